Context: an optimization exercise on an open-source flow, tuned for small area. The choices shown serve that exercise and are no tape-out recipe. Only simulation tests tie the RTL to the original design; equivalence was not proved. The runs stand in the order in which they began. Some may have run side by side, so a run need not build on the results above it, and the first need not be the original design. Not every run is shown, and edits may drop behaviour that the tests do not exercise.

[flow/run.sh]
#!/bin/bash
# synth_recipe.tcl (not shown) runs the flow's synth.tcl, then flattens the netlist and writes it again
# the make line also repeats each setting of config.mk as NAME=value (left out here)
make -C /OpenROAD-flow-scripts/flow DESIGN_CONFIG=/design/flow/config.mk WORK_HOME=/design/flow/orfs CLKGATE_MAP_FILE= SYNTH_SCRIPT=/design/flow/synth_recipe.tcl finish
[flow/config.mk]
export PLATFORM = sky130hd
export DESIGN_NAME = top_module
export DESIGN_NICKNAME = top_module
export VERILOG_FILES = /design/flow/design.v
export SDC_FILE = /design/flow/constraint.sdc
export NUM_CORES = 4
export LEC_CHECK = 0
export CAP_MARGIN = 20
export CORE_MARGIN = 2
export CORE_UTILIZATION = 40
export SLEW_MARGIN = 20
[flow/constraint.sdc]
create_clock -name core_clock -period 8.0 [get_ports {clk}]
set_input_delay 1.6000 -clock core_clock [delete_from_list [all_inputs] [get_ports {clk}]]
set_output_delay 1.6000 -clock core_clock [all_outputs]
set_load 0.01 [all_outputs]
[flow/design.v]
module spi_port (
    input wire clk,                
    input wire rst_n,              
    input wire spi_clk,           
    input wire spi_mosi,          
    output wire spi_miso,         
    input wire spi_cs_n,          
    output reg [15:0] capture_reg
);
    reg [15:0] shift_reg;          
    reg cs_n_prev;                 
    always @(posedge clk or negedge rst_n) begin
        if (!rst_n) begin
            shift_reg <= 16'b0;
            capture_reg <= 16'b0;
            cs_n_prev <= 1'b1;
        end else begin
            cs_n_prev <= spi_cs_n;
            if (!spi_cs_n) begin
                shift_reg <= {shift_reg[14:0], spi_mosi};
            end else if (cs_n_prev == 1'b0 && spi_cs_n == 1'b1) begin
                capture_reg <= shift_reg;
            end
        end
    end
    assign spi_miso = 1'b0;
    wire _unused_spi_clk = spi_clk;
endmodule
module config_memory #(
    parameter NUM_ADDRESSES = 8  
)(
    input wire clk,                    
    input wire rst_n,                  
    input wire [7:0] addr,             
    input wire [7:0] data_in,          
    input wire wr_en,                  
    input wire rd_en,                  
    output reg [7:0] data_out         
);
    reg [7:0] memory [0:NUM_ADDRESSES-1];  
    integer i;
    always @(posedge clk or negedge rst_n) begin
        if (!rst_n) begin
            for (i = 0; i < NUM_ADDRESSES; i = i + 1) begin
                memory[i] <= 8'b0;
            end
        end else if (wr_en && addr < NUM_ADDRESSES) begin
            memory[addr[2:0]] <= data_in;
        end
    end
    always @(posedge clk) begin
        if (rd_en) begin
            data_out <= (addr < NUM_ADDRESSES) ? memory[addr[2:0]] : 8'b0;
        end
    end
endmodule
module demux1to2 (
    input wire clk,                
    input wire rst_n,              
    input wire [7:0]sel,     
    input wire [7:0] d,            
    output wire [7:0] a,
    output wire [7:0] b            
);
    reg [7:0] a_hold;
    reg [7:0] b_hold;
    always @(posedge clk or negedge rst_n) begin
        if (!rst_n) begin
            a_hold <= 8'b0;
            b_hold <= 8'b0;
        end else begin
            case(sel)
                8'd0: a_hold <= d;
                8'd1: b_hold <= d;
                default: ;
            endcase
        end
    end
    assign a = (sel == 8'd0) ? d : a_hold;
    assign b = (sel == 8'd1) ? d : b_hold;
endmodule
module decimator (
    input wire clk,                
    input wire rst,                
    input wire [7:0] decimation_ratio,  
    input wire data,               
    output reg out,               
    output reg dec_clk            
);
    reg [7:0] counter;           
    always @(posedge clk or posedge rst) begin
        if (rst) begin
            counter <= 8'b0;
            out <= 1'b0;
            dec_clk <= 1'b0;
        end else begin
            if (decimation_ratio == 8'b1) begin
                out <= data;
            end else begin
                counter <= counter + 1;
                if (counter >= decimation_ratio-1) begin
                    counter <= 8'b0;
                    out <= data;
                    dec_clk <= ~dec_clk;
                end
            end
        end
    end
endmodule
module buffer #(
    parameter MAX_LENGTH = 256
)(
    input wire clk,             
    input wire rst,             
    input wire en,              
    input wire data_1,          
    input wire data_2,          
    input wire [7:0] length,    
    output reg [7:0] corr,      
    output reg pos,
    output reg neg
);
    reg [MAX_LENGTH-1:0] shift_reg_1;
    reg [MAX_LENGTH-1:0] shift_reg_2;
    reg [7:0] corr_neg;
    reg [7:0] corr_pos;
    integer i;
    always @(posedge clk or posedge rst) begin
        if (rst) begin
            shift_reg_1 <= {MAX_LENGTH{1'b0}};
            shift_reg_2 <= {MAX_LENGTH{1'b0}};
            pos <= 1'b0;
            neg <= 1'b0;
            corr <= 8'b0;
            corr_neg <= 8'b0;
            corr_pos <= 8'b0;
        end else if (en) begin
            shift_reg_1 <= {shift_reg_1[MAX_LENGTH-2:0], data_1};
            shift_reg_2 <= {shift_reg_2[MAX_LENGTH-2:0], data_2};
            corr <= corr + (data_1 ^ data_2) - (shift_reg_1[MAX_LENGTH - 1] ^ shift_reg_2[MAX_LENGTH - 1]) ;
            if (length > 1) begin
                corr_neg <= corr_neg + (shift_reg_1[0] ^ data_2) - (shift_reg_1[MAX_LENGTH - 1] ^ shift_reg_2[MAX_LENGTH - 2]);
                corr_pos <= corr_pos + (data_1 ^ shift_reg_2[0]) - (shift_reg_1[MAX_LENGTH - 2] ^ shift_reg_2[MAX_LENGTH - 1]);
            end
            if (corr_neg < corr_pos) begin
                neg <= 1'b1;
                pos <= 1'b0;
            end else if (corr_pos < corr_neg) begin
                pos <= 1'b1;
                neg <= 1'b0;
            end else begin
                pos <= 1'b0;
                neg <= 1'b0;
            end
        end
    end
endmodule
module top_module(
    input wire clk,
    input wire rst,
    input wire spi_mosi,
    input wire spi_cs_n,
    input wire mic_data_1,
    input wire mic_data_2,
    output wire [7:0] out,
    output wire pos,
    output wire neg
);
wire [7:0] addr;
wire [7:0] value;
wire wr_en = 1;
wire rd_en = 1;
wire [7:0] mem_out;
wire [7:0] decimation_ratio;
wire dec_data_1;
wire dec_data_2;
wire dec_clk;
wire [7:0] filter_length;
wire [7:0] filter_out;
wire [15:0] capture_reg;
wire dummy;
wire dummy2;
wire corr_dec_en;
assign addr = capture_reg[15:8];
assign value = capture_reg[7:0];
    spi_port u_spi_port(
        .clk(clk),
        .rst_n(!rst),
        .spi_clk(clk),
        .spi_mosi(spi_mosi),
        .spi_miso(dummy),
        .spi_cs_n(spi_cs_n),
        .capture_reg(capture_reg)
    );
    config_memory u_memory(
        .clk(clk),            
        .rst_n(!rst),          
        .addr(addr),     
        .data_in(value),  
        .wr_en(wr_en),          
        .rd_en(rd_en),          
        .data_out(mem_out) 
    );
    demux1to2 u_demux1to2(
        .clk(clk),
        .rst_n(!rst),
        .sel(addr),
        .d(mem_out),
        .a(decimation_ratio),  
        .b(filter_length)
    );
    decimator u_decimator_1(
        .clk(clk),              
        .rst(rst),              
        .decimation_ratio(decimation_ratio),
        .data(mic_data_1),             
        .out(dec_data_1),              
        .dec_clk(dec_clk)           
    );
    decimator u_decimator_2(
        .clk(clk),              
        .rst(rst),              
        .decimation_ratio(decimation_ratio),
        .data(mic_data_2),             
        .out(dec_data_2),              
        .dec_clk(dummy2)           
    );
    buffer u_buffer(
        .clk(clk),         
        .rst(rst),         
        .en(corr_dec_en),
        .data_1(dec_data_1),        
        .data_2(dec_data_2),        
        .length(filter_length),
        .corr(out),
        .pos(pos),
        .neg(neg)   
    );
reg dec_clk_q;
always @(posedge clk or posedge rst) begin
    if (rst) dec_clk_q <= 1'b0;
    else dec_clk_q <= dec_clk;
end
assign corr_dec_en = (decimation_ratio == 8'b1) | (dec_clk & ~dec_clk_q);
endmodule
==> run notes, run 1 <==
Inserted Clock Buffers 74; Clk Tree Root Cell clkbuf_16; CP required 8.47 ns; hold path cells 0; reg2reg setup slack 3.06 ns; Ys Warns 7; initial antenna violation count 0; grt ovf 0; XOR/XNOR Fraction of Synth Area 1.23%; Register-to-Register Path Depth 13; crit share post-route 61.8%; cell mode on critical path ha_1; Arr. time, crit path 5.41 ns; drt wl/cell 12.1 um; RSZ-0062 raised after global routing false; multiplexer area fraction after synthesis 5.07%; Synth area leaders dfrtp_1, nand2_1, mux2_2, ha_1, buf_2; Die Span Y 267 um; first-pass GRT wire length 84,300 um; Die Wd 267 um; Antenna Violating Nets Remaining 0; routed vias 18,245; initial drt markers 1,480; post-CTS setup buffers 0; Hold Path Sink dec_clk_q$_DFF_PP0_; worst hold path type reg -> reg; Worst Setup Path Type reg -> reg; CTS tree done; Critical Path Source Type register; vias per cell 4.69; hold buffers post-CTS 0; DRC Markers 0; vias in the first global route 17,950; Final Setup Violations 0; Post-Synth Simple-Gate Area 24.0%; Final Hold Vio Count 0; asr flop ratio synth 98.8%; Initial Util 40.3%; Clk Latency, worst-skew pair 0.61 ns; Final GP Congestion 0.783; CP Max Fanout 28; Top FF cell, synth dfrtp_1; R2R Path Start u_spi_port.capture_reg[9]$_DFFE_PP0P_; CP bufs+invs 0; clock skew 0.0271 ns; clk buf depth 3; largest net degree at the start of global routing 217; Diodes inserted 0; post-synth top area share 60.5%; top cell type by total area after synthesis dfrtp_1; HPWL Detailed 26,800 um; sequential fraction of the synthesis area 61.2%; MaxCap Viol Count 0; Worst path max stage delay 0.71 ns; Synth Net Count 2,989; number of synthesized flops with an enable pin 0; placed cell area 28,600 um2; Pre-antenna DRT Iters 5; die area 71,300 um2; final net count 2,956; highest-delay cell along the critical path dfrtp_1; HP Start u_decimator_1.dec_clk$_DFFE_PP0P_; Compound-Gate Fraction of Synth Area 3.27%; synth unique cells 59; Core ar. 68,600 um2; htree depth 3; I/O Pins 16; clk slew on worst S/H paths 0.06 ns; drt total wl 47,200 um; synthesized area 27,700 um2; CP Capture Type register; Buffers on Ports 15; fmax 0.202 GHz; outcome no timing/DRC/antenna violations; Area Growth Syn to Fin 12.9%; Slew headroom 30.1%; FILL cells 6,359; setup TNS 0 ns; main combinational cell family by area after synthesis simple AND/OR/NAND/NOR gates; Max Slew Vio Count 0; reg-to-reg critical path endpoint u_decimator_2.out$_DFFE_PP0P_; Worst Max-Slew Pin Slew 1.05 ns; GRT Overall Usage 13.9%; row cnt 96; min Tclk post-route 4.94 ns; clk sink count 678; ratio of cells with drive above 1 in the final layout 9.15%; Mean Syn Cell Area 9.43 um2; Finished Cell Area 31,200 um2; cell family contributing the most delay on the critical path compound AO/OA/AOI/OAI gates; Cells after Synth 2,935; adder-cell area share of the yosys netlist 2.33%; #FFs+latches synth 678; CP cell instances or3_1, nor3_4, mux2i_1, ha_1, xor2_1, ha_1, o21ai_0, o21bai_1, a21oi_1, a2111oi_2, o22ai_1, o21ai_1, mux2_2; post-cts resize count 0
[per-stage QoR]
step | hold slack [ns] | util [%] | setup WS [ns] | cells
after CTS | 0.381 | 45.5 | 3.08 | 3891
after global routing | 0.389 | 45.5 | 2.74 | 3893
final | 0.377 | 45.5 | 3.06 | 3893
after global placement | 0.372 | 41.7 | 3.26 | 3755
after detailed placement | 0.372 | 41.7 | 3.11 | 3755
after floorplan | 0.354 | - | -2.76 | 2935
[logic make-up after synthesis]
kind of cell	Yosys count
AND/OR/NAND/NOR	1708
flip-flops	678
buffers and inverters	192
AO/OA/AOI/OAI	142
multiplexers	126
adder cells (fa/ha/maj)	50
XOR/XNOR	39
[worst max path at each step]
stage / from / endpoint / depth (start not counted)
4_1_cts: u_spi_port.capture_reg[9]$_DFFE_PP0P_ / u_decimator_2.out$_DFFE_PP0P_ / 13
2_1_floorplan: rst / dec_clk_q$_DFF_PP0_ / 1
6_report: u_spi_port.capture_reg[9]$_DFFE_PP0P_ / u_decimator_2.out$_DFFE_PP0P_ / 13
5_1_grt: u_spi_port.capture_reg[9]$_DFFE_PP0P_ / u_decimator_2.out$_DFFE_PP0P_ / 13
3_5_place_dp: u_spi_port.capture_reg[9]$_DFFE_PP0P_ / u_decimator_2.out$_DFFE_PP0P_ / 13
3_3_place_gp: u_spi_port.capture_reg[9]$_DFFE_PP0P_ / u_decimator_2.out$_DFFE_PP0P_ / 13
[worst reg2reg max path, stage by stage (launching register included)]
cell       delay (ns)
dfrtp_1          0.71
or3_1            0.71
nor3_4           0.32
mux2i_1          0.48
ha_1             0.37
xor2_1           0.27
ha_1             0.21
o21ai_0          0.09
o21bai_1         0.21
a21oi_1          0.11
a2111oi_2        0.45
o22ai_1          0.19
o21ai_1          0.31
mux2_2           0.37
[placed cells by master (no fill, tap or decap), types with 18 or more instances in the layout]
| master | count |
|---|---|
| nor2_1 | 50 |
| a21oi_1 | 31 |
| inv_1 | 48 |
| clkbuf_1 | 18 |
| xor2_1 | 26 |
| clkbuf_16 | 78 |
| ha_1 | 45 |
| nand2_1 | 1577 |
| dfrtp_1 | 669 |
| o21ai_0 | 46 |
| mux2_2 | 113 |
[routing by layer]
metal  global-route usage (%)  vias up  routed length, um
li1                         -     9130                  -
met3                     2.45       60               1570
met4                     4.56        0                908
met1                     18.7     8863              23100
met5                        0        -                  0
met2                     22.7      192              21700
[cell usage after synthesis (6+ instances only)]
cell,n
xnor2_1,13
nor2_1,50
o22ai_1,6
xor2_1,26
dfrtp_1,669
a211oi_1,6
inv_1,49
buf_2,63
nand3_1,11
o21ai_0,46
clkbuf_1,76
nand2b_1,7
nand2_1,1577
nor2b_1,15
a21oi_1,31
mux2i_1,12
dfxtp_1,8
nor4_1,6
mux2_2,113
nand4_1,7
ha_1,45
nor3_1,9
a21o_1,10
[layout make-up]
cell class                 instances  area, um2  area share, %
sequential                       678      16900           54.2
multi-input combinational       2065       9960           31.9
clock buffer                     113       2250           7.22
tap                              931       1160           3.73
timing repair buffer              34        398           1.27
clock inverter                    23        338           1.08
inverter                          49        188          0.601
Power of run 1 is not shown: the default activity estimate is doubtful for this run.
==> run 2: changes to the inputs <==
==> flow/design.v (replaced) <==
module spi_port (
    input wire clk,
    input wire rst,
    input wire spi_mosi,
    input wire spi_cs_n,
    output wire cap_now,           
    output wire nxt_a0,            
    output wire nxt_a1,            
    output wire nxt_lt8,           
    output reg [7:0] value,
    output reg a0,
    output reg a1,
    output reg lt8
);
    reg [15:0] shift_reg;
    reg cs_n_prev;
    assign cap_now = spi_cs_n & ~cs_n_prev;
    assign nxt_lt8 = (shift_reg[15:11] == 5'd0);
    assign nxt_a0  = nxt_lt8 & (shift_reg[10:8] == 3'd0);
    assign nxt_a1  = nxt_lt8 & (shift_reg[10:8] == 3'd1);
    always @(posedge clk or posedge rst) begin
        if (rst) begin
            shift_reg <= 16'b0;
            cs_n_prev <= 1'b1;
            value <= 8'b0;
            a0 <= 1'b1;
            a1 <= 1'b0;
            lt8 <= 1'b1;
        end else begin
            cs_n_prev <= spi_cs_n;
            if (!spi_cs_n)
                shift_reg <= {shift_reg[14:0], spi_mosi};
            else if (!cs_n_prev) begin
                value <= shift_reg[7:0];
                a0 <= nxt_a0;
                a1 <= nxt_a1;
                lt8 <= nxt_lt8;
            end
        end
    end
endmodule
module config_memory (
    input wire clk,
    input wire rst,
    input wire cap_now,
    input wire nxt_a0,
    input wire nxt_a1,
    input wire [7:0] value,
    input wire a0,
    input wire a1,
    input wire lt8,
    output reg [7:0] ratio,
    output reg flen_gt1
);
    reg [7:0] mem0;
    reg mem1_gt1;
    wire val_gt1 = |value[7:1];
    always @(posedge clk or posedge rst) begin
        if (rst) begin
            mem0 <= 8'b0;
            mem1_gt1 <= 1'b0;
            ratio <= 8'b0;
            flen_gt1 <= 1'b0;
        end else begin
            if (a0) mem0 <= value;
            if (a1) mem1_gt1 <= val_gt1;
            if (cap_now) begin
                if (nxt_a0) ratio <= lt8 ? value : 8'b0;
                if (nxt_a1) flen_gt1 <= lt8 & val_gt1;
            end else begin
                if (a0) ratio <= mem0;
                if (a1) flen_gt1 <= mem1_gt1;
            end
        end
    end
endmodule
module decimator (
    input wire clk,
    input wire rst,
    input wire [7:0] ratio,
    input wire data_1,
    input wire data_2,
    output reg out_1,
    output reg out_2,
    output reg en
);
    reg [7:0] counter;
    reg dec_clk;
    wire r1 = (ratio == 8'd1);
    wire hit = (ratio != 8'd0) && (counter >= ratio - 8'd1);
    always @(posedge clk or posedge rst) begin
        if (rst) begin
            counter <= 8'b0;
            out_1 <= 1'b0;
            out_2 <= 1'b0;
            dec_clk <= 1'b0;
            en <= 1'b0;
        end else begin
            en <= 1'b0;
            if (r1) begin
                out_1 <= data_1;
                out_2 <= data_2;
            end else if (hit) begin
                counter <= 8'b0;
                out_1 <= data_1;
                out_2 <= data_2;
                dec_clk <= ~dec_clk;
                en <= ~dec_clk;
            end else begin
                counter <= counter + 8'd1;
            end
        end
    end
endmodule
module buffer (
    input wire clk,
    input wire rst,
    input wire en,
    input wire data_1,
    input wire data_2,
    input wire flen_gt1,
    output reg [7:0] corr,
    output reg pos,
    output reg neg
);
    reg [255:0] shift_reg_1;
    reg [255:0] shift_reg_2;
    reg [8:0] filled;              
    reg [7:0] corr_neg;
    reg [7:0] corr_pos;
    wire v0   = |filled;
    wire v255 = filled[8];
    wire v254 = filled[8] | (&filled[7:0]);
    wire n1_0   = v0 & shift_reg_1[0];
    wire n2_0   = v0 & shift_reg_2[0];
    wire o1_255 = v255 & shift_reg_1[255];
    wire o2_255 = v255 & shift_reg_2[255];
    wire o1_254 = v254 & shift_reg_1[254];
    wire o2_254 = v254 & shift_reg_2[254];
    always @(posedge clk) begin
        if (en) begin
            shift_reg_1 <= {shift_reg_1[254:0], data_1};
            shift_reg_2 <= {shift_reg_2[254:0], data_2};
        end
    end
    always @(posedge clk or posedge rst) begin
        if (rst) begin
            filled <= 9'b0;
            corr <= 8'b0;
            corr_neg <= 8'b0;
            corr_pos <= 8'b0;
            pos <= 1'b0;
            neg <= 1'b0;
        end else if (en) begin
            if (!filled[8]) filled <= filled + 9'd1;
            corr <= corr + (data_1 ^ data_2) - (o1_255 ^ o2_255);
            if (flen_gt1) begin
                corr_neg <= corr_neg + (n1_0 ^ data_2) - (o1_255 ^ o2_254);
                corr_pos <= corr_pos + (data_1 ^ n2_0) - (o1_254 ^ o2_255);
            end
            neg <= corr_neg < corr_pos;
            pos <= corr_pos < corr_neg;
        end
    end
endmodule
module top_module(
    input wire clk,
    input wire rst,
    input wire spi_mosi,
    input wire spi_cs_n,
    input wire mic_data_1,
    input wire mic_data_2,
    output wire [7:0] out,
    output wire pos,
    output wire neg
);
    wire cap_now, nxt_a0, nxt_a1, nxt_lt8;
    wire [7:0] value;
    wire a0, a1, lt8;
    wire [7:0] ratio;
    wire flen_gt1;
    wire dec_1, dec_2, dec_en;
    spi_port u_spi_port (
        .clk(clk), .rst(rst), .spi_mosi(spi_mosi), .spi_cs_n(spi_cs_n),
        .cap_now(cap_now), .nxt_a0(nxt_a0), .nxt_a1(nxt_a1), .nxt_lt8(nxt_lt8),
        .value(value), .a0(a0), .a1(a1), .lt8(lt8)
    );
    config_memory u_memory (
        .clk(clk), .rst(rst), .cap_now(cap_now), .nxt_a0(nxt_a0), .nxt_a1(nxt_a1),
        .value(value), .a0(a0), .a1(a1), .lt8(lt8),
        .ratio(ratio), .flen_gt1(flen_gt1)
    );
    decimator u_decimator (
        .clk(clk), .rst(rst), .ratio(ratio), .data_1(mic_data_1), .data_2(mic_data_2),
        .out_1(dec_1), .out_2(dec_2), .en(dec_en)
    );
    buffer u_buffer (
        .clk(clk), .rst(rst), .en(dec_en | (ratio == 8'd1)),
        .data_1(dec_1), .data_2(dec_2), .flen_gt1(flen_gt1),
        .corr(out), .pos(pos), .neg(neg)
    );
endmodule
==> run 2 against run 1 <==
  * First-iteration DRC count is 57% lower
  * Sequential share of layout area rose by 20 points
  * Still clean on timing, DRC and antenna
  * Cell count fell by 53%
  * Synthesized area decreased by 26%
  * Register-to-register slack better by 1.6 ns
  * Sequential cell count down 73
  * Synthesized cell count is 65% lower
  * Critical path type is now in -> reg
  * Maximum frequency grew 34%
  * Hold slack improved by 0.027 ns
==> run notes, run 2 <==
Arr. time, crit path 4.20 ns (-1.21 ns); Ys Warns 4 (-3); crit share post-route 46.0% (-16 points); hold path cells 0 (unchanged); drt wl/cell 14.8 um (+22%); clk slew on worst S/H paths 0.06 ns (about the same); Finished Cell Area 23,700 um2 (-24%); Post-synth top cells edfxtp_1, dfrtp_1, nand2_1; hold buffers post-CTS 0 (unchanged); Antenna Violating Nets Remaining 0 (unchanged); htree depth 2 (-1); outcome no timing/DRC/antenna violations; Multi-input gate area 2690 um2 (-73%); clk buf depth 3 (unchanged); ratio of cells with drive above 1 in the final layout 12.5% (+3.3 points); final net count 1,153 (-61%); Die Span Y 231 um (-13%); CTS tree done; Die Wd 231 um (-13%); grt ovf 0 (unchanged); register area 17,700 um2 (+4.6%); Buffers on Ports 15 (unchanged); Register-to-Register Path Depth 4 (-9); Final Hold Vio Count 0 (unchanged); row cnt 83 (-14%); Worst Setup Path Type in -> reg; Final GP Congestion 0.712 (-9.1%); WHS 0.404 ns (+0.0268 ns); Diodes inserted 0 (unchanged); vias in the first global route 8,279 (-54%); clk sink count 605 (-11%); Clk Latency, worst-skew pair 0.62 ns (about the same); setup TNS 0 ns (unchanged); post-CTS setup buffers 0 (unchanged); Clk Tree Root Cell clkbuf_16; Core ar. 51,100 um2 (-26%); clock skew 0.0289 ns (+0.00183 ns); Area Growth Syn to Fin 15.0%; Synth Net Count 1,085 (-64%); Top FF cell, synth edfxtp_1; Pre-antenna DRT Iters 5 (unchanged); synth unique cells 52 (-12%); most common cell after layout, fill and taps aside edfxtp_1; CP Max Fanout 22 (-21%); synthesized area 20,600 um2 (-26%); Critical Path Source Type input port; fmax 0.272 GHz (+34%); drt total wl 26,900 um (-43%); number of synthesized flops with an enable pin 512 (+512); min Tclk post-route 3.68 ns (-1.26 ns); placed cell area 21,600 um2 (-24%); Synth area leaders edfxtp_1, dfrtp_1, ha_1, mux2_2, nand2_1; die area 53,400 um2 (-25%); most common cell in the netlist edfxtp_1; MaxCap Viol Count 0 (unchanged); asr flop ratio synth 15.4% (-83 points); CP required 8.52 ns (+0.05 ns); HPWL Detailed 13,300 um (-51%); Slew headroom 29.1% (-1.1 points); Mean Syn Cell Area 20.0 um2 (+110%); initial antenna violation count 0 (unchanged); Worst Max-Slew Pin Slew 1.06 ns (+0.0158 ns); DRC Markers 0 (unchanged); post-synth top area share 74.6% (+14 points); Initial Util 40.3% (about the same); commonest non-fill, non-tap cells in the layout edfxtp_1, dfrtp_1, nand2_1; Post-Layout Cell Count 1,825 (-53%); sequential fraction of the synthesis area 85.9% (+25 points); Inserted Clock Buffers 59 (-20%); I/O Pins 16 (unchanged); Final Setup Violations 0 (unchanged); routed vias 8,450 (-54%); GRT Overall Usage 10.2% (-3.6 points); top cell type by total area after synthesis edfxtp_1; CP Capture Type register; Cells after Synth 1,030 (-65%); RSZ-0062 raised after global routing false; FILL cells 4,300 (-32%); largest net degree at the start of global routing 164 (-24%); Max Slew Vio Count 0 (unchanged); initial drt markers 635 (-57%); placed insts 1,717 (-54%); worst hold path type reg -> reg; post-cts resize count 0 (unchanged); vias per cell 4.63 (-1.2%); first-pass GRT wire length 44,200 um (-48%); #FFs+latches synth 605 (-11%)
run 2: changes by cell type in the layout (fill, tap and decap cells not counted), sizes merged, moves of 8 or more:
cell    before  now
a21oi       31   22
buf         19    5
clkbuf     113   69
dfrtp      669   90
dfxtp        8    0
edfxtp       0  512
mux2       114   30
mux2i       12    0
nand2     1577   73
nor2        50   25
o21ai       49   39
xor2        26   18
run 2: worst paths after layout:
path	start	endpoint	slack, ns
worst min-delay path	u_buffer.shift_reg_2[236]$_DFFE_PN_	u_buffer.shift_reg_2[237]$_DFFE_PN_	0.40
max in group asynchronous	rst	u_buffer.corr_pos[7]$_DFFE_PP0P_	5.74
worst max-delay path	spi_cs_n	u_memory.ratio[2]$_DFFE_PP0P_	4.32
worst max register to register	u_memory.ratio[2]$_DFFE_PP0P_	u_buffer.shift_reg_1[176]$_DFFE_PN_	4.66
worst min register to register	u_buffer.shift_reg_2[236]$_DFFE_PN_	u_buffer.shift_reg_2[237]$_DFFE_PN_	0.40
min in group asynchronous	rst	u_spi_port.shift_reg[10]$_DFFE_PP0N_	1.25
run 2: routing by layer:
layer,wire length (um),global-route usage [%],share of wire [%]
met1,14500,16.2,54
met3,975,2.37,3.6
met5,0,0,0
met4,772,4.62,2.9
met2,10700,13.2,40
run 2: worst max-delay path: stages:
cell,delay (ns)
clkdlybuf4s50_1,0.97
nand2b_1,0.64
o31ai_4,0.72
nor2_1,0.10
a31oi_1,0.17
run 2: final cells by class:
class	instances	share of cell area, %
inverters	41	0.686
multi-input cells	371	11.4
clock buffers	69	6.39
clock inverters	39	2.35
flip-flops and latches	605	74.7
repair buffers	20	0.913
well taps	680	3.59
run 2: per-stage QoR:
step                      setup slack, ns  util [%]
after floorplan                     0.500         -
after global placement               3.80      42.3
after detailed placement             3.70      42.3
after CTS                            4.34      46.4
after global routing                 4.02      46.4
final                                4.32      46.4
run 2: logic make-up (layout without fill, tap and decap cells):
logic type      after synthesis  after routing  share of synthesized area [%]
xor+xnor                     38             38                           1.61
compound gates              104            104                           3.20
simple gates                150            150                           3.53
buf+inv                      54            169                           1.02
mux                          30             30                           1.64
flops                       605            605                           85.9
fa+ha+maj                    49             49                           3.08
Power of run 2 is not shown: the default activity estimate is doubtful for this run.
==> run 3: changes to the inputs <==
--- a/flow/config.mk
+++ b/flow/config.mk
@@ -7,5 +7,8 @@
 export LEC_CHECK = 0
 export CAP_MARGIN = 20
 export CORE_MARGIN = 2
-export CORE_UTILIZATION = 40
+export CORE_UTILIZATION = 60
+export CTS_BUF_LIST = sky130_fd_sc_hd__clkbuf_8
+export CTS_CLUSTER_DIAMETER = 60
+export CTS_CLUSTER_SIZE = 20
 export SLEW_MARGIN = 20
==> run 3 against run 2 <==
  * Setup slack worse by 0.054 ns
  * Utilization is 19 points higher
  * Routed wire length is 5.8% lower
  * Via count is 3.2% lower
  * Critical endpoint is now u_memory.ratio[3]$_DFFE_PP0P_
  * Highest routed layer unchanged
==> run notes, run 3 <==
outcome no timing/DRC/antenna violations; final net count 1,132 (-1.8%); Post-synth top cells edfxtp_1, dfrtp_1, nand2_1; Worst Max-Slew Pin Slew 1.07 ns (+0.00463 ns); vias per cell 5.32 (+15%); CP cell instances clkdlybuf4s50_1, nand2b_1, o31ai_4, nor2_1, a31oi_1; GRT Overall Usage 14.5% (+4.2 points); #FFs+latches synth 605 (unchanged); hold buffers post-CTS 0 (unchanged); number of synthesized flops with an enable pin 512 (unchanged); initial antenna violation count 0 (unchanged); min Tclk post-route 3.73 ns (+0.0542 ns); met3 Use GR 2.85% (+0.48 points); Diodes inserted 0 (unchanged); Die Wd 189 um (-18%); crit share post-route 46.7% (+0.68 points); drt wl/cell 16.5 um (+12%); met2 Use GR 19.0% (+5.9 points); cell family contributing the most delay on the critical path buffers and inverters; CP Max Fanout 22 (unchanged); MaxCap Viol Count 0 (unchanged); routed vias 8,177 (-3.2%); die area 35,800 um2 (-33%); RSZ-0062 raised after global routing false; post-synth top area share 74.6% (unchanged); post-CTS setup buffers 0 (unchanged); largest net degree at the start of global routing 218 (+33%); Top FF cell, synth edfxtp_1; worst hold path type reg -> reg; CP required 8.48 ns (-0.04 ns); DRC Markers 0 (unchanged); reg2reg setup slack 4.54 ns (-0.12 ns); I/O Pins 16 (unchanged); HPWL Detailed 12,900 um (-2.5%); Die Span Y 189 um (-18%); CP Capture Type register; Worst path max stage delay 0.96 ns (about the same); clk slew on worst S/H paths 0.10 ns (+0.04 ns); row cnt 67 (-19%); Final Setup Violations 0 (unchanged); Core ar. 33,700 um2 (-34%); sequential fraction of the synthesis area 85.9% (unchanged); asr flop ratio synth 15.4% (unchanged); post-cts resize count 0 (unchanged); grt peak-use layer met1; CTS tree done; met1 GRT Util 24.5% (+8.3 points); Critical Path Source Type input port; Synth Net Count 1,085 (unchanged); clock skew 0.0290 ns (+0.000117 ns); Pre-antenna DRT Iters 6 (+1); Final GP Congestion 0.745 (+4.7%); Worst Setup Path Type in -> reg; drt total wl 25,400 um (-5.8%); setup TNS 0 ns (unchanged); first-pass GRT wire length 41,100 um (-6.9%); Max Slew Vio Count 0 (unchanged); Initial Util 61.2% (+21 points); Buffers on Ports 15 (unchanged); top cell type by total area after synthesis edfxtp_1; highest-delay cell along the critical path clkdlybuf4s50_1; initial drt markers 616 (-3.0%); ratio of cells with drive above 1 in the final layout 8.99% (-3.5 points); htree depth 2 (unchanged); Mean Syn Cell Area 20.0 um2 (unchanged); Ys Warns 4 (unchanged); clk sink count 605 (unchanged); clk buf depth 3 (unchanged); vias in the first global route 7,870 (-4.9%); Area Growth Syn to Fin 6.68%; Antenna Violating Nets Remaining 0 (unchanged); Slew headroom 28.8% (-0.31 points); Clk Tree Root Cell clkbuf_8; synthesized area 20,600 um2 (unchanged); Final Hold Vio Count 0 (unchanged); Inserted Clock Buffers 39 (-34%); most common cell after layout, fill and taps aside edfxtp_1; Clk Latency, worst-skew pair 0.58 ns (-0.04 ns); CP bufs+invs 1 (unchanged); Cells after Synth 1,030 (unchanged); grt ovf 0 (unchanged); synth unique cells 52 (unchanged); fmax 0.268 GHz (-1.5%); Arr. time, crit path 4.21 ns (about the same); most common cell in the netlist edfxtp_1; commonest non-fill, non-tap cells in the layout edfxtp_1, dfrtp_1, nand2_1; Synth area leaders edfxtp_1, dfrtp_1, ha_1, mux2_2, nand2_1
## run 3: cells by family (layout without fill, tap and decap cells)
kind of cell,count (synthesis),after routing,synth area share [%]
AND/OR/NAND/NOR,150,150,3.53
AO/OA/AOI/OAI,104,104,3.20
buffers and inverters,54,114,1.02
XOR/XNOR,38,38,1.61
flip-flops,605,605,85.9
adder cells (fa/ha/maj),49,49,3.08
multiplexers,30,30,1.64
## run 3: final timing paths
check / start / to / depth (start not counted)
worst max-delay path: spi_cs_n / u_memory.ratio[3]$_DFFE_PP0P_ / 5
worst min-delay path: u_buffer.shift_reg_1[52]$_DFFE_PN_ / u_buffer.shift_reg_1[53]$_DFFE_PN_ / 0
max in group asynchronous: rst / u_buffer.corr_pos[3]$_DFFE_PP0P_ / 3
worst min register to register: u_buffer.shift_reg_1[52]$_DFFE_PN_ / u_buffer.shift_reg_1[53]$_DFFE_PN_ / 0
worst max register to register: u_memory.ratio[2]$_DFFE_PP0P_ / u_buffer.shift_reg_2[80]$_DFFE_PN_ / 4
min in group asynchronous: rst / u_spi_port.shift_reg[0]$_DFFE_PP0N_ / 2
## run 3: per-stage QoR
step | worst slack, ns | util (%) | instances | cell area, um2 | hold WS (ns)
after global placement | 3.75 | 63.3 | 1484 | 21300 | 0.400
after floorplan | 0.500 | - | 1030 | 20600 | 0.400
after CTS | 4.29 | 65.2 | 1538 | 22000 | 0.426
after global routing | 3.99 | 65.2 | 1538 | 22000 | 0.427
after detailed placement | 3.67 | 63.3 | 1484 | 21300 | 0.405
final | 4.27 | 65.2 | 1538 | 22000 | 0.423
## run 3: worst reg2reg max path: stages, from the launching register on
cell     delay, ns
dfrtp_1       0.46
nor4_4        0.48
a31oi_4       0.38
inv_8         0.78
buf_12        0.87
## run 3: layer usage
metal	vias to the layer above	wire (um)
met4	0	604
li1	3949	-
met2	85	10100
met5	-	0
met1	4102	13900
met3	41	835
## run 3: area by class of cell
cell class	instances	area [um2]
Multi-Input combinational cell	371	2690
Fill cell	2278	11700
Timing Repair Buffer	19	205
Sequential cell	605	17700
Clock inverter	15	121
Inverter	41	163
Clock buffer	39	537
Tap cell	448	561
Power of run 3 is not shown: the default activity estimate is doubtful for this run.
==> run 4: changes to the inputs <==
--- a/flow/config.mk
+++ b/flow/config.mk
@@ -8,7 +8,7 @@
 export CAP_MARGIN = 20
 export CORE_MARGIN = 2
 export CORE_UTILIZATION = 60
-export CTS_BUF_LIST = sky130_fd_sc_hd__clkbuf_8
+export CTS_BUF_LIST = sky130_fd_sc_hd__clkbuf_4 sky130_fd_sc_hd__clkbuf_8 sky130_fd_sc_hd__clkbuf_16
 export CTS_CLUSTER_DIAMETER = 60
 export CTS_CLUSTER_SIZE = 20
 export SLEW_MARGIN = 20
==> run 4 against run 3 <==
  * Register-to-register slack worse by 0.14 ns
  * Routed wire length is 0.34% higher
  * First-iteration DRC count is 4.9% lower
  * Critical path depth stayed put
==> run notes, run 4 <==
grt ovf 0 (unchanged); Clk Latency, worst-skew pair 0.53 ns (-0.05 ns); clock skew 0.0164 ns (-0.0126 ns); htree depth 2 (unchanged); Worst Setup Path Type in -> reg; Crit path depth 5 (unchanged); min Tclk post-route 3.76 ns (+0.0290 ns); post-synth top area share 74.6% (unchanged); fmax 0.266 GHz (-0.77%); synthesized area 20,600 um2 (unchanged); #FFs+latches synth 605 (unchanged); reg-to-reg critical path endpoint u_buffer.shift_reg_1[212]$_DFFE_PN_; crit share post-route 47.0% (+0.36 points); Ys Warns 4 (unchanged); commonest non-fill, non-tap cells in the layout edfxtp_1, dfrtp_1, nand2_1; Synth Net Count 1,085 (unchanged); DRC Markers 0 (unchanged); Top FF cell, synth edfxtp_1; clk sink count 605 (unchanged); post-cts resize count 0 (unchanged); CP cell instances clkdlybuf4s50_1, nand2b_1, o31ai_4, nor2_1, a31oi_1; Inserted Clock Buffers 39 (unchanged); row cnt 67 (unchanged); Synth area leaders edfxtp_1, dfrtp_1, ha_1, mux2_2, nand2_1; most common cell after layout, fill and taps aside edfxtp_1; Core ar. 33,700 um2 (unchanged); Area Growth Syn to Fin 9.02%; HPWL Detailed 12,900 um (unchanged); clk buf depth 3 (unchanged); Mean Syn Cell Area 20.0 um2 (unchanged); CTS tree done; RSZ-0062 raised after global routing false; Diodes inserted 0 (unchanged); CP Capture Type register; CP Max Fanout 22 (unchanged); Buffers on Ports 15 (unchanged); Post-synth top cells edfxtp_1, dfrtp_1, nand2_1; vias per cell 5.36 (+0.79%); hold path cells 0 (unchanged); cell family contributing the most delay on the critical path buffers and inverters; initial drt markers 586 (-4.9%); MaxCap Viol Count 0 (unchanged); synth unique cells 52 (unchanged); number of synthesized flops with an enable pin 512 (unchanged); Pre-antenna DRT Iters 4 (-2); die area 35,800 um2 (unchanged); Cells after Synth 1,030 (unchanged); Register-to-Register Path Depth 5 (+1); Max Slew Vio Count 0 (unchanged); Critical Path Source Type input port; asr flop ratio synth 15.4% (unchanged); final net count 1,133 (+0.088%); most common cell in the netlist edfxtp_1; Hold Path Sink u_buffer.shift_reg_1[5]$_DFFE_PN_; Antenna Violating Nets Remaining 0 (unchanged); highest-delay cell along the critical path clkdlybuf4s50_1; routed vias 8,247 (+0.86%); top cell type by total area after synthesis edfxtp_1; CP required 8.45 ns (-0.03 ns); initial antenna violation count 0 (unchanged); I/O Pins 16 (unchanged); first-pass GRT wire length 41,400 um (+0.64%); worst hold path type reg -> reg; Die Wd 189 um (unchanged); GRT Overall Usage 14.6% (+0.097 points); Clk Tree Root Cell clkbuf_16; outcome no timing/DRC/antenna violations; ratio of cells with drive above 1 in the final layout 9.44% (+0.45 points); Worst path max stage delay 0.96 ns (about the same); largest net degree at the start of global routing 218 (unchanged); reg2reg setup slack 4.40 ns (-0.14 ns); Initial Util 61.2% (unchanged); Final GP Congestion 0.745 (unchanged); hold buffers post-CTS 0 (unchanged); Slew headroom 33.7% (+4.9 points); Worst Max-Slew Pin Slew 0.994 ns (-0.0738 ns); vias in the first global route 7,930 (+0.76%); sequential fraction of the synthesis area 85.9% (unchanged); HP Start u_buffer.shift_reg_1[4]$_DFFE_PN_; Die Span Y 189 um (unchanged); Arr. time, crit path 4.21 ns (about the same); post-CTS setup buffers 0 (unchanged); setup TNS 0 ns (unchanged); CP bufs+invs 1 (unchanged); FILL cells 2,222 (-2.5%); Final Hold Vio Count 0 (unchanged); R2R Path Start u_memory.ratio[2]$_DFFE_PP0P_; drt wl/cell 16.5 um (+0.27%); drt total wl 25,400 um (+0.34%); Final Setup Violations 0 (unchanged); clk slew on worst S/H paths 0.07 ns (-0.03 ns)
## run 4: per-layer routing
| layer | vias up | track usage (%) | wire, um |
|---|---|---|---|
| met3 | 38 | 2.87 | 832 |
| met4 | 0 | 4.17 | 524 |
| li1 | 3960 | - | - |
| met2 | 87 | 19.3 | 10200 |
| met1 | 4162 | 24.7 | 13900 |
| met5 | - | 0 | 0 |
## run 4: how the worst max path moves through the flow
stage	startpoint	endpoint	slack, ns
6_report	spi_cs_n	u_memory.ratio[3]$_DFFE_PP0P_	4.24
5_1_grt	spi_cs_n	u_memory.ratio[3]$_DFFE_PP0P_	3.94
2_1_floorplan	u_memory.ratio[2]$_DFFE_PP0P_	u_buffer.corr_neg[6]$_DFFE_PP0P_	0.50
3_5_place_dp	spi_cs_n	u_memory.ratio[7]$_DFFE_PP0P_	3.67
4_1_cts	spi_cs_n	u_memory.ratio[3]$_DFFE_PP0P_	4.24
3_3_place_gp	spi_cs_n	u_memory.ratio[2]$_DFFE_PP0P_	3.75
## run 4: worst register-to-register path, cell delays in order, from the launching register on
cell and delay (ns):
dfrtp_1 0.46, nor4_4 0.49, a31oi_4 0.38, inv_8 0.77, buf_12 0.53, buf_16 0.52
## run 4: cell type report
cell class              instances  area [um2]  share of cell area, %
repair buffers                 20         233                   1.04
multi-input cells             371        2690                   12.0
clock inverters                11         108                  0.479
clock buffers                  43        1010                   4.48
well taps                     448         561                   2.49
flip-flops and latches        605       17700                   78.8
inverters                      41         163                  0.724
## run 4: kinds of logic (layout without fill, tap and decap cells)
group	after synthesis	count (layout)	share of synthesized area, %
muxes	30	30	1.64
and+or+nand+nor	150	150	3.53
buffers and inverters	54	115	1.02
xor gates and xnor gates	38	38	1.61
adders and majority gates	49	49	3.08
AOI/OAI and AO/OA	104	104	3.20
DFF	605	605	85.9
## run 4: through the flow
| stage | util [%] | area, um2 | instances | hold slack [ns] | worst slack [ns] |
|---|---|---|---|---|---|
| finish | 66.7 | 22500 | 1539 | 0.415 | 4.24 |
| global route | 66.7 | 22500 | 1539 | 0.422 | 3.94 |
| CTS | 66.6 | 22400 | 1538 | 0.415 | 4.24 |
| detailed placement | 63.3 | 21300 | 1484 | 0.405 | 3.67 |
| global placement | 63.3 | 21300 | 1484 | 0.400 | 3.75 |
| floorplan | - | 20600 | 1030 | 0.400 | 0.500 |
Power of run 4 is not shown: the default activity estimate is doubtful for this run.
==> run 5: changes to the inputs <==
--- a/flow/design.v
+++ b/flow/design.v
@@ -87,7 +87,8 @@
     reg [7:0] counter;
     reg dec_clk;
     wire r1 = (ratio == 8'd1);
-    wire hit = (ratio != 8'd0) && (counter >= ratio - 8'd1);
+    wire [8:0] next = {1'b0, counter} + 9'd1;
+    wire hit = (ratio != 8'd0) && (next >= {1'b0, ratio});
     always @(posedge clk or posedge rst) begin
         if (rst) begin
             counter <= 8'b0;
@@ -107,7 +108,7 @@
                 dec_clk <= ~dec_clk;
                 en <= ~dec_clk;
             end else begin
-                counter <= counter + 8'd1;
+                counter <= next[7:0];
             end
         end
     end
@@ -137,6 +138,19 @@
     wire o2_255 = v255 & shift_reg_2[255];
     wire o1_254 = v254 & shift_reg_1[254];
     wire o2_254 = v254 & shift_reg_2[254];
+    function [7:0] step(input [7:0] x, input up, input dn);
+        integer i;
+        reg u, d;
+        begin
+            u = up & ~dn;
+            d = dn & ~up;
+            for (i = 0; i < 8; i = i + 1) begin
+                step[i] = x[i] ^ (u | d);
+                u = u & x[i];
+                d = d & ~x[i];
+            end
+        end
+    endfunction
     always @(posedge clk) begin
         if (en) begin
             shift_reg_1 <= {shift_reg_1[254:0], data_1};
@@ -153,10 +167,10 @@
             neg <= 1'b0;
         end else if (en) begin
             if (!filled[8]) filled <= filled + 9'd1;
-            corr <= corr + (data_1 ^ data_2) - (o1_255 ^ o2_255);
+            corr <= step(corr, data_1 ^ data_2, o1_255 ^ o2_255);
             if (flen_gt1) begin
-                corr_neg <= corr_neg + (n1_0 ^ data_2) - (o1_255 ^ o2_254);
-                corr_pos <= corr_pos + (data_1 ^ n2_0) - (o1_254 ^ o2_255);
+                corr_neg <= step(corr_neg, n1_0 ^ data_2, o1_255 ^ o2_254);
+                corr_pos <= step(corr_pos, data_1 ^ n2_0, o1_254 ^ o2_255);
             end
             neg <= corr_neg < corr_pos;
             pos <= corr_pos < corr_neg;
--- a/flow/config.mk
+++ b/flow/config.mk
@@ -8,7 +8,7 @@
 export CAP_MARGIN = 20
 export CORE_MARGIN = 2
 export CORE_UTILIZATION = 60
-export CTS_BUF_LIST = sky130_fd_sc_hd__clkbuf_4 sky130_fd_sc_hd__clkbuf_8 sky130_fd_sc_hd__clkbuf_16
+export CTS_BUF_LIST = sky130_fd_sc_hd__clkbuf_8
 export CTS_CLUSTER_DIAMETER = 60
 export CTS_CLUSTER_SIZE = 20
 export SLEW_MARGIN = 20
==> run 5 against run 4 <==
  * Cell count decreased by 4.4%
  * Synthesized area fell by 2.0%
  * Critical path type is now reg -> reg
  * Utilization down 1.8 points
  * Synthesized cell count fell by 6.8%
  * Maximum frequency increased by 7.8%
  * Clock-buffer cell count fell by 2
  * Critical path depth decreased by 1
  * Highest routed layer unchanged
  * Critical endpoint is now u_buffer.shift_reg_2[180]$_DFFE_PN_
  * Sequential share of layout area grew 3.0 points
==> run notes, run 5 <==
outcome no timing/DRC/antenna violations; DRC Markers 0 (unchanged); Inserted Clock Buffers 39 (unchanged); Core ar. 33,400 um2 (-0.99%); Pre-antenna DRT Iters 5 (+1); fmax 0.286 GHz (+7.8%); reg2reg setup slack 4.51 ns (+0.11 ns); Ys Warns 4 (unchanged); most common cell in the netlist edfxtp_1; Antenna Violating Nets Remaining 0 (unchanged); largest net degree at the start of global routing 195 (-11%); Final Hold Vio Count 0 (unchanged); HPWL Detailed 12,800 um (-1.1%); number of synthesized flops with an enable pin 512 (unchanged); Initial Util 60.5% (-0.64 points); sequential fraction of the synthesis area 87.7% (+1.8 points); HP Start u_buffer.shift_reg_2[4]$_DFFE_PN_; initial antenna violation count 0 (unchanged); MaxCap Viol Count 0 (unchanged); grt ovf 0 (unchanged); Buffers on Ports 15 (unchanged); drt wl/cell 17.4 um (+5.0%); Max Slew Vio Count 0 (unchanged); hold buffers post-CTS 0 (unchanged); htree depth 2 (unchanged); clk buf depth 3 (unchanged); synth unique cells 57 (+9.6%); Die Span Y 187 um (-1.0%); commonest non-fill, non-tap cells in the layout edfxtp_1, dfrtp_1, nand2_1; die area 35,100 um2 (-2.0%); #FFs+latches synth 605 (unchanged); GRT Overall Usage 14.8% (+0.29 points); Clk Latency, worst-skew pair 0.57 ns (+0.04 ns); post-CTS setup buffers 0 (unchanged); Clk Tree Root Cell clkbuf_8; crit share post-route 43.7% (-3.4 points); clock skew 0.0243 ns (+0.00785 ns); XOR/XNOR Fraction of Synth Area 1.87% (+0.25 points); Synth Net Count 991 (-8.7%); placed insts 1,415 (-4.6%); Synth area leaders edfxtp_1, dfrtp_1, mux2_2, ha_1, xnor2_1; min Tclk post-route 3.49 ns (-0.271 ns); Hold Path Sink u_buffer.shift_reg_2[5]$_DFFE_PN_; R2R Path Start u_memory.ratio[6]$_DFFE_PP0P_; vias in the first global route 7,882 (-0.61%); Final GP Congestion 0.790 (+6.0%); initial drt markers 608 (+3.8%); ratio of cells with drive above 1 in the final layout 10.6% (+1.2 points); Register-to-Register Path Depth 4 (-1); Die Wd 187 um (-1.0%); Area Growth Syn to Fin 7.14%; drt total wl 25,600 um (+0.43%); Compound-Gate Fraction of Synth Area 1.78% (-1.4 points); routed vias 7,817 (-5.2%); synthesized area 20,200 um2 (-2.0%); Mean Syn Cell Area 21.0 um2 (+5.1%); Arr. time, crit path 3.68 ns (-0.53 ns); Finished Cell Area 21,600 um2 (-3.7%); Cells after Synth 960 (-6.8%); I/O Pins 16 (unchanged); CTS tree done; top cell type by total area after synthesis edfxtp_1; Post-synth top cells edfxtp_1, dfrtp_1, nand2_1; post-cts resize count 0 (unchanged); WHS 0.418 ns (+0.00381 ns); Top FF cell, synth edfxtp_1; Critical Path Source Type register; vias per cell 5.31 (-0.90%); Worst Setup Path Type reg -> reg; Worst Max-Slew Pin Slew 1.13 ns (+0.133 ns); post-synth top area share 76.1% (+1.5 points); CP Capture Type register; Post-Layout Cell Count 1,472 (-4.4%); most common cell after layout, fill and taps aside edfxtp_1; CP Max Fanout 194 (+780%); clk slew on worst S/H paths 0.11 ns (+0.04 ns); reg-to-reg critical path endpoint u_buffer.shift_reg_2[180]$_DFFE_PN_; hold path cells 0 (unchanged); multiplexer area fraction after synthesis 2.72% (+1.1 points); main combinational cell family by area after synthesis simple AND/OR/NAND/NOR gates; worst hold path type reg -> reg; adder-cell area share of the yosys netlist 1.55% (-1.5 points); placed cell area 20,900 um2 (-2.0%); Diodes inserted 0 (unchanged); asr flop ratio synth 15.4% (unchanged); first-pass GRT wire length 41,900 um (+1.4%); clk sink count 605 (unchanged); row cnt 67 (unchanged); Slew headroom 24.6% (-9.1 points); final net count 1,039 (-8.3%); setup TNS 0 ns (unchanged); RSZ-0062 raised after global routing false; Post-Synth Simple-Gate Area 3.49% (-0.045 points); CP required 8.19 ns (-0.26 ns); Final Setup Violations 0 (unchanged)
[run 5: changes by cell type after synthesis, sizes merged, moves of 7 or more]
cell   delta
ha       -21
inv       -9
mux2i    +14
nand2    -21
nor2      +7
nor2b     -7
o21ai    -21
xnor2     +7
[run 5: final cells by class]
class                           instances  area [um2]
Clock inverter                         16         163
Timing Repair Buffer                   19         209
Clock buffer                           41         564
Sequential cell                       605       17700
Tap cell                              448         561
Multi-Input combinational cell        311        2300
Inverter                               32         129
Fill cell                            2277       11700
[run 5: how the worst max path moves through the flow]
| stage | startpoint | to | slack (ns) | depth (start not counted) |
|---|---|---|---|---|
| 2_1_floorplan | u_memory.ratio[3]$_DFFE_PP0P_ | u_buffer.corr[5]$_DFFE_PP0N_ | 0.55 | 6 |
| 6_report | u_memory.ratio[6]$_DFFE_PP0P_ | u_buffer.shift_reg_2[180]$_DFFE_PN_ | 4.51 | 4 |
| 5_1_grt | u_memory.ratio[3]$_DFFE_PP0P_ | u_buffer.shift_reg_1[121]$_DFFE_PN_ | 4.31 | 4 |
| 3_5_place_dp | spi_cs_n | u_memory.ratio[0]$_DFFE_PP0P_ | 3.97 | 5 |
| 3_3_place_gp | spi_cs_n | u_memory.ratio[0]$_DFFE_PP0P_ | 4.05 | 5 |
| 4_1_cts | spi_cs_n | u_memory.ratio[0]$_DFFE_PP0P_ | 4.57 | 5 |
[run 5: per-layer routing]
metal  global-route usage, %  vias up  wire, um
met3                    2.74       38       891
li1                        -     3696         -
met2                    20.7       98     10600
met5                       0        -         0
met1                    24.4     3985     13500
met4                    4.18        0       553
[run 5: stage by stage]
| step | setup WS (ns) | utilization [%] |
|---|---|---|
| 2_1_floorplan | 0.546 | - |
| 3_3_place_gp | 4.05 | 62.7 |
| 3_5_place_dp | 3.97 | 62.7 |
| 4_1_cts | 4.57 | 64.8 |
| 5_1_grt | 4.31 | 64.8 |
| 6_report | 4.51 | 64.8 |
[run 5: logic make-up after synthesis]
group	after synthesis
flops	605
simple gates	138
compound gates	55
mux	50
buf+inv	44
xor+xnor	43
fa+ha+maj	25
[run 5: worst max-delay path, stage by stage, from the launching register on]
cell and delay [ns]:
dfrtp_1 0.39, nor3_1 0.39, a31oi_2 0.49, inv_8 0.78
buf_12 0.68
Power of run 5 is not shown: the default activity estimate is doubtful for this run.
==> run 6: changes to the inputs <==
--- a/flow/config.mk
+++ b/flow/config.mk
@@ -8,7 +8,7 @@
 export CAP_MARGIN = 20
 export CORE_MARGIN = 2
 export CORE_UTILIZATION = 60
-export CTS_BUF_LIST = sky130_fd_sc_hd__clkbuf_8
+export CTS_BUF_LIST = sky130_fd_sc_hd__clkbuf_16
 export CTS_CLUSTER_DIAMETER = 60
-export CTS_CLUSTER_SIZE = 20
+export CTS_CLUSTER_SIZE = 36
 export SLEW_MARGIN = 20
==> run 6 against run 5 <==
  * Still clean
  * Via count up 1.6%
  * First-iteration DRC count up 8.1%
  * Setup slack worse by 0.021 ns
  * Sequential share of layout area down 1.7 points
  * Highest routed layer unchanged
==> run notes, run 6 <==
outcome no timing/DRC/antenna violations; met3 Use GR 2.55% (-0.19 points); vias per cell 5.37 (+1.1%); post-cts resize count 0 (unchanged); MaxCap Viol Count 0 (unchanged); crit share post-route 43.9% (+0.26 points); routed vias 7,944 (+1.6%); Worst Max-Slew Pin Slew 1.09 ns (-0.0375 ns); Final GP Congestion 0.790 (unchanged); Clk Latency, worst-skew pair 0.54 ns (-0.03 ns); synthesized area 20,200 um2 (unchanged); Cells after Synth 960 (unchanged); sequential fraction of the synthesis area 87.7% (unchanged); Final Setup Violations 0 (unchanged); Inserted Clock Buffers 36 (-7.7%); clk slew on worst S/H paths 0.09 ns (-0.02 ns); Post-synth top cells edfxtp_1, dfrtp_1, nand2_1; hold path cells 0 (unchanged); Core ar. 33,400 um2 (unchanged); Buffers on Ports 15 (unchanged); Synth Net Count 991 (unchanged); R2R Path Start u_memory.ratio[6]$_DFFE_PP0P_; vias in the first global route 7,843 (-0.49%); Worst path max stage delay 0.79 ns (about the same); adder-cell area share of the yosys netlist 1.55% (unchanged); Top FF cell, synth edfxtp_1; main combinational cell family by area after synthesis simple AND/OR/NAND/NOR gates; Post-Synth Simple-Gate Area 3.49% (unchanged); setup TNS 0 ns (unchanged); Hold Path Sink u_buffer.shift_reg_2[5]$_DFFE_PN_; CTS tree done; RSZ-0062 raised after global routing false; fmax 0.285 GHz (-0.60%); worst hold path type reg -> reg; Register-to-Register Path Depth 4 (unchanged); min Tclk post-route 3.51 ns (+0.0210 ns); met2 Use GR 20.7% (-0.057 points); grt ovf 0 (unchanged); grt peak-use layer met1; Initial Util 60.5% (unchanged); Worst Setup Path Type reg -> reg; I/O Pins 16 (unchanged); Synth area leaders edfxtp_1, dfrtp_1, mux2_2, ha_1, xnor2_1; reg-to-reg critical path endpoint u_buffer.shift_reg_2[108]$_DFFE_PN_; number of synthesized flops with an enable pin 512 (unchanged); Max Slew Vio Count 0 (unchanged); Pre-antenna DRT Iters 5 (unchanged); DRC Markers 0 (unchanged); Slew headroom 27.1% (+2.5 points); #FFs+latches synth 605 (unchanged); CP cell instances nor3_1, a31oi_2, inv_8, buf_12; post-CTS setup buffers 0 (unchanged); initial drt markers 657 (+8.1%); synth unique cells 57 (unchanged); drt wl/cell 17.2 um (-0.75%); met1 GRT Util 24.2% (-0.17 points); CP Max Fanout 194 (unchanged); ratio of cells with drive above 1 in the final layout 11.3% (+0.61 points); clk buf depth 3 (unchanged); CP required 8.16 ns (-0.03 ns); GRT Overall Usage 14.8% (-0.077 points); Antenna Violating Nets Remaining 0 (unchanged); die area 35,100 um2 (unchanged); cell family contributing the most delay on the critical path buffers and inverters; highest-delay cell along the critical path inv_8; multiplexer area fraction after synthesis 2.72% (unchanged); clk sink count 605 (unchanged); reg2reg setup slack 4.49 ns (-0.02 ns); Critical Path Source Type register; Ys Warns 4 (unchanged); Compound-Gate Fraction of Synth Area 1.78% (unchanged); Die Wd 187 um (unchanged); commonest non-fill, non-tap cells in the layout edfxtp_1, dfrtp_1, nand2_1; HPWL Detailed 12,800 um (unchanged); htree depth 2 (unchanged); most common cell in the netlist edfxtp_1; Diodes inserted 0 (unchanged); row cnt 67 (unchanged); Final Hold Vio Count 0 (unchanged); Clk Tree Root Cell clkbuf_16; Die Span Y 187 um (unchanged); HP Start u_buffer.shift_reg_2[4]$_DFFE_PN_; hold buffers post-CTS 0 (unchanged); post-synth top area share 76.1% (unchanged); asr flop ratio synth 15.4% (unchanged); CP Capture Type register; Area Growth Syn to Fin 9.47%; final net count 1,036 (-0.29%); Arr. time, crit path 3.67 ns (about the same); largest net degree at the start of global routing 195 (unchanged); drt total wl 25,500 um (-0.28%); most common cell after layout, fill and taps aside edfxtp_1; clock skew 0.0268 ns (+0.00256 ns); first-pass GRT wire length 41,900 um (-0.10%); top cell type by total area after synthesis edfxtp_1; initial antenna violation count 0 (unchanged); XOR/XNOR Fraction of Synth Area 1.87% (unchanged); Mean Syn Cell Area 21.0 um2 (unchanged); CP bufs+invs 2 (unchanged)
## run 6: cell types whose count changed in the layout (fill, tap and decap cells not counted), sizes merged
| cell | change |
|---|---|
| clkbuf | -4 |
| bufinv | -2 |
| inv | +13 |
| clkinvlp | -1 |
| clkinv | +1 |
## run 6: worst max-delay path by stage
| stage | start | end | cells after the start |
|---|---|---|---|
| 2_1_floorplan | u_memory.ratio[3]$_DFFE_PP0P_ | u_buffer.corr[5]$_DFFE_PP0N_ | 6 |
| 3_5_place_dp | spi_cs_n | u_memory.ratio[0]$_DFFE_PP0P_ | 5 |
| 4_1_cts | spi_cs_n | u_memory.ratio[0]$_DFFE_PP0P_ | 5 |
| 3_3_place_gp | spi_cs_n | u_memory.ratio[0]$_DFFE_PP0P_ | 5 |
| 6_report | u_memory.ratio[6]$_DFFE_PP0P_ | u_buffer.shift_reg_2[108]$_DFFE_PN_ | 4 |
| 5_1_grt | spi_cs_n | u_memory.ratio[0]$_DFFE_PP0P_ | 5 |
## run 6: cell families (layout without fill, tap and decap cells)
| logic type | count (synthesis) | in the layout |
|---|---|---|
| simple gates | 138 | 138 |
| mux | 50 | 50 |
| xor+xnor | 43 | 43 |
| fa+ha+maj | 25 | 25 |
| buf+inv | 44 | 115 |
| flops | 605 | 605 |
| compound gates | 55 | 55 |
## run 6: area by class of cell
type / instances / area, um2
flip-flops and latches: 605 / 17700
fillers: 2229 / 11300
multi-input cells: 311 / 2300
clock buffers: 37 / 926
well taps: 448 / 561
clock inverters: 27 / 270
repair buffers: 19 / 209
inverters: 32 / 129
## run 6: per-layer routing
layer / routed length, um / vias to the layer above
met5: 0 / -
met4: 605 / 0
met3: 827 / 49
met2: 10800 / 107
met1: 13200 / 4065
li1: - / 3723
## run 6: through the flow
| stage | worst slack, ns | cells | util [%] | cell area [um2] | hold WS, ns |
|---|---|---|---|---|---|
| CTS | 4.51 | 1479 | 66.2 | 22100 | 0.412 |
| floorplan | 0.546 | 960 | - | 20200 | 0.400 |
| detailed placement | 3.97 | 1415 | 62.7 | 20900 | 0.405 |
| finish | 4.49 | 1479 | 66.2 | 22100 | 0.411 |
| global route | 4.32 | 1479 | 66.2 | 22100 | 0.425 |
| global placement | 4.05 | 1415 | 62.7 | 20900 | 0.404 |
Power of run 6 is not shown: the default activity estimate is doubtful for this run.
==> run 7: changes to the inputs <==
--- a/flow/design.v
+++ b/flow/design.v
@@ -6,35 +6,38 @@
     output wire cap_now,           
     output wire nxt_a0,            
     output wire nxt_a1,            
-    output wire nxt_lt8,           
     output reg [7:0] value,
-    output reg a0,
-    output reg a1,
-    output reg lt8
-);
-    reg [15:0] shift_reg;
-    reg cs_n_prev;
-    assign cap_now = spi_cs_n & ~cs_n_prev;
-    assign nxt_lt8 = (shift_reg[15:11] == 5'd0);
+    output wire a0,                
+    output wire a1,                
+    output wire lt8                
+);
+    reg [10:0] shift_reg;          
+    reg [2:0] zeros;               
+    reg cs_low_prev;
+    reg [1:0] cls;                 
+    wire nxt_lt8 = (zeros == 3'd5);
     assign nxt_a0  = nxt_lt8 & (shift_reg[10:8] == 3'd0);
     assign nxt_a1  = nxt_lt8 & (shift_reg[10:8] == 3'd1);
-    always @(posedge clk or posedge rst) begin
-        if (rst) begin
-            shift_reg <= 16'b0;
-            cs_n_prev <= 1'b1;
+    assign cap_now = spi_cs_n & cs_low_prev;
+    assign a0  = (cls == 2'd0);
+    assign a1  = (cls == 2'd1);
+    assign lt8 = (cls != 2'd3);
+    always @(posedge clk or posedge rst) begin
+        if (rst) begin
+            shift_reg <= 11'b0;
+            zeros <= 3'd5;
+            cs_low_prev <= 1'b0;
             value <= 8'b0;
-            a0 <= 1'b1;
-            a1 <= 1'b0;
-            lt8 <= 1'b1;
+            cls <= 2'd0;
         end else begin
-            cs_n_prev <= spi_cs_n;
-            if (!spi_cs_n)
-                shift_reg <= {shift_reg[14:0], spi_mosi};
-            else if (!cs_n_prev) begin
+            cs_low_prev <= ~spi_cs_n;
+            if (!spi_cs_n) begin
+                shift_reg <= {shift_reg[9:0], spi_mosi};
+                if (shift_reg[10]) zeros <= 3'd0;
+                else if (!nxt_lt8) zeros <= zeros + 3'd1;
+            end else if (cs_low_prev) begin
                 value <= shift_reg[7:0];
-                a0 <= nxt_a0;
-                a1 <= nxt_a1;
-                lt8 <= nxt_lt8;
+                cls <= {~nxt_a0 & ~nxt_a1, ~nxt_a0 & (~nxt_lt8 | nxt_a1)};
             end
         end
     end
@@ -126,12 +129,14 @@
 );
     reg [255:0] shift_reg_1;
     reg [255:0] shift_reg_2;
-    reg [8:0] filled;              
+    reg seen, full;
+    reg [7:0] lfsr;
+    wire lfsr_home = (lfsr == 8'h01);
     reg [7:0] corr_neg;
     reg [7:0] corr_pos;
-    wire v0   = |filled;
-    wire v255 = filled[8];
-    wire v254 = filled[8] | (&filled[7:0]);
+    wire v0   = seen;
+    wire v255 = full;
+    wire v254 = full | (seen & lfsr_home);
     wire n1_0   = v0 & shift_reg_1[0];
     wire n2_0   = v0 & shift_reg_2[0];
     wire o1_255 = v255 & shift_reg_1[255];
@@ -159,14 +164,18 @@
     end
     always @(posedge clk or posedge rst) begin
         if (rst) begin
-            filled <= 9'b0;
+            seen <= 1'b0;
+            full <= 1'b0;
+            lfsr <= 8'h01;
             corr <= 8'b0;
             corr_neg <= 8'b0;
             corr_pos <= 8'b0;
             pos <= 1'b0;
             neg <= 1'b0;
         end else if (en) begin
-            if (!filled[8]) filled <= filled + 9'd1;
+            seen <= 1'b1;
+            if (v254) full <= 1'b1;
+            lfsr <= {lfsr[6:0], lfsr[7] ^ lfsr[5] ^ lfsr[4] ^ lfsr[3]};
             corr <= step(corr, data_1 ^ data_2, o1_255 ^ o2_255);
             if (flen_gt1) begin
                 corr_neg <= step(corr_neg, n1_0 ^ data_2, o1_255 ^ o2_254);
@@ -188,7 +197,7 @@
     output wire pos,
     output wire neg
 );
-    wire cap_now, nxt_a0, nxt_a1, nxt_lt8;
+    wire cap_now, nxt_a0, nxt_a1;
     wire [7:0] value;
     wire a0, a1, lt8;
     wire [7:0] ratio;
@@ -196,7 +205,7 @@
     wire dec_1, dec_2, dec_en;
     spi_port u_spi_port (
         .clk(clk), .rst(rst), .spi_mosi(spi_mosi), .spi_cs_n(spi_cs_n),
-        .cap_now(cap_now), .nxt_a0(nxt_a0), .nxt_a1(nxt_a1), .nxt_lt8(nxt_lt8),
+        .cap_now(cap_now), .nxt_a0(nxt_a0), .nxt_a1(nxt_a1),
         .value(value), .a0(a0), .a1(a1), .lt8(lt8)
     );
     config_memory u_memory (
--- a/flow/config.mk
+++ b/flow/config.mk
@@ -8,7 +8,7 @@
 export CAP_MARGIN = 20
 export CORE_MARGIN = 2
 export CORE_UTILIZATION = 60
-export CTS_BUF_LIST = sky130_fd_sc_hd__clkbuf_16
+export CTS_BUF_LIST = sky130_fd_sc_hd__clkbuf_8
 export CTS_CLUSTER_DIAMETER = 60
-export CTS_CLUSTER_SIZE = 36
+export CTS_CLUSTER_SIZE = 20
 export SLEW_MARGIN = 20
==> run 7 against run 6 <==
  * Utilization shrank 0.64 points
  * Synthesized area shrank 0.70%
  * Sequential share of layout area grew 2.2 points
  * Largest cell class unchanged
  * Routed wire length shrank 1.2%
  * Still clean
  * Die area shrank 0.68%
==> run notes, run 7 <==
CP required 8.50 ns (+0.34 ns); XOR/XNOR Fraction of Synth Area 1.92% (+0.057 points); clk slew on worst S/H paths 0.11 ns (+0.02 ns); reg2reg setup slack 4.82 ns (+0.33 ns); sequential fraction of the synthesis area 88.1% (+0.37 points); MaxCap Viol Count 0 (unchanged); highest-delay cell along the critical path clkdlybuf4s50_1; Worst Max-Slew Pin Slew 0.994 ns (-0.0956 ns); Worst Setup Path Type in -> reg; post-synth top area share 76.7% (+0.54 points); htree depth 2 (unchanged); clock skew 0.0161 ns (-0.0108 ns); number of synthesized flops with an enable pin 512 (unchanged); Inserted Clock Buffers 38 (+5.6%); CTS tree done; ratio of cells with drive above 1 in the final layout 9.56% (-1.7 points); clk buf depth 3 (unchanged); Slew headroom 33.7% (+6.6 points); CP cell instances clkdlybuf4s50_1, nand2_1, nor4_1, a22o_2, nor2_1, a21oi_1; first-pass GRT wire length 41,200 um (-1.7%); Pre-antenna DRT Iters 4 (-1); Clk Tree Root Cell clkbuf_8; clk sink count 603 (-0.33%); hold buffers post-CTS 0 (unchanged); setup TNS 0 ns (unchanged); Core ar. 32,700 um2 (-2.0%); post-cts resize count 0 (unchanged); Diodes inserted 0 (unchanged); synth unique cells 49 (-14%); drt wl/cell 17.2 um (-0.35%); Synth Net Count 992 (+0.10%); Initial Util 61.3% (+0.79 points); Ys Warns 4 (unchanged); adder-cell area share of the yosys netlist 1.56% (+0.011 points); post-CTS setup buffers 0 (unchanged); vias per cell 5.38 (+0.20%); Post-synth top cells edfxtp_1, dfrtp_1, nand2_1; GRT Overall Usage 14.6% (-0.21 points); synthesized area 20,100 um2 (-0.70%); cell family contributing the most delay on the critical path simple AND/OR/NAND/NOR gates; fmax 0.258 GHz (-9.2%); Worst path max stage delay 0.89 ns (+0.10 ns); Post-Synth Simple-Gate Area 3.56% (+0.068 points); Die Span Y 187 um (-0.34%); largest net degree at the start of global routing 302 (+55%); most common cell after layout, fill and taps aside edfxtp_1; DRC Markers 0 (unchanged); drt total wl 25,200 um (-1.2%); Compound-Gate Fraction of Synth Area 2.23% (+0.44 points); Cells after Synth 961 (+0.10%); row cnt 66 (-1.5%); Arr. time, crit path 4.37 ns (+0.70 ns); Final GP Congestion 0.777 (-1.6%); Die Wd 187 um (-0.34%); worst hold path type reg -> reg; Antenna Violating Nets Remaining 0 (unchanged); Final Hold Vio Count 0 (unchanged); Hold Path Sink u_buffer.shift_reg_2[10]$_DFFE_PP_; R2R Path Start u_memory.ratio[3]$_DFFE_PP0P_; Area Growth Syn to Fin 7.00%; routed vias 7,895 (-0.62%); Clk Latency, worst-skew pair 0.58 ns (+0.04 ns); crit share post-route 48.4% (+4.5 points); vias in the first global route 7,800 (-0.55%); Critical Path Source Type input port; Register-to-Register Path Depth 5 (+1); Buffers on Ports 15 (unchanged); CP Max Fanout 23 (-88%); Mean Syn Cell Area 20.9 um2 (-0.80%); asr flop ratio synth 15.1% (-0.28 points); RSZ-0062 raised after global routing false; final net count 1,041 (+0.48%); min Tclk post-route 3.87 ns (+0.357 ns); initial drt markers 642 (-2.3%); CP bufs+invs 1 (-1); hold path cells 0 (unchanged); multiplexer area fraction after synthesis 1.87% (-0.85 points); Max Slew Vio Count 0 (unchanged); #FFs+latches synth 603 (-0.33%); CP Capture Type register; commonest non-fill, non-tap cells in the layout edfxtp_1, dfrtp_1, nand2_1; Final Setup Violations 0 (unchanged); die area 34,900 um2 (-0.68%); HPWL Detailed 12,400 um (-3.3%); HP Start u_buffer.shift_reg_2[9]$_DFFE_PP_; Top FF cell, synth edfxtp_1; main combinational cell family by area after synthesis simple AND/OR/NAND/NOR gates; top cell type by total area after synthesis edfxtp_1; FILL cells 2,194 (-1.6%); grt ovf 0 (unchanged); outcome no timing/DRC/antenna violations; I/O Pins 16 (unchanged); Synth area leaders edfxtp_1, dfrtp_1, mux2_2, ha_1, xnor2_1; most common cell in the netlist edfxtp_1; initial antenna violation count 0 (unchanged); reg-to-reg critical path endpoint u_buffer.shift_reg_1[219]$_DFFE_PP_
[run 7: metal layers]
metal	global-route usage, %	up-vias	wire, um
met3	2.69	43	834
met5	0	-	0
met4	4.67	0	532
met2	20.4	102	10800
met1	23.6	4046	13000
li1	-	3704	-
[run 7: cell families after synthesis]
group | after synthesis
AND/OR/NAND/NOR | 150
flip-flops | 603
buffers and inverters | 38
adder cells (fa/ha/maj) | 25
XOR/XNOR | 44
multiplexers | 34
AO/OA/AOI/OAI | 67
[run 7: worst max-delay path by stage]
stage,slack (ns),start,to,cells past startpoint
2_1_floorplan,0.35,u_memory.ratio[3]$_DFFE_PP0P_,u_buffer.shift_reg_1[0]$_DFFE_PP_,5
3_3_place_gp,3.86,spi_cs_n,u_memory.ratio[0]$_DFFE_PP0P_,6
3_5_place_dp,3.64,spi_cs_n,u_memory.ratio[4]$_DFFE_PP0P_,6
4_1_cts,4.27,spi_cs_n,u_memory.ratio[4]$_DFFE_PP0P_,6
5_1_grt,3.95,spi_cs_n,u_memory.ratio[4]$_DFFE_PP0P_,6
6_report,4.13,spi_cs_n,u_memory.ratio[4]$_DFFE_PP0P_,6
[run 7: final cells by class]
class	instances	area [um2]	area share [%]
multi-input combinational	320	2230	10.4
tap	442	553	2.58
clock buffer	39	537	2.50
inverter	28	133	0.618
clock inverter	16	155	0.723
sequential	603	17700	82.3
timing repair buffer	19	188	0.875
[run 7: per-stage QoR]
stage	cells	instance area [um2]	setup slack [ns]	utilization, %	hold WS, ns
after floorplan	961	20100	0.354	-	0.400
final	1467	21500	4.13	65.6	0.420
after global routing	1467	21500	3.95	65.6	0.421
after detailed placement	1412	20800	3.64	63.5	0.405
after CTS	1467	21400	4.27	65.6	0.422
after global placement	1412	20800	3.86	63.5	0.403
Power of run 7 is not shown: the default activity estimate is doubtful for this run.
==> run 8: changes to the inputs <==
--- a/flow/config.mk
+++ b/flow/config.mk
@@ -5,10 +5,10 @@
 export SDC_FILE = /design/flow/constraint.sdc
 export NUM_CORES = 4
 export LEC_CHECK = 0
-export CAP_MARGIN = 20
+export CAP_MARGIN = 0
 export CORE_MARGIN = 2
 export CORE_UTILIZATION = 60
 export CTS_BUF_LIST = sky130_fd_sc_hd__clkbuf_8
 export CTS_CLUSTER_DIAMETER = 60
 export CTS_CLUSTER_SIZE = 20
-export SLEW_MARGIN = 20
+export SLEW_MARGIN = 0
==> run 8 against run 7 <==
  * Via count about the same
  * Hold slack stayed put
  * Clock-buffer cell count unchanged
  * First-iteration DRC count is the same
  * Synthesized area did not move
  * Non-clock buffer count stayed put
  * Sequential share of layout area about the same
  * Maximum frequency stayed put
  * Synthesized cell count unchanged
  * Global-route usage stayed put
  * Critical path depth stayed put
  * Utilization hardly changed
  * Highest routed layer unchanged
==> run notes, run 8 <==
clock skew 0.0161 ns (unchanged); CP Max Fanout 23 (unchanged); Final GP Congestion 0.777 (unchanged); Finished Cell Area 21,400 um2 (about the same); HPWL Detailed 12,400 um (unchanged); Compound-Gate Fraction of Synth Area 2.23% (unchanged); WHS 0.420 ns (unchanged); Slew headroom 22.4% (-11 points); R2R Path Start u_memory.ratio[3]$_DFFE_PP0P_; asr flop ratio synth 15.1% (unchanged); Worst path max stage delay 0.89 ns (about the same); I/O Pins 16 (unchanged); CTS tree done; Arr. time, crit path 4.37 ns (about the same); MaxCap Viol Count 0 (unchanged); Max Slew Vio Count 0 (unchanged); vias per cell 5.38 (about the same); sequential fraction of the synthesis area 88.1% (unchanged); post-synth top area share 76.7% (unchanged); post-CTS setup buffers 0 (unchanged); crit share post-route 48.4% (unchanged); Initial Util 61.3% (unchanged); outcome no timing/DRC/antenna violations; multiplexer area fraction after synthesis 1.87% (unchanged); Final Setup Violations 0 (unchanged); Final Hold Vio Count 0 (unchanged); routed vias 7,889 (-0.076%); Diodes inserted 0 (unchanged); Top FF cell, synth edfxtp_1; adder-cell area share of the yosys netlist 1.56% (unchanged); Post-synth top cells edfxtp_1, dfrtp_1, nand2_1; setup TNS 0 ns (unchanged); Pre-antenna DRT Iters 4 (unchanged); first-pass GRT wire length 41,200 um (unchanged); Post-Synth Simple-Gate Area 3.56% (unchanged); Die Span Y 187 um (unchanged); Inserted Clock Buffers 38 (unchanged); CP bufs+invs 1 (unchanged); largest net degree at the start of global routing 302 (unchanged); dpl ws 3.64 ns (unchanged); RSZ-0062 raised after global routing false; metal2 WL 10,800 um (about the same); fmax 0.258 GHz (unchanged); Die Wd 187 um (unchanged); synth unique cells 49 (unchanged); placed cell area 20,800 um2 (unchanged); drt wl/cell 17.2 um (about the same); Synth area leaders edfxtp_1, dfrtp_1, mux2_2, ha_1, xnor2_1; Register-to-Register Path Depth 5 (unchanged); cell family contributing the most delay on the critical path simple AND/OR/NAND/NOR gates; CP Capture Type register; clk slew on worst S/H paths 0.11 ns (about the same); CP required 8.50 ns (about the same); M1 WL 13,000 um (about the same); PnR worst setup slack 4.13 ns (unchanged); grt ovf 0 (unchanged); Antenna Violating Nets Remaining 0 (unchanged); Buffers on Ports 15 (unchanged); hold buffers post-CTS 0 (unchanged); Core ar. 32,700 um2 (unchanged); commonest non-fill, non-tap cells in the layout edfxtp_1, dfrtp_1, nand2_1; htree depth 2 (unchanged); clk buf depth 3 (unchanged); Cells after Synth 961 (unchanged); min Tclk post-route 3.87 ns (unchanged); vias in the first global route 7,800 (unchanged); row cnt 66 (unchanged); most common cell in the netlist edfxtp_1; GRT Overall Usage 14.6% (unchanged); uppermost routed layer met4; CP cell instances clkdlybuf4s50_1, nand2_1, nor4_1, a22o_2, nor2_1, a21oi_1; initial drt markers 642 (unchanged); drt total wl 25,200 um (about the same); main combinational cell family by area after synthesis simple AND/OR/NAND/NOR gates; #FFs+latches synth 603 (unchanged); top cell type by total area after synthesis edfxtp_1; Clk Tree Root Cell clkbuf_8; most common cell after layout, fill and taps aside edfxtp_1; Worst Max-Slew Pin Slew 1.16 ns (+0.171 ns); post-cts resize count 0 (unchanged); worst hold path type reg -> reg; Critical Path Source Type input port; die area 34,900 um2 (unchanged); XOR/XNOR Fraction of Synth Area 1.92% (unchanged); clk sink count 603 (unchanged); DRC Markers 0 (unchanged); Mean Syn Cell Area 20.9 um2 (unchanged); highest-delay cell along the critical path clkdlybuf4s50_1; Synth Net Count 992 (unchanged); Ys Warns 4 (unchanged); Area Growth Syn to Fin 6.96% (about the same); initial antenna violation count 0 (unchanged); reg-to-reg critical path endpoint u_buffer.shift_reg_1[176]$_DFFE_PP_; Worst Setup Path Type in -> reg; met3 WL 844 um (+1.2%); ratio of cells with drive above 1 in the final layout 9.56% (unchanged); number of synthesized flops with an enable pin 512 (unchanged); final net count 1,041 (unchanged); HP Start u_buffer.shift_reg_2[9]$_DFFE_PP_; Clk Latency, worst-skew pair 0.58 ns (about the same); Hold Path Sink u_buffer.shift_reg_2[10]$_DFFE_PP_; synthesized area 20,100 um2 (unchanged); hold path cells 0 (unchanged); reg2reg setup slack 4.68 ns (-0.14 ns)
==> run 8: logic make-up (layout without fill, tap and decap cells) <==
| group | count (synthesis) | after routing |
|---|---|---|
| AO/OA/AOI/OAI | 67 | 67 |
| XOR/XNOR | 44 | 44 |
| adder cells (fa/ha/maj) | 25 | 25 |
| buffers and inverters | 38 | 102 |
| flip-flops | 603 | 603 |
| multiplexers | 34 | 34 |
| AND/OR/NAND/NOR | 150 | 150 |
==> run 8: final cells by class <==
| type | count | area (um2) |
|---|---|---|
| clock buffer | 39 | 537 |
| clock inverter | 16 | 155 |
| fill | 2196 | 11300 |
| inverter | 28 | 133 |
| multi-input combinational | 320 | 2230 |
| sequential | 603 | 17700 |
| tap | 442 | 553 |
| timing repair buffer | 19 | 180 |
==> run 8: routing by layer <==
layer | GRT usage (%) | vias up
li1 | - | 3703
met4 | 4.67 | 0
met5 | 0 | -
met3 | 2.69 | 43
met2 | 20.4 | 100
met1 | 23.6 | 4043
==> run 8: how the worst max path moves through the flow <==
stage                                   from                           endpoint  slack, ns  cells after the start
2_1_floorplan  u_memory.ratio[3]$_DFFE_PP0P_  u_buffer.shift_reg_1[0]$_DFFE_PP_       0.35                      5
3_3_place_gp                        spi_cs_n      u_memory.ratio[0]$_DFFE_PP0P_       3.86                      6
3_5_place_dp                        spi_cs_n      u_memory.ratio[4]$_DFFE_PP0P_       3.64                      6
4_1_cts                             spi_cs_n      u_memory.ratio[4]$_DFFE_PP0P_       4.27                      6
5_1_grt                             spi_cs_n      u_memory.ratio[4]$_DFFE_PP0P_       3.95                      6
6_report                            spi_cs_n      u_memory.ratio[4]$_DFFE_PP0P_       4.13                      6
==> run 8: through the flow <==
step                util [%]  std cells
detailed placement      63.5       1412
finish                  65.6       1467
floorplan                  -        961
CTS                     65.6       1467
global route            65.6       1467
global placement        63.5       1412
Power of run 8 is not shown: the default activity estimate is doubtful for this run.
==> run 9: changes to the inputs <==
==> flow/flow/run.sh (new file) <==
#!/bin/bash
# The standard ORFS layout, with two changes: clock tree synthesis without
# dummy loads, and port buffers of the smallest buffer cell.
set -euo pipefail
export CTS_ARGS="-sink_clustering_enable -repair_clock_nets -buf_list sky130_fd_sc_hd__clkbuf_8 -sink_clustering_size 20 -sink_clustering_max_diameter 60 -dont_use_dummy_load"
export BUFFER_PORTS_ARGS="-buffer_cell sky130_fd_sc_hd__buf_1"
bash standard.sh finish > standard_flow.log 2>&1
==> flow/standard.sh (new file) <==
#!/bin/bash
# synth_recipe.tcl (not shown) runs the flow's synth.tcl, then flattens the netlist and writes it again
# the make line also repeats each setting of config.mk as NAME=value (left out here)
make -C /OpenROAD-flow-scripts/flow DESIGN_CONFIG=/design/flow/config.mk WORK_HOME=/design/flow/orfs CLKGATE_MAP_FILE= SYNTH_SCRIPT=/design/flow/synth_recipe.tcl "${@:-finish}"
--- a/flow/config.mk
+++ b/flow/config.mk
@@ -5,10 +5,10 @@
 export SDC_FILE = /design/flow/constraint.sdc
 export NUM_CORES = 4
 export LEC_CHECK = 0
-export CAP_MARGIN = 0
+export CAP_MARGIN = 20
 export CORE_MARGIN = 2
 export CORE_UTILIZATION = 60
 export CTS_BUF_LIST = sky130_fd_sc_hd__clkbuf_8
 export CTS_CLUSTER_DIAMETER = 60
 export CTS_CLUSTER_SIZE = 20
-export SLEW_MARGIN = 0
+export SLEW_MARGIN = 20
removed: flow/run.sh
==> run 9 against run 8 <==
  * Sequential share of layout area grew 0.71 points
  * Via count rose by 0.29%
  * Register-to-register slack worse by 0.54 ns
  * Cell count down 0.95%
  * Routed wire length is 1.1% lower
  * Clock skew up 0.052 ns
  * Sequential cell count unchanged
  * Hold slack worse by 0.060 ns
  * Synthesized area is the same
  * Utilization fell by 0.56 points
  * Final area decreased by 0.86%
  * Setup slack improved by 0.013 ns
  * Largest cell class unchanged
==> run notes, run 9 <==
HPWL Detailed 12,400 um (+0.20%); htree depth 2 (unchanged); commonest non-fill, non-tap cells in the layout edfxtp_1, dfrtp_1, nand2_1; Diodes inserted 0 (unchanged); die area 34,900 um2 (unchanged); Post-synth top cells edfxtp_1, dfrtp_1, nand2_1; asr flop ratio synth 15.1% (unchanged); WHS 0.360 ns (-0.0595 ns); Buffers on Ports 15 (unchanged); worst hold path type reg -> reg; CTS tree done; Multi-input gate area 2230 um2 (unchanged); R2R Path Start u_memory.ratio[3]$_DFFE_PP0P_; hold path cells 0 (unchanged); Final Hold Vio Count 0 (unchanged); clock skew 0.0681 ns (+0.0520 ns); routed vias 7,912 (+0.29%); post-layout util 65.0% (-0.56 points); grt ovf 0 (unchanged); synthesized area 20,100 um2 (unchanged); Die Wd 187 um (unchanged); Cells after Synth 961 (unchanged); ratio of cells with drive above 1 in the final layout 9.00% (-0.56 points); sequential fraction of the synthesis area 88.1% (unchanged); reg-to-reg critical path endpoint u_buffer.shift_reg_2[124]$_DFFE_PP_; RSZ-0062 raised after global routing false; HP Start u_buffer.shift_reg_1[204]$_DFFE_PP_; drt total wl 24,900 um (-1.1%); Synth Net Count 992 (unchanged); setup TNS 0 ns (unchanged); Clk Latency, worst-skew pair 0.57 ns (about the same); clk slew on worst S/H paths 0.10 ns (about the same); drt wl/cell 17.2 um (-0.11%); Clk Tree Root Cell clkbuf_8; Inserted Clock Buffers 40 (+5.3%); Core ar. 32,700 um2 (unchanged); first-pass GRT wire length 40,700 um (-1.2%); most common cell after layout, fill and taps aside edfxtp_1; Antenna Violating Nets Remaining 0 (unchanged); GRT Overall Usage 14.5% (-0.11 points); number of synthesized flops with an enable pin 512 (unchanged); Final Setup Violations 0 (unchanged); Area Growth Syn to Fin 6.05%; initial antenna violation count 0 (unchanged); post-CTS setup buffers 0 (unchanged); post-cts resize count 0 (unchanged); most common cell in the netlist edfxtp_1; top cell type by total area after synthesis edfxtp_1; Critical Path Source Type register; register area 17,700 um2 (unchanged); Max Slew Vio Count 0 (unchanged); #FFs+latches synth 603 (unchanged); Initial Util 61.3% (unchanged); crit share post-route 48.2% (-0.16 points); CP Capture Type register; initial drt markers 630 (-1.9%); Synth area leaders edfxtp_1, dfrtp_1, mux2_2, ha_1, xnor2_1; Hold Path Sink u_buffer.shift_reg_1[205]$_DFFE_PP_; Final GP Congestion 0.804 (+3.4%); reg2reg setup slack 4.14 ns (-0.54 ns); Top FF cell, synth edfxtp_1; vias in the first global route 7,814 (+0.18%); Mean Syn Cell Area 20.9 um2 (unchanged); min Tclk post-route 3.86 ns (-0.0126 ns); PnR worst setup slack 4.14 ns (+0.0126 ns); CP Max Fanout 173 (+650%); post-synth top area share 76.7% (unchanged); fmax 0.259 GHz (+0.33%); synth unique cells 49 (unchanged); largest net degree at the start of global routing 348 (+15%); row cnt 66 (unchanged); clk sink count 603 (unchanged); outcome no timing/DRC/antenna violations; hold buffers post-CTS 0 (unchanged); MaxCap Viol Count 0 (unchanged); Pre-antenna DRT Iters 5 (+1); dpl ws 3.87 ns (+0.228 ns); final net count 1,044 (+0.29%); CP required 8.17 ns (-0.33 ns); I/O Pins 16 (unchanged); Arr. time, crit path 4.03 ns (-0.34 ns); vias per cell 5.45 (+1.3%); clk buf depth 3 (unchanged); Register-to-Register Path Depth 7 (+2); Die Span Y 187 um (unchanged); FILL cells 2,202 (+0.27%); Worst Max-Slew Pin Slew 0.988 ns (-0.176 ns); Worst Setup Path Type reg -> reg; Slew headroom 34.1% (+12 points); Ys Warns 4 (unchanged); DRC Markers 0 (unchanged)
## run 9: cell counts after synthesis
No cell type changed its count.
## run 9: layout make-up
cell class,instances,share of cell area (%)
Clock buffer,40,2.59
Inverter,28,0.624
Multi-Input combinational cell,320,10.5
Sequential cell,603,83.0
Tap cell,442,2.60
Timing Repair Buffer,20,0.647
## run 9: cells by family (layout without fill, tap and decap cells)
logic type	after synthesis	in the layout	share of synthesized area (%)
AOI/OAI and AO/OA	67	67	2.23
xor gates and xnor gates	44	44	1.92
adders and majority gates	25	25	1.56
DFF	603	603	88.1
buffers and inverters	38	88	0.805
muxes	34	34	1.87
and+or+nand+nor	150	150	3.56
## run 9: critical path, stage by stage (launching register included)
cell and delay [ns]:
dfrtp_1 0.43, nor4_2 0.41, and3_4 0.29, nor2_4 0.11, clkinv_16 0.08, buf_16 0.46, buf_16 0.64, buf_6 0.71
## run 9: per-layer routing
layer	GRT usage, %	vias up	wire [um]
met5	0	-	0
met4	4.64	0	544
met3	2.84	42	989
met2	20.5	140	10800
met1	23.0	4035	12600
li1	-	3695	-
## run 9: worst max path at each step
| stage | cells after the start | from | slack, ns | end |
|---|---|---|---|---|
| after floorplan | 5 | u_memory.ratio[3]$_DFFE_PP0P_ | 0.35 | u_buffer.shift_reg_1[0]$_DFFE_PP_ |
| after global placement | 6 | spi_cs_n | 4.14 | u_memory.ratio[0]$_DFFE_PP0P_ |
| after detailed placement | 6 | spi_cs_n | 3.87 | u_memory.ratio[2]$_DFFE_PP0P_ |
| after CTS | 6 | spi_cs_n | 4.45 | u_memory.ratio[2]$_DFFE_PP0P_ |
| after global routing | 7 | u_memory.ratio[3]$_DFFE_PP0P_ | 3.89 | u_buffer.shift_reg_2[123]$_DFFE_PP_ |
| final | 7 | u_memory.ratio[3]$_DFFE_PP0P_ | 4.14 | u_buffer.shift_reg_2[124]$_DFFE_PP_ |
## run 9: through the flow
| stage | instances | instance area, um2 |
|---|---|---|
| floorplan | 961 | 20100 |
| global placement | 1411 | 20700 |
| detailed placement | 1411 | 20700 |
| CTS | 1451 | 21200 |
| global route | 1453 | 21300 |
| finish | 1453 | 21300 |
Power of run 9 is not shown: the default activity estimate is doubtful for this run.
==> run 10: changes to the inputs <==
--- a/flow/flow/run.sh
+++ b/flow/flow/run.sh
@@ -4,4 +4,5 @@
 set -euo pipefail
 export CTS_ARGS="-sink_clustering_enable -repair_clock_nets -buf_list sky130_fd_sc_hd__clkbuf_8 -sink_clustering_size 20 -sink_clustering_max_diameter 60 -dont_use_dummy_load"
 export BUFFER_PORTS_ARGS="-buffer_cell sky130_fd_sc_hd__buf_1"
+export RECOVER_POWER=100
 bash standard.sh finish > standard_flow.log 2>&1
--- a/flow/config.mk
+++ b/flow/config.mk
@@ -8,7 +8,4 @@
 export CAP_MARGIN = 20
 export CORE_MARGIN = 2
 export CORE_UTILIZATION = 60
-export CTS_BUF_LIST = sky130_fd_sc_hd__clkbuf_8
-export CTS_CLUSTER_DIAMETER = 60
-export CTS_CLUSTER_SIZE = 20
 export SLEW_MARGIN = 20
==> run 10 against run 9 <==
  * Register-to-register slack got worse by 1.4 ns
  * Now fails the layout checks on max-capacitance violations, max-slew violations
  * Critical endpoint is now u_buffer.shift_reg_2[170]$_DFFE_PP_
  * First-iteration DRC count decreased by 0.63%
  * Sequential cell count did not move
==> run notes, run 10 <==
routed vias 7,883 (-0.37%); CTS tree done; outcome finished with violations; min Tclk post-route 5.26 ns (+1.40 ns); clk slew on worst S/H paths 0.10 ns (about the same); Critical Path Source Type register; PnR worst setup slack 2.74 ns (-1.40 ns); drt total wl 25,000 um (+0.37%); Mean Syn Cell Area 20.9 um2 (unchanged); htree depth 2 (unchanged); CP required 8.12 ns (-0.05 ns); Antenna Violating Nets Remaining 0 (unchanged); Clk Latency, worst-skew pair 0.57 ns (about the same); top cell type by total area after synthesis edfxtp_1; clock skew 0.0684 ns (+0.000344 ns); most common cell after layout, fill and taps aside edfxtp_1; drt wl/cell 17.2 um (+0.37%); I/O Pins 16 (unchanged); die area 34,900 um2 (unchanged); FILL cells 2,210 (+0.36%); post-layout util 64.9% (-0.16 points); DRC Markers 0 (unchanged); post-CTS setup buffers 0 (unchanged); grt ovf 0 (unchanged); largest net degree at the start of global routing 348 (unchanged); Inserted Clock Buffers 40 (unchanged); commonest non-fill, non-tap cells in the layout edfxtp_1, dfrtp_1, nand2_1; Diodes inserted 0 (unchanged); met1 GRT Util 23.0% (unchanged); #FFs+latches synth 603 (unchanged); worst hold path type reg -> reg; Final Hold Vio Count 0 (unchanged); Synth Net Count 992 (unchanged); first-pass GRT wire length 40,700 um (unchanged); GRT Overall Usage 14.5% (unchanged); Clk Tree Root Cell clkbuf_8; number of synthesized flops with an enable pin 512 (unchanged); Buffers on Ports 15 (unchanged); met2 Use GR 20.5% (unchanged); crit share post-route 65.7% (+17 points); Worst Setup Path Type reg -> reg; fmax 0.190 GHz (-27%); sequential fraction of the synthesis area 88.1% (unchanged); clk sink count 603 (unchanged); post-synth top area share 76.7% (unchanged); synth unique cells 49 (unchanged); CP Max Fanout 173 (unchanged); initial antenna violation count 0 (unchanged); Slew headroom -43.2% (-77 points); Initial Util 61.3% (unchanged); Final GP Congestion 0.804 (unchanged); setup TNS 0 ns (unchanged); most common cell in the netlist edfxtp_1; Area Growth Syn to Fin 5.78%; Max Slew Vio Count 115 (+115); Cells after Synth 961 (unchanged); dpl ws 3.87 ns (unchanged); Die Wd 187 um (unchanged); met3 Use GR 2.84% (unchanged); SO Faults max-capacitance violations, max-slew violations; asr flop ratio synth 15.1% (unchanged); grt peak-use layer met1; reg2reg setup slack 2.74 ns (-1.40 ns); post-cts resize count 0 (unchanged); Top FF cell, synth edfxtp_1; Ys Warns 4 (unchanged); Arr. time, crit path 5.38 ns (+1.35 ns); HPWL Detailed 12,400 um (unchanged); hold buffers post-CTS 0 (unchanged); initial drt markers 626 (-0.63%); synthesized area 20,100 um2 (unchanged); final net count 1,044 (unchanged); Final Setup Violations 0 (unchanged); row cnt 66 (unchanged); ratio of cells with drive above 1 in the final layout 8.01% (-0.99 points); Pre-antenna DRT Iters 5 (unchanged); RSZ-0062 raised after global routing false; Post-synth top cells edfxtp_1, dfrtp_1, nand2_1; MaxCap Viol Count 2 (+2); Synth area leaders edfxtp_1, dfrtp_1, mux2_2, ha_1, xnor2_1; Die Span Y 187 um (unchanged); vias in the first global route 7,814 (unchanged); clk buf depth 3 (unchanged); Worst Max-Slew Pin Slew 2.15 ns (+1.16 ns); CP Capture Type register; Core ar. 32,700 um2 (unchanged); vias per cell 5.43 (-0.37%)
==> run 10: cell types whose count changed in the layout (fill, tap and decap cells not counted), sizes merged <==
cell	delta
buf	-2
clkinvlp	+1
clkinv	-1
clkbuf	+2
==> run 10: kinds of logic (layout without fill, tap and decap cells) <==
| group | count (synthesis) | in the layout | share of synthesized area, % |
|---|---|---|---|
| buffers and inverters | 38 | 88 | 0.805 |
| AOI/OAI and AO/OA | 67 | 67 | 2.23 |
| muxes | 34 | 34 | 1.87 |
| adders and majority gates | 25 | 25 | 1.56 |
| and+or+nand+nor | 150 | 150 | 3.56 |
| xor gates and xnor gates | 44 | 44 | 1.92 |
| DFF | 603 | 603 | 88.1 |
==> run 10: final cells by class <==
| type | instances | area [um2] | area share [%] |
|---|---|---|---|
| Clock buffer | 40 | 551 | 2.60 |
| Timing Repair Buffer | 20 | 131 | 0.619 |
| Inverter | 28 | 133 | 0.625 |
| Multi-Input combinational cell | 320 | 2190 | 10.3 |
| Sequential cell | 603 | 17700 | 83.2 |
| Tap cell | 442 | 553 | 2.61 |
==> run 10: worst paths after layout <==
kind | endpoint | depth (start not counted) | startpoint
setup / recovery | u_buffer.shift_reg_2[170]$_DFFE_PP_ | 7 | u_memory.ratio[3]$_DFFE_PP0P_
hold / removal | u_buffer.shift_reg_1[205]$_DFFE_PP_ | 0 | u_buffer.shift_reg_1[204]$_DFFE_PP_
setup reg to reg | u_buffer.shift_reg_2[170]$_DFFE_PP_ | 7 | u_memory.ratio[3]$_DFFE_PP0P_
hold reg to reg | u_buffer.shift_reg_1[205]$_DFFE_PP_ | 0 | u_buffer.shift_reg_1[204]$_DFFE_PP_
max in group asynchronous | u_decimator.counter[1]$_DFFE_PP0N_ | 3 | rst
min in group asynchronous | u_buffer.corr_neg[6]$_DFFE_PP0P_ | 2 | rst
==> run 10: per-layer routing <==
| layer | wire, um | share of wire, % |
|---|---|---|
| met2 | 10700 | 43 |
| met5 | 0 | 0 |
| met1 | 12800 | 51 |
| met4 | 543 | 2.2 |
| met3 | 960 | 3.8 |
==> run 10: critical path, cell delays in order, from the launching register on <==
cell	delay [ns]
dfrtp_1	0.42
nor4_1	0.52
and3_1	0.32
nor2_1	0.34
clkinv_16	0.14
buf_16	0.54
buf_16	0.63
clkbuf_2	1.66
==> run 10: through the flow <==
stage / cell area [um2] / cells / hold WS [ns]
2_1_floorplan: 20100 / 961 / 0.400
3_3_place_gp: 20700 / 1411 / 0.402
3_5_place_dp: 20700 / 1411 / 0.405
4_1_cts: 21200 / 1451 / 0.354
5_1_grt: 21200 / 1453 / 0.345
6_report: 21200 / 1453 / 0.360
Power of run 10 is not shown: the default activity estimate is doubtful for this run.
==> run 11: changes to the inputs <==
--- a/flow/config.mk
+++ b/flow/config.mk
@@ -7,5 +7,5 @@
 export LEC_CHECK = 0
 export CAP_MARGIN = 20
 export CORE_MARGIN = 2
-export CORE_UTILIZATION = 60
+export CORE_UTILIZATION = 70
 export SLEW_MARGIN = 20
==> run 11 against run 10 <==
  * Still fails the layout checks on max-capacitance violations, max-slew violations
  * Largest cell class unchanged
  * Cell count is 4.6% lower
  * Die area is 14% lower
  * Via count is 0.18% higher
  * Synthesized area unchanged
  * Register-to-register slack improved by 0.09 ns
  * Critical path type unchanged
  * Synthesized cell count did not move
  * Critical path depth fell by 2
  * Sequential cell count unchanged
  * Sequential share of layout area rose by 0.51 points
  * Final area shrank 0.61%
==> run notes, run 11 <==
outcome finished with violations; SO Faults max-capacitance violations, max-slew violations; routed vias 7,897 (+0.18%); setup TNS 0 ns (unchanged); Pre-antenna DRT Iters 5 (unchanged); crit share post-route 64.5% (-1.2 points); htree depth 2 (unchanged); worst hold path type reg -> reg; Core ar. 28,000 um2 (-14%); clk buf depth 3 (unchanged); Synth area leaders edfxtp_1, dfrtp_1, mux2_2, ha_1, xnor2_1; die area 30,000 um2 (-14%); CTS tree done; commonest non-fill, non-tap cells in the layout edfxtp_1, dfrtp_1, nand2_1; vias per cell 5.70 (+5.0%); DRC Markers 0 (unchanged); synth unique cells 49 (unchanged); final net count 1,041 (-0.29%); post-synth top area share 76.7% (unchanged); Arr. time, crit path 4.93 ns (-0.45 ns); Slew headroom -148% (-100 points); Cells after Synth 961 (unchanged); fmax 0.194 GHz (+1.8%); Top FF cell, synth edfxtp_1; drt total wl 24,700 um (-1.4%); Diodes inserted 0 (unchanged); Die Wd 173 um (-7.3%); most common cell after layout, fill and taps aside edfxtp_1; drt wl/cell 17.8 um (+3.4%); CP Max Fanout 153 (-12%); GRT Overall Usage 16.7% (+2.3 points); dpl ws 3.88 ns (+0.00806 ns); Area Growth Syn to Fin 5.13%; Max Slew Vio Count 92 (-20%); #FFs+latches synth 603 (unchanged); ratio of cells with drive above 1 in the final layout 7.54% (-0.47 points); Antenna Violating Nets Remaining 0 (unchanged); Initial Util 71.6% (+10 points); grt ovf 0 (unchanged); clock skew 0.0667 ns (-0.00173 ns); Clk Tree Root Cell clkbuf_8; Mean Syn Cell Area 20.9 um2 (unchanged); Post-synth top cells edfxtp_1, dfrtp_1, nand2_1; Final Hold Vio Count 0 (unchanged); HPWL Detailed 12,900 um (+4.0%); clk sink count 603 (unchanged); hold buffers post-CTS 0 (unchanged); I/O Pins 16 (unchanged); largest net degree at the start of global routing 209 (-40%); CP Capture Type register; clk slew on worst S/H paths 0.10 ns (about the same); Register-to-Register Path Depth 5 (-2); Clk Latency, worst-skew pair 0.56 ns (about the same); Worst Setup Path Type reg -> reg; MaxCap Viol Count 2 (unchanged); min Tclk post-route 5.16 ns (-0.0923 ns); post-cts resize count 0 (unchanged); hold path cells 0 (unchanged); Die Span Y 173 um (-7.3%); PnR worst setup slack 2.84 ns (+0.0923 ns); post-CTS setup buffers 0 (unchanged); sequential fraction of the synthesis area 88.1% (unchanged); CP required 7.77 ns (-0.35 ns); asr flop ratio synth 15.1% (unchanged); row cnt 61 (-7.6%); initial drt markers 704 (+12%); number of synthesized flops with an enable pin 512 (unchanged); first-pass GRT wire length 40,000 um (-1.7%); vias in the first global route 7,726 (-1.1%); WHS 0.398 ns (+0.0384 ns); Final Setup Violations 0 (unchanged); Synth Net Count 992 (unchanged); initial antenna violation count 0 (unchanged); Worst Max-Slew Pin Slew 3.71 ns (+1.56 ns); Inserted Clock Buffers 38 (-5.0%); Critical Path Source Type register; synthesized area 20,100 um2 (unchanged); RSZ-0062 raised after global routing false; Final GP Congestion 0.784 (-2.5%); most common cell in the netlist edfxtp_1; Ys Warns 4 (unchanged); reg2reg setup slack 2.84 ns (+0.09 ns); Buffers on Ports 15 (unchanged); top cell type by total area after synthesis edfxtp_1
[run 11: cell count changes in the layout (fill, tap and decap cells not counted), sizes merged]
| cell | change |
|---|---|
| clkbuf | -2 |
| buf | -1 |
[run 11: final cells by class]
class                   count  area [um2]
flip-flops and latches    603       17700
fillers                  1491        6930
multi-input cells         320        2190
clock buffers              38         523
well taps                 378         473
inverters                  28         133
repair buffers             19         103
[run 11: path summary, 6_finish.rpt]
check	to	start
min in group asynchronous	u_spi_port.zeros[1]$_DFFE_PP0P_	rst
worst min register to register	u_buffer.shift_reg_1[104]$_DFFE_PP_	u_buffer.shift_reg_1[103]$_DFFE_PP_
max in group asynchronous	u_memory.ratio[1]$_DFFE_PP0P_	rst
worst min-delay path	u_buffer.shift_reg_1[104]$_DFFE_PP_	u_buffer.shift_reg_1[103]$_DFFE_PP_
worst max-delay path	u_buffer.shift_reg_2[133]$_DFFE_PP_	u_memory.ratio[7]$_DFFE_PP0P_
worst max register to register	u_buffer.shift_reg_2[133]$_DFFE_PP_	u_memory.ratio[7]$_DFFE_PP0P_
[run 11: critical path: stages (launching register included)]
cell and delay [ns]:
dfrtp_1 0.41, nor3_1 0.09, and3_1 0.23, nor2_1 1.27, clkinv_16 0.73, clkbuf_1 1.52
[run 11: through the flow]
step	instance area (um2)	cells	util, %
6_report	21100	1386	75.3
5_1_grt	21100	1386	75.3
4_1_cts	21100	1386	75.4
3_5_place_dp	20600	1348	73.5
2_1_floorplan	20100	961	-
3_3_place_gp	20600	1348	73.5
[run 11: routing by layer]
layer / global-route usage [%] / part of all wire [%] / vias up
met5: 0 / 0 / -
met1: 26.4 / 48 / 4045
met3: 3.03 / 4.0 / 33
li1: - / - / 3682
met2: 25.0 / 46 / 137
met4: 4.56 / 1.5 / 0
[run 11: cell families (layout without fill, tap and decap cells)]
| kind of cell | count (synthesis) | in the layout | synth area share, % |
|---|---|---|---|
| simple gates | 150 | 150 | 3.56 |
| compound gates | 67 | 67 | 2.23 |
| fa+ha+maj | 25 | 25 | 1.56 |
| xor+xnor | 44 | 44 | 1.92 |
| flops | 603 | 603 | 88.1 |
| mux | 34 | 34 | 1.87 |
| buf+inv | 38 | 85 | 0.805 |
Power of run 11 is not shown: the default activity estimate is doubtful for this run.
==> run 12: changes to the inputs <==
==> flow/flow/run.sh (replaced) <==
#!/bin/bash
# The standard ORFS layout, with these changes: clock tree synthesis
# without dummy loads and with clkbuf_8 clusters of up to 20 sinks, port
# buffers of the smallest buffer cell, and power recovery (downsizing off
# the critical paths) after global routing, followed by a slew repair.
set -euo pipefail
here=$(pwd)
export CTS_ARGS="-sink_clustering_enable -repair_clock_nets -buf_list sky130_fd_sc_hd__clkbuf_8 -sink_clustering_size 20 -sink_clustering_max_diameter 60 -dont_use_dummy_load"
export BUFFER_PORTS_ARGS="-buffer_cell sky130_fd_sc_hd__buf_1"
export RECOVER_POWER=100
export POST_GLOBAL_ROUTE_TCL="$here/flow/post_grt.tcl"
bash standard.sh finish > standard_flow.log 2>&1
==> flow/flow/post_grt.tcl (new file) <==
# After power recovery has downsized cells off the critical paths, fix
# any slew or capacitance it broke, then refresh the route guides.
log_cmd estimate_parasitics -global_routing
log_cmd global_route -start_incremental
log_cmd repair_design -slew_margin 20 -cap_margin 20 -verbose
log_cmd detailed_placement
log_cmd global_route -end_incremental
log_cmd estimate_parasitics -global_routing
report_check_types -max_slew -max_capacitance -violators
write_guides $::env(RESULTS_DIR)/route.guide
==> run 12 against run 11 <==
  * The run now finishes clean
  * Setup slack better by 1.4 ns
  * Clock-buffer cell count did not move
  * Final area increased by 0.21%
  * Critical path depth up 1
  * Critical path type is now in -> reg
  * Highest routed layer unchanged
==> run notes, run 12 <==
Final Setup Violations 0 (unchanged); Final GP Congestion 0.784 (unchanged); HP Start u_buffer.shift_reg_1[103]$_DFFE_PP_; asr flop ratio synth 15.1% (unchanged); first-pass GRT wire length 40,000 um (unchanged); Max Slew Vio Count 0 (-100%); Die Wd 173 um (unchanged); setup TNS 0 ns (unchanged); WHS 0.398 ns (-0.000410 ns); Synth area leaders edfxtp_1, dfrtp_1, mux2_2, ha_1, xnor2_1; Buffers on Ports 15 (unchanged); vias per cell 5.69 (-0.21%); vias in the first global route 7,726 (unchanged); CP Max Fanout 23 (-85%); synthesized area 20,100 um2 (unchanged); ratio of cells with drive above 1 in the final layout 7.92% (+0.38 points); R2R Path Start u_memory.ratio[4]$_DFFE_PP0P_; crit share post-route 47.4% (-17 points); most common cell in the netlist edfxtp_1; row cnt 61 (unchanged); Worst Max-Slew Pin Slew 0.986 ns (-2.73 ns); FILL cells 1,484 (-0.47%); outcome no timing/DRC/antenna violations; CP Capture Type register; Mean Syn Cell Area 20.9 um2 (unchanged); htree depth 2 (unchanged); largest net degree at the start of global routing 209 (unchanged); Ys Warns 4 (unchanged); DRC Markers 0 (unchanged); hold buffers post-CTS 0 (unchanged); Arr. time, crit path 4.23 ns (-0.70 ns); HPWL Detailed 12,900 um (unchanged); synth unique cells 49 (unchanged); Slew headroom 34.3% (+180 points); Area Growth Syn to Fin 5.35%; top cell type by total area after synthesis edfxtp_1; CTS tree done; Post-synth top cells edfxtp_1, dfrtp_1, nand2_1; Top FF cell, synth edfxtp_1; grt ovf 0 (unchanged); Clk Latency, worst-skew pair 0.56 ns (about the same); highest-delay cell along the critical path nand2_1; Final Hold Vio Count 0 (unchanged); sequential fraction of the synthesis area 88.1% (unchanged); most common cell after layout, fill and taps aside edfxtp_1; die area 30,000 um2 (unchanged); Pre-antenna DRT Iters 5 (unchanged); Worst Setup SP spi_cs_n; routed vias 7,892 (-0.063%); GRT Overall Usage 16.7% (unchanged); Inserted Clock Buffers 38 (unchanged); clk buf depth 3 (unchanged); Synth Net Count 992 (unchanged); Diodes inserted 0 (unchanged); drt wl/cell 17.8 um (about the same); Core ar. 28,000 um2 (unchanged); Cells after Synth 961 (unchanged); post-CTS setup buffers 0 (unchanged); worst hold path type reg -> reg; commonest non-fill, non-tap cells in the layout edfxtp_1, dfrtp_1, nand2_1; Clk Tree Root Cell clkbuf_8; clock skew 0.0654 ns (-0.00125 ns); I/O Pins 16 (unchanged); drt total wl 24,700 um (about the same); final net count 1,043 (+0.19%); #FFs+latches synth 603 (unchanged); initial drt markers 682 (-3.1%); post-synth top area share 76.7% (unchanged); fmax 0.264 GHz (+36%); CP required 8.44 ns (+0.67 ns); post-cts resize count 0 (unchanged); clk slew on worst S/H paths 0.10 ns (about the same); Die Span Y 173 um (unchanged); Antenna Violating Nets Remaining 0 (unchanged); Worst Setup Path Type in -> reg; clk sink count 603 (unchanged); Initial Util 71.6% (unchanged); Critical Path Source Type input port; MaxCap Viol Count 0 (-2); min Tclk post-route 3.79 ns (-1.37 ns); Worst path max stage delay 0.68 ns (-0.84 ns); initial antenna violation count 0 (unchanged); number of synthesized flops with an enable pin 512 (unchanged); CP cell instances clkbuf_1, nand2_1, nor4_1, a22o_1, nor2_1, a21oi_1
[run 12: cell counts after synthesis]
Identical to the previous run, type by type.
[run 12: area by class of cell]
class,count,area (um2),area share [%]
clock buffers,38,523,2.48
inverters,28,133,0.628
well taps,378,473,2.24
flip-flops and latches,603,17700,83.6
repair buffers,21,145,0.687
multi-input cells,320,2190,10.4
[run 12: critical path: cells and delay by family]
family,cells,cell delay [ns]
buffers and inverters,1,0.56
AOI/OAI and AO/OA,2,0.68
and+or+nand+nor,3,1.39
[run 12: cell families (layout without fill, tap and decap cells)]
| family | after synthesis | in the layout | synth area share, % |
|---|---|---|---|
| multiplexers | 34 | 34 | 1.87 |
| buffers and inverters | 38 | 87 | 0.805 |
| adder cells (fa/ha/maj) | 25 | 25 | 1.56 |
| AND/OR/NAND/NOR | 150 | 150 | 3.56 |
| flip-flops | 603 | 603 | 88.1 |
| XOR/XNOR | 44 | 44 | 1.92 |
| AO/OA/AOI/OAI | 67 | 67 | 2.23 |
[run 12: metal layers]
layer	track usage, %	part of all wire (%)
met1	26.4	48
met2	25.0	46
met3	3.03	3.9
met4	4.56	1.5
met5	0	0
[run 12: path summary, 6_finish.rpt]
check | endpoint | slack (ns) | cells after the start
setup / recovery | u_memory.ratio[4]$_DFFE_PP0P_ | 4.21 | 6
hold / removal | u_buffer.shift_reg_1[104]$_DFFE_PP_ | 0.40 | 0
min in group asynchronous | u_spi_port.cls[0]$_DFFE_PP0P_ | 1.31 | 3
hold reg to reg | u_buffer.shift_reg_1[104]$_DFFE_PP_ | 0.40 | 0
max in group asynchronous | u_buffer.corr[2]$_DFFE_PP0P_ | 6.13 | 3
setup reg to reg | u_buffer.corr[7]$_DFFE_PP0P_ | 4.94 | 7
[run 12: per-stage QoR]
stage	area [um2]	cells	util [%]	worst slack [ns]
2_1_floorplan	20100	961	-	0.354
3_3_place_gp	20600	1348	73.5	4.15
3_5_place_dp	20600	1348	73.5	3.88
4_1_cts	21100	1386	75.4	4.43
6_report	21100	1388	75.4	4.21
Power of run 12 is not shown: the default activity estimate is doubtful for this run.
==> run 13: changes to the inputs <==
==> flow/flow/run.sh (replaced) <==
#!/bin/bash
# The standard ORFS layout, with two changes: clock tree synthesis without
# dummy loads, and port buffers of the smallest buffer cell.
set -euo pipefail
export CTS_ARGS="-sink_clustering_enable -repair_clock_nets -buf_list sky130_fd_sc_hd__clkbuf_8 -sink_clustering_size 20 -sink_clustering_max_diameter 60 -dont_use_dummy_load"
export BUFFER_PORTS_ARGS="-buffer_cell sky130_fd_sc_hd__buf_1"
bash standard.sh finish > standard_flow.log 2>&1
removed: flow/flow/post_grt.tcl
==> run 13 against run 12 <==
  * Synthesized area stayed put
  * Clock-buffer cell count did not move
  * Cell count down 0.14%
  * Via count shrank 0.11%
  * Hold slack about the same
  * Non-clock buffer count shrank 2
  * Critical path type unchanged
  * Critical endpoint unchanged
==> run notes, run 13 <==
outcome no timing/DRC/antenna violations; most common cell after layout, fill and taps aside edfxtp_1; ratio of cells with drive above 1 in the final layout 8.73% (+0.81 points); routed vias 7,883 (-0.11%); adder-cell area share of the yosys netlist 1.56% (unchanged); vias per cell 5.69 (about the same); I/O Pins 16 (unchanged); sequential fraction of the synthesis area 88.1% (unchanged); Clk Tree Root Cell clkbuf_8; HPWL Detailed 12,900 um (unchanged); Diodes inserted 0 (unchanged); Die Span Y 173 um (unchanged); initial drt markers 775 (+14%); grt ovf 0 (unchanged); Mean Syn Cell Area 20.9 um2 (unchanged); Synth Net Count 992 (unchanged); main combinational cell family by area after synthesis simple AND/OR/NAND/NOR gates; RSZ-0062 raised after global routing false; Ys Warns 4 (unchanged); Area Growth Syn to Fin 5.35% (unchanged); hold path cells 0 (unchanged); #FFs+latches synth 603 (unchanged); Die Wd 173 um (unchanged); fmax 0.275 GHz (+4.3%); min Tclk post-route 3.63 ns (-0.155 ns); FILL cells 1,483 (-0.067%); initial antenna violation count 0 (unchanged); DRC Markers 0 (unchanged); clk sink count 603 (unchanged); post-cts resize count 0 (unchanged); Antenna Violating Nets Remaining 0 (unchanged); Cells after Synth 961 (unchanged); most common cell in the netlist edfxtp_1; Worst Max-Slew Pin Slew 0.993 ns (+0.00679 ns); CP Max Fanout 23 (unchanged); crit share post-route 45.4% (-1.9 points); Register-to-Register Path Depth 7 (unchanged); largest net degree at the start of global routing 209 (unchanged); vias in the first global route 7,726 (unchanged); dpl ws 3.88 ns (unchanged); Setup crit end u_memory.ratio[4]$_DFFE_PP0P_; row cnt 61 (unchanged); Compound-Gate Fraction of Synth Area 2.23% (unchanged); Slew headroom 33.8% (-0.45 points); WHS 0.398 ns (+0.000175 ns); multiplexer area fraction after synthesis 1.87% (unchanged); Pre-antenna DRT Iters 5 (unchanged); CP Capture Type register; drt wl/cell 17.8 um (+0.36%); clk slew on worst S/H paths 0.10 ns (about the same); die area 30,000 um2 (unchanged); Worst Setup Path Type in -> reg; Multi-input gate area 2230 um2 (+1.8%); Inserted Clock Buffers 38 (unchanged); XOR/XNOR Fraction of Synth Area 1.92% (unchanged); Final Hold Vio Count 0 (unchanged); CP required 8.44 ns (about the same); first-pass GRT wire length 40,000 um (unchanged); R2R Path Start u_memory.ratio[4]$_DFFE_PP0P_; clk buf depth 3 (unchanged); Initial Util 71.6% (unchanged); Max Slew Vio Count 0 (unchanged); synth unique cells 49 (unchanged); post-CTS setup buffers 0 (unchanged); register area 17,700 um2 (unchanged); Post-Synth Simple-Gate Area 3.56% (unchanged); Synth area leaders edfxtp_1, dfrtp_1, mux2_2, ha_1, xnor2_1; reg-to-reg critical path endpoint u_buffer.corr[6]$_DFFE_PP0P_; Worst Setup SP spi_cs_n; commonest non-fill, non-tap cells in the layout edfxtp_1, dfrtp_1, nand2_1; clock skew 0.0658 ns (+0.000307 ns); Core ar. 28,000 um2 (unchanged); worst hold path type reg -> reg; reg2reg setup slack 4.97 ns (+0.03 ns); Clk Latency, worst-skew pair 0.55 ns (about the same); Final GP Congestion 0.784 (unchanged); htree depth 2 (unchanged); placed cell area 20,600 um2 (unchanged); Critical Path Source Type input port; drt total wl 24,700 um (+0.22%); synthesized area 20,100 um2 (unchanged); MaxCap Viol Count 0 (unchanged); hold buffers post-CTS 0 (unchanged); Finished Cell Area 21,100 um2 (unchanged); asr flop ratio synth 15.1% (unchanged); Top FF cell, synth edfxtp_1; final net count 1,041 (-0.19%); PnR worst setup slack 4.37 ns (+0.155 ns); post-synth top area share 76.7% (unchanged); Final Setup Violations 0 (unchanged); CTS tree done; Buffers on Ports 15 (unchanged); Post-synth top cells edfxtp_1, dfrtp_1, nand2_1; GRT Overall Usage 16.7% (unchanged); setup TNS 0 ns (unchanged); Arr. time, crit path 4.08 ns (-0.15 ns); number of synthesized flops with an enable pin 512 (unchanged); top cell type by total area after synthesis edfxtp_1
-- run 13: logic make-up (layout without fill, tap and decap cells) --
family	Yosys count	count (layout)
AOI/OAI and AO/OA	67	67
xor gates and xnor gates	44	44
adders and majority gates	25	25
buffers and inverters	38	85
DFF	603	603
muxes	34	34
and+or+nand+nor	150	150
-- run 13: stage by stage --
step	utilization [%]	std cells
global route	75.4	1386
global placement	73.5	1348
CTS	75.4	1386
finish	75.4	1386
floorplan	-	961
detailed placement	73.5	1348
-- run 13: area by class of cell --
type                    instances  area share, %
repair buffers                 19          0.503
well taps                     378           2.24
flip-flops and latches        603           83.6
clock buffers                  38           2.48
inverters                      28          0.628
multi-input cells             320           10.6
-- run 13: worst min path at each step --
stage,from,to
finish,u_buffer.shift_reg_1[103]$_DFFE_PP_,u_buffer.shift_reg_1[104]$_DFFE_PP_
global route,u_buffer.shift_reg_1[103]$_DFFE_PP_,u_buffer.shift_reg_1[104]$_DFFE_PP_
CTS,u_buffer.shift_reg_1[103]$_DFFE_PP_,u_buffer.shift_reg_1[104]$_DFFE_PP_
detailed placement,u_buffer.shift_reg_1[124]$_DFFE_PP_,u_buffer.shift_reg_1[125]$_DFFE_PP_
global placement,u_buffer.shift_reg_1[37]$_DFFE_PP_,u_buffer.shift_reg_1[38]$_DFFE_PP_
floorplan,u_buffer.shift_reg_1[99]$_DFFE_PP_,u_buffer.shift_reg_1[100]$_DFFE_PP_
-- run 13: routing by layer --
layer	GRT usage (%)	share of wire, %	wire length [um]	vias to the layer above
met5	0	0	0	-
met4	4.56	1.5	364	0
met3	3.03	3.8	936	35
met2	25.0	46	11400	133
met1	26.4	49	12000	4033
li1	-	-	-	3682
-- run 13: critical path, cell delays in order --
cell and delay, ns:
buf_1 0.55, nand2_1 0.67, nor4_1 0.58, a22o_2 0.40
nor2_1 0.10, a21oi_1 0.15
Power of run 13 is not shown: the default activity estimate is doubtful for this run.
==> run 14: changes to the inputs <==
--- a/flow/design.v
+++ b/flow/design.v
@@ -22,7 +22,7 @@
     assign a0  = (cls == 2'd0);
     assign a1  = (cls == 2'd1);
     assign lt8 = (cls != 2'd3);
-    always @(posedge clk or posedge rst) begin
+    always @(posedge clk) begin
         if (rst) begin
             shift_reg <= 11'b0;
             zeros <= 3'd5;
@@ -58,7 +58,7 @@
     reg [7:0] mem0;
     reg mem1_gt1;
     wire val_gt1 = |value[7:1];
-    always @(posedge clk or posedge rst) begin
+    always @(posedge clk) begin
         if (rst) begin
             mem0 <= 8'b0;
             mem1_gt1 <= 1'b0;
@@ -92,7 +92,7 @@
     wire r1 = (ratio == 8'd1);
     wire [8:0] next = {1'b0, counter} + 9'd1;
     wire hit = (ratio != 8'd0) && (next >= {1'b0, ratio});
-    always @(posedge clk or posedge rst) begin
+    always @(posedge clk) begin
         if (rst) begin
             counter <= 8'b0;
             out_1 <= 1'b0;
@@ -162,25 +162,30 @@
             shift_reg_2 <= {shift_reg_2[254:0], data_2};
         end
     end
-    always @(posedge clk or posedge rst) begin
+    always @(posedge clk) begin
         if (rst) begin
             seen <= 1'b0;
             full <= 1'b0;
             lfsr <= 8'h01;
-            corr <= 8'b0;
             corr_neg <= 8'b0;
             corr_pos <= 8'b0;
-            pos <= 1'b0;
-            neg <= 1'b0;
         end else if (en) begin
             seen <= 1'b1;
             if (v254) full <= 1'b1;
             lfsr <= {lfsr[6:0], lfsr[7] ^ lfsr[5] ^ lfsr[4] ^ lfsr[3]};
-            corr <= step(corr, data_1 ^ data_2, o1_255 ^ o2_255);
             if (flen_gt1) begin
                 corr_neg <= step(corr_neg, n1_0 ^ data_2, o1_255 ^ o2_254);
                 corr_pos <= step(corr_pos, data_1 ^ n2_0, o1_254 ^ o2_255);
             end
+        end
+    end
+    always @(posedge clk or posedge rst) begin
+        if (rst) begin
+            corr <= 8'b0;
+            pos <= 1'b0;
+            neg <= 1'b0;
+        end else if (en) begin
+            corr <= step(corr, data_1 ^ data_2, o1_255 ^ o2_255);
             neg <= corr_neg < corr_pos;
             pos <= corr_pos < corr_neg;
         end
==> flow/run.sh (new file) <==
#!/bin/bash
# synth_recipe.tcl (not shown) runs the flow's synth.tcl, then flattens the netlist and writes it again
# the make line also repeats each setting of config.mk as NAME=value (left out here)
make -C /OpenROAD-flow-scripts/flow DESIGN_CONFIG=/design/flow/config.mk WORK_HOME=/design/flow/orfs CLKGATE_MAP_FILE= SYNTH_SCRIPT=/design/flow/synth_recipe.tcl finish
--- a/flow/config.mk
+++ b/flow/config.mk
@@ -8,4 +8,7 @@
 export CAP_MARGIN = 20
 export CORE_MARGIN = 2
 export CORE_UTILIZATION = 70
+export CTS_BUF_LIST = sky130_fd_sc_hd__clkbuf_8
+export CTS_CLUSTER_DIAMETER = 60
+export CTS_CLUSTER_SIZE = 20
 export SLEW_MARGIN = 20
removed: flow/flow/run.sh
removed: flow/standard.sh
==> run 14 against run 13 <==
  * Still clean
  * Clock-buffer cell count up 3
  * Critical path depth down 1
  * Register-to-register slack worse by 0.10 ns
  * Sequential share of layout area down 2.2 points
  * Routed wire length down 2.2%
==> run notes, run 14 <==
Antenna Violating Nets Remaining 0 (unchanged); MaxCap Viol Count 0 (unchanged); I/O Pins 16 (unchanged); CP required 8.47 ns (+0.03 ns); post-layout util 76.0% (+0.62 points); most common cell in the netlist edfxtp_1; uppermost routed layer met4; Diodes inserted 0 (unchanged); min Tclk post-route 3.96 ns (+0.322 ns); final net count 1,106 (+6.2%); first-pass GRT wire length 37,300 um (-6.9%); Mean Syn Cell Area 19.2 um2 (-7.9%); Max Slew Vio Count 0 (unchanged); placed insts 1,412 (+4.7%); Post-Layout Cell Count 1,477 (+6.6%); Die Span Y 172 um (-0.54%); Pre-antenna DRT Iters 5 (unchanged); htree depth 2 (unchanged); DRC Markers 0 (unchanged); initial antenna violation count 0 (unchanged); die area 29,700 um2 (-1.1%); Synth area leaders edfxtp_1, dfxtp_1, ha_1, nor2_1, dfrtp_1; Inserted Clock Buffers 39 (+2.6%); Multi-input gate area 2400 um2 (+7.7%); Synth Net Count 1,063 (+7.2%); worst hold path type reg -> reg; post-synth top area share 77.5% (+0.85 points); Worst Setup Path Type in -> reg; most common cell after layout, fill and taps aside edfxtp_1; Final GP Congestion 0.807 (+2.9%); clk buf depth 3 (unchanged); post-CTS setup buffers 0 (unchanged); Top FF cell, synth edfxtp_1; Critical Path Source Type input port; synthesized area 19,800 um2 (-1.1%); met3 WL 759 um (-19%); largest net degree at the start of global routing 210 (+0.48%); Worst Max-Slew Pin Slew 1.08 ns (+0.0885 ns); clk slew on worst S/H paths 0.11 ns (about the same); Slew headroom 27.9% (-5.9 points); GRT Overall Usage 16.2% (-0.53 points); setup TNS 0 ns (unchanged); asr flop ratio synth 1.66% (-13 points); clock skew 0.0207 ns (-0.0451 ns); ratio of cells with drive above 1 in the final layout 6.19% (-2.5 points); Buffers on Ports 15 (unchanged); post-cts resize count 0 (unchanged); Cells after Synth 1,032 (+7.4%); Post-synth top cells edfxtp_1, dfxtp_1, nor2_1; CP cell instances clkdlybuf4s50_1, nand2_1, a21oi_1, a22oi_1, a211oi_1; hold buffers post-CTS 0 (unchanged); vias per cell 5.53 (-2.8%); outcome no timing/DRC/antenna violations; synth unique cells 52 (+6.1%); vias in the first global route 7,213 (-6.6%); number of synthesized flops with an enable pin 512 (unchanged); Final Hold Vio Count 0 (unchanged); drt total wl 24,200 um (-2.2%); commonest non-fill, non-tap cells in the layout edfxtp_1, dfxtp_1, nor2_1; HPWL Detailed 12,400 um (-3.6%); #FFs+latches synth 603 (unchanged); initial drt markers 713 (-8.0%); fmax 0.253 GHz (-8.1%); FILL cells 1,490 (+0.47%); Core ar. 27,900 um2 (-0.54%); grt ovf 0 (unchanged); Final Setup Violations 0 (unchanged); Worst path max stage delay 1.05 ns (+0.38 ns); metal2 WL 9920 um (-13%); register area 17,200 um2 (-2.3%); highest-delay cell along the critical path clkdlybuf4s50_1; CTS tree done; Arr. time, crit path 4.42 ns (+0.34 ns); crit share post-route 49.5% (+4.0 points); sequential fraction of the synthesis area 87.0% (-1.1 points); Ys Warns 4 (unchanged); CP Max Fanout 20 (-13%); Area Growth Syn to Fin 6.81%; M1 WL 13,000 um (+8.7%); drt wl/cell 16.4 um (-8.2%); CP Capture Type register; Clk Latency, worst-skew pair 0.56 ns (about the same); Clk Tree Root Cell clkbuf_8; RSZ-0062 raised after global routing false; top cell type by total area after synthesis edfxtp_1; clk sink count 603 (unchanged); Initial Util 71.2% (-0.39 points); Die Wd 172 um (-0.54%); routed vias 8,165 (+3.6%); WHS 0.417 ns (+0.0192 ns); row cnt 61 (unchanged)
[run 14: cell types whose count changed after synthesis, moves of 6 or more]
cell      change
dfxtp_1      +81
dfrtp_1      -78
nor2_1       +29
mux2_2       -26
a21oi_1      +23
mux2i_1      +18
o21ai_0      +17
clkbuf_1     +11
xnor2_1      -11
a211oi_1     +10
or3_1         +8
nand2_1       -6
nor3_1        +6
[run 14: cells by family after synthesis]
family	synth area share, %
flops	87.0
compound gates	3.51
fa+ha+maj	1.58
buf+inv	0.940
simple gates	4.36
mux	1.32
xor+xnor	1.32
[run 14: final cells by class]
class                   instances  share of cell area (%)
inverters                      29                   0.591
repair buffers                 20                   0.921
clock inverters                24                   0.815
multi-input cells             382                    11.4
clock buffers                  41                    2.66
well taps                     378                    2.23
flip-flops and latches        603                    81.4
[run 14: layer usage]
| metal | vias up | GRT usage [%] |
|---|---|---|
| met4 | 0 | 4.75 |
| met1 | 4026 | 27.5 |
| met3 | 40 | 2.77 |
| met5 | - | 0 |
| li1 | 3956 | - |
| met2 | 143 | 21.8 |
[run 14: final timing paths]
kind	start	end	slack (ns)	depth (start not counted)
worst max-delay path	spi_cs_n	u_memory.ratio[6]$_SDFFE_PP0P_	4.04	5
worst min-delay path	u_buffer.shift_reg_1[112]$_DFFE_PP_	u_buffer.shift_reg_1[113]$_DFFE_PP_	0.42	0
worst max register to register	u_buffer.lfsr[5]$_SDFFE_PP0P_	u_buffer.corr_pos[7]$_SDFFE_PP0P_	4.87	11
worst min register to register	u_buffer.shift_reg_1[112]$_DFFE_PP_	u_buffer.shift_reg_1[113]$_DFFE_PP_	0.42	0
max in group asynchronous	rst	u_buffer.corr[2]$_DFFE_PP0P_	5.96	3
min in group asynchronous	rst	u_buffer.neg$_DFFE_PP0P_	1.62	3
[run 14: critical path, delay by kind of cell]
family | cells | cell delay, ns
buffers and inverters | 1 | 1.05
AND/OR/NAND/NOR | 1 | 0.62
AO/OA/AOI/OAI | 3 | 1.14
[run 14: through the flow]
stage | cell area [um2] | setup WS [ns]
global placement | 20400 | 3.68
detailed placement | 20400 | 3.53
finish | 21200 | 4.04
global route | 21200 | 3.79
floorplan | 19800 | 0.318
CTS | 21200 | 4.11
Power of run 14 is not shown: the default activity estimate is doubtful for this run.
==> run 15: changes to the inputs <==
==> flow/flow/run.sh (new file) <==
#!/bin/bash
# The standard ORFS layout, with two changes: clock tree synthesis without
# dummy loads, and port buffers of the smallest buffer cell.
set -euo pipefail
export CTS_ARGS="-sink_clustering_enable -repair_clock_nets -buf_list sky130_fd_sc_hd__clkbuf_8 -sink_clustering_size 20 -sink_clustering_max_diameter 60 -dont_use_dummy_load"
export BUFFER_PORTS_ARGS="-buffer_cell sky130_fd_sc_hd__buf_1"
bash standard.sh finish > standard_flow.log 2>&1
==> flow/standard.sh (new file) <==
#!/bin/bash
# synth_recipe.tcl (not shown) runs the flow's synth.tcl, then flattens the netlist and writes it again
# the make line also repeats each setting of config.mk as NAME=value (left out here)
make -C /OpenROAD-flow-scripts/flow DESIGN_CONFIG=/design/flow/config.mk WORK_HOME=/design/flow/orfs CLKGATE_MAP_FILE= SYNTH_SCRIPT=/design/flow/synth_recipe.tcl "${@:-finish}"
--- a/flow/config.mk
+++ b/flow/config.mk
@@ -8,7 +8,4 @@
 export CAP_MARGIN = 20
 export CORE_MARGIN = 2
 export CORE_UTILIZATION = 70
-export CTS_BUF_LIST = sky130_fd_sc_hd__clkbuf_8
-export CTS_CLUSTER_DIAMETER = 60
-export CTS_CLUSTER_SIZE = 20
 export SLEW_MARGIN = 20
removed: flow/run.sh
==> run 15 against run 14 <==
  * Clock-buffer cell count down 2
  * Synthesized area unchanged
  * Register-to-register slack improved by 0.05 ns
  * Final area down 1.3%
  * Highest routed layer unchanged
  * Critical path type is now reg -> reg
  * Hold slack lost 0.036 ns
==> run notes, run 15 <==
outcome no timing/DRC/antenna violations; Register-to-Register Path Depth 5 (-6); Worst Max-Slew Pin Slew 0.969 ns (-0.112 ns); highest-delay cell along the critical path buf_4; clk buf depth 3 (unchanged); fmax 0.325 GHz (+29%); FILL cells 1,586 (+6.4%); synthesized area 19,800 um2 (unchanged); post-synth top area share 77.5% (unchanged); Post-synth top cells edfxtp_1, dfxtp_1, nor2_1; setup TNS 0 ns (unchanged); Top FF cell, synth edfxtp_1; drt wl/cell 16.5 um (+0.83%); Crit path depth 5 (unchanged); placed insts 1,414 (+0.14%); Final Setup Violations 0 (unchanged); Critical Path Source Type register; Clk Latency, worst-skew pair 0.57 ns (about the same); Setup crit end u_buffer.shift_reg_1[243]$_DFFE_PP_; grt ovf 0 (unchanged); CP cell instances nor4_2, a31oi_2, buf_4, inv_16, buf_4; Antenna Violating Nets Remaining 0 (unchanged); Diodes inserted 0 (unchanged); Area Growth Syn to Fin 5.37%; Multi-input gate area 2400 um2 (unchanged); Final GP Congestion 0.752 (-6.8%); Synth Net Count 1,063 (unchanged); synth unique cells 52 (unchanged); reg2reg setup slack 4.92 ns (+0.05 ns); Post-Synth Simple-Gate Area 4.36% (unchanged); DRC Markers 0 (unchanged); cell family contributing the most delay on the critical path buffers and inverters; row cnt 61 (unchanged); adder-cell area share of the yosys netlist 1.58% (unchanged); most common cell in the netlist edfxtp_1; Mean Syn Cell Area 19.2 um2 (unchanged); Worst path max stage delay 0.89 ns (-0.16 ns); clk slew on worst S/H paths 0.11 ns (about the same); MaxCap Viol Count 0 (unchanged); CP Capture Type register; min Tclk post-route 3.08 ns (-0.878 ns); Core ar. 27,900 um2 (unchanged); Clk Tree Root Cell clkbuf_8; vias per cell 5.56 (+0.66%); hold buffers post-CTS 0 (unchanged); asr flop ratio synth 1.66% (unchanged); vias in the first global route 7,319 (+1.5%); top cell type by total area after synthesis edfxtp_1; number of synthesized flops with an enable pin 512 (unchanged); most common cell after layout, fill and taps aside edfxtp_1; clk sink count 603 (unchanged); HPWL Detailed 12,100 um (-2.4%); CP Max Fanout 198 (+890%); CTS tree done; XOR/XNOR Fraction of Synth Area 1.32% (unchanged); ratio of cells with drive above 1 in the final layout 5.49% (-0.70 points); clock skew 0.0575 ns (+0.0368 ns); Worst Setup SP u_memory.ratio[3]$_SDFFE_PP0P_; Worst Setup Path Type reg -> reg; routed vias 8,085 (-0.98%); HP Start u_buffer.shift_reg_2[73]$_DFFE_PP_; Die Span Y 172 um (unchanged); Final Hold Vio Count 0 (unchanged); post-layout util 75.0% (-1.0 points); worst hold path type reg -> reg; R2R Path Start u_memory.ratio[3]$_SDFFE_PP0P_; final net count 1,108 (+0.18%); initial drt markers 679 (-4.8%); Ys Warns 4 (unchanged); Buffers on Ports 15 (unchanged); main combinational cell family by area after synthesis simple AND/OR/NAND/NOR gates; GRT Overall Usage 16.5% (+0.28 points); die area 29,700 um2 (unchanged); RSZ-0062 raised after global routing false; cell mode on critical path buf_4; register area 17,200 um2 (unchanged); largest net degree at the start of global routing 199 (-5.2%); initial antenna violation count 0 (unchanged); I/O Pins 16 (unchanged); drt total wl 24,000 um (-0.81%); htree depth 2 (unchanged); CP required 8.19 ns (-0.28 ns); Slew headroom 35.4% (+7.5 points); Die Wd 172 um (unchanged); post-cts resize count 0 (unchanged); Synth area leaders edfxtp_1, dfxtp_1, ha_1, nor2_1, dfrtp_1; Inserted Clock Buffers 39 (unchanged); first-pass GRT wire length 38,000 um (+1.8%); multiplexer area fraction after synthesis 1.32% (unchanged); Post-Layout Cell Count 1,453 (-1.6%); Initial Util 71.2% (unchanged); Compound-Gate Fraction of Synth Area 3.51% (unchanged); #FFs+latches synth 603 (unchanged); sequential fraction of the synthesis area 87.0% (unchanged); crit share post-route 38.5% (-11 points); reg-to-reg critical path endpoint u_buffer.shift_reg_1[243]$_DFFE_PP_; Max Slew Vio Count 0 (unchanged); Cells after Synth 1,032 (unchanged); post-CTS setup buffers 0 (unchanged); Arr. time, crit path 3.27 ns (-1.15 ns); Pre-antenna DRT Iters 5 (unchanged); CP bufs+invs 3 (+2); commonest non-fill, non-tap cells in the layout edfxtp_1, dfxtp_1, nor2_1
-- run 15: cell counts after synthesis --
No cell type changed its count.
-- run 15: area by class of cell --
| class | instances | share of cell area (%) |
|---|---|---|
| clock buffers | 39 | 2.57 |
| inverters | 29 | 0.599 |
| flip-flops and latches | 603 | 82.5 |
| well taps | 378 | 2.26 |
| multi-input cells | 382 | 11.5 |
| repair buffers | 22 | 0.527 |
-- run 15: kinds of logic after synthesis --
logic type,count (synthesis)
AND/OR/NAND/NOR,185
AO/OA/AOI/OAI,116
XOR/XNOR,30
flip-flops,603
adder cells (fa/ha/maj),25
buffers and inverters,47
multiplexers,26
-- run 15: routing by layer --
metal / share of wire (%) / GRT usage [%] / vias up / routed length [um]
li1: - / - / 3933 / -
met1: 54 / 29.0 / 3982 / 13000
met2: 40 / 21.1 / 124 / 9560
met3: 3.8 / 2.82 / 46 / 902
met4: 2.3 / 5.22 / 0 / 555
met5: 0 / 0 / - / 0
-- run 15: worst min path at each step --
stage                     cells past startpoint                                   to
after floorplan                               0  u_buffer.shift_reg_1[100]$_DFFE_PP_
after global routing                          0   u_buffer.shift_reg_2[56]$_DFFE_PP_
after detailed placement                      0  u_buffer.shift_reg_1[224]$_DFFE_PP_
after global placement                        0  u_buffer.shift_reg_1[119]$_DFFE_PP_
final                                         0   u_buffer.shift_reg_2[74]$_DFFE_PP_
after CTS                                     0   u_buffer.shift_reg_2[74]$_DFFE_PP_
-- run 15: stage by stage --
step           worst slack [ns]  area, um2  hold slack [ns]
2_1_floorplan             0.318      19800            0.400
3_3_place_gp               4.43      20400            0.401
3_5_place_dp               4.36      20400            0.405
4_1_cts                    4.94      20900            0.377
5_1_grt                    4.64      20900            0.387
6_report                   4.92      20900            0.381
Power of run 15 is not shown: the default activity estimate is doubtful for this run.
==> run 16: changes to the inputs <==
==> flow/flow/run.sh (replaced) <==
#!/bin/bash
# The standard ORFS layout, with two changes: clock tree synthesis without
# dummy loads, and port buffers of the smallest buffer cell.
set -euo pipefail
export CTS_ARGS="-sink_clustering_enable -repair_clock_nets -buf_list sky130_fd_sc_hd__clkbuf_8 -sink_clustering_size 22 -sink_clustering_max_diameter 80 -balance_levels -dont_use_dummy_load"
export BUFFER_PORTS_ARGS="-buffer_cell sky130_fd_sc_hd__buf_1"
bash standard.sh finish > standard_flow.log 2>&1
==> run 16 against run 15 <==
  * Still clean on timing, DRC and antenna
  * Routed wire length shrank 0.60%
  * Synthesized area is the same
  * Clock skew shrank 0.013 ns
  * Non-clock buffer count is the same
  * Register-to-register slack lost 0.02 ns
  * Setup slack lost 0.019 ns
  * Global-route usage shrank 0.25 points
  * Utilization shrank 0.40 points
  * Cell count shrank 0.55%
  * Synthesized cell count is the same
==> run notes, run 16 <==
XOR/XNOR Fraction of Synth Area 1.32% (unchanged); drt wl/cell 16.5 um (about the same); vias in the first global route 7,298 (-0.29%); crit share post-route 38.7% (+0.24 points); main combinational cell family by area after synthesis simple AND/OR/NAND/NOR gates; register area 17,200 um2 (unchanged); number of synthesized flops with an enable pin 512 (unchanged); Final GP Congestion 0.752 (unchanged); PnR worst setup slack 4.90 ns (-0.0191 ns); HPWL Detailed 12,100 um (unchanged); Cells after Synth 1,032 (unchanged); asr flop ratio synth 1.66% (unchanged); CP bufs+invs 3 (unchanged); Worst Max-Slew Pin Slew 0.973 ns (+0.00376 ns); highest-delay cell along the critical path buf_4; Mean Syn Cell Area 19.2 um2 (unchanged); cell family contributing the most delay on the critical path buffers and inverters; Post-Synth Simple-Gate Area 4.36% (unchanged); Final Setup Violations 0 (unchanged); Die Span Y 172 um (unchanged); most common cell after layout, fill and taps aside edfxtp_1; CP cell instances nor4_2, a31oi_2, buf_4, inv_16, buf_4; Critical Path Source Type register; Final Hold Vio Count 0 (unchanged); post-cts resize count 0 (unchanged); Inserted Clock Buffers 31 (-21%); clk slew on worst S/H paths 0.12 ns (about the same); Synth area leaders edfxtp_1, dfxtp_1, ha_1, nor2_1, dfrtp_1; htree depth 1 (-1); Clk Tree Root Cell clkbuf_8; dpl ws 4.36 ns (unchanged); Worst Setup SP u_memory.ratio[3]$_SDFFE_PP0P_; RSZ-0062 raised after global routing false; CP Capture Type register; initial antenna violation count 0 (unchanged); FILL cells 1,580 (-0.38%); Ys Warns 4 (unchanged); R2R Path Start u_memory.ratio[3]$_SDFFE_PP0P_; Compound-Gate Fraction of Synth Area 3.51% (unchanged); drt total wl 23,900 um (-0.60%); Buffers on Ports 15 (unchanged); vias per cell 5.54 (-0.48%); CTS tree done; first-pass GRT wire length 37,700 um (-0.66%); synth unique cells 52 (unchanged); GRT Overall Usage 16.2% (-0.25 points); grt ovf 0 (unchanged); Clk Latency, worst-skew pair 0.64 ns (+0.07 ns); HP Start u_buffer.shift_reg_2[68]$_DFFE_PP_; min Tclk post-route 3.10 ns (+0.0191 ns); commonest non-fill, non-tap cells in the layout edfxtp_1, dfxtp_1, nor2_1; Worst path max stage delay 0.89 ns (about the same); Worst Setup Path Type reg -> reg; post-CTS setup buffers 0 (unchanged); DRC Markers 0 (unchanged); CP Max Fanout 198 (unchanged); ratio of cells with drive above 1 in the final layout 4.78% (-0.71 points); initial drt markers 662 (-2.5%); routed vias 8,002 (-1.0%); clock skew 0.0448 ns (-0.0126 ns); hold buffers post-CTS 0 (unchanged); outcome no timing/DRC/antenna violations; Core ar. 27,900 um2 (unchanged); multiplexer area fraction after synthesis 1.32% (unchanged); adder-cell area share of the yosys netlist 1.58% (unchanged); Initial Util 71.2% (unchanged); fmax 0.323 GHz (-0.62%); Max Slew Vio Count 0 (unchanged); worst hold path type reg -> reg; synthesized area 19,800 um2 (unchanged); top cell type by total area after synthesis edfxtp_1; Synth Net Count 1,063 (unchanged); CP required 8.23 ns (+0.04 ns); die area 29,700 um2 (unchanged); sequential fraction of the synthesis area 87.0% (unchanged); largest net degree at the start of global routing 199 (unchanged); I/O Pins 16 (unchanged); Antenna Violating Nets Remaining 0 (unchanged); Area Growth Syn to Fin 4.81%; row cnt 61 (unchanged); WHS 0.380 ns (-0.000903 ns); Multi-input gate area 2400 um2 (unchanged); most common cell in the netlist edfxtp_1; Die Wd 172 um (unchanged); post-synth top area share 77.5% (unchanged); Top FF cell, synth edfxtp_1; Pre-antenna DRT Iters 5 (unchanged); #FFs+latches synth 603 (unchanged); Post-synth top cells edfxtp_1, dfxtp_1, nor2_1; Slew headroom 35.2% (-0.25 points); final net count 1,100 (-0.72%); clk buf depth 3 (unchanged); Diodes inserted 0 (unchanged); clk sink count 603 (unchanged); MaxCap Viol Count 0 (unchanged); cell mode on critical path buf_4; setup TNS 0 ns (unchanged); Arr. time, crit path 3.33 ns (+0.06 ns)
==> run 16: through the flow <==
| stage | cells | cell area (um2) | util (%) |
|---|---|---|---|
| after floorplan | 1032 | 19800 | - |
| after global placement | 1414 | 20400 | 73.1 |
| after detailed placement | 1414 | 20400 | 73.1 |
| after CTS | 1445 | 20800 | 74.6 |
| after global routing | 1445 | 20800 | 74.6 |
| final | 1445 | 20800 | 74.6 |
==> run 16: area by class of cell <==
| class | count | share of cell area (%) |
|---|---|---|
| timing repair buffer | 22 | 0.530 |
| tap | 378 | 2.28 |
| multi-input combinational | 382 | 11.6 |
| sequential | 603 | 83.0 |
| inverter | 29 | 0.602 |
| clock buffer | 31 | 2.05 |
==> run 16: worst paths after layout <==
kind | end | slack [ns] | cells past startpoint
setup / recovery | u_buffer.shift_reg_1[45]$_DFFE_PP_ | 4.90 | 5
hold / removal | u_buffer.shift_reg_2[69]$_DFFE_PP_ | 0.38 | 0
setup reg to reg | u_buffer.shift_reg_1[45]$_DFFE_PP_ | 4.90 | 5
hold reg to reg | u_buffer.shift_reg_2[69]$_DFFE_PP_ | 0.38 | 0
max in group asynchronous | u_buffer.pos$_DFFE_PP0P_ | 6.12 | 3
min in group asynchronous | u_buffer.corr[1]$_DFFE_PP0P_ | 1.46 | 3
==> run 16: logic make-up (layout without fill, tap and decap cells) <==
logic type | Yosys count | in the layout
compound gates | 116 | 116
flops | 603 | 603
fa+ha+maj | 25 | 25
buf+inv | 47 | 82
xor+xnor | 30 | 30
mux | 26 | 26
simple gates | 185 | 185
==> run 16: routing by layer <==
metal | routed length (um) | track usage [%] | vias to the layer above | part of all wire (%)
met3 | 902 | 2.70 | 33 | 3.8
met1 | 12800 | 28.5 | 3941 | 54
met5 | 0 | 0 | - | 0
met2 | 9700 | 21.5 | 110 | 41
li1 | - | - | 3918 | -
met4 | 491 | 3.84 | 0 | 2.1
Power of run 16 is not shown: the default activity estimate is doubtful for this run.
==> run 17: changes to the inputs <==
==> flow/flow/run.sh (replaced) <==
#!/bin/bash
# The standard ORFS layout, with two changes: clock tree synthesis without
# dummy loads, and port buffers of the smallest buffer cell.
set -euo pipefail
export CTS_ARGS="-sink_clustering_enable -repair_clock_nets -buf_list sky130_fd_sc_hd__clkbuf_8 -sink_clustering_size 23 -sink_clustering_max_diameter 50 -dont_use_dummy_load"
export BUFFER_PORTS_ARGS="-buffer_cell sky130_fd_sc_hd__buf_1"
bash standard.sh finish > standard_flow.log 2>&1
==> run 17 against run 16 <==
  * Global-route usage is 0.19 points higher
  * Non-clock buffer count is the same
  * Clock skew is 0.020 ns higher
  * Sequential cell count is the same
  * Maximum frequency up 0.28%
  * Largest cell class unchanged
  * Highest routed layer unchanged
==> run notes, run 17 <==
outcome no timing/DRC/antenna violations; Mean Syn Cell Area 19.2 um2 (unchanged); grt ovf 0 (unchanged); vias in the first global route 7,338 (+0.55%); hold buffers post-CTS 0 (unchanged); #FFs+latches synth 603 (unchanged); most common cell after layout, fill and taps aside edfxtp_1; GRT Overall Usage 16.4% (+0.19 points); synthesized area 19,800 um2 (unchanged); Ys Warns 4 (unchanged); PnR worst setup slack 4.91 ns (+0.00865 ns); Antenna Violating Nets Remaining 0 (unchanged); Synth area leaders edfxtp_1, dfxtp_1, ha_1, nor2_1, dfrtp_1; crit share post-route 38.6% (-0.11 points); CP Max Fanout 198 (unchanged); top cell type by total area after synthesis edfxtp_1; Inserted Clock Buffers 39 (+26%); HPWL Detailed 12,100 um (unchanged); R2R Path Start u_memory.ratio[3]$_SDFFE_PP0P_; Register-to-Register Path Depth 5 (unchanged); asr flop ratio synth 1.66% (unchanged); reg-to-reg critical path endpoint u_buffer.shift_reg_1[17]$_DFFE_PP_; dpl ws 4.36 ns (unchanged); Clk Tree Root Cell clkbuf_8; setup TNS 0 ns (unchanged); min Tclk post-route 3.09 ns (-0.00865 ns); Die Wd 172 um (unchanged); post-cts resize count 0 (unchanged); Hold Path Sink u_buffer.shift_reg_2[55]$_DFFE_PP_; routed vias 8,054 (+0.65%); htree depth 2 (+1); Buffers on Ports 15 (unchanged); synth unique cells 52 (unchanged); clk sink count 603 (unchanged); worst hold path type reg -> reg; clk slew on worst S/H paths 0.12 ns (about the same); Core ar. 27,900 um2 (unchanged); Final Setup Violations 0 (unchanged); DRC Markers 0 (unchanged); Die Span Y 172 um (unchanged); Pre-antenna DRT Iters 5 (unchanged); first-pass GRT wire length 37,800 um (+0.37%); Final GP Congestion 0.752 (unchanged); commonest non-fill, non-tap cells in the layout edfxtp_1, dfxtp_1, nor2_1; clock skew 0.0650 ns (+0.0201 ns); fmax 0.324 GHz (+0.28%); Worst Setup Path Type reg -> reg; Worst Max-Slew Pin Slew 0.972 ns (-0.000378 ns); Cells after Synth 1,032 (unchanged); hold path cells 0 (unchanged); most common cell in the netlist edfxtp_1; initial antenna violation count 0 (unchanged); MaxCap Viol Count 0 (unchanged); row cnt 61 (unchanged); Max Slew Vio Count 0 (unchanged); Critical Path Source Type register; Clk Latency, worst-skew pair 0.57 ns (-0.07 ns); Area Growth Syn to Fin 5.37%; largest net degree at the start of global routing 199 (unchanged); reg2reg setup slack 4.91 ns (about the same); die area 29,700 um2 (unchanged); Final Hold Vio Count 0 (unchanged); CTS tree done; Initial Util 71.2% (unchanged); CP required 8.16 ns (-0.07 ns); I/O Pins 16 (unchanged); HP Start u_buffer.shift_reg_2[54]$_DFFE_PP_; final net count 1,108 (+0.73%); post-synth top area share 77.5% (unchanged); number of synthesized flops with an enable pin 512 (unchanged); CP Capture Type register; clk buf depth 3 (unchanged); vias per cell 5.54 (about the same); sequential fraction of the synthesis area 87.0% (unchanged); RSZ-0062 raised after global routing false; Post-synth top cells edfxtp_1, dfxtp_1, nor2_1; Arr. time, crit path 3.25 ns (-0.08 ns); post-CTS setup buffers 0 (unchanged); Synth Net Count 1,063 (unchanged); drt total wl 23,900 um (+0.10%); ratio of cells with drive above 1 in the final layout 5.49% (+0.71 points); drt wl/cell 16.4 um (-0.45%); Diodes inserted 0 (unchanged); Slew headroom 35.2% (about the same); Top FF cell, synth edfxtp_1; initial drt markers 737 (+11%)
==> run 17: cell types whose count changed in the layout (fill, tap and decap cells not counted), sizes merged <==
cell / delta
clkbuf: +8
==> run 17: worst max-delay path, cell delays in order (launching register included) <==
cell     delay (ns)
dfxtp_1        0.34
nor4_2         0.41
a31oi_2        0.14
buf_4          0.25
inv_16         0.45
buf_4          0.90
==> run 17: layer usage <==
layer	share of wire (%)	global-route usage, %	vias to the layer above
li1	-	-	3938
met1	54	28.6	3955
met2	40	21.3	125
met3	4.5	3.48	36
met4	1.8	4.35	0
met5	0	0	-
==> run 17: worst max-delay path by stage <==
stage | slack [ns] | depth (start not counted) | from | end
global route | 4.63 | 11 | u_buffer.seen$_SDFFE_PP0P_ | u_buffer.corr_pos[7]$_SDFFE_PP0P_
global placement | 4.43 | 6 | rst | u_decimator.counter[5]$_SDFFE_PP0N_
finish | 4.91 | 5 | u_memory.ratio[3]$_SDFFE_PP0P_ | u_buffer.shift_reg_1[17]$_DFFE_PP_
CTS | 4.93 | 6 | rst | u_decimator.counter[6]$_SDFFE_PP0N_
detailed placement | 4.36 | 6 | rst | u_decimator.counter[6]$_SDFFE_PP0N_
floorplan | 0.32 | 4 | u_memory.ratio[4]$_SDFFE_PP0P_ | u_buffer.neg$_DFFE_PP0P_
==> run 17: layout make-up <==
type                            instances  area (um2)
Tap cell                              378         473
Multi-Input combinational cell        382        2400
Sequential cell                       603       17200
Timing Repair Buffer                   22         110
Clock buffer                           39         537
Fill cell                            1581        6960
Inverter                               29         125
==> run 17: per-stage QoR <==
step                hold slack [ns]  area, um2  std cells  util [%]
global route                  0.387      20900       1453      75.0
finish                        0.379      20900       1453      75.0
detailed placement            0.405      20400       1414      73.1
CTS                           0.380      20900       1453      75.0
global placement              0.401      20400       1414      73.1
floorplan                     0.400      19800       1032         -
==> run 17: kinds of logic after synthesis <==
logic type | after synthesis | synth area share, %
simple gates | 185 | 4.36
fa+ha+maj | 25 | 1.58
buf+inv | 47 | 0.940
mux | 26 | 1.32
flops | 603 | 87.0
xor+xnor | 30 | 1.32
compound gates | 116 | 3.51
Power of run 17 is not shown: the default activity estimate is doubtful for this run.
==> run 18: changes to the inputs <==
--- a/flow/design.v
+++ b/flow/design.v
@@ -27,8 +27,7 @@
             shift_reg <= 11'b0;
             zeros <= 3'd5;
             cs_low_prev <= 1'b0;
-            value <= 8'b0;
-            cls <= 2'd0;
+            cls <= 2'd3;
         end else begin
             cs_low_prev <= ~spi_cs_n;
             if (!spi_cs_n) begin
@@ -36,11 +35,12 @@
                 if (shift_reg[10]) zeros <= 3'd0;
                 else if (!nxt_lt8) zeros <= zeros + 3'd1;
             end else if (cs_low_prev) begin
-                value <= shift_reg[7:0];
                 cls <= {~nxt_a0 & ~nxt_a1, ~nxt_a0 & (~nxt_lt8 | nxt_a1)};
             end
         end
     end
+    always @(posedge clk)
+        if (cap_now) value <= shift_reg[7:0];
 endmodule
 module config_memory (
     input wire clk,
@@ -162,21 +162,23 @@
             shift_reg_2 <= {shift_reg_2[254:0], data_2};
         end
     end
+    wire en_sums = en & flen_gt1;
     always @(posedge clk) begin
         if (rst) begin
             seen <= 1'b0;
             full <= 1'b0;
             lfsr <= 8'h01;
-            corr_neg <= 8'b0;
-            corr_pos <= 8'b0;
         end else if (en) begin
             seen <= 1'b1;
             if (v254) full <= 1'b1;
             lfsr <= {lfsr[6:0], lfsr[7] ^ lfsr[5] ^ lfsr[4] ^ lfsr[3]};
-            if (flen_gt1) begin
-                corr_neg <= step(corr_neg, n1_0 ^ data_2, o1_255 ^ o2_254);
-                corr_pos <= step(corr_pos, data_1 ^ n2_0, o1_254 ^ o2_255);
-            end
+        end
+        if (rst) begin
+            corr_neg <= 8'b0;
+            corr_pos <= 8'b0;
+        end else begin
+            corr_neg <= step(corr_neg, en_sums & (n1_0 ^ data_2), en_sums & (o1_255 ^ o2_254));
+            corr_pos <= step(corr_pos, en_sums & (data_1 ^ n2_0), en_sums & (o1_254 ^ o2_255));
         end
     end
     always @(posedge clk or posedge rst) begin
@@ -184,10 +186,12 @@
             corr <= 8'b0;
             pos <= 1'b0;
             neg <= 1'b0;
-        end else if (en) begin
-            corr <= step(corr, data_1 ^ data_2, o1_255 ^ o2_255);
-            neg <= corr_neg < corr_pos;
-            pos <= corr_pos < corr_neg;
+        end else begin
+            corr <= step(corr, en & (data_1 ^ data_2), en & (o1_255 ^ o2_255));
+            if (en) begin
+                neg <= corr_neg < corr_pos;
+                pos <= corr_pos < corr_neg;
+            end
         end
     end
 endmodule
==> flow/flow/run.sh (replaced) <==
#!/bin/bash
# The standard ORFS layout, with two changes: clock tree synthesis without
# dummy loads, and port buffers of the smallest buffer cell.
set -euo pipefail
export CTS_ARGS="-sink_clustering_enable -repair_clock_nets -buf_list sky130_fd_sc_hd__clkbuf_8 -sink_clustering_size 20 -sink_clustering_max_diameter 80 -balance_levels -dont_use_dummy_load"
export BUFFER_PORTS_ARGS="-buffer_cell sky130_fd_sc_hd__buf_1"
bash standard.sh finish > standard_flow.log 2>&1
==> run 18 against run 17 <==
  * Synthesized area grew 0.17%
  * Cell count down 1.7%
  * Global-route usage up 0.24 points
  * Utilization is essentially flat
  * Critical path type unchanged
  * Critical endpoint is now u_buffer.shift_reg_1[107]$_DFFE_PN_
  * Highest routed layer unchanged
==> run notes, run 18 <==
HPWL Detailed 12,200 um (+0.47%); clk slew on worst S/H paths 0.11 ns (about the same); crit share post-route 55.2% (+17 points); asr flop ratio synth 1.66% (unchanged); drt total wl 24,400 um (+2.0%); most common cell after layout, fill and taps aside edfxtp_1; met3 WL 980 um (-8.2%); Mean Syn Cell Area 19.6 um2 (+2.1%); grt ovf 0 (unchanged); worst hold path type reg -> reg; row cnt 61 (unchanged); CP Max Fanout 210 (+6.1%); Diodes inserted 0 (unchanged); initial drt markers 631 (-14%); highest-delay cell along the critical path buf_4; vias per cell 5.68 (+2.4%); Synth Net Count 1,043 (-1.9%); top cell type by total area after synthesis edfxtp_1; Core ar. 27,900 um2 (unchanged); CP Capture Type register; Die Span Y 172 um (about the same); Register-to-Register Path Depth 8 (+3); Die Wd 172 um (about the same); hold buffers post-CTS 0 (unchanged); Buffers on Ports 15 (unchanged); post-CTS setup buffers 0 (unchanged); initial antenna violation count 0 (unchanged); Cells after Synth 1,012 (-1.9%); Antenna Violating Nets Remaining 0 (unchanged); commonest non-fill, non-tap cells in the layout edfxtp_1, dfxtp_1, nand2_1; Top FF cell, synth edfxtp_1; final net count 1,084 (-2.2%); Slew headroom 28.5% (-6.6 points); Final Hold Vio Count 0 (unchanged); post-synth top area share 78.6% (+1.1 points); Max Slew Vio Count 0 (unchanged); largest net degree at the start of global routing 211 (+6.0%); vias in the first global route 7,474 (+1.9%); Clk Latency, worst-skew pair 0.56 ns (about the same); synthesized area 19,900 um2 (+0.17%); Inserted Clock Buffers 36 (-7.7%); CTS tree done; Synth area leaders edfxtp_1, dfxtp_1, ha_1, dfrtp_1, xnor2_1; Pre-antenna DRT Iters 5 (unchanged); Arr. time, crit path 4.60 ns (+1.35 ns); metal2 WL 9820 um (+2.4%); min Tclk post-route 4.42 ns (+1.33 ns); #FFs+latches synth 603 (unchanged); Initial Util 71.3% (+0.12 points); setup TNS 0 ns (unchanged); CP cell instances or4_4, nor4_2, buf_4, a21oi_1, buf_4, inv_8, buf_12, buf_4; fmax 0.226 GHz (-30%); DRC Markers 0 (unchanged); Crit path depth 8 (+3); number of synthesized flops with an enable pin 520 (+1.6%); drt wl/cell 17.0 um (+3.7%); routed vias 8,112 (+0.72%); synth unique cells 55 (+5.8%); Final Setup Violations 0 (unchanged); hold path cells 0 (unchanged); clk buf depth 3 (unchanged); first-pass GRT wire length 38,300 um (+1.1%); sequential fraction of the synthesis area 87.2% (+0.26 points); Final GP Congestion 0.786 (+4.6%); Worst Setup Path Type reg -> reg; clk sink count 603 (unchanged); htree depth 2 (unchanged); RSZ-0062 raised after global routing false; MaxCap Viol Count 0 (unchanged); ratio of cells with drive above 1 in the final layout 5.23% (-0.26 points); uppermost routed layer met4; CP required 8.18 ns (+0.02 ns); Critical Path Source Type register; clock skew 0.0558 ns (-0.00916 ns); most common cell in the netlist edfxtp_1; Worst Max-Slew Pin Slew 1.07 ns (+0.0996 ns); Clk Tree Root Cell clkbuf_8; outcome no timing/DRC/antenna violations; cell family contributing the most delay on the critical path buffers and inverters; I/O Pins 16 (unchanged); Worst path max stage delay 0.95 ns (+0.05 ns); post-cts resize count 0 (unchanged); die area 29,700 um2 (+0.17%); CP bufs+invs 5 (+2); Ys Warns 4 (unchanged); Post-synth top cells edfxtp_1, dfxtp_1, nand2_1; M1 WL 13,100 um (+2.0%); GRT Overall Usage 16.7% (+0.24 points); Area Growth Syn to Fin 5.17%; cell mode on critical path buf_4
## run 18: cell type report
class	count	area, um2
fill	1559	6970
sequential	603	17300
clock buffer	36	495
tap	378	473
inverter	29	116
timing repair buffer	23	134
multi-input combinational	360	2350
## run 18: metrics by stage
stage | util, % | instances | setup WS [ns] | area, um2 | hold WS, ns
3_3_place_gp | 73.2 | 1392 | 3.59 | 20400 | 0.401
3_5_place_dp | 73.2 | 1392 | 3.52 | 20400 | 0.405
6_report | 75.0 | 1429 | 3.58 | 20900 | 0.358
5_1_grt | 75.0 | 1429 | 3.19 | 20900 | 0.360
4_1_cts | 75.0 | 1428 | 3.56 | 20900 | 0.355
2_1_floorplan | - | 1012 | 1.44 | 19900 | 0.400
## run 18: layer usage
layer,global-route usage (%),vias to the layer above
met3,3.18,37
met5,0,-
met1,28.1,4068
li1,-,3882
met4,4.57,0
met2,22.6,125
## run 18: cell families after synthesis
logic type	synth area share (%)
xor gates and xnor gates	1.81
muxes	0.819
buffers and inverters	0.964
and+or+nand+nor	4.26
AOI/OAI and AO/OA	3.35
DFF	87.2
adders and majority gates	1.57
## run 18: worst paths after layout
| path | startpoint | to | slack [ns] |
|---|---|---|---|
| setup / recovery | u_memory.ratio[2]$_SDFFE_PP0P_ | u_buffer.shift_reg_1[107]$_DFFE_PN_ | 3.58 |
| hold / removal | u_buffer.shift_reg_2[77]$_DFFE_PN_ | u_buffer.shift_reg_2[78]$_DFFE_PN_ | 0.36 |
| setup reg to reg | u_memory.ratio[2]$_SDFFE_PP0P_ | u_buffer.shift_reg_1[107]$_DFFE_PN_ | 3.58 |
| hold reg to reg | u_buffer.shift_reg_2[77]$_DFFE_PN_ | u_buffer.shift_reg_2[78]$_DFFE_PN_ | 0.36 |
| max in group asynchronous | rst | u_buffer.pos$_DFFE_PP0N_ | 6.05 |
| min in group asynchronous | rst | u_buffer.corr[0]$_DFF_PP0_ | 1.54 |
## run 18: worst register-to-register path, stage by stage, from the launching register on
cell and delay [ns]:
dfxtp_1 0.33, or4_4 0.53, nor4_2 0.14, buf_4 0.22
a21oi_1 0.08, buf_4 0.21, inv_8 0.58, buf_12 0.78
buf_4 1.13
Power of run 18 is not shown: the default activity estimate is doubtful for this run.
==> run 19: changes to the inputs <==
==> flow/flow/run.sh (replaced) <==
#!/bin/bash
# The standard ORFS layout, with two changes: clock tree synthesis without
# dummy loads, and port buffers of the smallest buffer cell.
set -euo pipefail
export CTS_ARGS="-sink_clustering_enable -repair_clock_nets -buf_list sky130_fd_sc_hd__clkbuf_8 -sink_clustering_size 20 -sink_clustering_max_diameter 60 -dont_use_dummy_load"
export BUFFER_PORTS_ARGS="-buffer_cell sky130_fd_sc_hd__buf_1"
bash standard.sh finish > standard_flow.log 2>&1
==> run 19 against run 18 <==
  * Setup slack improved by 0.090 ns
  * Hold slack improved by 0.038 ns
  * Cell count increased by 0.14%
  * Non-clock buffer count unchanged
  * Routed wire length decreased by 0.50%
  * Maximum frequency increased by 2.1%
  * Sequential share of layout area decreased by 0.11 points
  * Synthesized area unchanged
  * Via count increased by 0.84%
  * Highest routed layer unchanged
==> run notes, run 19 <==
sequential fraction of the synthesis area 87.2% (unchanged); outcome no timing/DRC/antenna violations; Cells after Synth 1,012 (unchanged); Hold Path Sink u_buffer.shift_reg_1[15]$_DFFE_PN_; clock skew 0.0431 ns (-0.0127 ns); drt wl/cell 16.9 um (-0.64%); R2R Path Start u_memory.ratio[2]$_SDFFE_PP0P_; largest net degree at the start of global routing 211 (unchanged); die area 29,700 um2 (unchanged); post-synth top area share 78.6% (unchanged); synth unique cells 55 (unchanged); hold path cells 0 (unchanged); HP Start u_buffer.shift_reg_1[14]$_DFFE_PN_; hold buffers post-CTS 0 (unchanged); min Tclk post-route 4.33 ns (-0.0903 ns); initial drt markers 713 (+13%); Synth area leaders edfxtp_1, dfxtp_1, ha_1, dfrtp_1, xnor2_1; Clk Latency, worst-skew pair 0.56 ns (about the same); Antenna Violating Nets Remaining 0 (unchanged); most common cell after layout, fill and taps aside edfxtp_1; ratio of cells with drive above 1 in the final layout 5.41% (+0.18 points); most common cell in the netlist edfxtp_1; commonest non-fill, non-tap cells in the layout edfxtp_1, dfxtp_1, nand2_1; DRC Markers 0 (unchanged); asr flop ratio synth 1.66% (unchanged); Die Wd 172 um (unchanged); Arr. time, crit path 4.51 ns (-0.09 ns); Finished Cell Area 20,900 um2 (+0.13%); FILL cells 1,555 (-0.26%); routed vias 8,180 (+0.84%); CP required 8.18 ns (about the same); clk slew on worst S/H paths 0.11 ns (about the same); post-layout util 75.1% (+0.099 points); setup TNS 0 ns (unchanged); initial antenna violation count 0 (unchanged); drt total wl 24,200 um (-0.50%); htree depth 2 (unchanged); Critical Path Source Type register; Worst Setup Path Type reg -> reg; Clk Tree Root Cell clkbuf_8; Final GP Congestion 0.786 (unchanged); number of synthesized flops with an enable pin 520 (unchanged); Core ar. 27,900 um2 (unchanged); I/O Pins 16 (unchanged); reg-to-reg critical path endpoint u_buffer.shift_reg_1[158]$_DFFE_PN_; Worst Max-Slew Pin Slew 1.06 ns (-0.0158 ns); HPWL Detailed 12,200 um (unchanged); final net count 1,086 (+0.18%); Die Span Y 172 um (unchanged); PnR worst setup slack 3.67 ns (+0.0903 ns); Multi-input gate area 2350 um2 (unchanged); post-CTS setup buffers 0 (unchanged); Initial Util 71.3% (unchanged); worst hold path type reg -> reg; reg2reg setup slack 3.67 ns (+0.09 ns); clk buf depth 3 (unchanged); vias per cell 5.72 (+0.70%); first-pass GRT wire length 38,300 um (about the same); Final Setup Violations 0 (unchanged); post-cts resize count 0 (unchanged); Max Slew Vio Count 0 (unchanged); Ys Warns 4 (unchanged); CP Max Fanout 210 (unchanged); placed cell area 20,400 um2 (unchanged); #FFs+latches synth 603 (unchanged); RSZ-0062 raised after global routing false; CP Capture Type register; row cnt 61 (unchanged); Mean Syn Cell Area 19.6 um2 (unchanged); Synth Net Count 1,043 (unchanged); Inserted Clock Buffers 38 (+5.6%); Pre-antenna DRT Iters 5 (unchanged); MaxCap Viol Count 0 (unchanged); Register-to-Register Path Depth 8 (unchanged); vias in the first global route 7,557 (+1.1%); Top FF cell, synth edfxtp_1; fmax 0.231 GHz (+2.1%); dpl ws 3.52 ns (unchanged); Buffers on Ports 15 (unchanged); synthesized area 19,900 um2 (unchanged); Slew headroom 29.6% (+1.1 points); Diodes inserted 0 (unchanged); Area Growth Syn to Fin 5.31%; CTS tree done; top cell type by total area after synthesis edfxtp_1; Final Hold Vio Count 0 (unchanged); Post-synth top cells edfxtp_1, dfxtp_1, nand2_1; grt ovf 0 (unchanged); register area 17,300 um2 (unchanged); clk sink count 603 (unchanged); crit share post-route 54.1% (-1.1 points); GRT Overall Usage 16.7% (about the same)
## run 19: layout make-up
| class | count | share of cell area, % |
|---|---|---|
| clock buffers | 38 | 2.50 |
| inverters | 29 | 0.556 |
| multi-input cells | 360 | 11.2 |
| flip-flops and latches | 603 | 82.8 |
| well taps | 378 | 2.26 |
| repair buffers | 23 | 0.640 |
## run 19: worst max-delay path by stage
| stage | startpoint | endpoint | slack, ns | depth (start not counted) |
|---|---|---|---|---|
| final | u_memory.ratio[2]$_SDFFE_PP0P_ | u_buffer.shift_reg_1[158]$_DFFE_PN_ | 3.67 | 8 |
| after global routing | u_memory.ratio[2]$_SDFFE_PP0P_ | u_buffer.shift_reg_1[158]$_DFFE_PN_ | 3.25 | 8 |
| after CTS | u_memory.ratio[2]$_SDFFE_PP0P_ | u_buffer.shift_reg_1[158]$_DFFE_PN_ | 3.63 | 8 |
| after detailed placement | u_memory.ratio[2]$_SDFFE_PP0P_ | u_buffer.shift_reg_1[117]$_DFFE_PN_ | 3.52 | 8 |
| after global placement | u_memory.ratio[2]$_SDFFE_PP0P_ | u_buffer.shift_reg_1[117]$_DFFE_PN_ | 3.59 | 8 |
| after floorplan | u_memory.ratio[2]$_SDFFE_PP0P_ | u_buffer.corr[7]$_DFF_PP0_ | 1.44 | 13 |
## run 19: critical path, cell delays in order, from the launching register on
cell     delay (ns)
dfxtp_1        0.31
or4_4          0.53
nor4_2         0.14
buf_4          0.23
a21oi_1        0.08
buf_4          0.21
inv_8          0.56
buf_12         0.81
buf_4          0.95
## run 19: cells by family after synthesis
kind of cell / synth area share, %
AO/OA/AOI/OAI: 3.35
XOR/XNOR: 1.81
adder cells (fa/ha/maj): 1.57
buffers and inverters: 0.964
flip-flops: 87.2
multiplexers: 0.819
AND/OR/NAND/NOR: 4.26
## run 19: through the flow
| step | hold WS, ns | instances |
|---|---|---|
| global route | 0.399 | 1431 |
| global placement | 0.401 | 1392 |
| detailed placement | 0.405 | 1392 |
| floorplan | 0.400 | 1012 |
| CTS | 0.394 | 1430 |
| finish | 0.396 | 1431 |
## run 19: routing by layer
layer	global-route usage, %	share of wire, %	up-vias
met3	2.84	3.7	42
li1	-	-	3885
met1	27.7	53	4095
met5	0	0	-
met4	5.04	2.1	0
met2	23.0	41	158
Power of run 19 is not shown: the default activity estimate is doubtful for this run.
==> run 20: changes to the inputs <==
--- a/flow/design.v
+++ b/flow/design.v
@@ -162,23 +162,21 @@
             shift_reg_2 <= {shift_reg_2[254:0], data_2};
         end
     end
-    wire en_sums = en & flen_gt1;
     always @(posedge clk) begin
         if (rst) begin
             seen <= 1'b0;
             full <= 1'b0;
             lfsr <= 8'h01;
+            corr_neg <= 8'b0;
+            corr_pos <= 8'b0;
         end else if (en) begin
             seen <= 1'b1;
             if (v254) full <= 1'b1;
             lfsr <= {lfsr[6:0], lfsr[7] ^ lfsr[5] ^ lfsr[4] ^ lfsr[3]};
-        end
-        if (rst) begin
-            corr_neg <= 8'b0;
-            corr_pos <= 8'b0;
-        end else begin
-            corr_neg <= step(corr_neg, en_sums & (n1_0 ^ data_2), en_sums & (o1_255 ^ o2_254));
-            corr_pos <= step(corr_pos, en_sums & (data_1 ^ n2_0), en_sums & (o1_254 ^ o2_255));
+            if (flen_gt1) begin
+                corr_neg <= step(corr_neg, n1_0 ^ data_2, o1_255 ^ o2_254);
+                corr_pos <= step(corr_pos, data_1 ^ n2_0, o1_254 ^ o2_255);
+            end
         end
     end
     always @(posedge clk or posedge rst) begin
@@ -186,12 +184,10 @@
             corr <= 8'b0;
             pos <= 1'b0;
             neg <= 1'b0;
-        end else begin
-            corr <= step(corr, en & (data_1 ^ data_2), en & (o1_255 ^ o2_255));
-            if (en) begin
-                neg <= corr_neg < corr_pos;
-                pos <= corr_pos < corr_neg;
-            end
+        end else if (en) begin
+            corr <= step(corr, data_1 ^ data_2, o1_255 ^ o2_255);
+            neg <= corr_neg < corr_pos;
+            pos <= corr_pos < corr_neg;
         end
     end
 endmodule
==> flow/flow/run.sh (replaced) <==
#!/bin/bash
# The standard ORFS layout, with two changes: clock tree synthesis without
# dummy loads, and port buffers of the smallest buffer cell.
set -euo pipefail
export CTS_ARGS="-sink_clustering_enable -repair_clock_nets -buf_list sky130_fd_sc_hd__clkbuf_8 -sink_clustering_size 20 -sink_clustering_max_diameter 80 -balance_levels -dont_use_dummy_load"
export BUFFER_PORTS_ARGS="-buffer_cell sky130_fd_sc_hd__buf_1"
bash standard.sh finish > standard_flow.log 2>&1
==> run 20 against run 19 <==
  * Register-to-register slack improved by 1.0 ns
  * Sequential share of layout area rose by 0.28 points
  * Die area down 0.32%
  * Global-route usage grew 0.98 points
  * Routed wire length grew 7.5%
  * Hold slack improved by 0.0050 ns
  * Utilization down 0.050 points
  * Cell count down 0.77%
  * Clock-buffer cell count shrank 2
  * Clock skew is 0.018 ns higher
  * Via count barely moved
  * Critical path type is now in -> reg
==> run notes, run 20 <==
hold buffers post-CTS 0 (unchanged); worst hold path type reg -> reg; Clk Tree Root Cell clkbuf_8; most common cell in the netlist edfxtp_1; number of synthesized flops with an enable pin 520 (unchanged); Mean Syn Cell Area 19.8 um2 (+0.67%); initial antenna violation count 0 (unchanged); vias per cell 5.76 (+0.79%); CP Capture Type register; FILL cells 1,565 (+0.64%); Area Growth Syn to Fin 5.30% (about the same); Ys Warns 4 (unchanged); Critical Path Source Type input port; Synth area leaders edfxtp_1, dfxtp_1, ha_1, dfrtp_1, mux2i_1; top cell type by total area after synthesis edfxtp_1; MaxCap Viol Count 0 (unchanged); register area 17,300 um2 (unchanged); htree depth 2 (unchanged); #FFs+latches synth 603 (unchanged); Final Hold Vio Count 0 (unchanged); first-pass GRT wire length 40,500 um (+5.8%); post-CTS setup buffers 0 (unchanged); Antenna Violating Nets Remaining 0 (unchanged); Die Wd 172 um (-0.16%); initial drt markers 786 (+10%); outcome no timing/DRC/antenna violations; placed insts 1,382 (-0.72%); Pre-antenna DRT Iters 5 (unchanged); most common cell after layout, fill and taps aside edfxtp_1; sequential fraction of the synthesis area 87.5% (+0.29 points); final net count 1,075 (-1.0%); drt total wl 26,000 um (+7.5%); Worst Setup Path Type in -> reg; post-synth top area share 78.9% (+0.26 points); Clk Latency, worst-skew pair 0.55 ns (about the same); Inserted Clock Buffers 36 (-5.3%); Arr. time, crit path 4.21 ns (-0.30 ns); Post-synth top cells edfxtp_1, dfxtp_1, nor2_1; Diodes inserted 0 (unchanged); asr flop ratio synth 1.66% (unchanged); Synth Net Count 1,033 (-0.96%); commonest non-fill, non-tap cells in the layout edfxtp_1, dfxtp_1, nor2_1; Cells after Synth 1,002 (-0.99%); Core ar. 27,800 um2 (-0.27%); clk sink count 603 (unchanged); min Tclk post-route 3.75 ns (-0.575 ns); GRT Overall Usage 17.6% (+0.98 points); CP required 8.46 ns (+0.28 ns); synthesized area 19,800 um2 (-0.33%); Max Slew Vio Count 0 (unchanged); ratio of cells with drive above 1 in the final layout 5.28% (-0.13 points); largest net degree at the start of global routing 253 (+20%); post-layout util 75.0% (about the same); clock skew 0.0615 ns (+0.0184 ns); row cnt 61 (unchanged); setup TNS 0 ns (unchanged); CP Max Fanout 19 (-91%); Top FF cell, synth edfxtp_1; post-cts resize count 0 (unchanged); DRC Markers 0 (unchanged); synth unique cells 53 (-3.6%); Initial Util 71.3% (about the same); Final GP Congestion 0.795 (+1.1%); CTS tree done; clk buf depth 3 (unchanged); Post-Layout Cell Count 1,420 (-0.77%); Die Span Y 172 um (-0.16%); Final Setup Violations 0 (unchanged); HPWL Detailed 13,500 um (+11%); RSZ-0062 raised after global routing false; Multi-input gate area 2300 um2 (-2.2%); Slew headroom 33.0% (+3.4 points); fmax 0.267 GHz (+15%); I/O Pins 16 (unchanged); grt ovf 0 (unchanged); Worst Max-Slew Pin Slew 1.01 ns (-0.0509 ns); vias in the first global route 7,813 (+3.4%); die area 29,600 um2 (-0.32%); routed vias 8,181 (+0.012%); clk slew on worst S/H paths 0.12 ns (about the same); Buffers on Ports 15 (unchanged); drt wl/cell 18.3 um (+8.3%); crit share post-route 46.9% (-7.2 points)
run 20: layout make-up:
type                            instances  share of cell area, %
Clock buffer                           36                   2.38
Multi-Input combinational cell        353                   11.0
Timing Repair Buffer                   21                  0.636
Sequential cell                       603                   83.1
Inverter                               29                  0.600
Tap cell                              378                   2.27
run 20: worst max-delay path, stage by stage:
cell	delay, ns
buf_1	0.73
nand2_1	0.63
a21oi_1	0.76
a221oi_1	0.20
a211oi_1	0.29
run 20: cells by family (layout without fill, tap and decap cells):
group | count (synthesis) | in the layout | synth area share, %
buf+inv | 46 | 86 | 0.929
xor+xnor | 30 | 30 | 1.33
mux | 26 | 26 | 1.33
simple gates | 162 | 162 | 3.89
compound gates | 110 | 110 | 3.44
fa+ha+maj | 25 | 25 | 1.58
flops | 603 | 603 | 87.5
run 20: worst paths after layout:
path	start	endpoint	slack [ns]	cells after the start
min reg2reg	u_spi_port.shift_reg[3]$_SDFFE_PP0N_	u_spi_port.value[3]$_DFFE_PP_	0.40	0
max in group asynchronous	rst	u_buffer.corr[2]$_DFFE_PP0P_	6.04	3
min	u_spi_port.shift_reg[3]$_SDFFE_PP0N_	u_spi_port.value[3]$_DFFE_PP_	0.40	0
max reg2reg	u_memory.ratio[3]$_SDFFE_PP0P_	u_buffer.corr[5]$_DFFE_PP0P_	4.71	7
min in group asynchronous	rst	u_buffer.corr[6]$_DFFE_PP0P_	1.53	3
max	spi_cs_n	u_memory.ratio[3]$_SDFFE_PP0P_	4.25	5
run 20: per-stage QoR:
stage	worst slack, ns	hold WS [ns]	cell area (um2)
final	4.25	0.401	20800
after global routing	4.06	0.407	20800
after CTS	4.08	0.395	20800
after detailed placement	3.47	0.405	20300
after global placement	3.79	0.406	20300
after floorplan	0.343	0.400	19800
run 20: metal layers:
metal / vias to the layer above / global-route usage, % / share of wire (%)
met1: 4151 / 26.3 / 48
met4: 0 / 5.44 / 2.3
met5: - / 0 / 0
met2: 136 / 27.4 / 46
met3: 47 / 3.04 / 3.7
li1: 3847 / - / -
Power of run 20 is not shown: the default activity estimate is doubtful for this run.
==> run 21: changes to the inputs <==
--- a/flow/config.mk
+++ b/flow/config.mk
@@ -7,5 +7,5 @@
 export LEC_CHECK = 0
 export CAP_MARGIN = 20
 export CORE_MARGIN = 2
-export CORE_UTILIZATION = 70
+export CORE_UTILIZATION = 80
 export SLEW_MARGIN = 20
==> run 21 against run 20 <==
  * The run now fails in 3_5_place_dp
  * Synthesized cell count did not move
  * Synthesized area did not move
==> run notes, run 21 <==
Top FF cell, synth edfxtp_1; error msg [ERROR DPL-0033] detailed placement checks failed during check placement.; sequential fraction of the synthesis area 87.5% (unchanged); #FFs+latches synth 603 (unchanged); synth unique cells 53 (unchanged); Initial Util 81.4% (+10 points); outcome stopped before the end; Post-synth top cells edfxtp_1, dfxtp_1, nor2_1; HPWL Detailed 19,600 um (+46%); Die Span Y 161 um (-6.3%); Synth Net Count 1,033 (unchanged); Buffers on Ports 15 (unchanged); number of synthesized flops with an enable pin 520 (unchanged); Compound-Gate Fraction of Synth Area 3.44% (unchanged); I/O Pins 16 (unchanged); Synth area leaders edfxtp_1, dfxtp_1, ha_1, dfrtp_1, mux2i_1; Post-Synth Simple-Gate Area 3.89% (unchanged); Final GP Congestion 0.854 (+7.5%); XOR/XNOR Fraction of Synth Area 1.33% (unchanged); Mean Syn Cell Area 19.8 um2 (unchanged); Die Wd 161 um (-6.3%); Cells after Synth 1,002 (unchanged); synthesized area 19,800 um2 (unchanged); adder-cell area share of the yosys netlist 1.58% (unchanged); top cell type by total area after synthesis edfxtp_1; main combinational cell family by area after synthesis simple AND/OR/NAND/NOR gates; most common cell in the netlist edfxtp_1; multiplexer area fraction after synthesis 1.33% (unchanged); Fail Step 3_5_place_dp; Ys Warns 4 (unchanged); post-synth top area share 78.9% (unchanged); row cnt 57 (-6.6%); asr flop ratio synth 1.66% (unchanged)
==> run 21: cell counts after synthesis <==
Identical to the previous run, type by type.
==> run 21: stage by stage <==
| step | setup WS [ns] | std cells |
|---|---|---|
| global placement | 3.81 | 1327 |
| floorplan | 0.343 | 1002 |
==> run 21: kinds of logic after synthesis <==
family,Yosys count
adders and majority gates,25
buffers and inverters,46
AOI/OAI and AO/OA,110
muxes,26
DFF,603
and+or+nand+nor,162
xor gates and xnor gates,30
==> run 21: worst max-delay path by stage <==
stage | from | end | slack (ns) | cells after the start
after global placement | spi_cs_n | u_memory.ratio[0]$_SDFFE_PP0P_ | 3.81 | 6
after floorplan | u_memory.ratio[4]$_SDFFE_PP0P_ | u_buffer.neg$_DFFE_PP0P_ | 0.34 | 4
==> run 22: changes to the inputs <==
--- a/flow/config.mk
+++ b/flow/config.mk
@@ -7,5 +7,6 @@
 export LEC_CHECK = 0
 export CAP_MARGIN = 20
 export CORE_MARGIN = 2
-export CORE_UTILIZATION = 80
+export CORE_UTILIZATION = 85
+export PLACE_DENSITY = 0.9
 export SLEW_MARGIN = 20
==> run 22 against run 21 <==
  * The flow again stops in 3_5_place_dp
  * Synthesized cell count stayed put
  * Synthesized area stayed put
==> run notes, run 22 <==
error msg [ERROR DPL-0033] detailed placement checks failed during check placement.; Cells after Synth 1,002 (unchanged); I/O Pins 16 (unchanged); Buffers on Ports 15 (unchanged); number of synthesized flops with an enable pin 520 (unchanged); synth unique cells 53 (unchanged); Mean Syn Cell Area 19.8 um2 (unchanged); Final GP Congestion 0.873 (+2.2%); Initial Util 86.9% (+5.5 points); Synth Net Count 1,033 (unchanged); #FFs+latches synth 603 (unchanged); Synth area leaders edfxtp_1, dfxtp_1, ha_1, dfrtp_1, mux2i_1; Ys Warns 4 (unchanged); Top FF cell, synth edfxtp_1; outcome stopped before the end; synthesized area 19,800 um2 (unchanged); Die Span Y 157 um (-2.9%); Post-synth top cells edfxtp_1, dfxtp_1, nor2_1; sequential fraction of the synthesis area 87.5% (unchanged); top cell type by total area after synthesis edfxtp_1; asr flop ratio synth 1.66% (unchanged); HPWL Detailed 21,700 um (+11%); Fail Step 3_5_place_dp; post-synth top area share 78.9% (unchanged); row cnt 55 (-3.5%); most common cell in the netlist edfxtp_1; Die Wd 157 um (-2.9%)
run 22: cells by family after synthesis:
kind of cell | Yosys count | share of synthesized area, %
DFF | 603 | 87.5
and+or+nand+nor | 162 | 3.89
AOI/OAI and AO/OA | 110 | 3.44
buffers and inverters | 46 | 0.929
xor gates and xnor gates | 30 | 1.33
muxes | 26 | 1.33
adders and majority gates | 25 | 1.58
run 22: through the flow:
stage | cell area, um2 | hold WS [ns] | worst slack [ns] | cells
3_3_place_gp | 20200 | 0.402 | 3.71 | 1318
2_1_floorplan | 19800 | 0.400 | 0.343 | 1002
run 22: how the worst max path moves through the flow:
| stage | endpoint | cells past startpoint |
|---|---|---|
| 3_3_place_gp | u_memory.ratio[0]$_SDFFE_PP0P_ | 6 |
| 2_1_floorplan | u_buffer.neg$_DFFE_PP0P_ | 4 |
==> run 23: changes to the inputs <==
==> flow/flow/run.sh (replaced) <==
#!/bin/bash
# The standard ORFS layout, with these changes:
# - synthesis maps the logic with an area-oriented ABC script (flow/abc.script)
#   in place of ORFS's delay-oriented one; everything else in synthesis,
#   including the register mapping, is the standard synthesis;
# - clock tree synthesis without dummy loads, with clkbuf_8 clusters;
# - port buffers of the smallest buffer cell.
set -euo pipefail
here=$(pwd)
rm -rf "$here/scripts_abc"
cp -r "$FLOW_HOME/scripts" "$here/scripts_abc"
cp "$here/flow/abc.script" "$here/scripts_abc/abc_speed.script"
bash standard.sh SCRIPTS_DIR="$here/scripts_abc" synth > synth_flow.log 2>&1
export CTS_ARGS="-sink_clustering_enable -repair_clock_nets -buf_list sky130_fd_sc_hd__clkbuf_8 -sink_clustering_size 20 -sink_clustering_max_diameter 80 -balance_levels -dont_use_dummy_load"
export BUFFER_PORTS_ARGS="-buffer_cell sky130_fd_sc_hd__buf_1"
bash standard.sh finish > standard_flow.log 2>&1
==> flow/flow/abc.script (new file) <==
strash
dch -f
amap
topo
stime -c
--- a/flow/config.mk
+++ b/flow/config.mk
@@ -7,6 +7,5 @@
 export LEC_CHECK = 0
 export CAP_MARGIN = 20
 export CORE_MARGIN = 2
-export CORE_UTILIZATION = 85
-export PLACE_DENSITY = 0.9
+export CORE_UTILIZATION = 70
 export SLEW_MARGIN = 20
==> run 23 against run 22 <==
  * Now clean on timing, DRC and antenna
  * Synthesized area fell by 1.2%
  * Synthesized cell count rose by 0.70%
==> run notes, run 23 <==
commonest non-fill, non-tap cells in the layout edfxtp_1, nor2_1, dfxtp_1; I/O Pins 16 (unchanged); GRT Overall Usage 16.0%; ratio of cells with drive above 1 in the final layout 4.22%; Setup crit end u_memory.ratio[3]$_SDFFE_PP0P_; metal2 WL 9260 um; hold path cells 0; Post-Synth Simple-Gate Area 3.61% (-0.28 points); Final Setup Violations 0; clk buf depth 3; placed insts 1,408; Worst path max stage delay 0.99 ns; synthesized area 19,600 um2 (-1.2%); Worst Setup SP spi_cs_n; clk slew on worst S/H paths 0.11 ns; HPWL Detailed 12,200 um (-44%); Synth area leaders edfxtp_1, dfxtp_1, nor2_1, ha_1, dfrtp_1; min Tclk post-route 4.08 ns; Initial Util 70.8% (-16 points); M1 WL 12,600 um; reg2reg setup slack 4.11 ns; RSZ-0062 raised after global routing false; Crit path depth 7; most common cell after layout, fill and taps aside edfxtp_1; clock skew 0.0843 ns; Antenna Violating Nets Remaining 0; asr flop ratio synth 1.66% (unchanged); Max Slew Vio Count 0; Area Growth Syn to Fin 5.64%; grt ovf 0; vias per cell 5.55; Final GP Congestion 0.768 (-12%); #FFs+latches synth 603 (unchanged); routed vias 8,018; post-CTS setup buffers 0; register area 17,300 um2; drt total wl 23,500 um; highest-delay cell along the critical path o21ai_0; Ys Warns 4 (unchanged); CP Max Fanout 23; CP Capture Type register; reg-to-reg critical path endpoint u_buffer.shift_reg_1[71]$_DFFE_PP_; Top FF cell, synth edfxtp_1; initial antenna violation count 0; worst hold path type reg -> reg; Pre-antenna DRT Iters 7; MaxCap Viol Count 0; vias in the first global route 7,136; post-layout util 74.8%; number of synthesized flops with an enable pin 520 (unchanged); Diodes inserted 0; Die Span Y 171 um (+9.3%); Clk Latency, worst-skew pair 0.55 ns; FILL cells 1,602; Mean Syn Cell Area 19.4 um2 (-1.9%); Worst Max-Slew Pin Slew 1.01 ns; Critical Path Source Type input port; R2R Path Start u_memory.ratio[4]$_SDFFE_PP0P_; XOR/XNOR Fraction of Synth Area 0.0448% (-1.3 points); fmax 0.245 GHz; drt wl/cell 16.3 um; clk sink count 603; CTS tree done; Buffers on Ports 15 (unchanged); Synth Net Count 1,040 (+0.68%); cell family contributing the most delay on the critical path buffers and inverters; setup TNS 0 ns; Core ar. 27,600 um2; CP cell instances buf_1, nand2_1, clkinv_1, o21ai_0, clkinv_1, a22oi_1, nor2_1; Register-to-Register Path Depth 8; cell mode on critical path clkinv_1; sequential fraction of the synthesis area 88.6% (+1.1 points); top cell type by total area after synthesis edfxtp_1; die area 29,300 um2; Worst Setup Path Type in -> reg; hold buffers post-CTS 0; outcome no timing/DRC/antenna violations; initial drt markers 742; Inserted Clock Buffers 36; CP bufs+invs 3; final net count 1,099; CP required 8.33 ns; Slew headroom 32.3%; Arr. time, crit path 4.41 ns; main combinational cell family by area after synthesis compound AO/OA/AOI/OAI gates; post-cts resize count 0; Compound-Gate Fraction of Synth Area 4.91% (+1.5 points); synth unique cells 32 (-40%); Clk Tree Root Cell clkbuf_8; post-synth top area share 79.9% (+0.99 points); first-pass GRT wire length 36,400 um; most common cell in the netlist edfxtp_1; Final Hold Vio Count 0; uppermost routed layer met4; Multi-input gate area 1990 um2; Cells after Synth 1,009 (+0.70%); largest net degree at the start of global routing 190; Post-synth top cells edfxtp_1, nor2_1, dfxtp_1; DRC Markers 0; row cnt 61 (+11%); adder-cell area share of the yosys netlist 1.60% (+0.020 points); htree depth 2; Post-Layout Cell Count 1,444; Die Wd 171 um (+9.3%); met3 WL 1180 um; multiplexer area fraction after synthesis 0% (-1.3 points); crit share post-route 51.0%
[run 23: cell type report]
| cell class | instances | share of cell area [%] |
|---|---|---|
| sequential | 603 | 83.9 |
| multi-input combinational | 342 | 9.63 |
| tap | 378 | 2.29 |
| clock buffer | 36 | 2.40 |
| inverter | 64 | 1.29 |
| timing repair buffer | 21 | 0.515 |
[run 23: metal layers]
layer / GRT usage (%) / vias to the layer above
met3: 3.35 / 42
met5: 0 / -
li1: - / 3944
met4: 4.38 / 0
met1: 27.7 / 3901
met2: 20.9 / 131
[run 23: logic make-up after synthesis]
family | count (synthesis)
xor gates and xnor gates | 1
AOI/OAI and AO/OA | 148
and+or+nand+nor | 168
buffers and inverters | 64
DFF | 603
adders and majority gates | 25
[run 23: how the worst min path moves through the flow]
stage                                         from                             endpoint  slack (ns)
3_3_place_gp   u_buffer.shift_reg_2[166]$_DFFE_PP_  u_buffer.shift_reg_2[167]$_DFFE_PP_        0.40
5_1_grt         u_buffer.shift_reg_1[12]$_DFFE_PP_   u_buffer.shift_reg_1[13]$_DFFE_PP_        0.42
6_report       u_buffer.shift_reg_2[112]$_DFFE_PP_  u_buffer.shift_reg_2[113]$_DFFE_PP_        0.41
2_1_floorplan   u_buffer.shift_reg_1[99]$_DFFE_PP_  u_buffer.shift_reg_1[100]$_DFFE_PP_        0.40
4_1_cts        u_buffer.shift_reg_2[105]$_DFFE_PP_  u_buffer.shift_reg_2[106]$_DFFE_PP_        0.42
3_5_place_dp    u_buffer.shift_reg_1[10]$_DFFE_PP_   u_buffer.shift_reg_1[11]$_DFFE_PP_        0.40
[run 23: stage by stage]
stage	hold WS (ns)	setup slack, ns	area, um2
2_1_floorplan	0.400	2.28	19600
3_3_place_gp	0.400	3.72	20200
3_5_place_dp	0.405	3.43	20200
4_1_cts	0.416	3.97	20700
5_1_grt	0.422	3.60	20700
6_report	0.411	3.92	20700
Power of run 23 is not shown: the default activity estimate is doubtful for this run.
==> run 24: changes to the inputs <==
==> flow/flow/abc.script (replaced) <==
strash
&get -n
&st
&dch
&nf -a
&put
topo
stime -c
dnsize -c
==> run 24 against run 23 <==
  * Register-to-register slack gained 0.52 ns
  * Hold slack lost 0.061 ns
  * Critical path depth shrank 2
  * Global-route usage grew 0.26 points
  * Final area grew 0.35%
  * First-iteration DRC count shrank 5.8%
  * Clock-buffer cell count is the same
  * Sequential cell count is the same
  * Via count grew 0.34%
  * Critical endpoint unchanged
==> run notes, run 24 <==
multiplexer area fraction after synthesis 0.612% (+0.61 points); Compound-Gate Fraction of Synth Area 3.82% (-1.1 points); RSZ-0062 raised after global routing false; Ys Warns 4 (unchanged); Worst path max stage delay 0.72 ns (-0.27 ns); most common cell after layout, fill and taps aside edfxtp_1; initial antenna violation count 0 (unchanged); vias per cell 5.63 (+1.3%); synthesized area 19,600 um2 (+0.32%); Final GP Congestion 0.801 (+4.3%); reg2reg setup slack 4.63 ns (+0.52 ns); grt ovf 0 (unchanged); DRC Markers 0 (unchanged); setup TNS 0 ns (unchanged); Final Setup Violations 0 (unchanged); Cells after Synth 994 (-1.5%); Clk Tree Root Cell clkbuf_8; Area Growth Syn to Fin 5.67% (about the same); outcome no timing/DRC/antenna violations; Mean Syn Cell Area 19.7 um2 (+1.8%); Crit path depth 5 (-2); Register-to-Register Path Depth 5 (-3); first-pass GRT wire length 36,900 um (+1.3%); reg-to-reg critical path endpoint u_buffer.shift_reg_1[153]$_DFFE_PP_; WHS 0.350 ns (-0.0613 ns); Pre-antenna DRT Iters 5 (-2); initial drt markers 699 (-5.8%); drt wl/cell 16.8 um (+3.1%); fmax 0.282 GHz (+15%); Inserted Clock Buffers 36 (unchanged); Max Slew Vio Count 0 (unchanged); hold path cells 0 (unchanged); routed vias 8,045 (+0.34%); clk buf depth 3 (unchanged); asr flop ratio synth 1.66% (unchanged); Die Wd 171 um (+0.15%); #FFs+latches synth 603 (unchanged); CP bufs+invs 1 (-2); HPWL Detailed 12,400 um (+1.6%); crit share post-route 44.3% (-6.7 points); Top FF cell, synth edfxtp_1; row cnt 61 (unchanged); GRT Overall Usage 16.3% (+0.26 points); die area 29,400 um2 (+0.31%); Worst Max-Slew Pin Slew 0.976 ns (-0.0296 ns); min Tclk post-route 3.54 ns (-0.536 ns); Critical Path Source Type input port; Die Span Y 171 um (+0.15%); I/O Pins 16 (unchanged); Buffers on Ports 15 (unchanged); Core ar. 27,700 um2 (+0.28%); final net count 1,085 (-1.3%); post-cts resize count 0 (unchanged); Post-synth top cells edfxtp_1, nor2_1, dfxtp_1; Initial Util 70.8% (about the same); drt total wl 24,000 um (+2.1%); CTS tree done; cell family contributing the most delay on the critical path compound AO/OA/AOI/OAI gates; clk slew on worst S/H paths 0.11 ns (about the same); htree depth 2 (unchanged); XOR/XNOR Fraction of Synth Area 1.07% (+1.0 points); Arr. time, crit path 4.00 ns (-0.41 ns); CP required 8.45 ns (+0.12 ns); Synth Net Count 1,025 (-1.4%); MaxCap Viol Count 0 (unchanged); Hold Path Sink u_buffer.shift_reg_1[41]$_DFFE_PP_; adder-cell area share of the yosys netlist 1.59% (-0.0051 points); CP Capture Type register; CP cell instances buf_1, nand2_1, a21oi_1, a221oi_1, a211oi_1; highest-delay cell along the critical path a21oi_1; clock skew 0.0572 ns (-0.0271 ns); post-synth top area share 79.6% (-0.25 points); Worst Setup Path Type in -> reg; sequential fraction of the synthesis area 88.3% (-0.28 points); Slew headroom 34.9% (+2.7 points); largest net degree at the start of global routing 216 (+14%); ratio of cells with drive above 1 in the final layout 4.47% (+0.25 points); synth unique cells 35 (+9.4%); Final Hold Vio Count 0 (unchanged); Clk Latency, worst-skew pair 0.57 ns (+0.02 ns); R2R Path Start u_memory.ratio[7]$_SDFFE_PP0P_; vias in the first global route 7,274 (+1.9%); Synth area leaders edfxtp_1, dfxtp_1, ha_1, a21oi_1, nor2_1; commonest non-fill, non-tap cells in the layout edfxtp_1, nor2_1, dfxtp_1; top cell type by total area after synthesis edfxtp_1; Post-Synth Simple-Gate Area 3.94% (+0.33 points); Diodes inserted 0 (unchanged); Antenna Violating Nets Remaining 0 (unchanged); worst hold path type reg -> reg; number of synthesized flops with an enable pin 520 (unchanged); clk sink count 603 (unchanged); post-CTS setup buffers 0 (unchanged); HP Start u_buffer.shift_reg_1[40]$_DFFE_PP_; CP Max Fanout 19 (-17%); hold buffers post-CTS 0 (unchanged); main combinational cell family by area after synthesis simple AND/OR/NAND/NOR gates; FILL cells 1,592 (-0.62%); most common cell in the netlist edfxtp_1
==> run 24: cell families (layout without fill, tap and decap cells) <==
| kind of cell | Yosys count | after routing |
|---|---|---|
| buffers and inverters | 33 | 91 |
| and+or+nand+nor | 169 | 169 |
| adders and majority gates | 25 | 25 |
| xor gates and xnor gates | 24 | 24 |
| DFF | 603 | 603 |
| AOI/OAI and AO/OA | 128 | 128 |
| muxes | 12 | 12 |
==> run 24: worst reg2reg max path, delay by kind of cell, from the launching register on <==
kind,cells,cell delay (ns)
buffers and inverters,2,1.44
DFF,1,0.33
and+or+nand+nor,3,1.18
==> run 24: how the worst max path moves through the flow <==
stage	slack (ns)	end	startpoint
2_1_floorplan	2.30	u_buffer.corr_pos[5]$_SDFFE_PP0P_	u_memory.ratio[1]$_SDFFE_PP0P_
3_3_place_gp	4.03	u_memory.flen_gt1$_SDFFE_PP0P_	spi_cs_n
3_5_place_dp	3.92	u_memory.ratio[6]$_SDFFE_PP0P_	spi_cs_n
4_1_cts	4.39	u_buffer.shift_reg_1[34]$_DFFE_PP_	u_memory.ratio[1]$_SDFFE_PP0P_
5_1_grt	4.26	u_memory.ratio[1]$_SDFFE_PP0P_	spi_cs_n
6_report	4.46	u_memory.ratio[3]$_SDFFE_PP0P_	spi_cs_n
==> run 24: routing by layer <==
| layer | up-vias | routed length, um | track usage [%] |
|---|---|---|---|
| met5 | - | 0 | 0 |
| met4 | 0 | 497 | 4.86 |
| met3 | 43 | 858 | 2.95 |
| met2 | 111 | 9830 | 22.0 |
| met1 | 4018 | 12800 | 27.6 |
| li1 | 3873 | - | - |
==> run 24: final cells by class <==
cell class,instances,area [um2],share of cell area [%]
Clock buffer,36,495,2.39
Timing Repair Buffer,22,110,0.531
Inverter,33,150,0.724
Multi-Input combinational cell,358,2170,10.5
Sequential cell,603,17300,83.6
Tap cell,378,473,2.28
==> run 24: metrics by stage <==
stage | area (um2) | util [%] | cells | setup WS, ns
CTS | 20700 | 74.8 | 1430 | 4.39
detailed placement | 20200 | 73.0 | 1394 | 3.92
global route | 20700 | 74.8 | 1430 | 4.26
floorplan | 19600 | - | 994 | 2.30
finish | 20700 | 74.8 | 1430 | 4.46
global placement | 20200 | 73.0 | 1394 | 4.03
Power of run 24 is not shown: the default activity estimate is doubtful for this run.
==> run 25: changes to the inputs <==
--- a/flow/flow/run.sh
+++ b/flow/flow/run.sh
@@ -11,6 +11,6 @@
 cp -r "$FLOW_HOME/scripts" "$here/scripts_abc"
 cp "$here/flow/abc.script" "$here/scripts_abc/abc_speed.script"
 bash standard.sh SCRIPTS_DIR="$here/scripts_abc" synth > synth_flow.log 2>&1
-export CTS_ARGS="-sink_clustering_enable -repair_clock_nets -buf_list sky130_fd_sc_hd__clkbuf_8 -sink_clustering_size 20 -sink_clustering_max_diameter 80 -balance_levels -dont_use_dummy_load"
+export CTS_ARGS="-sink_clustering_enable -repair_clock_nets -buf_list sky130_fd_sc_hd__clkbuf_8 -sink_clustering_size 20 -sink_clustering_max_diameter 60 -dont_use_dummy_load"
 export BUFFER_PORTS_ARGS="-buffer_cell sky130_fd_sc_hd__buf_1"
 bash standard.sh finish > standard_flow.log 2>&1
==> flow/flow/abc.script (replaced) <==
strash
dch -f
amap
topo
stime -c
==> run 25 against run 24 <==
  * Critical endpoint is now u_memory.ratio[4]$_SDFFE_PP0P_
  * Clock-buffer cell count increased by 1
  * Maximum frequency fell by 12%
  * Non-clock buffer count down 1
  * Final area shrank 0.28%
==> run notes, run 25 <==
Post-synth top cells edfxtp_1, nor2_1, dfxtp_1; CP Max Fanout 23 (+4); largest net degree at the start of global routing 190 (-12%); first-pass GRT wire length 36,600 um (-0.82%); row cnt 61 (unchanged); htree depth 2 (unchanged); Clk Latency, worst-skew pair 0.54 ns (-0.03 ns); asr flop ratio synth 1.66% (unchanged); Inserted Clock Buffers 37 (+2.8%); clock skew 0.0468 ns (-0.0104 ns); synthesized area 19,600 um2 (-0.32%); outcome no timing/DRC/antenna violations; grt ovf 0 (unchanged); Clk Tree Root Cell clkbuf_8; post-cts resize count 0 (unchanged); synth unique cells 32 (-8.6%); initial drt markers 724 (+3.6%); clk sink count 603 (unchanged); Top FF cell, synth edfxtp_1; top cell type by total area after synthesis edfxtp_1; number of synthesized flops with an enable pin 520 (unchanged); drt total wl 23,600 um (-1.4%); commonest non-fill, non-tap cells in the layout edfxtp_1, nor2_1, dfxtp_1; CTS tree done; Antenna Violating Nets Remaining 0 (unchanged); sequential fraction of the synthesis area 88.6% (+0.28 points); Slew headroom 32.6% (-2.4 points); GRT Overall Usage 16.1% (-0.17 points); clk slew on worst S/H paths 0.11 ns (about the same); CP Capture Type register; clk buf depth 3 (unchanged); Pre-antenna DRT Iters 5 (unchanged); Final GP Congestion 0.768 (-4.1%); Diodes inserted 0 (unchanged); Die Wd 171 um (-0.15%); min Tclk post-route 4.03 ns (+0.490 ns); drt wl/cell 16.4 um (-2.4%); DRC Markers 0 (unchanged); Worst Setup Path Type in -> reg; Area Growth Syn to Fin 5.71% (about the same); dpl ws 3.43 ns (-0.493 ns); CP required 8.40 ns (-0.05 ns); Max Slew Vio Count 0 (unchanged); Final Hold Vio Count 0 (unchanged); Initial Util 70.8% (about the same); fmax 0.248 GHz (-12%); post-synth top area share 79.9% (+0.25 points); ratio of cells with drive above 1 in the final layout 4.31% (-0.16 points); Synth area leaders edfxtp_1, dfxtp_1, nor2_1, ha_1, dfrtp_1; Core ar. 27,600 um2 (-0.28%); vias per cell 5.57 (-0.92%); PnR worst setup slack 3.97 ns (-0.490 ns); I/O Pins 16 (unchanged); Buffers on Ports 15 (unchanged); die area 29,300 um2 (-0.31%); setup TNS 0 ns (unchanged); final net count 1,100 (+1.4%); Mean Syn Cell Area 19.4 um2 (-1.8%); Critical Path Source Type input port; Ys Warns 4 (unchanged); MaxCap Viol Count 0 (unchanged); Arr. time, crit path 4.44 ns (+0.44 ns); Synth Net Count 1,040 (+1.5%); Worst Max-Slew Pin Slew 1.00 ns (+0.0251 ns); RSZ-0062 raised after global routing false; hold buffers post-CTS 0 (unchanged); vias in the first global route 7,197 (-1.1%); Final Setup Violations 0 (unchanged); Die Span Y 171 um (-0.15%); crit share post-route 50.4% (+6.1 points); #FFs+latches synth 603 (unchanged); Cells after Synth 1,009 (+1.5%); initial antenna violation count 0 (unchanged); FILL cells 1,594 (+0.13%); routed vias 8,055 (+0.12%); HPWL Detailed 12,200 um (-1.5%); most common cell in the netlist edfxtp_1; most common cell after layout, fill and taps aside edfxtp_1; worst hold path type reg -> reg; WHS 0.411 ns (+0.0611 ns); post-CTS setup buffers 0 (unchanged)
-- run 25: critical path, stage by stage --
cell and delay [ns]:
buf_1 0.25, nand2_1 0.19, clkinv_1 0.53, o21ai_0 1.00, clkinv_1 0.50, a22oi_1 0.30
nor2_1 0.06
-- run 25: cell families (layout without fill, tap and decap cells) --
kind of cell	Yosys count	count (layout)	share of synthesized area, %
adders and majority gates	25	25	1.60
buffers and inverters	64	122	1.23
xor gates and xnor gates	1	1	0.0448
DFF	603	603	88.6
AOI/OAI and AO/OA	148	148	4.91
and+or+nand+nor	168	168	3.61
-- run 25: metal layers --
layer	GRT usage (%)	wire length, um	vias up	part of all wire, %
met5	0	0	-	0
met2	21.0	9450	124	40
li1	-	-	3953	-
met1	27.9	12800	3943	54
met4	4.64	421	0	1.8
met3	3.24	992	35	4.2
-- run 25: per-stage QoR --
step	utilization [%]	instances	instance area, um2
3_3_place_gp	73.0	1408	20200
5_1_grt	74.8	1445	20700
2_1_floorplan	-	1009	19600
4_1_cts	74.8	1445	20700
6_report	74.8	1445	20700
3_5_place_dp	73.0	1408	20200
-- run 25: final timing paths --
| path | from | endpoint | slack, ns | cells past startpoint |
|---|---|---|---|---|
| worst min register to register | u_buffer.shift_reg_1[239]$_DFFE_PP_ | u_buffer.shift_reg_1[240]$_DFFE_PP_ | 0.41 | 0 |
| min in group asynchronous | rst | u_buffer.corr[1]$_DFFE_PP0P_ | 1.51 | 3 |
| max in group asynchronous | rst | u_buffer.pos$_DFFE_PP0P_ | 6.12 | 3 |
| worst min-delay path | u_buffer.shift_reg_1[239]$_DFFE_PP_ | u_buffer.shift_reg_1[240]$_DFFE_PP_ | 0.41 | 0 |
| worst max-delay path | spi_cs_n | u_memory.ratio[4]$_SDFFE_PP0P_ | 3.97 | 7 |
| worst max register to register | u_memory.ratio[4]$_SDFFE_PP0P_ | u_buffer.shift_reg_1[90]$_DFFE_PP_ | 4.18 | 8 |
-- run 25: final cells by class --
| cell class | instances | area (um2) | area share, % |
|---|---|---|---|
| repair buffers | 21 | 106 | 0.514 |
| well taps | 378 | 473 | 2.29 |
| clock buffers | 37 | 509 | 2.46 |
| flip-flops and latches | 603 | 17300 | 83.8 |
| multi-input cells | 342 | 1990 | 9.62 |
| inverters | 64 | 267 | 1.29 |
Power of run 25 is not shown: the default activity estimate is doubtful for this run.
==> run 26: changes to the inputs <==
--- a/flow/design.v
+++ b/flow/design.v
@@ -162,21 +162,23 @@
             shift_reg_2 <= {shift_reg_2[254:0], data_2};
         end
     end
+    wire en_sums = en & flen_gt1;
     always @(posedge clk) begin
         if (rst) begin
             seen <= 1'b0;
             full <= 1'b0;
             lfsr <= 8'h01;
-            corr_neg <= 8'b0;
-            corr_pos <= 8'b0;
         end else if (en) begin
             seen <= 1'b1;
             if (v254) full <= 1'b1;
             lfsr <= {lfsr[6:0], lfsr[7] ^ lfsr[5] ^ lfsr[4] ^ lfsr[3]};
-            if (flen_gt1) begin
-                corr_neg <= step(corr_neg, n1_0 ^ data_2, o1_255 ^ o2_254);
-                corr_pos <= step(corr_pos, data_1 ^ n2_0, o1_254 ^ o2_255);
-            end
+        end
+        if (rst) begin
+            corr_neg <= 8'b0;
+            corr_pos <= 8'b0;
+        end else begin
+            corr_neg <= step(corr_neg, en_sums & (n1_0 ^ data_2), en_sums & (o1_255 ^ o2_254));
+            corr_pos <= step(corr_pos, en_sums & (data_1 ^ n2_0), en_sums & (o1_254 ^ o2_255));
         end
     end
     always @(posedge clk or posedge rst) begin
@@ -184,10 +186,12 @@
             corr <= 8'b0;
             pos <= 1'b0;
             neg <= 1'b0;
-        end else if (en) begin
-            corr <= step(corr, data_1 ^ data_2, o1_255 ^ o2_255);
-            neg <= corr_neg < corr_pos;
-            pos <= corr_pos < corr_neg;
+        end else begin
+            corr <= step(corr, en & (data_1 ^ data_2), en & (o1_255 ^ o2_255));
+            if (en) begin
+                neg <= corr_neg < corr_pos;
+                pos <= corr_pos < corr_neg;
+            end
         end
     end
 endmodule
==> run 26 against run 25 <==
  * Cell count fell by 0.97%
  * Global-route usage fell by 0.096 points
  * Maximum frequency fell by 0.44%
  * Still clean
  * Sequential share of layout area barely moved
  * Setup slack got worse by 0.018 ns
==> run notes, run 26 <==
uppermost routed layer met4; drt wl/cell 16.3 um (-0.15%); Antenna Violating Nets Remaining 0 (unchanged); RSZ-0062 raised after global routing false; FILL cells 1,614 (+1.3%); post-synth top area share 80.0% (+0.14 points); HPWL Detailed 11,800 um (-3.5%); I/O Pins 16 (unchanged); initial drt markers 650 (-10%); drt total wl 23,400 um (-1.1%); hold buffers post-CTS 0 (unchanged); dpl ws 3.46 ns (+0.0263 ns); grt ovf 0 (unchanged); initial antenna violation count 0 (unchanged); MaxCap Viol Count 0 (unchanged); number of synthesized flops with an enable pin 520 (unchanged); GRT Overall Usage 16.0% (-0.096 points); reg2reg setup slack 4.28 ns (+0.10 ns); Mean Syn Cell Area 19.6 um2 (+1.3%); asr flop ratio synth 1.66% (unchanged); clk buf depth 3 (unchanged); largest net degree at the start of global routing 210 (+11%); top cell type by total area after synthesis edfxtp_1; min Tclk post-route 4.05 ns (+0.0177 ns); Final GP Congestion 0.748 (-2.6%); CP required 8.39 ns (about the same); Inserted Clock Buffers 39 (+5.4%); final net count 1,086 (-1.3%); Clk Latency, worst-skew pair 0.56 ns (+0.02 ns); CP cell instances buf_1, nand2_1, clkinv_1, o21ai_0, clkinv_1, a22oi_1, nor2_1; #FFs+latches synth 603 (unchanged); Initial Util 70.7% (-0.12 points); crit share post-route 50.6% (+0.22 points); Multi-input gate area 1920 um2 (-3.4%); commonest non-fill, non-tap cells in the layout edfxtp_1, nor2_1, dfxtp_1; clk sink count 603 (unchanged); Critical Path Source Type input port; Final Hold Vio Count 0 (unchanged); synthesized area 19,500 um2 (-0.17%); Post-synth top cells edfxtp_1, nor2_1, clkinv_1, dfxtp_1; CP Max Fanout 22 (-4.3%); Arr. time, crit path 4.45 ns (about the same); Max Slew Vio Count 0 (unchanged); register area 17,300 um2 (unchanged); fmax 0.247 GHz (-0.44%); sequential fraction of the synthesis area 88.8% (+0.15 points); htree depth 2 (unchanged); cell mode on critical path clkinv_1; Worst path max stage delay 0.98 ns (-0.02 ns); Slew headroom 26.7% (-5.9 points); met3 WL 954 um (-3.8%); Worst Max-Slew Pin Slew 1.10 ns (+0.0993 ns); worst hold path type reg -> reg; Area Growth Syn to Fin 5.89%; routed vias 7,902 (-1.9%); clock skew 0.0610 ns (+0.0142 ns); row cnt 61 (unchanged); setup TNS 0 ns (unchanged); Ys Warns 4 (unchanged); metal2 WL 9220 um (-2.5%); CP bufs+invs 3 (unchanged); Diodes inserted 0 (unchanged); most common cell in the netlist edfxtp_1; vias per cell 5.52 (-0.94%); ratio of cells with drive above 1 in the final layout 4.46% (+0.15 points); CP Capture Type register; Top FF cell, synth edfxtp_1; post-CTS setup buffers 0 (unchanged); outcome no timing/DRC/antenna violations; Clk Tree Root Cell clkbuf_8; highest-delay cell along the critical path o21ai_0; cell family contributing the most delay on the critical path compound AO/OA/AOI/OAI gates; DRC Markers 0 (unchanged); vias in the first global route 7,170 (-0.38%); Final Setup Violations 0 (unchanged); Die Wd 171 um (about the same); CTS tree done; Core ar. 27,600 um2 (unchanged); most common cell after layout, fill and taps aside edfxtp_1; Die Span Y 171 um (about the same); Buffers on Ports 15 (unchanged); Worst Setup Path Type in -> reg; first-pass GRT wire length 36,300 um (-0.83%); synth unique cells 38 (+19%); M1 WL 12,700 um (-0.67%); post-cts resize count 0 (unchanged); Pre-antenna DRT Iters 5 (unchanged); WHS 0.375 ns (-0.0360 ns); Synth Net Count 1,025 (-1.4%); clk slew on worst S/H paths 0.10 ns (about the same); Cells after Synth 994 (-1.5%); post-layout util 74.8% (about the same); Synth area leaders edfxtp_1, dfxtp_1, ha_1, nor2_1, clkinv_1; die area 29,200 um2 (-0.17%); PnR worst setup slack 3.95 ns (-0.0177 ns)
-- run 26: changes by cell type in the layout (fill, tap and decap cells not counted), moves of 4 or more --
cell and delta:
a211oi_1 -4, o221ai_1 +4, nor2_1 -19, nor4_1 -4
nor3_1 +5, a21oi_1 -9, o21ai_0 -6, clkinv_1 +9
and3_1 -7
-- run 26: metrics by stage --
stage | cell area (um2) | instances
3_3_place_gp | 20100 | 1392
2_1_floorplan | 19500 | 994
3_5_place_dp | 20100 | 1392
5_1_grt | 20700 | 1431
4_1_cts | 20700 | 1431
6_report | 20700 | 1431
-- run 26: cell families (layout without fill, tap and decap cells) --
group,after synthesis,after routing,share of synthesized area [%]
XOR/XNOR,2,2,0.0898
AO/OA/AOI/OAI,139,139,4.83
adder cells (fa/ha/maj),25,25,1.60
buffers and inverters,73,132,1.40
AND/OR/NAND/NOR,152,152,3.31
flip-flops,603,603,88.8
-- run 26: worst reg2reg max path, delay by kind of cell (launching register included) --
kind	cells	cell delay (ns)
compound gates	2	0.32
fa+ha+maj	1	0.12
buf+inv	4	0.74
simple gates	9	2.04
flops	1	0.36
-- run 26: cell type report --
cell class                      count  share of cell area (%)
Multi-Input combinational cell    318                    9.30
Inverter                           73                    1.45
Sequential cell                   603                    83.8
Clock buffer                       39                    2.60
Tap cell                          378                    2.29
Timing Repair Buffer               20                   0.539
-- run 26: final timing paths --
path | startpoint | to | cells past startpoint
worst max-delay path | spi_cs_n | u_memory.ratio[7]$_SDFFE_PP0P_ | 7
worst min-delay path | u_buffer.shift_reg_1[22]$_DFFE_PN_ | u_buffer.shift_reg_1[23]$_DFFE_PN_ | 0
worst max register to register | u_memory.ratio[2]$_SDFFE_PP0P_ | u_buffer.corr_pos[7]$_SDFF_PP0_ | 16
worst min register to register | u_buffer.shift_reg_1[22]$_DFFE_PN_ | u_buffer.shift_reg_1[23]$_DFFE_PN_ | 0
max in group asynchronous | rst | u_buffer.corr[1]$_DFF_PP0_ | 3
min in group asynchronous | rst | u_buffer.corr[3]$_DFF_PP0_ | 3
-- run 26: per-layer routing --
metal | global-route usage, % | vias up
met5 | 0 | -
met4 | 5.05 | 0
met2 | 20.9 | 127
li1 | - | 3883
met3 | 3.10 | 45
met1 | 27.6 | 3847
Power of run 26 is not shown: the default activity estimate is doubtful for this run.
==> run 27: changes to the inputs <==
--- a/flow/flow/run.sh
+++ b/flow/flow/run.sh
@@ -11,6 +11,6 @@
 cp -r "$FLOW_HOME/scripts" "$here/scripts_abc"
 cp "$here/flow/abc.script" "$here/scripts_abc/abc_speed.script"
 bash standard.sh SCRIPTS_DIR="$here/scripts_abc" synth > synth_flow.log 2>&1
-export CTS_ARGS="-sink_clustering_enable -repair_clock_nets -buf_list sky130_fd_sc_hd__clkbuf_8 -sink_clustering_size 20 -sink_clustering_max_diameter 60 -dont_use_dummy_load"
+export CTS_ARGS="-sink_clustering_enable -repair_clock_nets -buf_list sky130_fd_sc_hd__clkbuf_8 -sink_clustering_size 22 -sink_clustering_max_diameter 60 -dont_use_dummy_load"
 export BUFFER_PORTS_ARGS="-buffer_cell sky130_fd_sc_hd__buf_1"
 bash standard.sh finish > standard_flow.log 2>&1
==> run 27 against run 26 <==
  * Still clean on timing, DRC and antenna
  * Global-route usage fell by 0.066 points
  * Sequential share of layout area rose by 0.11 points
  * Clock skew fell by 0.014 ns
  * Synthesized area did not move
  * Die area did not move
  * Via count barely moved
  * Synthesized cell count did not move
  * Non-clock buffer count did not move
  * Cell count fell by 0.14%
  * Utilization fell by 0.10 points
  * Critical path type unchanged
  * Largest cell class unchanged
  * Highest routed layer unchanged
==> run notes, run 27 <==
outcome no timing/DRC/antenna violations; I/O Pins 16 (unchanged); Inserted Clock Buffers 37 (-5.1%); cell family contributing the most delay on the critical path compound AO/OA/AOI/OAI gates; Max Slew Vio Count 0 (unchanged); grt peak-use layer met1; CP required 8.39 ns (about the same); post-layout util 74.7% (-0.10 points); Critical Path Source Type input port; initial antenna violation count 0 (unchanged); GRT Overall Usage 16.0% (-0.066 points); synth unique cells 38 (unchanged); dpl ws 3.46 ns (unchanged); row cnt 61 (unchanged); Area Growth Syn to Fin 5.75%; Die Wd 171 um (unchanged); clk sink count 603 (unchanged); RSZ-0062 raised after global routing false; final net count 1,084 (-0.18%); Ys Warns 4 (unchanged); post-cts resize count 0 (unchanged); Synth Net Count 1,025 (unchanged); clock skew 0.0474 ns (-0.0136 ns); CP bufs+invs 3 (unchanged); synthesized area 19,500 um2 (unchanged); drt wl/cell 16.2 um (-0.60%); Final Hold Vio Count 0 (unchanged); HPWL Detailed 11,800 um (unchanged); first-pass GRT wire length 36,200 um (-0.30%); Worst Max-Slew Pin Slew 1.06 ns (-0.0382 ns); Multi-input gate area 1920 um2 (unchanged); min Tclk post-route 4.01 ns (-0.0409 ns); number of synthesized flops with an enable pin 520 (unchanged); grt ovf 0 (unchanged); Synth area leaders edfxtp_1, dfxtp_1, ha_1, nor2_1, clkinv_1; top cell type by total area after synthesis edfxtp_1; Pre-antenna DRT Iters 5 (unchanged); Initial Util 70.7% (unchanged); post-synth top area share 80.0% (unchanged); asr flop ratio synth 1.66% (unchanged); CP Max Fanout 22 (unchanged); Slew headroom 29.2% (+2.5 points); CP cell instances buf_1, nand2_1, clkinv_1, o21ai_0, clkinv_1, a22oi_1, nor2_1; Final Setup Violations 0 (unchanged); Die Span Y 171 um (unchanged); Arr. time, crit path 4.40 ns (-0.05 ns); Worst Setup Path Type in -> reg; Worst path max stage delay 0.96 ns (-0.02 ns); ratio of cells with drive above 1 in the final layout 4.28% (-0.18 points); hold buffers post-CTS 0 (unchanged); #FFs+latches synth 603 (unchanged); most common cell after layout, fill and taps aside edfxtp_1; cell mode on critical path clkinv_1; worst hold path type reg -> reg; largest net degree at the start of global routing 210 (unchanged); fmax 0.249 GHz (+1.0%); most common cell in the netlist edfxtp_1; initial drt markers 682 (+4.9%); routed vias 7,899 (-0.038%); Final GP Congestion 0.748 (unchanged); register area 17,300 um2 (unchanged); die area 29,200 um2 (unchanged); Core ar. 27,600 um2 (unchanged); Clk Latency, worst-skew pair 0.55 ns (about the same); vias per cell 5.53 (+0.10%); Cells after Synth 994 (unchanged); met1 GRT Util 27.5% (-0.059 points); DRC Markers 0 (unchanged); Mean Syn Cell Area 19.6 um2 (unchanged); clk buf depth 3 (unchanged); Buffers on Ports 15 (unchanged); Post-synth top cells edfxtp_1, nor2_1, clkinv_1, dfxtp_1; MaxCap Viol Count 0 (unchanged); FILL cells 1,632 (+1.1%); met2 Use GR 21.0% (about the same); Clk Tree Root Cell clkbuf_8; sequential fraction of the synthesis area 88.8% (unchanged); setup TNS 0 ns (unchanged); CP Capture Type register; vias in the first global route 7,186 (+0.22%); drt total wl 23,200 um (-0.74%); Diodes inserted 0 (unchanged); PnR worst setup slack 3.99 ns (+0.0409 ns); post-CTS setup buffers 0 (unchanged); commonest non-fill, non-tap cells in the layout edfxtp_1, nor2_1, dfxtp_1; CTS tree done; htree depth 2 (unchanged); clk slew on worst S/H paths 0.11 ns (about the same); highest-delay cell along the critical path o21ai_0; Antenna Violating Nets Remaining 0 (unchanged); met3 Use GR 3.03% (-0.069 points); Top FF cell, synth edfxtp_1; crit share post-route 50.1% (-0.51 points)
==> run 27: cell families after synthesis <==
kind of cell,share of synthesized area [%]
AND/OR/NAND/NOR,3.31
buffers and inverters,1.40
adder cells (fa/ha/maj),1.60
flip-flops,88.8
AO/OA/AOI/OAI,4.83
XOR/XNOR,0.0898
==> run 27: worst register-to-register path, delay by kind of cell, from the launching register on <==
kind | cells | cell delay, ns
adder cells (fa/ha/maj) | 1 | 0.12
AND/OR/NAND/NOR | 9 | 1.92
AO/OA/AOI/OAI | 3 | 0.43
flip-flops | 1 | 0.35
buffers and inverters | 4 | 0.76
==> run 27: path summary, 6_finish.rpt <==
| check | from | to | slack (ns) | cells past startpoint |
|---|---|---|---|---|
| worst max register to register | u_memory.ratio[1]$_SDFFE_PP0P_ | u_buffer.corr_pos[7]$_SDFF_PP0_ | 4.29 | 17 |
| worst min-delay path | u_buffer.shift_reg_1[22]$_DFFE_PN_ | u_buffer.shift_reg_1[23]$_DFFE_PN_ | 0.37 | 0 |
| worst min register to register | u_buffer.shift_reg_1[22]$_DFFE_PN_ | u_buffer.shift_reg_1[23]$_DFFE_PN_ | 0.37 | 0 |
| min in group asynchronous | rst | u_buffer.corr[5]$_DFF_PP0_ | 1.51 | 3 |
| max in group asynchronous | rst | u_buffer.corr[1]$_DFF_PP0_ | 6.09 | 3 |
| worst max-delay path | spi_cs_n | u_memory.ratio[7]$_SDFFE_PP0P_ | 3.99 | 7 |
==> run 27: layer usage <==
metal	vias up	routed length, um	part of all wire, %
li1	3872	-	-
met1	3890	12600	55
met2	105	9310	40
met3	32	857	3.7
met4	0	384	1.7
met5	-	0	0
==> run 27: cell type report <==
cell class / instances / area share, %
inverter: 73 / 1.45
multi-input combinational: 318 / 9.31
tap: 378 / 2.29
clock buffer: 37 / 2.47
timing repair buffer: 20 / 0.539
sequential: 603 / 83.9
==> run 27: stage by stage <==
step	instance area [um2]	hold WS (ns)	std cells
after detailed placement	20100	0.405	1392
after CTS	20600	0.367	1429
final	20600	0.367	1429
after floorplan	19500	0.400	994
after global routing	20600	0.390	1429
after global placement	20100	0.401	1392
Power of run 27 is not shown: the default activity estimate is doubtful for this run.
==> run 28: changes to the inputs <==
--- a/flow/design.v
+++ b/flow/design.v
@@ -127,8 +127,11 @@
     output reg pos,
     output reg neg
 );
-    reg [255:0] shift_reg_1;
-    reg [255:0] shift_reg_2;
+    reg [255:0] stored_1;
+    reg [255:0] stored_2;
+    reg phase;
+    wire [255:0] shift_reg_1 = stored_1 ^ {256{phase}};
+    wire [255:0] shift_reg_2 = stored_2 ^ {256{phase}};
     reg seen, full;
     reg [7:0] lfsr;
     wire lfsr_home = (lfsr == 8'h01);
@@ -157,10 +160,9 @@
         end
     endfunction
     always @(posedge clk) begin
-        if (en) begin
-            shift_reg_1 <= {shift_reg_1[254:0], data_1};
-            shift_reg_2 <= {shift_reg_2[254:0], data_2};
-        end
+        phase <= ~rst & ~phase;
+        stored_1 <= ~(en ? {stored_1[254:0], data_1 ^ phase} : stored_1);
+        stored_2 <= ~(en ? {stored_2[254:0], data_2 ^ phase} : stored_2);
     end
     wire en_sums = en & flen_gt1;
     always @(posedge clk) begin
--- a/flow/flow/run.sh
+++ b/flow/flow/run.sh
@@ -11,6 +11,6 @@
 cp -r "$FLOW_HOME/scripts" "$here/scripts_abc"
 cp "$here/flow/abc.script" "$here/scripts_abc/abc_speed.script"
 bash standard.sh SCRIPTS_DIR="$here/scripts_abc" synth > synth_flow.log 2>&1
-export CTS_ARGS="-sink_clustering_enable -repair_clock_nets -buf_list sky130_fd_sc_hd__clkbuf_8 -sink_clustering_size 22 -sink_clustering_max_diameter 60 -dont_use_dummy_load"
+export CTS_ARGS="-sink_clustering_enable -repair_clock_nets -buf_list sky130_fd_sc_hd__clkbuf_8 -sink_clustering_size 20 -sink_clustering_max_diameter 60 -dont_use_dummy_load"
 export BUFFER_PORTS_ARGS="-buffer_cell sky130_fd_sc_hd__buf_1"
 bash standard.sh finish > standard_flow.log 2>&1
==> run 28 against run 27 <==
  * Still clean
  * Register-to-register slack got worse by 0.04 ns
  * First-iteration DRC count increased by 13%
  * Clock skew increased by 0.0026 ns
  * Clock-buffer cell count unchanged
  * Die area decreased by 9.2%
  * Maximum frequency increased by 2.5%
  * Setup slack improved by 0.099 ns
  * Final area decreased by 8.3%
  * Via count increased by 49%
  * Sequential cell count increased by 1
  * Critical path type unchanged
  * Critical endpoint is now u_memory.ratio[1]$_SDFFE_PP0P_
  * Highest routed layer unchanged
==> run notes, run 28 <==
fmax 0.256 GHz (+2.5%); Slew headroom 27.6% (-1.6 points); top cell type by total area after synthesis dfxtp_1; largest net degree at the start of global routing 277 (+32%); reg2reg setup slack 4.25 ns (-0.04 ns); highest-delay cell along the critical path o21ai_0; met3 WL 770 um (-10%); synthesized area 17,700 um2 (-9.5%); clk slew on worst S/H paths 0.12 ns (about the same); Clk Tree Root Cell clkbuf_8; synth unique cells 36 (-5.3%); I/O Pins 16 (unchanged); worst hold path type reg -> reg; Pre-antenna DRT Iters 5 (unchanged); Worst Setup Path Type in -> reg; Final Hold Vio Count 0 (unchanged); M1 WL 14,100 um (+12%); Die Span Y 163 um (-4.7%); post-CTS setup buffers 0 (unchanged); CTS tree done; CP Max Fanout 23 (+4.5%); die area 26,500 um2 (-9.2%); Worst Max-Slew Pin Slew 1.07 ns (+0.0122 ns); Top FF cell, synth dfxtp_1; DRC Markers 0 (unchanged); hold buffers post-CTS 0 (unchanged); Final GP Congestion 0.781 (+4.5%); ratio of cells with drive above 1 in the final layout 5.38% (+1.1 points); #FFs+latches synth 604 (+0.17%); CP required 8.42 ns (+0.03 ns); dpl ws 3.55 ns (+0.0913 ns); min Tclk post-route 3.91 ns (-0.0989 ns); Area Growth Syn to Fin 7.06%; Die Wd 163 um (-4.7%); Initial Util 70.8% (+0.15 points); CP Capture Type register; Synth area leaders dfxtp_1, o22ai_1, nor2_1, ha_1, clkinv_1; most common cell after layout, fill and taps aside dfxtp_1; outcome no timing/DRC/antenna violations; Post-synth top cells dfxtp_1, o22ai_1, nor2_1; grt ovf 0 (unchanged); uppermost routed layer met4; post-synth top area share 66.4% (-14 points); HPWL Detailed 15,800 um (+34%); initial drt markers 772 (+13%); Core ar. 25,000 um2 (-9.6%); initial antenna violation count 0 (unchanged); first-pass GRT wire length 48,800 um (+35%); cell mode on critical path clkinv_1; routed vias 11,759 (+49%); Diodes inserted 0 (unchanged); clk buf depth 3 (unchanged); Finished Cell Area 18,900 um2 (-8.3%); sequential fraction of the synthesis area 69.1% (-20 points); Final Setup Violations 0 (unchanged); WHS 0.374 ns (+0.00655 ns); Worst path max stage delay 0.96 ns (about the same); htree depth 2 (unchanged); Ys Warns 4 (unchanged); Inserted Clock Buffers 37 (unchanged); clock skew 0.0500 ns (+0.00256 ns); vias in the first global route 10,996 (+53%); Antenna Violating Nets Remaining 0 (unchanged); Clk Latency, worst-skew pair 0.54 ns (about the same); final net count 1,612 (+49%); number of synthesized flops with an enable pin 8 (-98%); GRT Overall Usage 21.2% (+5.2 points); placed cell area 18,400 um2 (-8.7%); Max Slew Vio Count 0 (unchanged); most common cell in the netlist dfxtp_1; RSZ-0062 raised after global routing false; Mean Syn Cell Area 11.6 um2 (-41%); clk sink count 604 (+0.17%); vias per cell 6.16 (+11%); commonest non-fill, non-tap cells in the layout dfxtp_1, o22ai_1, nor2_1; drt total wl 28,000 um (+21%); MaxCap Viol Count 0 (unchanged); post-cts resize count 0 (unchanged); asr flop ratio synth 1.66% (-0.0027 points); CP cell instances buf_1, nand2_1, clkinv_1, o21ai_0, clkinv_1, a22oi_1, nor2_1; Critical Path Source Type input port; Arr. time, crit path 4.33 ns (-0.07 ns); Cells after Synth 1,519 (+53%); metal2 WL 12,700 um (+36%); Buffers on Ports 15 (unchanged); crit share post-route 48.9% (-1.2 points); PnR worst setup slack 4.09 ns (+0.0989 ns); drt wl/cell 14.7 um (-9.5%); Synth Net Count 1,550 (+51%); row cnt 58 (-4.9%)
run 28: cell types whose count changed after synthesis, moves of 4 or more:
cell / previous run / this run
a21oi_1: 29 / 37
dfxtp_1: 73 / 586
edfxtp_1: 520 / 8
nand2_1: 33 / 29
nor2_1: 83 / 90
o21ai_0: 18 / 23
o22ai_1: 11 / 524
run 28: path summary, 6_finish.rpt:
kind                                                  start                        endpoint  depth (start not counted)
setup reg to reg             u_memory.ratio[6]$_SDFFE_PP0P_   u_buffer.stored_1[63]$_DFF_P_                          8
setup / recovery                                   spi_cs_n  u_memory.ratio[1]$_SDFFE_PP0P_                          7
hold / removal             u_decimator.dec_clk$_SDFFE_PP0P_       u_decimator.en$_SDFF_PP0_                          1
max in group asynchronous                               rst      u_buffer.corr[7]$_DFF_PP0_                          3
min in group asynchronous                               rst      u_buffer.corr[3]$_DFF_PP0_                          3
hold reg to reg            u_decimator.dec_clk$_SDFFE_PP0P_       u_decimator.en$_SDFF_PP0_                          1
run 28: final cells by class:
class                           count  area (um2)
Tap cell                          330         413
Fill cell                        1750        6040
Multi-Input combinational cell    845        5340
Timing Repair Buffer               23         158
Inverter                           70         275
Clock buffer                       37         509
Sequential cell                   604       12200
run 28: per-stage QoR:
stage          utilization (%)  TNS [ns]  instances
4_1_cts                   75.7         0       1908
3_5_place_dp              73.6         0       1871
5_1_grt                   75.8         0       1909
3_3_place_gp              73.6         0       1871
2_1_floorplan                -  -5308.83       1519
6_report                  75.8         0       1909
run 28: critical path, delay by kind of cell:
kind                   cells  cell delay (ns)
AO/OA/AOI/OAI              2             1.23
AND/OR/NAND/NOR            2             0.25
buffers and inverters      3             1.24
run 28: per-layer routing:
metal,up-vias,GRT usage (%)
met5,-,0
met4,0,5.87
met3,41,3.21
met2,133,35.3
met1,5486,29.0
li1,6099,-
run 28: cell families after synthesis:
family                     after synthesis  synth area share [%]
AOI/OAI and AO/OA                      663                  23.8
DFF                                    604                  69.1
and+or+nand+nor                        157                  3.76
buffers and inverters                   70                  1.49
adders and majority gates               25                  1.77
Power of run 28 is not shown: the default activity estimate is doubtful for this run.
==> run 29: changes to the inputs <==
--- a/flow/design.v
+++ b/flow/design.v
@@ -130,22 +130,14 @@
     reg [255:0] stored_1;
     reg [255:0] stored_2;
     reg phase;
+    reg [7:0] corr_neg;
+    reg [7:0] corr_pos;
     wire [255:0] shift_reg_1 = stored_1 ^ {256{phase}};
     wire [255:0] shift_reg_2 = stored_2 ^ {256{phase}};
-    reg seen, full;
-    reg [7:0] lfsr;
-    wire lfsr_home = (lfsr == 8'h01);
-    reg [7:0] corr_neg;
-    reg [7:0] corr_pos;
-    wire v0   = seen;
-    wire v255 = full;
-    wire v254 = full | (seen & lfsr_home);
-    wire n1_0   = v0 & shift_reg_1[0];
-    wire n2_0   = v0 & shift_reg_2[0];
-    wire o1_255 = v255 & shift_reg_1[255];
-    wire o2_255 = v255 & shift_reg_2[255];
-    wire o1_254 = v254 & shift_reg_1[254];
-    wire o2_254 = v254 & shift_reg_2[254];
+    wire sel   = en | rst;             
+    wire sel_n = ~en | rst;            
+    wire [255:0] next_1 = ~(({256{sel_n}} | {stored_1[254:0], data_1 ^ phase}) & ({256{sel}} | stored_1));
+    wire [255:0] next_2 = ~(({256{sel_n}} | {stored_2[254:0], data_2 ^ phase}) & ({256{sel}} | stored_2));
     function [7:0] step(input [7:0] x, input up, input dn);
         integer i;
         reg u, d;
@@ -161,26 +153,19 @@
     endfunction
     always @(posedge clk) begin
         phase <= ~rst & ~phase;
-        stored_1 <= ~(en ? {stored_1[254:0], data_1 ^ phase} : stored_1);
-        stored_2 <= ~(en ? {stored_2[254:0], data_2 ^ phase} : stored_2);
+        stored_1 <= next_1;
+        stored_2 <= next_2;
     end
     wire en_sums = en & flen_gt1;
     always @(posedge clk) begin
-        if (rst) begin
-            seen <= 1'b0;
-            full <= 1'b0;
-            lfsr <= 8'h01;
-        end else if (en) begin
-            seen <= 1'b1;
-            if (v254) full <= 1'b1;
-            lfsr <= {lfsr[6:0], lfsr[7] ^ lfsr[5] ^ lfsr[4] ^ lfsr[3]};
-        end
         if (rst) begin
             corr_neg <= 8'b0;
             corr_pos <= 8'b0;
         end else begin
-            corr_neg <= step(corr_neg, en_sums & (n1_0 ^ data_2), en_sums & (o1_255 ^ o2_254));
-            corr_pos <= step(corr_pos, en_sums & (data_1 ^ n2_0), en_sums & (o1_254 ^ o2_255));
+            corr_neg <= step(corr_neg, en_sums & (shift_reg_1[0] ^ data_2),
+                             en_sums & (shift_reg_1[255] ^ shift_reg_2[254]));
+            corr_pos <= step(corr_pos, en_sums & (data_1 ^ shift_reg_2[0]),
+                             en_sums & (shift_reg_1[254] ^ shift_reg_2[255]));
         end
     end
     always @(posedge clk or posedge rst) begin
@@ -189,7 +174,7 @@
             pos <= 1'b0;
             neg <= 1'b0;
         end else begin
-            corr <= step(corr, en & (data_1 ^ data_2), en & (o1_255 ^ o2_255));
+            corr <= step(corr, en & (data_1 ^ data_2), en & (shift_reg_1[255] ^ shift_reg_2[255]));
             if (en) begin
                 neg <= corr_neg < corr_pos;
                 pos <= corr_pos < corr_neg;
==> run 29 against run 28 <==
  * Clock-buffer cell count decreased by 1
  * Clock skew is 0.016 ns higher
  * Still clean on timing, DRC and antenna
  * Via count is 4.1% lower
  * Setup slack worse by 0.56 ns
  * Final area decreased by 2.7%
  * Routed wire length fell by 6.9%
==> run notes, run 29 <==
setup TNS 0 ns (unchanged); Initial Util 71.3% (+0.46 points); min Tclk post-route 4.47 ns (+0.559 ns); largest net degree at the start of global routing 160 (-42%); Synth Net Count 1,507 (-2.8%); outcome no timing/DRC/antenna violations; initial drt markers 584 (-24%); CP Max Fanout 159 (+590%); Register-to-Register Path Depth 17 (+9); Antenna Violating Nets Remaining 0 (unchanged); Top FF cell, synth dfxtp_1; synthesized area 17,300 um2 (-2.2%); placed cell area 17,900 um2 (-2.6%); Die Span Y 161 um (-1.1%); main combinational cell family by area after synthesis compound AO/OA/AOI/OAI gates; Setup crit end u_buffer.stored_2[115]$_DFF_P_; drt total wl 26,100 um (-6.9%); FILL cells 1,700 (-2.9%); Worst Max-Slew Pin Slew 0.987 ns (-0.0869 ns); asr flop ratio synth 1.68% (+0.028 points); clk sink count 594 (-1.7%); Inserted Clock Buffers 36 (-2.7%); Diodes inserted 0 (unchanged); clk slew on worst S/H paths 0.11 ns (about the same); GRT Overall Usage 20.4% (-0.76 points); R2R Path Start u_memory.ratio[7]$_SDFFE_PP0P_; Ys Warns 4 (unchanged); Mean Syn Cell Area 11.7 um2 (+0.61%); Clk Latency, worst-skew pair 0.57 ns (+0.03 ns); Synth area leaders dfxtp_1, o22ai_1, ha_1, nor2_1, dfrtp_1; Arr. time, crit path 4.87 ns (+0.54 ns); grt ovf 0 (unchanged); drt wl/cell 14.0 um (-4.5%); register area 12,000 um2 (-1.7%); #FFs+latches synth 594 (-1.7%); post-synth top area share 66.7% (+0.36 points); Compound-Gate Fraction of Synth Area 23.4% (-0.41 points); HPWL Detailed 15,000 um (-5.2%); top cell type by total area after synthesis dfxtp_1; I/O Pins 16 (unchanged); Finished Cell Area 18,400 um2 (-2.7%); Post-Synth Simple-Gate Area 3.76% (about the same); Worst Setup SP rst; multiplexer area fraction after synthesis 0% (unchanged); Max Slew Vio Count 0 (unchanged); Worst Setup Path Type in -> reg; sequential fraction of the synthesis area 69.6% (+0.42 points); final net count 1,571 (-2.5%); CTS tree done; Final Setup Violations 0 (unchanged); Die Wd 161 um (-1.1%); adder-cell area share of the yosys netlist 1.81% (+0.040 points); reg2reg setup slack 4.46 ns (+0.21 ns); fmax 0.224 GHz (-13%); PnR worst setup slack 3.53 ns (-0.559 ns); Post-synth top cells dfxtp_1, o22ai_1, nor2_1; vias in the first global route 10,335 (-6.0%); Core ar. 24,200 um2 (-2.9%); worst hold path type reg -> reg; Pre-antenna DRT Iters 5 (unchanged); reg-to-reg critical path endpoint u_buffer.corr[7]$_DFF_PP0_; Multi-input gate area 5040 um2 (-5.6%); initial antenna violation count 0 (unchanged); ratio of cells with drive above 1 in the final layout 3.25% (-2.1 points); clock skew 0.0655 ns (+0.0156 ns); Buffers on Ports 15 (unchanged); most common cell after layout, fill and taps aside dfxtp_1; post-cts resize count 0 (unchanged); DRC Markers 0 (unchanged); vias per cell 6.06 (-1.7%); synth unique cells 31 (-14%); MaxCap Viol Count 0 (unchanged); Cells after Synth 1,476 (-2.8%); Final GP Congestion 0.753 (-3.7%); die area 26,000 um2 (-2.2%); routed vias 11,276 (-4.1%); crit share post-route 55.9% (+7.0 points); htree depth 2 (unchanged); XOR/XNOR Fraction of Synth Area 0% (unchanged); most common cell in the netlist dfxtp_1; commonest non-fill, non-tap cells in the layout dfxtp_1, o22ai_1, nor2_1; Clk Tree Root Cell clkbuf_8; Area Growth Syn to Fin 6.50%; post-CTS setup buffers 0 (unchanged); CP Capture Type register; clk buf depth 3 (unchanged); Slew headroom 34.2% (+6.6 points); dpl ws 3.02 ns (-0.526 ns); row cnt 57 (-1.7%); hold buffers post-CTS 0 (unchanged); number of synthesized flops with an enable pin 8 (unchanged); first-pass GRT wire length 46,100 um (-5.5%); CP required 8.40 ns (-0.02 ns); RSZ-0062 raised after global routing false; Critical Path Source Type input port; Final Hold Vio Count 0 (unchanged)
-- run 29: cell types whose count changed after synthesis, moves of 4 or more --
cell,before,now
a21oi_1,37,25
clkinv_1,70,66
dfxtp_1,586,576
nand2_1,29,34
nor2_1,90,82
nor2b_1,3,8
-- run 29: cell families (layout without fill, tap and decap cells) --
kind of cell             after synthesis  count (layout)
AO/OA/AOI/OAI                        638             638
flip-flops                           594             594
AND/OR/NAND/NOR                      153             153
buffers and inverters                 66             128
adder cells (fa/ha/maj)               25              25
-- run 29: worst min path at each step --
stage / slack [ns] / end / cells past startpoint / from
floorplan: 0.41 / u_decimator.en$_SDFF_PP0_ / 1 / u_decimator.dec_clk$_SDFFE_PP0P_
global placement: 0.42 / u_decimator.en$_SDFF_PP0_ / 1 / u_decimator.dec_clk$_SDFFE_PP0P_
detailed placement: 0.42 / u_decimator.en$_SDFF_PP0_ / 1 / u_decimator.dec_clk$_SDFFE_PP0P_
CTS: 0.40 / u_buffer.stored_2[102]$_DFF_P_ / 1 / u_buffer.stored_2[101]$_DFF_P_
global route: 0.44 / u_buffer.stored_2[102]$_DFF_P_ / 1 / u_buffer.stored_2[101]$_DFF_P_
finish: 0.40 / u_buffer.stored_2[102]$_DFF_P_ / 1 / u_buffer.stored_2[101]$_DFF_P_
-- run 29: final cells by class --
class                      count  share of cell area, %
inverter                      66                   1.35
clock buffer                  36                   2.69
multi-input combinational    816                   27.4
sequential                   594                   65.3
tap                          324                   2.20
timing repair buffer          26                   1.03
-- run 29: through the flow --
step                hold WS (ns)  std cells  util [%]
finish                     0.403       1862      75.9
global route               0.436       1862      75.9
CTS                        0.403       1862      75.9
detailed placement         0.424       1826      73.8
global placement           0.420       1826      73.8
floorplan                  0.410       1476         -
-- run 29: routing by layer --
layer / track usage, % / wire length (um) / vias up
li1: - / - / 5891
met1: 28.8 / 13300 / 5251
met2: 33.2 / 11600 / 97
met3: 3.78 / 797 / 37
met4: 4.67 / 411 / 0
met5: 0 / 0 / -
-- run 29: critical path, cell delays in order --
cell and delay (ns):
clkbuf_2 0.08, buf_4 0.47, clkinv_1 0.85, nand2_8 0.93
buf_12 0.52, o22ai_1 0.13
Power of run 29 is not shown: the default activity estimate is doubtful for this run.
==> run 30: changes to the inputs <==
--- a/flow/flow/run.sh
+++ b/flow/flow/run.sh
@@ -11,6 +11,6 @@
 cp -r "$FLOW_HOME/scripts" "$here/scripts_abc"
 cp "$here/flow/abc.script" "$here/scripts_abc/abc_speed.script"
 bash standard.sh SCRIPTS_DIR="$here/scripts_abc" synth > synth_flow.log 2>&1
-export CTS_ARGS="-sink_clustering_enable -repair_clock_nets -buf_list sky130_fd_sc_hd__clkbuf_8 -sink_clustering_size 20 -sink_clustering_max_diameter 60 -dont_use_dummy_load"
+export CTS_ARGS="-sink_clustering_enable -repair_clock_nets -buf_list sky130_fd_sc_hd__clkbuf_8 -sink_clustering_size 22 -sink_clustering_max_diameter 60 -dont_use_dummy_load"
 export BUFFER_PORTS_ARGS="-buffer_cell sky130_fd_sc_hd__buf_1"
 bash standard.sh finish > standard_flow.log 2>&1
==> run 30 against run 29 <==
  * Synthesized cell count is the same
  * First-iteration DRC count grew 3.6%
  * Die area is the same
  * Non-clock buffer count is the same
  * Register-to-register slack is essentially flat
  * Critical endpoint is now u_buffer.stored_2[164]$_DFF_P_
==> run notes, run 30 <==
Inserted Clock Buffers 35 (-2.8%); clk sink count 594 (unchanged); largest net degree at the start of global routing 160 (unchanged); Clk Tree Root Cell clkbuf_8; CP Capture Type register; drt wl/cell 14.1 um (+0.34%); reg-to-reg critical path endpoint u_buffer.corr[7]$_DFF_PP0_; Antenna Violating Nets Remaining 0 (unchanged); synth unique cells 31 (unchanged); ratio of cells with drive above 1 in the final layout 3.19% (-0.063 points); Clk Latency, worst-skew pair 0.57 ns (about the same); top cell type by total area after synthesis dfxtp_1; setup TNS 0 ns (unchanged); CP required 8.37 ns (-0.03 ns); Final Setup Violations 0 (unchanged); Register-to-Register Path Depth 17 (unchanged); CTS tree done; Ys Warns 4 (unchanged); synthesized area 17,300 um2 (unchanged); vias per cell 6.04 (-0.32%); initial antenna violation count 0 (unchanged); Critical Path Source Type input port; Core ar. 24,200 um2 (unchanged); routed vias 11,234 (-0.37%); first-pass GRT wire length 46,200 um (about the same); Max Slew Vio Count 0 (unchanged); most common cell in the netlist dfxtp_1; fmax 0.222 GHz (-0.90%); htree depth 2 (unchanged); min Tclk post-route 4.51 ns (+0.0405 ns); final net count 1,570 (-0.064%); vias in the first global route 10,386 (+0.49%); Final Hold Vio Count 0 (unchanged); outcome no timing/DRC/antenna violations; clk slew on worst S/H paths 0.11 ns (about the same); FILL cells 1,686 (-0.82%); Die Wd 161 um (unchanged); clock skew 0.0812 ns (+0.0156 ns); Initial Util 71.3% (unchanged); die area 26,000 um2 (unchanged); commonest non-fill, non-tap cells in the layout dfxtp_1, o22ai_1, nor2_1; sequential fraction of the synthesis area 69.6% (unchanged); clk buf depth 3 (unchanged); hold buffers post-CTS 0 (unchanged); most common cell after layout, fill and taps aside dfxtp_1; drt total wl 26,200 um (+0.28%); crit share post-route 56.4% (+0.51 points); asr flop ratio synth 1.68% (unchanged); I/O Pins 16 (unchanged); post-cts resize count 0 (unchanged); WHS 0.406 ns (+0.00267 ns); Worst Max-Slew Pin Slew 0.970 ns (-0.0173 ns); CP Max Fanout 159 (unchanged); Synth area leaders dfxtp_1, o22ai_1, ha_1, nor2_1, dfrtp_1; Worst Setup Path Type in -> reg; Diodes inserted 0 (unchanged); Top FF cell, synth dfxtp_1; post-CTS setup buffers 0 (unchanged); RSZ-0062 raised after global routing false; HP Start u_buffer.stored_2[101]$_DFF_P_; post-synth top area share 66.7% (unchanged); Area Growth Syn to Fin 6.42% (about the same); Hold Path Sink u_buffer.stored_2[102]$_DFF_P_; worst hold path type reg -> reg; HPWL Detailed 15,000 um (unchanged); Slew headroom 35.3% (+1.2 points); Final GP Congestion 0.753 (unchanged); GRT Overall Usage 20.4% (-0.048 points); R2R Path Start u_memory.ratio[7]$_SDFFE_PP0P_; #FFs+latches synth 594 (unchanged); grt ovf 0 (unchanged); DRC Markers 0 (unchanged); Synth Net Count 1,507 (unchanged); MaxCap Viol Count 0 (unchanged); Cells after Synth 1,476 (unchanged); initial drt markers 605 (+3.6%); Buffers on Ports 15 (unchanged); Post-synth top cells dfxtp_1, o22ai_1, nor2_1; Arr. time, crit path 4.89 ns (+0.02 ns); row cnt 57 (unchanged); reg2reg setup slack 4.47 ns (about the same); Die Span Y 161 um (unchanged); number of synthesized flops with an enable pin 8 (unchanged); Mean Syn Cell Area 11.7 um2 (unchanged); Pre-antenna DRT Iters 4 (-1); hold path cells 1 (unchanged)
[run 30: cell families (layout without fill, tap and decap cells)]
group	count (synthesis)	after routing	synth area share [%]
simple gates	153	153	3.76
compound gates	638	638	23.4
buf+inv	66	127	1.43
fa+ha+maj	25	25	1.81
flops	594	594	69.6
[run 30: cell type report]
cell class | count | area (um2) | area share, %
clock buffer | 35 | 482 | 2.62
sequential | 594 | 12000 | 65.4
timing repair buffer | 26 | 190 | 1.03
inverter | 66 | 248 | 1.35
tap | 324 | 405 | 2.20
multi-input combinational | 816 | 5040 | 27.4
[run 30: worst max-delay path: stages]
cell and delay (ns):
clkbuf_2 0.08, buf_4 0.48, clkinv_1 0.85, nand2_8 0.95
buf_12 0.51, o22ai_1 0.15
[run 30: stage by stage]
step	std cells	utilization (%)	worst slack (ns)	instance area, um2
6_report	1861	75.8	3.49	18400
5_1_grt	1861	75.8	3.17	18400
4_1_cts	1861	75.8	3.58	18400
3_5_place_dp	1826	73.8	3.02	17900
3_3_place_gp	1826	73.8	3.07	17900
2_1_floorplan	1476	-	0.786	17300
[run 30: metal layers]
metal / GRT usage, % / up-vias / part of all wire, %
li1: - / 5896 / -
met1: 28.8 / 5215 / 52
met2: 33.4 / 90 / 44
met3: 2.98 / 33 / 2.4
met4: 5.19 / 0 / 1.7
met5: 0 / - / 0
[run 30: how the worst max path moves through the flow]
| stage | from | slack, ns | cells after the start | endpoint |
|---|---|---|---|---|
| floorplan | rst | 0.79 | 3 | u_buffer.stored_1[0]$_DFF_P_ |
| global placement | rst | 3.07 | 6 | u_buffer.stored_1[114]$_DFF_P_ |
| detailed placement | rst | 3.02 | 6 | u_buffer.stored_2[104]$_DFF_P_ |
| CTS | rst | 3.58 | 6 | u_buffer.stored_2[164]$_DFF_P_ |
| global route | rst | 3.17 | 6 | u_buffer.stored_2[173]$_DFF_P_ |
| finish | rst | 3.49 | 6 | u_buffer.stored_2[164]$_DFF_P_ |
Power of run 30 is not shown: the default activity estimate is doubtful for this run.
==> run 31: changes to the inputs <==
--- a/flow/flow/run.sh
+++ b/flow/flow/run.sh
@@ -11,6 +11,6 @@
 cp -r "$FLOW_HOME/scripts" "$here/scripts_abc"
 cp "$here/flow/abc.script" "$here/scripts_abc/abc_speed.script"
 bash standard.sh SCRIPTS_DIR="$here/scripts_abc" synth > synth_flow.log 2>&1
-export CTS_ARGS="-sink_clustering_enable -repair_clock_nets -buf_list sky130_fd_sc_hd__clkbuf_8 -sink_clustering_size 22 -sink_clustering_max_diameter 60 -dont_use_dummy_load"
+export CTS_ARGS="-sink_clustering_enable -repair_clock_nets -buf_list sky130_fd_sc_hd__clkbuf_8 -sink_clustering_size 20 -sink_clustering_max_diameter 60 -dont_use_dummy_load"
 export BUFFER_PORTS_ARGS="-buffer_cell sky130_fd_sc_hd__buf_1"
 bash standard.sh finish > standard_flow.log 2>&1
==> flow/flow/abc.script (replaced) <==
strash
dch
amap
topo
stime -c
==> run 31 against run 30 <==
  * Sequential share of layout area increased by 0.067 points
  * Utilization down 0.077 points
  * Routed wire length up 5.0%
  * Maximum frequency rose by 14%
  * Still clean on timing, DRC and antenna
  * Die area shrank 0.32%
==> run notes, run 31 <==
most common cell in the netlist dfxtp_1; Die Wd 161 um (-0.16%); drt wl/cell 14.9 um (+5.7%); top cell type by total area after synthesis dfxtp_1; CP bufs+invs 3 (-1); Pre-antenna DRT Iters 5 (+1); Mean Syn Cell Area 11.8 um2 (+0.49%); Ys Warns 4 (unchanged); commonest non-fill, non-tap cells in the layout dfxtp_1, o22ai_1, nor2_1; ratio of cells with drive above 1 in the final layout 3.28% (+0.091 points); RSZ-0062 raised after global routing false; Synth Net Count 1,495 (-0.80%); Worst Max-Slew Pin Slew 1.00 ns (+0.0338 ns); Worst path max stage delay 0.72 ns (-0.23 ns); clk sink count 594 (unchanged); clk buf depth 3 (unchanged); HPWL Detailed 15,800 um (+5.5%); Clk Latency, worst-skew pair 0.57 ns (about the same); synth unique cells 34 (+9.7%); post-synth top area share 67.0% (+0.22 points); largest net degree at the start of global routing 146 (-8.8%); vias in the first global route 10,709 (+3.1%); Inserted Clock Buffers 37 (+5.7%); final net count 1,558 (-0.76%); CP cell instances clkbuf_2, inv_2, nand2_8, buf_4, o22ai_1; Core ar. 24,200 um2 (unchanged); GRT Overall Usage 21.0% (+0.67 points); Clk Tree Root Cell clkbuf_8; Worst Setup SP rst; Diodes inserted 0 (unchanged); fmax 0.253 GHz (+14%); CP Capture Type register; vias per cell 6.20 (+2.7%); synthesized area 17,200 um2 (-0.33%); clk slew on worst S/H paths 0.11 ns (about the same); min Tclk post-route 3.95 ns (-0.562 ns); drt total wl 27,500 um (+5.0%); I/O Pins 16 (unchanged); htree depth 2 (unchanged); outcome no timing/DRC/antenna violations; R2R Path Start u_memory.ratio[1]$_SDFFE_PP0P_; Final GP Congestion 0.754 (+0.17%); Arr. time, crit path 4.36 ns (-0.53 ns); Area Growth Syn to Fin 6.66%; row cnt 57 (unchanged); Worst Setup Path Type in -> reg; cell family contributing the most delay on the critical path buffers and inverters; Slew headroom 33.1% (-2.3 points); Die Span Y 161 um (-0.16%); worst hold path type reg -> reg; highest-delay cell along the critical path clkbuf_2; post-cts resize count 0 (unchanged); routed vias 11,466 (+2.1%); Final Setup Violations 0 (unchanged); Buffers on Ports 15 (unchanged); #FFs+latches synth 594 (unchanged); most common cell after layout, fill and taps aside dfxtp_1; initial drt markers 762 (+26%); grt ovf 0 (unchanged); Cells after Synth 1,464 (-0.81%); clock skew 0.0564 ns (-0.0248 ns); die area 25,900 um2 (-0.32%); Synth area leaders dfxtp_1, o22ai_1, ha_1, nor2_1, dfrtp_1; CP Max Fanout 132 (-17%); first-pass GRT wire length 47,600 um (+3.1%); HP Start u_buffer.stored_1[224]$_DFF_P_; CTS tree done; asr flop ratio synth 1.68% (unchanged); crit share post-route 49.4% (-7.0 points); CP required 8.41 ns (+0.04 ns); hold buffers post-CTS 0 (unchanged); Finished Cell Area 18,400 um2 (-0.10%); placed cell area 17,900 um2 (-0.26%); Initial Util 71.0% (-0.23 points); MaxCap Viol Count 0 (unchanged); DRC Markers 0 (unchanged); number of synthesized flops with an enable pin 8 (unchanged); Antenna Violating Nets Remaining 0 (unchanged); initial antenna violation count 0 (unchanged); Top FF cell, synth dfxtp_1; Post-synth top cells dfxtp_1, o22ai_1, nor2_1; Critical Path Source Type input port; Final Hold Vio Count 0 (unchanged); Max Slew Vio Count 0 (unchanged); post-CTS setup buffers 0 (unchanged); setup TNS 0 ns (unchanged); sequential fraction of the synthesis area 69.8% (+0.23 points)
-- run 31: cell families after synthesis --
logic type | share of synthesized area, %
AO/OA/AOI/OAI | 23.8
flip-flops | 69.8
AND/OR/NAND/NOR | 3.12
buffers and inverters | 1.39
adder cells (fa/ha/maj) | 1.82
XOR/XNOR | 0.0509
-- run 31: worst paths after layout --
| kind | cells after the start | to | slack (ns) |
|---|---|---|---|
| worst max-delay path | 5 | u_buffer.stored_1[160]$_DFF_P_ | 4.05 |
| worst min-delay path | 1 | u_buffer.stored_1[225]$_DFF_P_ | 0.41 |
| worst max register to register | 13 | u_buffer.corr[7]$_DFF_PP0_ | 4.38 |
| worst min register to register | 1 | u_buffer.stored_1[225]$_DFF_P_ | 0.41 |
| max in group asynchronous | 2 | u_buffer.pos$_DFFE_PP0N_ | 5.75 |
| min in group asynchronous | 2 | u_buffer.corr[3]$_DFF_PP0_ | 1.82 |
-- run 31: cell type report --
| type | instances | area (um2) |
|---|---|---|
| clock buffers | 37 | 509 |
| multi-input cells | 806 | 4990 |
| inverters | 64 | 240 |
| flip-flops and latches | 594 | 12000 |
| fillers | 1692 | 5880 |
| well taps | 324 | 405 |
| repair buffers | 24 | 200 |
-- run 31: routing by layer --
layer  track usage (%)  share of wire [%]  vias up
met5                 0                  0        -
met4              6.13                1.9        0
met3              2.92                2.5       39
met2              36.3                 47      127
met1              27.8                 49     5414
li1                  -                  -     5886
-- run 31: per-stage QoR --
stage	cells	setup WS (ns)	util [%]	hold slack (ns)
floorplan	1464	0.644	-	0.410
global placement	1812	2.59	73.7	0.417
detailed placement	1812	2.52	73.7	0.427
CTS	1849	3.14	75.8	0.418
global route	1849	3.73	75.8	0.430
finish	1849	4.05	75.8	0.413
-- run 31: worst reg2reg max path: stages, from the launching register on --
cell and delay (ns):
dfxtp_1 0.31, clkinv_1 0.11, nand4_1 0.16, clkinv_1 0.24, nor2_1 0.69, clkinv_1 0.50, o221ai_1 0.23, ha_1 0.22
nand2_1 0.07, nor3_1 0.36, and3_1 0.28, nand3_1 0.11, o21ai_0 0.11, xor2_1 0.17
Power of run 31 is not shown: the default activity estimate is doubtful for this run.
==> run 32: changes to the inputs <==
--- a/flow/config.mk
+++ b/flow/config.mk
@@ -7,5 +7,5 @@
 export LEC_CHECK = 0
 export CAP_MARGIN = 20
 export CORE_MARGIN = 2
-export CORE_UTILIZATION = 70
+export CORE_UTILIZATION = 75
 export SLEW_MARGIN = 20
==> run 32 against run 31 <==
  * Maximum frequency grew 8.2%
  * Utilization grew 5.4 points
  * Sequential cell count is the same
  * Die area shrank 6.5%
  * Synthesized cell count is the same
  * Setup slack gained 0.30 ns
  * Global-route usage grew 2.0 points
  * Via count shrank 0.12%
  * Non-clock buffer count grew 4
  * Register-to-register slack is essentially flat
==> run notes, run 32 <==
outcome no timing/DRC/antenna violations; multiplexer area fraction after synthesis 0% (unchanged); FILL cells 1,384 (-18%); drt wl/cell 15.6 um (+4.9%); post-cts resize count 0 (unchanged); register area 12,000 um2 (unchanged); RSZ-0062 raised after global routing false; synthesized area 17,200 um2 (unchanged); Initial Util 76.3% (+5.3 points); hold buffers post-CTS 0 (unchanged); Clk Tree Root Cell clkbuf_8; R2R Path Start u_memory.ratio[1]$_SDFFE_PP0P_; cell family contributing the most delay on the critical path buffers and inverters; vias in the first global route 10,482 (-2.1%); Max Slew Vio Count 0 (unchanged); Post-synth top cells dfxtp_1, o22ai_1, nor2_1; Clk Latency, worst-skew pair 0.56 ns (about the same); Worst Setup SP rst; cell mode on critical path buf_4; initial drt markers 840 (+10%); asr flop ratio synth 1.68% (unchanged); min Tclk post-route 3.65 ns (-0.301 ns); most common cell in the netlist dfxtp_1; CTS tree done; grt ovf 0 (unchanged); Setup crit end u_buffer.stored_2[37]$_DFF_P_; DRC Markers 0 (unchanged); top cell type by total area after synthesis dfxtp_1; Core ar. 22,600 um2 (-6.9%); Critical Path Source Type input port; final net count 1,561 (+0.19%); Top FF cell, synth dfxtp_1; Synth Net Count 1,495 (unchanged); largest net degree at the start of global routing 175 (+20%); initial antenna violation count 0 (unchanged); XOR/XNOR Fraction of Synth Area 0.0509% (unchanged); CP required 8.39 ns (-0.02 ns); crit share post-route 45.6% (-3.8 points); Die Span Y 156 um (-3.3%); worst hold path type reg -> reg; Synth area leaders dfxtp_1, o22ai_1, ha_1, nor2_1, dfrtp_1; post-CTS setup buffers 0 (unchanged); Buffers on Ports 15 (unchanged); CP Capture Type register; Worst Setup Path Type in -> reg; Slew headroom 32.5% (-0.55 points); Crit path depth 6 (+1); first-pass GRT wire length 47,800 um (+0.45%); drt total wl 28,300 um (+2.9%); setup TNS 0 ns (unchanged); CP cell instances clkbuf_2, buf_4, inv_2, nand2_8, buf_4, o22ai_1; clk slew on worst S/H paths 0.11 ns (about the same); CP bufs+invs 4 (+1); HPWL Detailed 16,500 um (+4.7%); ratio of cells with drive above 1 in the final layout 3.47% (+0.19 points); synth unique cells 34 (unchanged); Antenna Violating Nets Remaining 0 (unchanged); clk buf depth 3 (unchanged); number of synthesized flops with an enable pin 8 (unchanged); Worst Max-Slew Pin Slew 1.01 ns (+0.00827 ns); #FFs+latches synth 594 (unchanged); clk sink count 594 (unchanged); main combinational cell family by area after synthesis compound AO/OA/AOI/OAI gates; Post-Synth Simple-Gate Area 3.12% (unchanged); vias per cell 6.32 (+1.9%); clock skew 0.0550 ns (-0.00140 ns); Area Growth Syn to Fin 6.40%; Arr. time, crit path 4.04 ns (-0.32 ns); row cnt 55 (-3.5%); fmax 0.274 GHz (+8.2%); Final Hold Vio Count 0 (unchanged); Final Setup Violations 0 (unchanged); htree depth 2 (unchanged); adder-cell area share of the yosys netlist 1.82% (unchanged); die area 24,200 um2 (-6.5%); CP Max Fanout 151 (+14%); MaxCap Viol Count 0 (unchanged); Die Wd 156 um (-3.3%); reg2reg setup slack 4.38 ns (about the same); Compound-Gate Fraction of Synth Area 23.8% (unchanged); Multi-input gate area 4990 um2 (unchanged); commonest non-fill, non-tap cells in the layout dfxtp_1, o22ai_1, nor2_1; Diodes inserted 0 (unchanged); Final GP Congestion 0.760 (+0.77%); GRT Overall Usage 23.0% (+2.0 points); Register-to-Register Path Depth 8 (-5); Finished Cell Area 18,300 um2 (-0.24%); reg-to-reg critical path endpoint u_buffer.stored_2[37]$_DFF_P_; routed vias 11,452 (-0.12%); Inserted Clock Buffers 36 (-2.7%); Mean Syn Cell Area 11.8 um2 (unchanged); sequential fraction of the synthesis area 69.8% (unchanged); I/O Pins 16 (unchanged); most common cell after layout, fill and taps aside dfxtp_1; Worst path max stage delay 0.69 ns (-0.03 ns); highest-delay cell along the critical path nand2_8; Pre-antenna DRT Iters 5 (unchanged); Cells after Synth 1,464 (unchanged); placed cell area 17,800 um2 (-0.18%); Ys Warns 4 (unchanged); post-synth top area share 67.0% (unchanged)
run 32: area by class of cell:
type                            instances  share of cell area [%]
Sequential cell                       594                    65.6
Multi-Input combinational cell        806                    27.2
Tap cell                              285                    1.95
Timing Repair Buffer                   28                    1.19
Inverter                               64                    1.31
Clock buffer                           36                    2.70
run 32: cells by family after synthesis:
kind of cell	after synthesis
and+or+nand+nor	129
DFF	594
xor gates and xnor gates	1
buffers and inverters	64
AOI/OAI and AO/OA	651
adders and majority gates	25
run 32: worst min path at each step:
stage | start | to | slack [ns] | cells past startpoint
4_1_cts | u_buffer.stored_2[1]$_DFF_P_ | u_buffer.stored_2[2]$_DFF_P_ | 0.40 | 1
6_report | u_buffer.stored_2[1]$_DFF_P_ | u_buffer.stored_2[2]$_DFF_P_ | 0.41 | 1
2_1_floorplan | u_decimator.dec_clk$_SDFFE_PP0P_ | u_decimator.en$_SDFF_PP0_ | 0.41 | 1
5_1_grt | u_buffer.stored_2[135]$_DFF_P_ | u_buffer.stored_2[136]$_DFF_P_ | 0.43 | 1
3_5_place_dp | u_decimator.dec_clk$_SDFFE_PP0P_ | u_decimator.en$_SDFF_PP0_ | 0.43 | 1
3_3_place_gp | u_decimator.dec_clk$_SDFFE_PP0P_ | u_decimator.en$_SDFF_PP0_ | 0.42 | 1
run 32: worst register-to-register path, delay by kind of cell (launching register included):
kind | cells | cell delay (ns)
buffers and inverters | 4 | 1.48
AO/OA/AOI/OAI | 1 | 0.16
flip-flops | 1 | 0.33
AND/OR/NAND/NOR | 3 | 1.52
run 32: metal layers:
layer / track usage, % / share of wire [%]
met3: 3.33 / 2.6
met2: 37.8 / 46
met5: 0 / 0
met4: 5.85 / 1.8
met1: 32.5 / 49
run 32: per-stage QoR:
step / instances / hold WS, ns / setup slack, ns / util [%]
after floorplan: 1464 / 0.410 / 0.644 / -
after global placement: 1777 / 0.417 / 3.02 / 79.0
after detailed placement: 1777 / 0.429 / 2.91 / 79.0
after CTS: 1813 / 0.402 / 3.50 / 81.2
after global routing: 1813 / 0.430 / 4.12 / 81.2
final: 1813 / 0.409 / 4.35 / 81.2
Power of run 32 is not shown: the default activity estimate is doubtful for this run.

-- separate check: timing with driven ports --
In the flow no input, the clock included, has a driving cell. The finished layouts below were timed again as built, in two steps. Step 1 assumes that a clkbuf_16 drives the clock port and a buf_2 every other input. Step 2 also shifts input and output timing later by t, the mid clock arrival at the registers, as if the neighbouring blocks saw the same clock. Three values: ideal, step 1, step 2; two values: the first two.
run	shift t [ns]	setup slack, ns	clock arrival spread, ns	pins driven straight from the clock port
run 1	0.651	3.058 / 3.058 / 3.058	0.027 / 0.027	1
run 2	0.655	4.320 / 4.354 / 3.698	0.032 / 0.033	1
run 3	0.613	4.266 / 4.292 / 3.680	0.029 / 0.029	1
run 4	0.579	4.237 / 4.267 / 3.688	0.020 / 0.020	1
run 5	0.607	4.508 / 4.508 / 3.972	0.025 / 0.025	1
run 6	0.574	4.487 / 4.487 / 3.956	0.027 / 0.027	1
run 7	0.619	4.130 / 4.152 / 3.533	0.019 / 0.019	1
run 8	0.619	4.130 / 4.152 / 3.533	0.019 / 0.019	1
run 9	0.589	4.142 / 4.142 / 3.821	0.073 / 0.072	1
run 10	0.588	2.745 / 2.745 / 2.745	0.072 / 0.072	1
run 11	0.568	2.837 / 2.837 / 2.837	0.066 / 0.067	1
run 12	0.568	4.211 / 4.220 / 3.652	0.065 / 0.065	1
run 13	0.566	4.366 / 4.376 / 3.810	0.066 / 0.066	1
run 14	0.601	4.044 / 4.072 / 3.471	0.025 / 0.025	1
run 15	0.585	4.922 / 4.922 / 4.386	0.058 / 0.057	1
run 16	0.643	4.903 / 4.903 / 4.400	0.084 / 0.084	1
run 17	0.589	4.911 / 4.911 / 4.394	0.065 / 0.066	1
run 18	0.582	3.584 / 3.584 / 3.584	0.058 / 0.057	1
run 19	0.582	3.675 / 3.675 / 3.675	0.052 / 0.053	1
run 20	0.581	4.250 / 4.262 / 3.681	0.098 / 0.098	1
run 23	0.557	3.920 / 3.944 / 3.387	0.084 / 0.084	1
run 24	0.587	4.456 / 4.472 / 3.885	0.060 / 0.060	1
run 25	0.571	3.966 / 3.991 / 3.420	0.058 / 0.058	1
run 26	0.584	3.948 / 3.978 / 3.394	0.071 / 0.071	1
run 27	0.575	3.989 / 4.015 / 3.440	0.058 / 0.058	1
run 28	0.578	4.088 / 4.097 / 3.519	0.074 / 0.074	1
run 29	0.579	3.529 / 3.549 / 2.970	0.066 / 0.066	1
run 30	0.572	3.488 / 3.509 / 2.937	0.081 / 0.082	1
run 31	0.593	4.051 / 4.082 / 3.489	0.057 / 0.057	1
run 32	0.579	4.352 / 4.374 / 3.795	0.056 / 0.056	1
The setup slack of run 2, which loses most, moves by +0.034 ns with the drivers and by -0.622 ns with both steps.
